Context: an optimization exercise on an open-source flow, tuned for small area and a short achievable clock period. The choices shown serve that exercise and are no tape-out recipe. Where RTL was checked, it was by simulation tests only, not by an equivalence proof against the original. Runs are listed by start time; runs that overlapped did not see each other's results, and the first one shown may already differ from the original design. Not every run is shown, and edits may drop behaviour that the tests do not exercise. For runs 2 to 5, 7 to 11 and 16, only the layout was checked, not whether the RTL still works. The clock cells of runs 6 to 12 and 14 to 23 come from the design's own scripts or RTL, not from TritonCTS. The clock port is modelled as an ideal driver, which makes a skipped or thinned clock tree look cheaper than it is; a real chip needs a root buffer or a tree. No activity file was given, so power comes from the tool's default toggle rates.

## flow/run.sh

```bash
#!/bin/bash
# synth_recipe.tcl (not shown) runs the flow's synth.tcl, then flattens the netlist and writes it again
# the make line also repeats each setting of config.mk as NAME=value (left out here)
make -C /OpenROAD-flow-scripts/flow DESIGN_CONFIG=/design/flow/config.mk WORK_HOME=/design/flow/orfs CLKGATE_MAP_FILE= SYNTH_SCRIPT=/design/flow/synth_recipe.tcl finish
```

## flow/design.v

```verilog
module rca_adder_64 (
    input  wire [63:0] a,      
    input  wire [63:0] b,      
    input  wire        cin,    
    output wire [63:0] sum,    
    output wire        cout    
);
    assign {cout, sum} = a + b + cin;
endmodule
module carry_sel_adder_64 (
	input  wire [63:0] a,
	input  wire [63:0] b,
	input  wire        cin,
	output wire [63:0] sum,
	output wire        cout
);
	parameter BLOCK_WIDTH = 16;   
	wire [3:0] carry;   
	wire [BLOCK_WIDTH:0] sum0_block0;  
	wire [BLOCK_WIDTH:0] sum1_block0;  
	assign {sum0_block0[BLOCK_WIDTH], sum0_block0[BLOCK_WIDTH - 1:0]} = a[15:0] + b[15:0] + 1'b0;
	assign {sum1_block0[BLOCK_WIDTH], sum1_block0[BLOCK_WIDTH - 1:0]} = a[15:0] + b[15:0] + 1'b1;
	assign {carry[0], sum[15:0]} = cin ? sum1_block0 : sum0_block0;
	genvar i;
	generate
		for (i = 1; i < 4; i = i + 1) begin : cs_block
			wire [BLOCK_WIDTH:0] sum0;  
			wire [BLOCK_WIDTH:0] sum1;  
			localparam integer L = i * BLOCK_WIDTH;
			localparam integer H = i * BLOCK_WIDTH + BLOCK_WIDTH - 1;
			assign {sum0[BLOCK_WIDTH], sum0[BLOCK_WIDTH - 1:0]} = a[H:L] + b[H:L] + 1'b0;
			assign {sum1[BLOCK_WIDTH], sum1[BLOCK_WIDTH - 1:0]} = a[H:L] + b[H:L] + 1'b1;
			assign {carry[i], sum[H:L]} = carry[i - 1] ? sum1 : sum0;
		end
	endgenerate
	assign cout = carry[3];
endmodule
module ling_adder_64 (
  input  wire [63:0] a,
  input  wire [63:0] b,
  input  wire        cin,
  output wire [63:0] sum,
  output wire        cout
);
  wire [63:0] p = a ^ b;
  wire [63:0] g = a & b;
  wire [63:0] t = a | b;
  localparam BLK = 4;
  localparam NB  = 64/BLK;  
  wire [NB-1:0] Pblk, Gblk;
  genvar bi;
  generate
    for (bi=0; bi<NB; bi=bi+1) begin : GEN_BLK_PG
      localparam integer L = bi*BLK;
      localparam integer H = L+BLK-1;
      wire [3:0] pp = p[H:L];
      wire [3:0] gg = g[H:L];
      assign Pblk[bi] = &pp;  
      assign Gblk[bi] = gg[3]
                      | (pp[3] & gg[2])
                      | (pp[3] & pp[2] & gg[1])
                      | (pp[3] & pp[2] & pp[1] & gg[0]);
    end
  endgenerate
  wire [NB-1:0] Pg0 = Pblk;
  wire [NB-1:0] Gg0 = Gblk;
  function integer POW2; input integer k; begin POW2 = (1<<k); end endfunction
  wire [NB-1:0] Pg1, Gg1, Pg2, Gg2, Pg3, Gg3, Pg4, Gg4;
  genvar i1;
  generate
    for (i1=0; i1<NB; i1=i1+1) begin : LVL1
      if (i1>=1) begin
        assign Gg1[i1] = Gg0[i1] | (Pg0[i1] & Gg0[i1-1]);
        assign Pg1[i1] = Pg0[i1] & Pg0[i1-1];
      end else begin
        assign Gg1[i1] = Gg0[i1];
        assign Pg1[i1] = Pg0[i1];
      end
    end
  endgenerate
  genvar i2;
  generate
    for (i2=0; i2<NB; i2=i2+1) begin : LVL2
      if (i2>=2) begin
        assign Gg2[i2] = Gg1[i2] | (Pg1[i2] & Gg1[i2-2]);
        assign Pg2[i2] = Pg1[i2] & Pg1[i2-2];
      end else begin
        assign Gg2[i2] = Gg1[i2];
        assign Pg2[i2] = Pg1[i2];
      end
    end
  endgenerate
  genvar i3;
  generate
    for (i3=0; i3<NB; i3=i3+1) begin : LVL3
      if (i3>=4) begin
        assign Gg3[i3] = Gg2[i3] | (Pg2[i3] & Gg2[i3-4]);
        assign Pg3[i3] = Pg2[i3] & Pg2[i3-4];
      end else begin
        assign Gg3[i3] = Gg2[i3];
        assign Pg3[i3] = Pg2[i3];
      end
    end
  endgenerate
  genvar i4;
  generate
    for (i4=0; i4<NB; i4=i4+1) begin : LVL4
      if (i4>=8) begin
        assign Gg4[i4] = Gg3[i4] | (Pg3[i4] & Gg3[i4-8]);
        assign Pg4[i4] = Pg3[i4] & Pg3[i4-8];
      end else begin
        assign Gg4[i4] = Gg3[i4];
        assign Pg4[i4] = Pg3[i4];
      end
    end
  endgenerate
  wire [NB:0] Hblk;   
  assign Hblk[0] = cin;
  genvar ci;
  generate
    for (ci=1; ci<=NB; ci=ci+1) begin : GEN_HBLK
      assign Hblk[ci] = Gg4[ci-1] | (Pg4[ci-1] & cin);
    end
  endgenerate
  genvar bj;
  generate
    for (bj=0; bj<NB; bj=bj+1) begin : GEN_BLOCK_SUM
      localparam integer L = bj*BLK;
      localparam integer H = L+BLK-1;
      wire [3:0] pp = p[H:L];
      wire [3:0] gg = g[H:L];
      wire [3:0] tt = t[H:L];
      wire       h_m1 = Hblk[bj];
      wire       h0   = gg[0] | (pp[0] & h_m1);
      wire       h1   = gg[1] | (pp[1] & gg[0]) | (pp[1] & pp[0] & h_m1);
      wire       h2   = gg[2] | (pp[2] & gg[1]) | (pp[2] & pp[1] & gg[0]) | (pp[2] & pp[1] & pp[0] & h_m1);
      wire       h3   = gg[3] | (pp[3] & gg[2]) | (pp[3] & pp[2] & gg[1]) | (pp[3] & pp[2] & pp[1] & gg[0]) | (pp[3] & pp[2] & pp[1] & pp[0] & h_m1);
      assign sum[L+0] = pp[0] ^ (h_m1);
      assign sum[L+1] = pp[1] ^ (h0   & tt[0]);
      assign sum[L+2] = pp[2] ^ (h1   & tt[1]);
      assign sum[L+3] = pp[3] ^ (h2   & tt[2]);
    end
  endgenerate
  assign cout = Hblk[NB] & t[63];
endmodule
module cla_adder_64 (
  input  wire [63:0] a,
  input  wire [63:0] b,
  input  wire        cin,
  output wire [63:0] sum,
  output wire        cout
);
  localparam integer WIDTH = 64;
  localparam integer BLK   = 4;           
  localparam integer GRP   = 4;           
  localparam integer NB    = WIDTH/BLK;   
  localparam integer NG    = NB/GRP;      
  wire [WIDTH-1:0] p = a ^ b;
  wire [WIDTH-1:0] g = a & b;
  wire [NB-1:0] GP_block_G;
  wire [NB-1:0] GP_block_P;
  wire [NB:0] c_block;   
  assign c_block[0] = cin;
  wire [NG:0] c_group;   
  assign c_group[0] = cin;
  genvar bi, bj;
  generate
    for (bi = 0; bi < NB; bi = bi + 1) begin : GEN_BLK
      wire [BLK-1:0] pp, gg;
      for (bj = 0; bj < BLK; bj = bj + 1) begin : GEN_BITIDX
        assign pp[bj] = p[bi * BLK + bj];
        assign gg[bj] = g[bi * BLK + bj];
      end
      wire Pblk =  pp[3] &  pp[2] &  pp[1] &  pp[0];
      wire Gblk =  gg[3] |
                  (pp[3] & gg[2]) |
                  (pp[3] & pp[2] & gg[1]) |
                  (pp[3] & pp[2] & pp[1] & gg[0]);
      assign GP_block_P[bi] = Pblk;
      assign GP_block_G[bi] = Gblk;
    end
  endgenerate
  wire [NG-1:0] GP_group_G, GP_group_P;
  generate
    genvar gi;
    for (gi = 0; gi < NG; gi = gi + 1) begin : GEN_GRP
      localparam integer base = gi*GRP;
      wire p0 = GP_block_P[base + 0];
      wire p1 = GP_block_P[base + 1];
      wire p2 = GP_block_P[base + 2];
      wire p3 = GP_block_P[base + 3];
      wire g0 = GP_block_G[base + 0];
      wire g1 = GP_block_G[base + 1];
      wire g2 = GP_block_G[base + 2];
      wire g3 = GP_block_G[base + 3];
      wire Pgrp = p3 & p2 & p1 & p0;
      wire Ggrp = g3 |(p3 & g2) |(p3 & p2 & g1) |(p3 & p2 & p1 & g0);
      assign GP_group_P[gi] = Pgrp;
      assign GP_group_G[gi] = Ggrp;
      assign c_group[gi+1] = Ggrp | (Pgrp & c_group[gi]);
      assign c_block[base+0] = c_group[gi];
      assign c_block[base+1] = g0 | (p0 & c_block[base+0]);
      assign c_block[base+2] = g1 | (p1 & c_block[base+1]);
      assign c_block[base+3] = g2 | (p2 & c_block[base+2]);
    end
  endgenerate
  assign cout = c_group[NG];
  generate
    genvar kb;
    for (kb = 0; kb < NB; kb = kb + 1) begin : GEN_SUM_BLK
      wire c0 = c_block[kb + 0];
      wire c1 = g[kb * BLK + 0] | (p[kb * BLK + 0] & c0);
      wire c2 = g[kb * BLK + 1] | (p[kb * BLK + 1] & c1);
      wire c3 = g[kb * BLK + 2] | (p[kb * BLK + 2] & c2);
      assign sum[kb * BLK + 0] = p[kb * BLK + 0] ^ c0;
      assign sum[kb * BLK + 1] = p[kb * BLK + 1] ^ c1;
      assign sum[kb * BLK + 2] = p[kb * BLK + 2] ^ c2;
      assign sum[kb * BLK + 3] = p[kb * BLK + 3] ^ c3;
    end
  endgenerate
endmodule
module carry_skip_adder_64 (
  input  wire [63:0] a,
  input  wire [63:0] b,
  input  wire        cin,
  output wire [63:0] sum,
  output wire        cout
);
  localparam integer WIDTH = 64;
  localparam integer BLK   = 8;
  localparam integer NB = WIDTH/BLK;
  wire [WIDTH-1:0] p = a ^ b;
  wire [WIDTH-1:0] g = a & b;
  wire [NB:0] c_blk;
  assign c_blk[0] = cin;
  wire [NB-1:0] P_blk;
  wire [NB-1:0] Cout_blk;
  genvar bi, j;
  generate
    for (bi = 0; bi < NB; bi = bi + 1) begin : GEN_BLK
      localparam integer base = bi*BLK;
      wire [BLK:0] c;     
      assign c[0] = c_blk[bi];
      for (j = 0; j < BLK; j = j + 1) begin : GEN_BITS
        assign c[j+1]           = g[base+j] | (p[base+j] & c[j]);
        assign sum[base + j]    = p[base+j] ^ c[j];
      end
      wire P_all = &p[base +: BLK];
      assign P_blk[bi]  = P_all;
      assign Cout_blk[bi] = c[BLK];
      assign c_blk[bi+1] = (P_all & c_blk[bi]) | ((~P_all) & Cout_blk[bi]);
    end
  endgenerate
  assign cout = c_blk[NB];
endmodule
module adders_top (
    input  wire        clk,
    input  wire        rst_n,
    input  wire        a_bit_in,            
    input  wire        b_bit_in,            
    input  wire        cin_in,              
    input  wire        start_in,            
    output reg  [63:0] sum_out,
    output reg         cout_out,
    output wire        ready_out            
);
    reg a_q, b_q, cin_q;
    reg       start_q;
    reg [6:0] cnt;
    reg       ready_q;
    wire idle = (cnt == 7'd0);
    wire init = (cnt == 7'd62);    
    always @(posedge clk) begin
        a_q   <= a_bit_in;
        b_q   <= b_bit_in;
        cin_q <= cin_in;
    end
    always @(posedge clk) begin
        sum_out  <= {a_q ^ b_q ^ cout_out, sum_out[63:1]};
        cout_out <= init ? cin_q : ((a_q & b_q) | (cout_out & (a_q | b_q)));
    end
    always @(posedge clk or negedge rst_n) begin
        if (!rst_n) begin
            start_q <= 1'b0;
            cnt     <= 7'd0;
            ready_q <= 1'b0;
        end else begin
            start_q <= start_in;
            if (!idle)
                cnt <= cnt + 7'd1;
            else if (start_q)
                cnt <= 7'd62;
            ready_q <= (cnt == 7'd126);
        end
    end
    assign ready_out = ready_q;
endmodule
```

## flow/constraint.sdc

```tcl
create_clock -name core_clock -period 4.0 [get_ports {clk}]
set_input_delay 0.8000 -clock core_clock [delete_from_list [all_inputs] [get_ports {clk}]]
set_output_delay 0.8000 -clock core_clock [all_outputs]
set_load 0.01 [all_outputs]
```

## flow/config.mk

```make
export PLATFORM = sky130hd
export DESIGN_NAME = adders_top
export DESIGN_NICKNAME = adders_top
export VERILOG_FILES = /design/flow/design.v
export SDC_FILE = /design/flow/constraint.sdc
export NUM_CORES = 4
export LEC_CHECK = 0
export CAP_MARGIN = 20
export CORE_MARGIN = 2
export CORE_UTILIZATION = 40
export SLEW_MARGIN = 20
```

==> flow_metrics.tcl, run 1 <==
set metrics [dict create \
    status "no timing/DRC/antenna violations" \
    rsz0062_at_grt "false" \
    holdCritPathClass "register to register" \
    finish.instance_area_mm2 0.00282 \
    async_reset_ff_share_pct 11.7 \
    finalMaxSlewViolations 0 \
    drc 0 \
    grt_usage_pct 14.6 \
    final_core_util_pct 63.9 \
    avgSynthCellArea_um2 16.5 \
    crit_path_top_delay_cell "clkdlybuf4s50_1" \
    grt_overflow 0 \
    finalSetupTns_ps 0 \
    cts_resized 0 \
    drt-total-wl_mm 3.34 \
    cap_violations 0 \
    ys_ff_latch 77 \
    maxSlewHeadroom_pct 70.2 \
    vias 1118 \
    synth_flop_cell "dfxtp_1" \
    synthesis.area_mm2 0.00187 \
    drt_iter0_markers 32 \
    synthMuxAreaShare_pct 1.14 \
    start_util_pct 42.3 \
    endpoint_kind "primary output" \
    fmax_mhz 490 \
    final.period_utilization_pct 51.1 \
    fp.dieH_um 72.3 \
    slowest_delay_ps 550 \
    place_congestion 0.728 \
    met1_usage_pct 17.9 \
    htreeDepth 3 \
    yosysUniqueCellTypes 23 \
    nets 205 \
    grtUsageMet2_pct 18.8 \
    synth-simple-area-share_pct 6.17 \
    clkSinkCount 77 \
    clkTransAtPathRegs_ps 70 \
    grt_antenna_before_repair 0 \
    clock_skew_ps 5.64 \
    cts_buffers 9 \
    setup_slack_ps 1960 \
    grt_pass1_vias 1088 \
    cts.path.max_buffers 2 \
    synthCells 113 \
    synth_top_family_by_area "simple AND/OR/NAND/NOR gates" \
    arrival_ps 1240 \
    tightest_slew_ps 446 \
    dp_hpwl_mm 2.37 \
    synth_xor_area_share_pct 1.41 \
    power.total_uw 2100 \
    ant_nets 0 \
    core_area_mm2 0.00441 \
    first_pass_iters 4 \
    synth_compound_area_share_pct 2.82 \
    cts-root-buf "clkbuf_8" \
    synth_edf_count 0 \
    p_per_area_mw_per_mm2 746 \
    insertion_delay_ps 330 \
    critical_path.top_delay_family "buffers and inverters" \
    required_ps 3200 \
    critPathMaxFanout 2 \
    path_cells "clkdlybuf4s50_1" \
    postPlaceCellArea_mm2 0.00264 \
    syn_to_final_growth_pct 51.1 \
    synth_fa_ha_area_share_pct 3.08 \
    wl_per_cell_um 13.3 \
    use_met3_pct 11.4 \
    path_class "register to primary output" \
    start_kind "register" \
    io_pins 72 \
    cts_setup_buffers 0 \
    ir_worst_vdd_mv 0.446 \
    hold_viol 0 \
    grt_max_degree 13 \
    synth_fp_nets 123 \
    routed_via_density 4.44 \
    grt_pass1_wl_mm 5.36 \
    cts_tree "yes" \
    finalSetupViolCount 0 \
    cp_num_buf_inv 1 \
    yosys_warnings 1 \
    min_period_ps 2040 \
    port_buffers 71 \
    die_x_um 72.3 \
    n_antenna_cell 0 \
    busiest_layer "met2" \
    nFillCells 328 \
    die_area_mm2 0.00523 \
    leakagePower_uw 0.00115 \
    drive_gt1_share_pct 8.50 \
    num_rows 24 \
    postCtsHoldBufs 0 \
    dpl_worst_slack_ps 2300 \
    seq_area_frac_synth_pct 85.0 \
]
==> cell families after synthesis <==
kind of cell	after synthesis
AOI/OAI and AO/OA	8
xor gates and xnor gates	3
adders and majority gates	4
buffers and inverters	2
DFF	77
muxes	2
and+or+nand+nor	17
==> final cells by class <==
cell class	instances	area, um^2	share of cell area (%)
multi-input cells	34	273	9.67
clock buffers	13	159	5.63
inverters	2	7.51	0.266
clock inverters	3	18.8	0.665
repair buffers	71	711	25.2
well taps	52	65.1	2.31
flip-flops and latches	77	1590	56.3
==> power by group <==
part	switching [uW]	internal, uW
sequential	132	959
combinational	189	312
clock	252	260
==> Yosys cell counts (2+ instances only) <==
| library cell | n | area, um^2 |
|---|---|---|
| dfxtp_1 | 68 | 1360 |
| dfrtp_1 | 9 | 225 |
| nand2_1 | 4 | 15.0 |
| a21oi_1 | 3 | 15.0 |
| ha_1 | 3 | 37.5 |
| nor2_1 | 3 | 11.3 |
| a22oi_1 | 2 | 15.0 |
| a31oi_1 | 2 | 12.5 |
| inv_1 | 2 | 7.51 |
| nand2b_1 | 2 | 12.5 |
| nand3b_1 | 2 | 15.0 |
| xor2_1 | 2 | 17.5 |
==> registers in the layout (all words and copies together) (netlist names) <==
signal	count
b_q	1
a_q	1
cout_out	1
cnt	7
start_q	1
ready_q	1
cin_q	1
sum_out	64
==> path summary, 6_finish.rpt <==
path	depth (start not counted)	end	slack [ps]	from
max reg2reg	5	cnt[2]	2370	cnt[0]
min reg2reg	0	sum_out[27]	340	sum_out[28]
min	0	sum_out[27]	340	sum_out[28]
max	1	cout_out	1960	cout_out
min in group asynchronous	1	cnt[5]	780	rst_n
max in group asynchronous	1	cnt[1]	2920	rst_n
==> stage by stage <==
step,std cells,hold slack (ps)
floorplan,113,382
global placement,236,331
detailed placement,236,336
CTS,252,350
global route,252,347
finish,252,344
==> cells in the final DEF, fill, tap and decap left out <==
cell type        count
inv_6                1
nor2_1               3
mux2i_1              1
nand2_1              4
clkinv_2             2
fa_1                 1
ha_1                 3
clkbuf_8            11
xnor2_1              1
a21oi_1              3
nand4_1              1
nand3b_1             2
a22oi_1              2
dfrtp_1              9
and4_1               1
clkdlybuf4s50_1     71
a31oi_1              2
and3_1               1
and4_2               1
nor2b_1              1
nor4b_4              1
dfxtp_1             68
clkbuf_1             2
a311o_1              1
xor2_1               2
nand2b_1             2
inv_1                2
mux2_2               1
==> routing by layer <==
metal	routed length (um)	share of wire (%)	vias to the layer above
li1	-	-	542
met1	1560	47	501
met2	1370	41	71
met3	392	12	4
met4	22	0.66	0
met5	0	0	-
==> run 2: changes to the inputs <==
--- a/flow/design.v
+++ b/flow/design.v
@@ -264,33 +264,33 @@
     output reg         cout_out,
     output wire        ready_out            
 );
-    reg a_q, b_q, cin_q;
-    reg       start_q;
+    reg       s_q;
     reg [6:0] cnt;
+    reg       busy;
     reg       ready_q;
-    wire idle = (cnt == 7'd0);
-    wire init = (cnt == 7'd62);    
+    wire load_cin = (cnt == 7'd62);
+    wire last     = (cnt == 7'd127);
     always @(posedge clk) begin
-        a_q   <= a_bit_in;
-        b_q   <= b_bit_in;
-        cin_q <= cin_in;
+        s_q     <= a_bit_in ^ b_bit_in ^ cout_out;
+        sum_out <= {s_q, sum_out[63:1]};
+        if (load_cin)
+            cout_out <= cin_in;
+        else if (!last)
+            cout_out <= (a_bit_in & b_bit_in) | (cout_out & (a_bit_in | b_bit_in));
     end
     always @(posedge clk) begin
-        sum_out  <= {a_q ^ b_q ^ cout_out, sum_out[63:1]};
-        cout_out <= init ? cin_q : ((a_q & b_q) | (cout_out & (a_q | b_q)));
+        if (busy)
+            cnt <= cnt + 7'd1;
+        else
+            cnt <= 7'd62;
     end
     always @(posedge clk or negedge rst_n) begin
         if (!rst_n) begin
-            start_q <= 1'b0;
-            cnt     <= 7'd0;
+            busy    <= 1'b0;
             ready_q <= 1'b0;
         end else begin
-            start_q <= start_in;
-            if (!idle)
-                cnt <= cnt + 7'd1;
-            else if (start_q)
-                cnt <= 7'd62;
-            ready_q <= (cnt == 7'd126);
+            busy    <= busy ? !last : start_in;
+            ready_q <= busy & last;
         end
     end
     assign ready_out = ready_q;
==> run 2 against run 1 <==
Sequential share of layout area up 0.49 points. Synthesized area down 7.0%. Flip-flop and latch count down 2. Clock power down 1%. Sequential power about the same. Cell count down 4.4%. Routed wire length down 13%. Critical path type unchanged. Critical endpoint unchanged. Largest cell class unchanged. Highest routed layer unchanged.
==> flow_metrics.tcl, run 2 <==
set metrics [dict create \
    clock_skew_ps 2.99 \
    status "no timing/DRC/antenna violations" \
    postPlaceCellArea_mm2 0.00250 \
    cap_violations 0 \
    cts_buffers 9 \
    hold_ws_ps 328 \
    slowest_delay_ps 540 \
    synth_top_cell_by_area "dfxtp_1" \
    synthCells 107 \
    endpoint_kind "primary output" \
    rr_worst_depth 5 \
    cts_resized 0 \
    grt_overflow 0 \
    routed_via_density 4.34 \
    finalSetupViolCount 0 \
    drc 0 \
    cts_tree "yes" \
    synth_fp_nets 116 \
    final_cells 241 \
    rsz0062_at_grt "false" \
    die_area_mm2 0.00488 \
    clkSinkCount 75 \
    fp.dieH_um 69.9 \
    drt-total-wl_mm 2.92 \
    grt_usage_pct 13.0 \
    grt_antenna_before_repair 0 \
    synth_top_area_share_pct 83.0 \
    ys_ff_latch 75 \
    path_class "register to primary output" \
    hold_depth 0 \
    synthesis.area_mm2 0.00174 \
    synth_common_cells "dfxtp_1, nand2_1, nor2_1" \
    syn_to_final_growth_pct 54.4 \
    nets 197 \
    drt_iter0_markers 20 \
    reg_top3 "sum_out (64), cnt (7)" \
    leakagePower_uw 0.00109 \
    fmax_mhz 491 \
    ir_worst_vdd_mv 0.424 \
    regMostFlops "sum_out" \
    critPathMaxFanout 2 \
    cts_setup_buffers 0 \
    final_common_cell "dfxtp_1" \
    vias 1045 \
    grt_pass1_vias 1011 \
    start_kind "register" \
    port_buffers 71 \
    io_pins 72 \
    synth_flop_cell "dfxtp_1" \
    postCtsHoldBufs 0 \
    required_ps 3200 \
    synth_edf_count 1 \
    synth_area_leaders "dfxtp_1, dfrtp_1, nand2_1" \
    cp_num_buf_inv 1 \
    cts.path.max_buffers 2 \
    avgSynthCellArea_um2 16.2 \
    die_x_um 69.9 \
    start_util_pct 42.5 \
    core_area_mm2 0.00409 \
    grt_pass1_wl_mm 4.75 \
    min_period_ps 2040 \
    final.period_utilization_pct 50.9 \
    yosys_warnings 1 \
    layout_common_cells "dfxtp_1, clkdlybuf4s50_1, clkbuf_8" \
    finish.instance_area_mm2 0.00268 \
    finalMaxSlewViolations 0 \
    place_congestion 0.710 \
    finalSetupTns_ps 0 \
    insertion_delay_ps 320 \
    crit_path_top_delay_cell "clkdlybuf4s50_1" \
    clkTransAtPathRegs_ps 70 \
    drive_gt1_share_pct 8.90 \
    dp_hpwl_mm 2.12 \
    path_cells "clkdlybuf4s50_1" \
    p_per_area_mw_per_mm2 796 \
    largest_register_ffs 64 \
    wl_per_cell_um 12.1 \
    path_depth 1 \
    num_rows 23 \
    ant_nets 0 \
    seq_area_frac_synth_pct 87.6 \
    n_antenna_cell 0 \
    tightest_slew_ps 265 \
    first_pass_iters 4 \
    hold_viol 0 \
    critical_path.top_delay_family "buffers and inverters" \
    power.total_uw 2130 \
    maxSlewHeadroom_pct 82.3 \
    yosysMostFrequentCell "dfxtp_1" \
    holdCritPathClass "register to register" \
    arrival_ps 1240 \
    grt_max_degree 12 \
    htreeDepth 3 \
    async_reset_ff_share_pct 2.67 \
    cts-root-buf "clkbuf_8" \
    yosysUniqueCellTypes 21 \
    dp.cells 227 \
]
run 2: cell types whose count changed after synthesis, moves of 2 or more:
cell,previous run,this run
a21oi_1,3,0
dfxtp_1,68,72
nand3b_1,2,0
nand2_1,4,9
a31oi_1,2,0
nand3_1,0,2
a22oi_1,2,0
dfrtp_1,9,2
nand3_2,0,2
run 2: report_power, final:
part / internal (uW) / leakage, uW / total (uW) / switching (uW)
Clock: 271 / 0.0000932 / 505 / 234
Combinational: 329 / 0.000358 / 538 / 210
Sequential: 968 / 0.000636 / 1090 / 123
Total: 1570 / 0.00109 / 2130 / 567
run 2: final cells by class:
| cell class | count | area, um^2 |
|---|---|---|
| sequential | 75 | 1520 |
| fill | 309 | 1410 |
| timing repair buffer | 71 | 711 |
| multi-input combinational | 30 | 206 |
| clock buffer | 12 | 166 |
| tap | 50 | 62.6 |
| clock inverter | 2 | 10.0 |
| inverter | 1 | 3.75 |
run 2: metrics by stage:
step	setup WS, ps	utilization [%]
6_report	1960	65.6
5_1_grt	1910	65.6
4_1_cts	1940	65.6
3_5_place_dp	1800	61.3
3_3_place_gp	1850	61.3
2_1_floorplan	2300	-
run 2: path summary, 6_finish.rpt:
path,slack (ps),from,to
setup / recovery,1960,cout_out,cout_out
hold / removal,330,s_q,sum_out[63]
setup reg to reg,2690,cnt[0],cout_out
hold reg to reg,330,s_q,sum_out[63]
min in group asynchronous,630,rst_n,busy
max in group asynchronous,3250,rst_n,ready_q
run 2: layer usage:
| metal | track usage (%) | vias up | part of all wire, % |
|---|---|---|---|
| met4 | 7.69 | 0 | 1.7 |
| met5 | 0 | - | 0 |
| met3 | 7.65 | 6 | 11 |
| li1 | - | 501 | - |
| met1 | 15.3 | 481 | 45 |
| met2 | 18.3 | 57 | 42 |
run 2: logic make-up after synthesis:
| logic type | after synthesis | synth area share [%] |
|---|---|---|
| simple gates | 21 | 6.27 |
| fa+ha+maj | 3 | 2.59 |
| mux | 2 | 1.22 |
| buf+inv | 2 | 0.504 |
| compound gates | 1 | 0.288 |
| xor+xnor | 3 | 1.51 |
| flops | 75 | 87.6 |
==> run 3: changes to the inputs <==
--- a/flow/config.mk
+++ b/flow/config.mk
@@ -8,4 +8,5 @@
 export CAP_MARGIN = 20
 export CORE_MARGIN = 2
 export CORE_UTILIZATION = 40
+export SETUP_SLACK_MARGIN = 2.5
 export SLEW_MARGIN = 20
==> run 3 against run 2 <==
Routed wire length is 10% higher. Global-route usage grew 1.3 points. Via count grew 2.2%. Utilization up 6.3 points. First-iteration DRC count is 5.0% lower. Clock power rose by 17%. Largest cell class unchanged.
==> flow_metrics.tcl, run 3 <==
set metrics [dict create \
    drc 0 \
    rsz0062_at_grt "true" \
    postPlaceCellArea_mm2 0.00251 \
    synth_top_family_by_area "simple AND/OR/NAND/NOR gates" \
    cts_buffers 9 \
    final_cells 252 \
    drt-total-wl_mm 3.22 \
    first_pass_iters 2 \
    yosys_warnings 1 \
    syn_to_final_growth_pct 69.2 \
    port_buffers 71 \
    grt_max_degree 13 \
    status "no timing/DRC/antenna violations" \
    cts-root-buf "clkbuf_8" \
    num_rows 23 \
    maxSlewHeadroom_pct 81.1 \
    finish.instance_area_mm2 0.00294 \
    comb_power_share_pct 25.2 \
    seq_area_frac_synth_pct 87.6 \
    pwr-share-clk_pct 25.2 \
    synth_common_cells "dfxtp_1, nand2_1, nor2_1" \
    clock_skew_ps 3.59 \
    place_congestion 0.715 \
    critPathMaxFanout 2 \
    ant_nets 0 \
    synthesis.area_mm2 0.00174 \
    drive_gt1_share_pct 79.2 \
    nets 207 \
    dp_hpwl_mm 2.15 \
    min_period_ps 1700 \
    grt_overflow 0 \
    routed_via_density 4.24 \
    synth_top_cell_by_area "dfxtp_1" \
    p_sw_uw 619 \
    drt_iter0_markers 19 \
    cts_tree "yes" \
    wl_per_cell_um 12.8 \
    synth_area_leaders "dfxtp_1, dfrtp_1, nand2_1" \
    largest_register_ffs 64 \
    synth_compound_area_share_pct 0.288 \
    crit_path_top_delay_cell "edfxtp_1" \
    p_per_area_mw_per_mm2 797 \
    clkTransAtPathRegs_ps 70 \
    regMostFlops "sum_out" \
    ys_ff_latch 75 \
    vias 1068 \
    n_antenna_cell 0 \
    synthCells 107 \
    grt_pass1_wl_mm 5.21 \
    holdCritPathClass "register to register" \
    finalMaxSlewViolations 0 \
    final.period_utilization_pct 42.4 \
    htreeDepth 3 \
    synth_edf_count 1 \
    synthMuxAreaShare_pct 1.22 \
    slowest_delay_ps 410 \
    p_int_uw 1720 \
    avgSynthCellArea_um2 16.2 \
    fmax_mhz 589 \
    cp_num_buf_inv 1 \
    die_x_um 69.9 \
    core_area_mm2 0.00409 \
    required_ps 3200 \
    cap_violations 0 \
    synth_xor_area_share_pct 1.51 \
    io_pins 72 \
    dpl_worst_slack_ps 1840 \
    path_cells "buf_2" \
    cts.path.max_buffers 2 \
    endpoint_kind "primary output" \
    ir_worst_vdd_mv 0.473 \
    leakagePower_uw 0.00131 \
    postCtsHoldBufs 0 \
    path_class "register to primary output" \
    start_util_pct 42.5 \
    reg_top3 "sum_out (64), cnt (7)" \
    hold_viol 0 \
    yosysUniqueCellTypes 21 \
    grt_usage_pct 14.3 \
    async_reset_ff_share_pct 2.67 \
    switching_share_pct 26.4 \
    seqPwrFrac_pct 49.6 \
    synth_top_area_share_pct 83.0 \
    finalSetupTns_ps 0 \
    layout_common_cells "buf_6, dfxtp_2, buf_4" \
    dp.cells 227 \
    setup_slack_ps 2300 \
    start_kind "register" \
    arrival_ps 900 \
    insertion_delay_ps 330 \
    fp.dieH_um 69.9 \
    synth_fa_ha_area_share_pct 2.59 \
    grt_antenna_before_repair 0 \
    grt_pass1_vias 1086 \
    die_area_mm2 0.00488 \
    synth-simple-area-share_pct 6.27 \
    synth_fp_nets 116 \
    yosysMostFrequentCell "dfxtp_1" \
    critical_path.top_delay_family "flip-flops" \
    tightest_slew_ps 283 \
    synth_flop_cell "dfxtp_1" \
    finalSetupViolCount 0 \
    final_core_util_pct 71.9 \
    clkSinkCount 75 \
    nFillCells 284 \
]
## run 3: changes by cell type in the layout (fill, tap and decap cells not counted), sizes merged
| cell | previous run | this run |
|---|---|---|
| bufinv | 0 | 2 |
| clkdlybuf4s15 | 0 | 1 |
| clkinv | 2 | 3 |
| clkbuf | 12 | 10 |
| buf | 0 | 77 |
| clkdlybuf4s50 | 71 | 3 |
## run 3: timing repair
item | in CTS | in global routing
resized for setup | 396 | 2
buffers inserted | 6 | 4
endpoints found under the setup margin | 68 | 66
hold endpoints to repair | 0 | 0
pin swaps | 1 | 0
## run 3: power by group through the flow
stage	clock network [uW]	logic [uW]	registers, uW
floorplan	0	97.7	1170
global placement	0	540	1100
detailed placement	0	548	1110
CTS	611	590	1170
global route	645	631	1190
finish	590	590	1160
## run 3: worst register-to-register path, stage by stage, from the launching register on
cell,delay [ps]
edfxtp_1,410
buf_4,160
fa_2,340
mux2_4,270
## run 3: logic make-up (layout without fill, tap and decap cells)
logic type	after synthesis	in the layout
buffers and inverters	2	97
XOR/XNOR	3	3
multiplexers	2	2
adder cells (fa/ha/maj)	3	3
flip-flops	75	75
AND/OR/NAND/NOR	21	21
AO/OA/AOI/OAI	1	1
## run 3: through the flow
step                      hold slack (ps)  power, uW
after floorplan                       310       1270
after global placement                313       1640
after detailed placement              322       1660
after CTS                             329       2370
after global routing                  345       2470
final                                 329       2340
## run 3: final timing paths
path	start	to	slack (ps)	cells past startpoint
max	cout_out	cout_out	2300	1
min	s_q	sum_out[63]	330	0
max reg2reg	cout_out	cout_out	2580	3
min reg2reg	s_q	sum_out[63]	330	0
max in group asynchronous	rst_n	busy	3250	1
min in group asynchronous	rst_n	ready_q	630	1
## run 3: cell type report
type | count | area [um^2] | area share, %
Clock buffer | 10 | 128 | 4.34
Clock inverter | 5 | 78.8 | 2.68
Inverter | 1 | 3.75 | 0.128
Multi-Input combinational cell | 30 | 213 | 7.24
Sequential cell | 75 | 1600 | 54.5
Tap cell | 50 | 62.6 | 2.13
Timing Repair Buffer | 81 | 851 | 29.0
## run 3: metal layers
metal	vias to the layer above	global-route usage [%]	part of all wire [%]
met3	8	6.64	9.7
met2	63	20.4	43
met1	478	16.9	44
met4	0	10.3	3.2
met5	-	0	0
li1	519	-	-
==> run 4: changes to the inputs <==
--- a/flow/design.v
+++ b/flow/design.v
@@ -270,13 +270,12 @@
     reg       ready_q;
     wire load_cin = (cnt == 7'd62);
     wire last     = (cnt == 7'd127);
+    wire a_m      = a_bit_in & !last;
+    wire b_m      = b_bit_in | last;
     always @(posedge clk) begin
         s_q     <= a_bit_in ^ b_bit_in ^ cout_out;
         sum_out <= {s_q, sum_out[63:1]};
-        if (load_cin)
-            cout_out <= cin_in;
-        else if (!last)
-            cout_out <= (a_bit_in & b_bit_in) | (cout_out & (a_bit_in | b_bit_in));
+        cout_out <= load_cin ? cin_in : ((a_m & b_m) | (cout_out & (a_m | b_m)));
     end
     always @(posedge clk) begin
         if (busy)
==> flow/flow/run.sh (new file) <==
#!/bin/bash
set -euo pipefail
bash standard.sh BUFFER_PORTS_ARGS="-buffer_cell sky130_fd_sc_hd__buf_1" finish > standard.log 2>&1
==> flow/standard.sh (new file) <==
#!/bin/bash
# synth_recipe.tcl (not shown) runs the flow's synth.tcl, then flattens the netlist and writes it again
# the make line also repeats each setting of config.mk as NAME=value (left out here)
make -C /OpenROAD-flow-scripts/flow DESIGN_CONFIG=/design/flow/config.mk WORK_HOME=/design/flow/orfs CLKGATE_MAP_FILE= SYNTH_SCRIPT=/design/flow/synth_recipe.tcl "${@:-finish}"
--- a/flow/config.mk
+++ b/flow/config.mk
@@ -8,5 +8,4 @@
 export CAP_MARGIN = 20
 export CORE_MARGIN = 2
 export CORE_UTILIZATION = 40
-export SETUP_SLACK_MARGIN = 2.5
 export SLEW_MARGIN = 20
removed: flow/run.sh
==> run 4 against run 3 <==
Critical endpoint unchanged. Register-to-register slack improved by 60 ps. Still clean on timing, DRC and antenna. Fmax fell by 2.1%. First-iteration DRC count rose by 26%. Critical path type unchanged. Worst hold slack got worse by 85 ps.
==> flow_metrics.tcl, run 4 <==
set metrics [dict create \
    status "no timing/DRC/antenna violations" \
    final.period_utilization_pct 43.3 \
    grt_antenna_before_repair 0 \
    min_period_ps 1730 \
    largest_register_ffs 64 \
    io_pins 72 \
    seq_area_frac_synth_pct 85.6 \
    p_per_area_mw_per_mm2 982 \
    grt_pass1_vias 1020 \
    cts.path.max_buffers 2 \
    drc 0 \
    hold_ws_ps 244 \
    maxSlewHeadroom_pct 81.0 \
    num_rows 24 \
    drt_iter0_markers 24 \
    synth_fp_nets 121 \
    regMostFlops "sum_out" \
    fp.dieH_um 70.5 \
    synthCells 113 \
    leakagePower_uw 0.000924 \
    synth_area_leaders "dfxtp_1, dfrtp_1, xnor2_1" \
    synth_top_area_share_pct 82.7 \
    final_common_cell "dfxtp_1" \
    routed_via_density 4.28 \
    required_ps 3200 \
    dpl_worst_slack_ps 2360 \
    slowest_delay_ps 430 \
    synth_top_cell_by_area "dfxtp_1" \
    vias 1075 \
    critical_path.top_delay_family "flip-flops" \
    yosysMostFrequentCell "dfxtp_1" \
    nets 202 \
    path_class "register to primary output" \
    synthesis.area_mm2 0.00177 \
    start_util_pct 41.1 \
    synth_flop_cell "dfxtp_1" \
    finalSetupViolCount 0 \
    path_cells "buf_1" \
    drt-total-wl_mm 3.03 \
    async_reset_ff_share_pct 2.67 \
    grt_max_degree 14 \
    ir_worst_vdd_mv 0.451 \
    ant_nets 0 \
    holdCritPathClass "primary input to asynchronous set/reset pin" \
    tightest_slew_ps 284 \
    drive_gt1_share_pct 10.6 \
    die_x_um 70.5 \
    grt_overflow 0 \
    core_area_mm2 0.00429 \
    synth_edf_count 0 \
    layout_common_cells "dfxtp_1, buf_1, clkbuf_8" \
    fmax_mhz 577 \
    clkTransAtPathRegs_ps 70 \
    reg_top3 "sum_out (64), cnt (7)" \
    syn_to_final_growth_pct 30.5 \
    place_congestion 0.757 \
    finalSetupTns_ps 0 \
    first_pass_iters 3 \
    clkSinkCount 75 \
    rr_worst_depth 5 \
    cts_buffers 9 \
    hold_viol 0 \
    reg2reg_from "cnt[0]" \
    yosys_warnings 1 \
    critPathMaxFanout 5 \
    cap_violations 0 \
    cp_num_buf_inv 1 \
    ys_ff_latch 75 \
    port_buffers 71 \
    rr_endpoint "cout_out" \
    cts_resized 0 \
    grt_pass1_wl_mm 4.84 \
    finalMaxSlewViolations 0 \
    start_kind "register" \
    avgSynthCellArea_um2 15.6 \
    rsz0062_at_grt "false" \
    insertion_delay_ps 330 \
    cts_setup_buffers 0 \
    clock_skew_ps 7.49 \
    wl_per_cell_um 12.1 \
    crit_path_top_delay_cell "dfxtp_1" \
    die_area_mm2 0.00496 \
    cts-root-buf "clkbuf_8" \
    cts_tree "yes" \
    setup_slack_ps 2270 \
    path_depth 1 \
    r2r_setup_slack_ps 2640 \
    endpoint_kind "primary output" \
    grt_usage_pct 13.5 \
    n_antenna_cell 0 \
    nFillCells 384 \
    htreeDepth 3 \
    yosysUniqueCellTypes 20 \
    postCtsHoldBufs 0 \
    arrival_ps 930 \
    dp_hpwl_mm 2.22 \
    synth_common_cells "dfxtp_1, nand2_1, nand3_1, nor2_1, xnor2_1" \
]
-- run 4: power breakdown --
part	internal [uW]	switching (uW)
registers	1050	167
clock network	324	261
logic	179	286
-- run 4: metrics by stage --
stage               utilization (%)  area [um^2]  total power (uW)  instances
floorplan                         -         1770              1460        113
finish                         53.7         2310              2260        251
global route                   53.7         2310              2410        251
CTS                            53.7         2310              2300        251
detailed placement             48.8         2090              1710        235
global placement               48.8         2090              1680        235
-- run 4: metal layers --
layer | vias to the layer above | part of all wire [%] | track usage [%]
met2 | 55 | 46 | 20.1
met1 | 494 | 40 | 14.2
met3 | 6 | 11 | 9.96
li1 | 520 | - | -
met4 | 0 | 1.9 | 6.41
met5 | - | 0 | 0
-- run 4: worst max path at each step --
stage	startpoint	end
floorplan	b_bit_in	cout_out
global placement	b_bit_in	cout_out
detailed placement	b_bit_in	cout_out
CTS	cout_out	cout_out
global route	cout_out	cout_out
finish	cout_out	cout_out
-- run 4: kinds of logic (layout without fill, tap and decap cells) --
family | after synthesis | after routing | synth area share, %
flops | 75 | 75 | 85.6
simple gates | 19 | 19 | 5.67
xor+xnor | 7 | 7 | 3.47
compound gates | 6 | 6 | 2.69
fa+ha+maj | 3 | 3 | 1.98
buf+inv | 3 | 89 | 0.637
-- run 4: area by class of cell --
class,instances,area [um^2],share of cell area (%)
flip-flops and latches,75,1510,65.5
clock inverters,5,60.1,2.60
multi-input cells,35,244,10.6
well taps,52,65.1,2.82
clock buffers,11,151,6.57
inverters,2,7.51,0.326
repair buffers,71,267,11.6
==> run 5: changes to the inputs <==
==> flow/flow/run.sh (replaced) <==
#!/bin/bash
set -euo pipefail
bash standard.sh BUFFER_PORTS_ARGS="-buffer_cell sky130_fd_sc_hd__buf_2" finish > standard.log 2>&1
==> run 5 against run 4 <==
Still clean on timing, DRC and antenna. Synthesized cell count stayed put. Register-to-register slack hardly changed. Sequential power hardly changed. Routed wire length is 0.23% higher. Synthesized area stayed put. Worst hold slack worse by 9.4 ps. Non-clock buffer count stayed put. First-iteration DRC count is 38% lower. Largest cell class unchanged. Largest power group unchanged. Highest routed layer unchanged.
==> flow_metrics.tcl, run 5 <==
set metrics [dict create \
    status "no timing/DRC/antenna violations" \
    fmax_mhz 570 \
    die_area_mm2 0.00496 \
    n_antenna_cell 0 \
    synth_fa_ha_area_share_pct 1.98 \
    first_pass_iters 3 \
    holdCritPathClass "primary input to asynchronous set/reset pin" \
    slowest_delay_ps 440 \
    final.period_utilization_pct 43.9 \
    avgSynthCellArea_um2 15.6 \
    drc 0 \
    core_area_mm2 0.00429 \
    synth-simple-area-share_pct 5.67 \
    cts_tree "yes" \
    synth_top_family_by_area "simple AND/OR/NAND/NOR gates" \
    grt_overflow 0 \
    endpoint_kind "primary output" \
    nets 202 \
    die_x_um 70.5 \
    vias 1070 \
    critPathMaxFanout 5 \
    path_class "register to primary output" \
    synth_xor_area_share_pct 3.47 \
    start_kind "register" \
    seqPwrFrac_pct 50.8 \
    finalMaxSlewViolations 0 \
    p_sw_uw 697 \
    leakagePower_uw 0.00115 \
    critical_path.top_delay_family "flip-flops" \
    rsz0062_at_grt "false" \
    hold_viol 0 \
    yosysMostFrequentCell "dfxtp_1" \
    required_ps 3200 \
    dp.cells 235 \
    synth_area_leaders "dfxtp_1, dfrtp_1, xnor2_1" \
    io_pins 72 \
    synthCells 113 \
    final_cells 251 \
    routed_via_density 4.26 \
    synth_edf_count 0 \
    synth_top_area_share_pct 82.7 \
    cts_setup_buffers 0 \
    synth_fp_nets 121 \
    yosysUniqueCellTypes 20 \
    synthMuxAreaShare_pct 0 \
    ir_worst_vdd_mv 0.419 \
    cts_resized 0 \
    cts.path.max_buffers 2 \
    crit_path_top_delay_cell "dfxtp_1" \
    synth_common_cells "dfxtp_1, nand2_1, nand3_1, nor2_1, xnor2_1" \
    switching_share_pct 29.4 \
    min_period_ps 1750 \
    comb_power_share_pct 22.4 \
    ant_nets 0 \
    postCtsHoldBufs 0 \
    path_cells "buf_2" \
    p_int_uw 1680 \
    pwr-share-clk_pct 26.8 \
    synthesis.area_mm2 0.00177 \
    clock_skew_ps 4.27 \
    reg_top3 "sum_out (64), cnt (7)" \
    port_buffers 71 \
    yosys_warnings 1 \
    grt_antenna_before_repair 0 \
    wl_per_cell_um 12.1 \
    grt_pass1_wl_mm 4.88 \
    grt_max_degree 13 \
    synth_compound_area_share_pct 2.69 \
    final_common_cell "dfxtp_1" \
    arrival_ps 950 \
    cap_violations 0 \
    finalSetupViolCount 0 \
    ys_ff_latch 75 \
    cts_buffers 9 \
    grt_usage_pct 13.7 \
    drt-total-wl_mm 3.03 \
    htreeDepth 3 \
    regMostFlops "sum_out" \
    cts-root-buf "clkbuf_8" \
    clkSinkCount 75 \
    clkTransAtPathRegs_ps 70 \
    syn_to_final_growth_pct 36.5 \
    place_congestion 0.777 \
    num_rows 24 \
    start_util_pct 41.1 \
    synth_top_cell_by_area "dfxtp_1" \
    finalSetupTns_ps 0 \
    insertion_delay_ps 340 \
    tightest_slew_ps 267 \
    maxSlewHeadroom_pct 82.2 \
    drive_gt1_share_pct 45.7 \
    p_per_area_mw_per_mm2 985 \
    seq_area_frac_synth_pct 85.6 \
    fp.dieH_um 70.5 \
    async_reset_ff_share_pct 2.67 \
    layout_common_cells "dfxtp_1, buf_2, clkbuf_8" \
    final_core_util_pct 56.1 \
    drt_iter0_markers 15 \
    cp_num_buf_inv 1 \
    grt_pass1_vias 1069 \
    dp_hpwl_mm 2.17 \
    largest_register_ffs 64 \
    synth_flop_cell "dfxtp_1" \
]
run 5: changes by cell type in the layout (fill, tap and decap cells not counted), sizes merged:
cell    previous run  this run
clkbuf            11        12
bufinv             1         2
clkinv             2         1
inv                3         2
run 5: layout make-up:
| class | instances | area, um^2 |
|---|---|---|
| clock buffer | 12 | 155 |
| multi-input combinational | 35 | 244 |
| timing repair buffer | 71 | 355 |
| inverter | 2 | 7.51 |
| sequential | 75 | 1510 |
| tap | 52 | 65.1 |
| clock inverter | 4 | 72.6 |
| fill | 370 | 1880 |
run 5: path summary, 6_finish.rpt:
check | from | endpoint | depth (start not counted) | slack [ps]
worst min register to register | s_q | sum_out[63] | 0 | 340
worst max-delay path | cout_out | cout_out | 1 | 2250
min in group core_clock | s_q | sum_out[63] | 0 | 340
max in group asynchronous | rst_n | busy | 1 | 3670
worst min-delay path | rst_n | ready_q | 1 | 230
worst max register to register | cnt[0] | cout_out | 5 | 2640
run 5: logic make-up after synthesis:
group	after synthesis
flops	75
buf+inv	3
simple gates	19
xor+xnor	7
compound gates	6
fa+ha+maj	3
run 5: through the flow:
step                      area, um^2  setup slack [ps]  hold slack (ps)  total power, uW
after floorplan                 1770              2570              310             1460
final                           2410              2250              235             2370
after detailed placement        2180              2370              314             1760
after global placement          2180              2410              320             1740
after global routing            2410              2190              220             2510
after CTS                       2410              2220              208             2410
run 5: per-layer routing:
metal  wire, um  share of wire, %  GRT usage, %
met5          0                 0             0
met4         75               2.5          10.9
met3        360                12          9.24
met2       1330                44          19.4
met1       1270                42          14.0
run 5: power groups by stage:
stage | clock [uW] | combinational (uW) | sequential [uW]
floorplan | 0 | 138 | 1330
global placement | 0 | 533 | 1210
detailed placement | 0 | 541 | 1220
CTS | 654 | 545 | 1210
global route | 683 | 578 | 1250
finish | 637 | 532 | 1210
==> run 6: changes to the inputs <==
--- a/flow/design.v
+++ b/flow/design.v
@@ -265,17 +265,17 @@
     output wire        ready_out            
 );
     reg       s_q;
+    reg       c;
     reg [6:0] cnt;
     reg       busy;
     reg       ready_q;
     wire load_cin = (cnt == 7'd62);
     wire last     = (cnt == 7'd127);
-    wire a_m      = a_bit_in & !last;
-    wire b_m      = b_bit_in | last;
     always @(posedge clk) begin
-        s_q     <= a_bit_in ^ b_bit_in ^ cout_out;
-        sum_out <= {s_q, sum_out[63:1]};
-        cout_out <= load_cin ? cin_in : ((a_m & b_m) | (cout_out & (a_m | b_m)));
+        s_q      <= a_bit_in ^ b_bit_in ^ c;
+        c        <= load_cin ? cin_in : ((a_bit_in & b_bit_in) | (c & (a_bit_in | b_bit_in)));
+        sum_out  <= {s_q, sum_out[63:1]};
+        cout_out <= c;
     end
     always @(posedge clk) begin
         if (busy)
==> flow/flow/run.sh (replaced) <==
#!/bin/bash
set -euo pipefail
HERE=$(pwd)
bash standard.sh BUFFER_PORTS_ARGS="-buffer_cell sky130_fd_sc_hd__buf_1" \
  POST_CTS_TCL="$HERE/flow/clock.tcl" finish > standard.log 2>&1
==> flow/flow/clock.tcl (new file) <==
# POST_CTS hook: replace the clock tree that CTS built with a single level of
# clock buffers driven straight from the clock port. The flip-flops are split
# into NB groups by location (recursive median cuts); each group gets one
# buffer at its centroid. All flip-flops see the same one-buffer path.
set NB 4
set M sky130_fd_sc_hd__clkbuf_16
if { [info exists ::env(CLK_NB)] } { set NB $::env(CLK_NB) }
if { [info exists ::env(CLK_CELL)] } { set M $::env(CLK_CELL) }

set db [ord::get_db]
set block [ord::get_db_block]
set clknet [$block findNet clk]
set master [$db findMaster $M]

# Walk the clock tree from the port: collect tree cells and flip-flop clock pins.
set tree_insts {}
set tree_nets {}
set sinks {}
set todo [list $clknet]
while { [llength $todo] > 0 } {
  set net [lindex $todo 0]
  set todo [lrange $todo 1 end]
  foreach it [$net getITerms] {
    if { ![$it isInputSignal] && [[$it getMTerm] getSigType] != "CLOCK" } {
      # driver pin of this net
      continue
    }
    set inst [$it getInst]
    if { [[$inst getMaster] isSequential] } {
      lappend sinks $it
    } elseif { [lsearch -exact $tree_insts $inst] < 0 } {
      lappend tree_insts $inst
      foreach ot [$inst getITerms] {
        if { [$ot isOutputSignal] && [$ot getNet] != "NULL" } {
          lappend todo [$ot getNet]
          lappend tree_nets [$ot getNet]
        }
      }
    }
  }
}
puts "clock.tcl: [llength $sinks] sinks, removing [llength $tree_insts] tree cells"

foreach it $sinks { $it disconnect }
foreach inst $tree_insts { odb::dbInst_destroy $inst }
foreach net $tree_nets { if { [llength [$net getITerms]] == 0 } { odb::dbNet_destroy $net } }

# Group the sinks by recursive median cuts along the longer side.
proc split_groups { items n } {
  if { $n <= 1 || [llength $items] < 2 } { return [list $items] }
  set xs {}; set ys {}
  foreach d $items { lappend xs [lindex $d 0]; lappend ys [lindex $d 1] }
  set xs [lsort -integer $xs]; set ys [lsort -integer $ys]
  set w [expr {[lindex $xs end] - [lindex $xs 0]}]
  set h [expr {[lindex $ys end] - [lindex $ys 0]}]
  set idx [expr {$w >= $h ? 0 : 1}]
  set s [lsort -integer -index $idx $items]
  set n1 [expr {$n / 2}]
  set k [expr {[llength $s] * $n1 / $n}]
  return [concat [split_groups [lrange $s 0 [expr {$k-1}]] $n1] \
                 [split_groups [lrange $s $k end] [expr {$n - $n1}]]]
}
set data {}
foreach it $sinks {
  set inst [$it getInst]
  set b [$inst getBBox]
  lappend data [list [expr {([$b xMin]+[$b xMax])/2}] [expr {([$b yMin]+[$b yMax])/2}] $it]
}
set g 0
foreach grp [split_groups $data $NB] {
  set sx 0; set sy 0
  foreach d $grp { set sx [expr {$sx+[lindex $d 0]}]; set sy [expr {$sy+[lindex $d 1]}] }
  set cx [expr {$sx/[llength $grp]}]; set cy [expr {$sy/[llength $grp]}]
  set inst [odb::dbInst_create $block $master "clkroot_$g"]
  $inst setLocation $cx $cy
  $inst setPlacementStatus PLACED
  set net [odb::dbNet_create $block "clknet_root_$g"]
  $net setSigType CLOCK
  [$inst findITerm A] connect $clknet
  [$inst findITerm X] connect $net
  foreach d $grp { [lindex $d 2] connect $net }
  puts "clock.tcl: clkroot_$g drives [llength $grp] sinks"
  incr g
}
detailed_placement
check_placement -verbose
set_propagated_clock [all_clocks]
estimate_parasitics -placement
report_clock_skew
report_checks -group_path_count 5 -format end
==> run 6 against run 5 <==
Register-to-register slack better by 70 ps. Utilization down 5.4 points. Routed wire length down 17%. Critical endpoint is now c. Power down 29%. Worst setup slack better by 250 ps. Cell area down 9.5%. Synthesized cell count down 4.4%. Worst hold slack better by 100 ps. Clock power down 46%. Sequential share of layout area up 7.5 points. Synthesized area down 0.78%. Sequential power down 12%.
==> flow_metrics.tcl, run 6 <==
set metrics [dict create \
    status "no timing/DRC/antenna violations" \
    seqPwrFrac_pct 62.5 \
    seq_area_frac_synth_pct 87.4 \
    insertion_delay_ps 140 \
    async_reset_ff_share_pct 2.63 \
    pwr-share-clk_pct 20.4 \
    arrival_ps 1540 \
    min_to "sum_out[63]" \
    min_from "s_q" \
    synth_common_cells "dfxtp_1, nand2_1, nor2_1" \
    grt_usage_pct 10.7 \
    drc 0 \
    fmax_mhz 663 \
    finish.instance_area_mm2 0.00218 \
    tightest_slew_ps 267 \
    cap_violations 0 \
    required_ps 4030 \
    n_antenna_cell 0 \
    yosys_warnings 1 \
    leakagePower_uw 0.000868 \
    p_sw_uw 455 \
    critPathMaxFanout 1 \
    fp.dieH_um 70.2 \
    grt_overflow 0 \
    routed_via_density 4.21 \
    synth_area_leaders "dfxtp_1, dfrtp_1, nand2_1" \
    start_util_pct 40.8 \
    die_x_um 70.2 \
    final_common_cell "dfxtp_1" \
    setup_slack_ps 2490 \
    syn_to_final_growth_pct 24.4 \
    nFillCells 381 \
    ant_nets 0 \
    grt_pass1_wl_mm 4.11 \
    endpoint_kind "register" \
    final.period_utilization_pct 37.7 \
    dpl_worst_slack_ps 2330 \
    vias 986 \
    grt_pass1_vias 948 \
    drt-total-wl_mm 2.52 \
    wl_per_cell_um 10.8 \
    largest_register_ffs 64 \
    comb_power_share_pct 17.2 \
    postPlaceCellArea_mm2 0.00208 \
    maxSlewHeadroom_pct 82.2 \
    io_pins 72 \
    holdCritPathClass "register to register" \
    core_area_mm2 0.00429 \
    min_period_ps 1510 \
    reg2reg_from "cnt[0]" \
    p_per_area_mw_per_mm2 777 \
    r2r_setup_slack_ps 2710 \
    grt_antenna_before_repair 0 \
    port_buffers 71 \
    path_class "primary input to register" \
    finalMaxSlewViolations 0 \
    hold_depth 0 \
    num_rows 24 \
    yosysUniqueCellTypes 21 \
    drt_iter0_markers 36 \
    first_pass_iters 4 \
    yosysMostFrequentCell "dfxtp_1" \
    die_area_mm2 0.00493 \
    dp_hpwl_mm 1.87 \
    reg_top3 "sum_out (64), cnt (7)" \
    rr_endpoint "c" \
    avgSynthCellArea_um2 16.2 \
    clkSinkCount 76 \
    power.total_uw 1690 \
    synth_fp_nets 117 \
    clkTransAtPathRegs_ps 70 \
    final_core_util_pct 50.8 \
    p_int_uw 1240 \
    clock_skew_ps 6.00 \
    synth_edf_count 0 \
    drive_gt1_share_pct 3.85 \
    finalSetupTns_ps 0 \
    start_kind "primary input" \
    synthesis.area_mm2 0.00175 \
    rr_worst_depth 5 \
    synth_top_cell_by_area "dfxtp_1" \
    synthCells 108 \
    finalSetupViolCount 0 \
    nets 193 \
    regMostFlops "sum_out" \
    hold_viol 0 \
    synth_top_area_share_pct 84.5 \
    critPathLaunch "a_bit_in" \
    synth_flop_cell "dfxtp_1" \
    grt_max_degree 20 \
    ys_ff_latch 76 \
    place_congestion 0.786 \
    switching_share_pct 26.9 \
    layout_common_cells "dfxtp_1, buf_1, nand2_1" \
    rsz0062_at_grt "false" \
    ir_worst_vdd_mv 0.322 \
]
-- run 6: area by class of cell --
| cell class | instances | area (um^2) | area share (%) |
|---|---|---|---|
| plain buffers | 4 | 100 | 4.59 |
| inverters | 2 | 7.51 | 0.344 |
| multi-input cells | 29 | 210 | 9.64 |
| flip-flops and latches | 76 | 1530 | 70.2 |
| well taps | 52 | 65.1 | 2.98 |
| repair buffers | 71 | 267 | 12.2 |
-- run 6: critical path, cell delays in order --
cell and delay [ps]:
buf_1 80, fa_1 380, mux2_1 280
-- run 6: how the worst max path moves through the flow --
stage / cells past startpoint / slack [ps] / end
final: 3 / 2490 / c
after global placement: 3 / 2350 / c
after global routing: 3 / 2490 / c
after detailed placement: 3 / 2330 / c
after floorplan: 2 / 2450 / c
-- run 6: routing by layer --
metal / global-route usage [%] / part of all wire (%) / wire [um]
met2: 17.7 / 45 / 1140
met3: 4.04 / 8.6 / 217
met5: 0 / 0 / 0
met1: 12.0 / 44 / 1100
met4: 5.77 / 2.6 / 65
-- run 6: per-stage QoR --
step,instances,hold slack (ps)
floorplan,108,310
global placement,230,318
detailed placement,230,319
global route,234,346
finish,234,338
-- run 6: kinds of logic after synthesis --
logic type      after synthesis  synth area share [%]
simple gates                 21                  6.92
compound gates                1                 0.285
flops                        76                  87.4
buf+inv                       3                 0.642
mux                           2                  1.21
xor+xnor                      2                 0.999
fa+ha+maj                     3                  2.57
-- run 6: power by group through the flow --
stage | Sequential, uW | Clock (uW) | Combinational [uW]
final | 1060 | 345 | 291
after global routing | 1090 | 388 | 321
after detailed placement | 1080 | 0 | 296
after global placement | 1070 | 0 | 292
after floorplan | 1130 | 0 | 99.9
==> run 7: changes to the inputs <==
--- a/flow/design.v
+++ b/flow/design.v
@@ -264,24 +264,28 @@
     output reg         cout_out,
     output wire        ready_out            
 );
+    localparam [6:0] SEED = 7'b0010101;    
     reg       s_q;
-    reg       c;
+    reg       ci;
     reg [6:0] cnt;
     reg       busy;
     reg       ready_q;
-    wire load_cin = (cnt == 7'd62);
-    wire last     = (cnt == 7'd127);
+    wire first = cnt[3] & !cnt[2] & cnt[1] & cnt[0];    
+    wire last  = cnt[6] & !cnt[5] & cnt[1] & !cnt[0];   
+    wire c_in = first ? ci : cout_out;
+    wire a_m  = a_bit_in & !last;
+    wire b_m  = b_bit_in | last;
     always @(posedge clk) begin
-        s_q      <= a_bit_in ^ b_bit_in ^ c;
-        c        <= load_cin ? cin_in : ((a_bit_in & b_bit_in) | (c & (a_bit_in | b_bit_in)));
+        ci       <= cin_in;
+        s_q      <= a_m ^ b_m ^ c_in;
+        cout_out <= (a_m & b_m) | (c_in & (a_m | b_m));
         sum_out  <= {s_q, sum_out[63:1]};
-        cout_out <= c;
     end
     always @(posedge clk) begin
         if (busy)
-            cnt <= cnt + 7'd1;
+            cnt <= {cnt[5:0], cnt[6] ^ cnt[0]};
         else
-            cnt <= 7'd62;
+            cnt <= SEED;
     end
     always @(posedge clk or negedge rst_n) begin
         if (!rst_n) begin
==> run 7 against run 6 <==
Via count shrank 6.9%. Clock skew shrank 3.2 ps. Register-to-register slack lost 110 ps. Largest cell class unchanged. Worst setup slack lost 10 ps. Worst hold slack got worse by 5.1 ps.
==> flow_metrics.tcl, run 7 <==
set metrics [dict create \
    seq_area_frac_synth_pct 91.9 \
    start_kind "primary input" \
    power.total_uw 1910 \
    synth_flop_cell "dfxtp_1" \
    finish.instance_area_mm2 0.00210 \
    rr_worst_depth 3 \
    dpl_worst_slack_ps 2320 \
    switching_share_pct 28.1 \
    io_pins 72 \
    yosys_warnings 1 \
    cap_violations 0 \
    grt_pass1_vias 764 \
    finalSetupTns_ps 0 \
    async_reset_ff_share_pct 2.63 \
    critPathLaunch "b_bit_in" \
    place_congestion 0.585 \
    reg2reg_from "cnt[0]" \
    regMostFlops "sum_out" \
    seq_area_mm2 0.00153 \
    pwr-share-clk_pct 18.1 \
    required_ps 4020 \
    path_class "primary input to register" \
    ir_worst_vdd_mv 0.471 \
    reg_top3 "sum_out (64), cnt (7)" \
    avgSynthCellArea_um2 17.9 \
    grt_pass1_wl_mm 3.45 \
    synth_common_cells "dfxtp_1, and2_1, dfrtp_1, nand2b_1" \
    dp_hpwl_mm 1.88 \
    synth_fp_nets 100 \
    yosysMostFrequentCell "dfxtp_1" \
    crit_end "s_q" \
    layout_common_cells "dfxtp_1, buf_1, and2_1, clkbuf_16" \
    final.period_utilization_pct 38.0 \
    status "no timing/DRC/antenna violations" \
    yosysUniqueCellTypes 15 \
    ant_nets 0 \
    insertion_delay_ps 140 \
    syn_to_final_growth_pct 25.8 \
    synthesis.area_mm2 0.00167 \
    synthCells 93 \
    drc 0 \
    leakagePower_uw 0.000826 \
    largest_register_ffs 64 \
    hold_viol 0 \
    rsz0062_at_grt "false" \
    die_x_um 68.6 \
    clkTransAtPathRegs_ps 70 \
    rr_endpoint "s_q" \
    drt-total-wl_mm 2.47 \
    drive_gt1_share_pct 3.57 \
    synth_area_leaders "dfxtp_1, dfrtp_1, and2_1" \
    n_antenna_cell 0 \
    clock_skew_ps 2.84 \
    multiInputGateArea_um2 135 \
    synth_top_cell_by_area "dfxtp_1" \
    fp.dieH_um 68.6 \
    core_area_mm2 0.00400 \
    die_area_mm2 0.00470 \
    holdCritPathClass "register to register" \
    min_from "s_q" \
    start_util_pct 41.7 \
    synth_edf_count 0 \
    maxSlewHeadroom_pct 83.4 \
    routed_via_density 4.21 \
    grt_usage_pct 10.4 \
    grt_antenna_before_repair 0 \
    p_int_uw 1370 \
    first_pass_iters 3 \
    endpoint_kind "register" \
    finalMaxSlewViolations 0 \
    seqPwrFrac_pct 62.4 \
    wl_per_cell_um 11.3 \
    fmax_mhz 658 \
    p_sw_uw 538 \
    grt_max_degree 20 \
    vias 918 \
    num_rows 23 \
    finalSetupViolCount 0 \
    tightest_slew_ps 249 \
    postPlaceCellArea_mm2 0.00200 \
    nFillCells 367 \
    ys_ff_latch 76 \
    drt_iter0_markers 25 \
    min_period_ps 1520 \
    synth_top_area_share_pct 88.9 \
    port_buffers 71 \
    grt_overflow 0 \
    arrival_ps 1540 \
    p_per_area_mw_per_mm2 913 \
    clkSinkCount 76 \
    r2r_setup_slack_ps 2600 \
    setup_slack_ps 2480 \
    critPathMaxFanout 1 \
    comb_power_share_pct 19.4 \
    final_common_cell "dfxtp_1" \
    nets 177 \
]
[run 7: critical path, cell delays in order]
cell and delay (ps):
buf_1 70, or2_1 230, fa_1 440
[run 7: area by class of cell]
type / instances / share of cell area, %
plain buffers: 4 / 4.78
multi-input cells: 17 / 6.45
flip-flops and latches: 76 / 73.1
well taps: 50 / 2.99
repair buffers: 71 / 12.7
[run 7: how the worst min path moves through the flow]
stage                  endpoint  depth (start not counted)  slack, ps
floorplan           sum_out[63]                          0        310
global placement    sum_out[63]                          0        320
detailed placement  sum_out[63]                          0        320
global route        sum_out[63]                          0        350
finish              sum_out[63]                          0        330
[run 7: power by group through the flow]
stage / sequential [uW] / clock (uW) / combinational [uW]
5_1_grt: 1230 / 379 / 406
2_1_floorplan: 1310 / 0 / 64.5
3_5_place_dp: 1210 / 0 / 381
3_3_place_gp: 1200 / 0 / 375
6_report: 1190 / 347 / 372
[run 7: logic make-up (layout without fill, tap and decap cells)]
logic type               Yosys count  after routing  share of synthesized area, %
buffers and inverters              0             75                             0
AO/OA/AOI/OAI                      1              1                         0.300
XOR/XNOR                           1              1                         0.526
multiplexers                       1              1                         0.676
AND/OR/NAND/NOR                   13             13                          5.41
adder cells (fa/ha/maj)            1              1                          1.20
flip-flops                        76             76                          91.9
[run 7: through the flow]
stage               utilization (%)  std cells  hold WS [ps]
detailed placement             49.9        214           322
finish                         52.4        218           333
global route                   52.4        218           346
global placement               49.9        214           319
floorplan                         -         93           310
[run 7: routing by layer]
layer	GRT usage, %	routed length (um)	vias to the layer above
met2	15.9	1120	49
met1	12.2	1040	426
met3	5.84	285	2
met4	3.75	28	0
li1	-	-	441
met5	0	0	-
==> run 8: changes to the inputs <==
--- a/flow/design.v
+++ b/flow/design.v
@@ -267,18 +267,18 @@
     localparam [6:0] SEED = 7'b0010101;    
     reg       s_q;
     reg       ci;
+    reg       c;
     reg [6:0] cnt;
     reg       busy;
     reg       ready_q;
     wire first = cnt[3] & !cnt[2] & cnt[1] & cnt[0];    
     wire last  = cnt[6] & !cnt[5] & cnt[1] & !cnt[0];   
-    wire c_in = first ? ci : cout_out;
-    wire a_m  = a_bit_in & !last;
-    wire b_m  = b_bit_in | last;
+    wire c_in = first ? ci : c;
     always @(posedge clk) begin
         ci       <= cin_in;
-        s_q      <= a_m ^ b_m ^ c_in;
-        cout_out <= (a_m & b_m) | (c_in & (a_m | b_m));
+        s_q      <= a_bit_in ^ b_bit_in ^ c_in;
+        c        <= (a_bit_in & b_bit_in) | (c_in & (a_bit_in | b_bit_in));
+        cout_out <= c;
         sum_out  <= {s_q, sum_out[63:1]};
     end
     always @(posedge clk) begin
==> run 8 against run 7 <==
Via count is 0.33% lower. Global-route usage is 0.35 points lower. Utilization is 0.060 points higher. Worst setup slack better by 39 ps. Cell count is 0.92% higher. Critical path depth is 2 lower. Highest routed layer unchanged. Power is 5.2% lower. Sequential power is 3% lower. First-iteration DRC count is 48% lower.
==> flow_metrics.tcl, run 8 <==
set metrics [dict create \
    clkSinkCount 77 \
    grt_max_degree 21 \
    drc 0 \
    seq_area_frac_synth_pct 92.1 \
    seq_area_mm2 0.00155 \
    yosysMostFrequentCell "dfxtp_1" \
    num_rows 23 \
    io_pins 72 \
    port_buffers 71 \
    fmax_mhz 675 \
    core_area_mm2 0.00403 \
    cp_num_buf_inv 1 \
    nets 179 \
    reg_top3 "sum_out (64), cnt (7)" \
    holdCritPathClass "register to register" \
    critPathMaxFanout 2 \
    cap_violations 0 \
    min_period_ps 1480 \
    status "no timing/DRC/antenna violations" \
    synth_area_leaders "dfxtp_1, dfrtp_1, and2_2" \
    hold_ws_ps 337 \
    ant_nets 0 \
    yosysUniqueCellTypes 12 \
    routed_via_density 4.16 \
    finalSetupViolCount 0 \
    path_class "register to primary output" \
    arrival_ps 680 \
    synth_top_area_share_pct 89.2 \
    vias 915 \
    tightest_slew_ps 221 \
    synth_edf_count 0 \
    r2r_setup_slack_ps 2700 \
    synthesis.area_mm2 0.00168 \
    finalMaxSlewViolations 0 \
    start_util_pct 41.8 \
    grt_usage_pct 10.0 \
    grt_pass1_wl_mm 3.28 \
    grt_pass1_vias 745 \
    nFillCells 351 \
    synth_top_cell_by_area "dfxtp_1" \
    path_cells "buf_1" \
    final.period_utilization_pct 37.0 \
    start_kind "register" \
    critical_path.top_delay_family "flip-flops" \
    largest_register_ffs 64 \
    clkTransAtPathRegs_ps 70 \
    clock_skew_ps 4.27 \
    grt_antenna_before_repair 0 \
    syn_to_final_growth_pct 25.5 \
    finalSetupTns_ps 0 \
    required_ps 3200 \
    insertion_delay_ps 140 \
    leakagePower_uw 0.000857 \
    endpoint_kind "primary output" \
    synth_flop_cell "dfxtp_1" \
    final_common_cell "dfxtp_1" \
    dp.cells 216 \
    drt-total-wl_mm 2.48 \
    ys_ff_latch 77 \
    regMostFlops "sum_out" \
    grt_overflow 0 \
    synth_common_cells "dfxtp_1, and2_2, inv_1" \
    first_pass_iters 2 \
    avgSynthCellArea_um2 17.7 \
    wl_per_cell_um 11.3 \
    crit_path_top_delay_cell "dfxtp_1" \
    maxSlewHeadroom_pct 85.3 \
    die_x_um 68.9 \
    rsz0062_at_grt "false" \
    hold_viol 0 \
    p_per_area_mw_per_mm2 858 \
    async_reset_ff_share_pct 2.60 \
    power.total_uw 1810 \
    yosys_warnings 1 \
    final_cells 220 \
    drive_gt1_share_pct 4.71 \
    dp_hpwl_mm 1.80 \
    layout_common_cells "dfxtp_1, buf_1, inv_1, and2_2, clkbuf_16" \
    place_congestion 0.604 \
    multiInputGateArea_um2 118 \
    n_antenna_cell 0 \
    drt_iter0_markers 13 \
    synthCells 95 \
    die_area_mm2 0.00475 \
    synth_fp_nets 102 \
    ir_worst_vdd_mv 0.331 \
    slowest_delay_ps 370 \
    fp.dieH_um 68.9 \
]
-- run 8: changes by cell type in the layout (fill, tap and decap cells not counted), moves of 2 or more --
cell and change:
and2_1 -4, and2_2 +3, nand2b_1 -2, inv_1 +4, or2b_1 +2
-- run 8: final cells by class --
type                    instances  area share (%)
well taps                      50            2.96
inverters                       4           0.710
repair buffers                 71            12.6
flip-flops and latches         77            73.4
plain buffers                   4            4.74
multi-input cells              14            5.57
-- run 8: final timing paths --
check                             from     endpoint  depth (start not counted)
setup / recovery           sum_out[34]  sum_out[34]                          1
hold / removal                     s_q  sum_out[63]                          0
setup reg to reg                cnt[0]          s_q                          4
hold reg to reg                    s_q  sum_out[63]                          0
max in group asynchronous        rst_n         busy                          1
min in group asynchronous        rst_n      ready_q                          1
-- run 8: cells by family after synthesis --
group	synth area share, %
flip-flops	92.1
adder cells (fa/ha/maj)	1.19
buffers and inverters	0.891
AND/OR/NAND/NOR	4.16
XOR/XNOR	0.520
AO/OA/AOI/OAI	0.520
multiplexers	0.594
-- run 8: metrics by stage --
step / instance area, um^2 / setup slack (ps) / util, %
final: 2110 / 2520 / 52.5
after floorplan: 1680 / 2510 / -
after detailed placement: 2010 / 2400 / 50.0
after global routing: 2110 / 2470 / 52.5
after global placement: 2010 / 2420 / 50.0
-- run 8: metal layers --
layer / global-route usage (%) / vias to the layer above / share of wire (%) / routed length, um
met5: 0 / - / 0 / 0
met4: 3.68 / 0 / 1.3 / 32
met3: 6.33 / 4 / 12 / 304
met2: 15.3 / 52 / 42 / 1050
met1: 11.4 / 416 / 44 / 1090
li1: - / 443 / - / -
-- run 8: report_power, final --
group	switching, uW	total [uW]	leakage (uW)	internal (uW)
Combinational	190	316	0.000157	125
Sequential	123	1150	0.000651	1020
Clock	172	352	0.0000493	180
==> run 9: changes to the inputs <==
--- a/flow/config.mk
+++ b/flow/config.mk
@@ -8,4 +8,5 @@
 export CAP_MARGIN = 20
 export CORE_MARGIN = 2
 export CORE_UTILIZATION = 40
+export GPL_TIMING_DRIVEN = 1
 export SLEW_MARGIN = 20
==> run 9 against run 8 <==
Still clean on timing, DRC and antenna. Routed wire length unchanged. Register-to-register slack about the same. Utilization did not move. Critical path type unchanged.
==> flow_metrics.tcl, run 9 <==
set metrics [dict create \
    status "no timing/DRC/antenna violations" \
    finalSetupViolCount 0 \
    path_cells "buf_1" \
    clock_skew_ps 4.27 \
    vias 915 \
    synth_area_leaders "dfxtp_1, dfrtp_1, and2_2" \
    grt_overflow 0 \
    grt_max_degree 21 \
    min_period_ps 1480 \
    place_congestion 0.604 \
    seq_area_frac_synth_pct 92.1 \
    tightest_slew_ps 221 \
    nets 179 \
    met3WireLength_um 304 \
    arrival_ps 680 \
    final_core_util_pct 52.5 \
    finalMaxSlewViolations 0 \
    io_pins 72 \
    critPathMaxFanout 2 \
    core_area_mm2 0.00403 \
    largest_register_ffs 64 \
    met1_length_mm 1.09 \
    final.period_utilization_pct 37.0 \
    cap_violations 0 \
    start_util_pct 41.8 \
    dp_hpwl_mm 1.80 \
    fp.dieH_um 68.9 \
    layout_common_cells "dfxtp_1, buf_1, inv_1, and2_2, clkbuf_16" \
    drc 0 \
    critical_path.top_delay_family "flip-flops" \
    avgSynthCellArea_um2 17.7 \
    synth_top_area_share_pct 89.2 \
    p_per_area_mw_per_mm2 858 \
    regMostFlops "sum_out" \
    grt_antenna_before_repair 0 \
    yosys_warnings 1 \
    wl_per_cell_um 11.3 \
    async_reset_ff_share_pct 2.60 \
    ir_worst_vdd_mv 0.331 \
    yosysMostFrequentCell "dfxtp_1" \
    synth_fp_nets 102 \
    synthesis.area_mm2 0.00168 \
    maxSlewHeadroom_pct 85.3 \
    finalSetupTns_ps 0 \
    hold_viol 0 \
    dpl_worst_slack_ps 2400 \
    drt-total-wl_mm 2.48 \
    slowest_delay_ps 370 \
    insertion_delay_ps 140 \
    cp_num_buf_inv 1 \
    die_x_um 68.9 \
    clkTransAtPathRegs_ps 70 \
    port_buffers 71 \
    required_ps 3200 \
    holdCritPathClass "register to register" \
    reg_top3 "sum_out (64), cnt (7)" \
    first_pass_iters 2 \
    grt_pass1_vias 745 \
    crit_path_top_delay_cell "dfxtp_1" \
    drt_iter0_markers 13 \
    n_antenna_cell 0 \
    drive_gt1_share_pct 4.71 \
    setup_slack_ps 2520 \
    yosysUniqueCellTypes 12 \
    num_rows 23 \
    top_layer_used "met4" \
    fmax_mhz 675 \
    grt_pass1_wl_mm 3.28 \
    ys_ff_latch 77 \
    start_kind "register" \
    synth_edf_count 0 \
    grt_usage_pct 10.0 \
    syn_to_final_growth_pct 25.5 \
    synth_flop_cell "dfxtp_1" \
    endpoint_kind "primary output" \
    final_common_cell "dfxtp_1" \
    synth_common_cells "dfxtp_1, and2_2, inv_1" \
    leakagePower_uw 0.000857 \
    rsz0062_at_grt "false" \
    synthCells 95 \
    synth_top_cell_by_area "dfxtp_1" \
    wl_met2_mm 1.05 \
    ant_nets 0 \
    clkSinkCount 77 \
    die_area_mm2 0.00475 \
    routed_via_density 4.16 \
    path_class "register to primary output" \
]
[run 9: path summary, 6_finish.rpt]
check / startpoint / to / slack, ps / depth (start not counted)
setup / recovery: sum_out[34] / sum_out[34] / 2520 / 1
min in group asynchronous: rst_n / ready_q / 430 / 1
hold / removal: s_q / sum_out[63] / 340 / 0
hold reg to reg: s_q / sum_out[63] / 340 / 0
max in group asynchronous: rst_n / busy / 3450 / 1
setup reg to reg: cnt[0] / s_q / 2700 / 4
[run 9: through the flow]
step	power, uW	hold WS, ps	instance area, um^2	instances
6_report	1810	337	2110	220
5_1_grt	1920	352	2110	220
3_5_place_dp	1490	326	2010	216
3_3_place_gp	1480	323	2010	216
2_1_floorplan	1310	310	1680	95
[run 9: cell type report]
| cell class | instances | area [um^2] |
|---|---|---|
| Buffer | 4 | 100 |
| Fill cell | 351 | 1920 |
| Inverter | 4 | 15.0 |
| Multi-Input combinational cell | 14 | 118 |
| Sequential cell | 77 | 1550 |
| Tap cell | 50 | 62.6 |
| Timing Repair Buffer | 71 | 267 |
[run 9: report_power, final]
group | internal, uW | leakage [uW] | total [uW] | switching, uW
combinational | 125 | 0.000157 | 316 | 190
clock | 180 | 0.0000493 | 352 | 172
sequential | 1020 | 0.000651 | 1150 | 123
total | 1330 | 0.000857 | 1810 | 485
[run 9: layer usage]
layer | vias up | global-route usage [%]
met5 | - | 0
met4 | 0 | 3.68
met3 | 4 | 6.33
met2 | 52 | 15.3
met1 | 416 | 11.4
li1 | 443 | -
[run 9: cells by family after synthesis]
| group | count (synthesis) | share of synthesized area [%] |
|---|---|---|
| xor+xnor | 1 | 0.520 |
| buf+inv | 4 | 0.891 |
| compound gates | 1 | 0.520 |
| simple gates | 10 | 4.16 |
| flops | 77 | 92.1 |
| fa+ha+maj | 1 | 1.19 |
| mux | 1 | 0.594 |
==> run 10: changes to the inputs <==
--- a/flow/config.mk
+++ b/flow/config.mk
@@ -7,6 +7,5 @@
 export LEC_CHECK = 0
 export CAP_MARGIN = 20
 export CORE_MARGIN = 2
-export CORE_UTILIZATION = 40
-export GPL_TIMING_DRIVEN = 1
+export CORE_UTILIZATION = 60
 export SLEW_MARGIN = 20
==> run 10 against run 9 <==
Die area shrank 32%. Worst hold slack lost 8.5 ps. Cell count shrank 8.6%. Sequential share of layout area grew 0.84 points. Combinational power is essentially flat. Register-to-register slack gained 30 ps. Fmax grew 1.6%. Utilization grew 25 points. First-iteration DRC count shrank 31%. Via count shrank 1.2%. Synthesized cell count is the same.
==> flow_metrics.tcl, run 10 <==
set metrics [dict create \
    status "no timing/DRC/antenna violations" \
    yosys_warnings 1 \
    final.period_utilization_pct 36.4 \
    synth_flop_cell "dfxtp_1" \
    crit_path_top_delay_cell "dfxtp_1" \
    start_util_pct 62.1 \
    dp_hpwl_mm 1.75 \
    insertion_delay_ps 140 \
    grt_usage_pct 16.5 \
    routed_via_density 4.50 \
    start_kind "register" \
    regMostFlops "sum_out" \
    finalSetupTns_ps 0 \
    r2r_setup_slack_ps 2730 \
    clock_skew_ps 5.44 \
    drt-total-wl_mm 2.43 \
    grt_pass1_wl_mm 4.00 \
    core_area_mm2 0.00271 \
    io_pins 72 \
    drc 0 \
    async_reset_ff_share_pct 2.60 \
    cap_violations 0 \
    critPathMaxFanout 2 \
    arrival_ps 660 \
    required_ps 3200 \
    seq_area_frac_synth_pct 92.1 \
    dp.cells 197 \
    reg_top3 "sum_out (64), cnt (7)" \
    holdCritPathClass "register to register" \
    final_cells 201 \
    synth_top_cell_by_area "dfxtp_1" \
    n_antenna_cell 0 \
    fp.dieH_um 57.0 \
    cp_num_buf_inv 1 \
    place_congestion 0.663 \
    syn_to_final_growth_pct 24.1 \
    nFillCells 198 \
    synth_fp_nets 102 \
    p_per_area_mw_per_mm2 866 \
    vias 904 \
    largest_register_ffs 64 \
    grt_antenna_before_repair 0 \
    min_period_ps 1460 \
    synth_top_family_by_area "simple AND/OR/NAND/NOR gates" \
    slowest_delay_ps 350 \
    critical_path.top_delay_family "flip-flops" \
    port_buffers 71 \
    leakagePower_uw 0.000857 \
    synth_compound_area_share_pct 0.520 \
    grt_pass1_vias 858 \
    final_core_util_pct 77.1 \
    synth_area_leaders "dfxtp_1, dfrtp_1, and2_2" \
    fmax_mhz 686 \
    synth_fa_ha_area_share_pct 1.19 \
    nets 179 \
    ant_nets 0 \
    path_class "register to primary output" \
    power.total_uw 1810 \
    clkSinkCount 77 \
    rsz0062_at_grt "false" \
    clkTransAtPathRegs_ps 70 \
    hold_ws_ps 328 \
    synth-simple-area-share_pct 4.16 \
    yosysMostFrequentCell "dfxtp_1" \
    path_cells "buf_1" \
    yosysUniqueCellTypes 12 \
    wl_per_cell_um 12.1 \
    synth_top_area_share_pct 89.2 \
    synth_xor_area_share_pct 0.520 \
    finalSetupViolCount 0 \
    synthMuxAreaShare_pct 0.594 \
    die_x_um 57.0 \
    ir_worst_vdd_mv 0.728 \
    grt_max_degree 21 \
    layout_common_cells "dfxtp_1, buf_1, inv_1, and2_2, clkbuf_16" \
    hold_viol 0 \
    endpoint_kind "primary output" \
    synthesis.area_mm2 0.00168 \
    num_rows 19 \
    drt_iter0_markers 9 \
    tightest_slew_ps 225 \
    maxSlewHeadroom_pct 85.0 \
    grt_overflow 0 \
    die_area_mm2 0.00325 \
    avgSynthCellArea_um2 17.7 \
    first_pass_iters 3 \
    synth_common_cells "dfxtp_1, and2_2, inv_1" \
    final_common_cell "dfxtp_1" \
    drive_gt1_share_pct 4.71 \
    ys_ff_latch 77 \
    synth_edf_count 0 \
    finalMaxSlewViolations 0 \
    synthCells 95 \
]
-- run 10: cell counts in the layout (fill, tap and decap cells not counted) --
No cell type changed its count.
-- run 10: final timing paths --
| kind | start | depth (start not counted) | to |
|---|---|---|---|
| setup reg to reg | cnt[0] | 4 | s_q |
| hold / removal | s_q | 0 | sum_out[63] |
| hold reg to reg | s_q | 0 | sum_out[63] |
| setup / recovery | sum_out[42] | 1 | sum_out[42] |
| max in group asynchronous | rst_n | 1 | ready_q |
| min in group asynchronous | rst_n | 1 | busy |
-- run 10: layout make-up --
type                    instances  area (um^2)  share of cell area, %
well taps                      31         38.8                   1.86
repair buffers                 71          267                   12.8
inverters                       4         15.0                  0.719
flip-flops and latches         77         1550                   74.3
multi-input cells              14          118                   5.63
plain buffers                   4          100                   4.79
-- run 10: through the flow --
step                area (um^2)  setup WS [ps]
finish                     2090           2540
floorplan                  1680           2510
global placement           1990           2420
global route               2090           2500
detailed placement         1990           2390
-- run 10: logic make-up (layout without fill, tap and decap cells) --
logic type | count (synthesis) | after routing
compound gates | 1 | 1
xor+xnor | 1 | 1
simple gates | 10 | 10
buf+inv | 4 | 79
fa+ha+maj | 1 | 1
mux | 1 | 1
flops | 77 | 77
-- run 10: worst register-to-register path: cells and delay by family, from the launching register on --
family,cells,cell delay [ps]
AND/OR/NAND/NOR,1,140
flip-flops,1,380
multiplexers,1,150
adder cells (fa/ha/maj),1,480
buffers and inverters,1,40
-- run 10: per-layer routing --
metal / global-route usage, % / part of all wire [%] / vias to the layer above
li1: - / - / 444
met1: 19.1 / 40 / 418
met5: 0 / 0 / -
met2: 28.2 / 51 / 38
met4: 6.98 / 1.6 / 0
met3: 5.22 / 7.3 / 4
-- run 10: power by group --
part | switching, uW | internal (uW)
Sequential | 125 | 1020
Combinational | 189 | 125
Clock | 168 | 180
Total | 483 | 1330
==> run 11: changes to the inputs <==
--- a/flow/flow/clock.tcl
+++ b/flow/flow/clock.tcl
@@ -3,7 +3,7 @@
 # into NB groups by location (recursive median cuts); each group gets one
 # buffer at its centroid. All flip-flops see the same one-buffer path.
 set NB 4
-set M sky130_fd_sc_hd__clkbuf_16
+set M sky130_fd_sc_hd__buf_12
 if { [info exists ::env(CLK_NB)] } { set NB $::env(CLK_NB) }
 if { [info exists ::env(CLK_CELL)] } { set M $::env(CLK_CELL) }
 
==> run 11 against run 10 <==
Clock skew fell by 2.2 ps. First-iteration DRC count unchanged. Cell count unchanged. Clock power decreased by 5.7%. Routed wire length is 1.5% lower. Still clean on timing, DRC and antenna. Cell area down 0.96%. Critical path type is now primary input to register. Synthesized cell count is the same. Die area unchanged. Critical endpoint is now s_q. Register-to-register slack barely moved.
==> flow_metrics.tcl, run 11 <==
set metrics [dict create \
    ir_worst_vdd_mv 0.673 \
    finalMaxSlewViolations 0 \
    finalSetupTns_ps 0 \
    start_util_pct 62.1 \
    rsz0062_at_grt "false" \
    start_kind "primary input" \
    dp_hpwl_mm 1.75 \
    seq_area_frac_synth_pct 92.1 \
    crit_path_top_delay_cell "fa_1" \
    min_period_ps 1480 \
    synth_top_area_share_pct 89.2 \
    clock_skew_ps 3.28 \
    grt_overflow 0 \
    path_class "primary input to register" \
    status "no timing/DRC/antenna violations" \
    rr_worst_depth 4 \
    drt_iter0_markers 9 \
    synth_top_cell_by_area "dfxtp_1" \
    synth_flop_cell "dfxtp_1" \
    regMostFlops "sum_out" \
    port_buffers 71 \
    yosys_warnings 1 \
    ys_ff_latch 77 \
    synth_area_leaders "dfxtp_1, dfrtp_1, and2_2" \
    holdCritPathClass "register to register" \
    yosysUniqueCellTypes 12 \
    synthesis.area_mm2 0.00168 \
    leakagePower_uw 0.000845 \
    finish.instance_area_mm2 0.00207 \
    wl_per_cell_um 11.9 \
    final_common_cell "dfxtp_1" \
    slowest_delay_ps 520 \
    finalSetupViolCount 0 \
    async_reset_ff_share_pct 2.60 \
    n_antenna_cell 0 \
    final.period_utilization_pct 36.9 \
    routed_via_density 4.44 \
    drt-total-wl_mm 2.39 \
    layout_common_cells "dfxtp_1, buf_1, inv_1, and2_2, buf_12" \
    reg_top3 "sum_out (64), cnt (7)" \
    tightest_slew_ps 226 \
    synth_fp_nets 102 \
    core_area_mm2 0.00271 \
    nets 179 \
    grt_usage_pct 15.9 \
    grt_pass1_vias 849 \
    synthCells 95 \
    yosysMostFrequentCell "dfxtp_1" \
    vias 893 \
    die_area_mm2 0.00325 \
    crit_top_cell "inv_1" \
    synth_edf_count 0 \
    place_congestion 0.663 \
    first_pass_iters 3 \
    postPlaceCellArea_mm2 0.00199 \
    hold_depth 0 \
    fmax_mhz 678 \
    syn_to_final_growth_pct 22.9 \
    path_cells "buf_1, inv_1, fa_1, inv_1" \
    clkTransAtPathRegs_ps 70 \
    grt_antenna_before_repair 0 \
    maxSlewHeadroom_pct 85.0 \
    fp.dieH_um 57.0 \
    num_rows 19 \
    drc 0 \
    die_x_um 57.0 \
    avgSynthCellArea_um2 17.7 \
    cap_violations 0 \
    required_ps 4020 \
    ant_nets 0 \
    grt_max_degree 21 \
    endpoint_kind "register" \
    drive_gt1_share_pct 4.71 \
    arrival_ps 1490 \
    critPathMaxFanout 1 \
    clkSinkCount 77 \
    io_pins 72 \
    grt_pass1_wl_mm 3.90 \
    p_per_area_mw_per_mm2 866 \
    synth_common_cells "dfxtp_1, and2_2, inv_1" \
    insertion_delay_ps 110 \
    hold_viol 0 \
    largest_register_ffs 64 \
]
[run 11: cells by family after synthesis]
| family | synth area share, % |
|---|---|
| AO/OA/AOI/OAI | 0.520 |
| XOR/XNOR | 0.520 |
| adder cells (fa/ha/maj) | 1.19 |
| buffers and inverters | 0.891 |
| flip-flops | 92.1 |
| multiplexers | 0.594 |
| AND/OR/NAND/NOR | 4.16 |
[run 11: report_power, final]
| group | internal [uW] | switching, uW | total, uW | leakage (uW) |
|---|---|---|---|---|
| Sequential | 1020 | 126 | 1150 | 0.000651 |
| Combinational | 125 | 190 | 315 | 0.000157 |
| Clock | 162 | 166 | 328 | 0.0000376 |
[run 11: final cells by class]
cell class	instances	area [um^2]
Fill cell	199	641
Timing Repair Buffer	71	267
Sequential cell	77	1550
Tap cell	31	38.8
Inverter	4	15.0
Buffer	4	80.1
Multi-Input combinational cell	14	118
[run 11: final timing paths]
kind / start / endpoint / slack [ps]
worst min register to register: s_q / sum_out[63] / 330
max in group asynchronous: rst_n / busy / 3430
worst max-delay path: a_bit_in / s_q / 2520
worst min-delay path: s_q / sum_out[63] / 330
worst max register to register: cnt[0] / s_q / 2730
min in group asynchronous: rst_n / ready_q / 450
[run 11: layer usage]
| metal | share of wire (%) | GRT usage (%) |
|---|---|---|
| met1 | 41 | 18.3 |
| met2 | 51 | 27.8 |
| met3 | 7.0 | 4.54 |
| met4 | 0.96 | 6.98 |
| met5 | 0 | 0 |
[run 11: worst max-delay path, delay by kind of cell]
kind | cells | cell delay, ps
buffers and inverters | 3 | 180
adder cells (fa/ha/maj) | 1 | 520
[run 11: stage by stage]
| stage | instances | hold WS [ps] | utilization [%] | power [uW] | worst slack [ps] |
|---|---|---|---|---|---|
| floorplan | 95 | 310 | - | 1310 | 2510 |
| global placement | 197 | 317 | 73.4 | 1470 | 2420 |
| detailed placement | 197 | 321 | 73.4 | 1490 | 2390 |
| global route | 201 | 337 | 76.4 | 1890 | 2490 |
| finish | 201 | 328 | 76.4 | 1790 | 2520 |
==> run 12: changes to the inputs <==
--- a/flow/design.v
+++ b/flow/design.v
@@ -265,21 +265,20 @@
     output wire        ready_out            
 );
     localparam [6:0] SEED = 7'b0010101;    
-    reg       s_q;
-    reg       ci;
-    reg       c;
+    reg       a_q, b_q;
     reg [6:0] cnt;
     reg       busy;
     reg       ready_q;
-    wire first = cnt[3] & !cnt[2] & cnt[1] & cnt[0];    
-    wire last  = cnt[6] & !cnt[5] & cnt[1] & !cnt[0];   
-    wire c_in = first ? ci : c;
+    wire at_seed = !cnt[6] & cnt[2] & !cnt[1] & cnt[0];    
+    wire at_s1   = cnt[3] & !cnt[2] & cnt[1] & cnt[0];     
+    wire last    = cnt[6] & !cnt[5] & cnt[1] & !cnt[0];    
+    wire a_m = a_q & !at_s1;
+    wire b_m = b_q | at_s1;
     always @(posedge clk) begin
-        ci       <= cin_in;
-        s_q      <= a_bit_in ^ b_bit_in ^ c_in;
-        c        <= (a_bit_in & b_bit_in) | (c_in & (a_bit_in | b_bit_in));
-        cout_out <= c;
-        sum_out  <= {s_q, sum_out[63:1]};
+        a_q      <= a_bit_in;
+        b_q      <= b_bit_in;
+        sum_out  <= {a_m ^ b_m ^ cout_out, sum_out[63:1]};
+        cout_out <= at_seed ? cin_in : ((a_m & b_m) | (cout_out & (a_m | b_m)));
     end
     always @(posedge clk) begin
         if (busy)
==> flow/flow/run.sh (replaced) <==
#!/bin/bash
set -euo pipefail
HERE=$(pwd)
ARGS=(BUFFER_PORTS_ARGS="-buffer_cell sky130_fd_sc_hd__buf_1" POST_CTS_TCL="$HERE/flow/clock.tcl")
bash standard.sh "${ARGS[@]}" cts > standard_cts.log 2>&1
bash standard.sh "${ARGS[@]}" SETUP_SLACK_MARGIN=2.58 finish > standard_finish.log 2>&1
==> run 12 against run 11 <==
Fmax rose by 3.0%. Die area up 0.47%. Via count increased by 5.0%. Power is 11% higher. Utilization grew 3.2 points. Worst hold slack better by 21 ps. Synthesized area increased by 0.52%. Register-to-register slack lost 50 ps. Critical path type is now register to primary output. Largest cell class unchanged. Highest routed layer unchanged.
==> flow_metrics.tcl, run 12 <==
set metrics [dict create \
    synth_top_family_by_area "simple AND/OR/NAND/NOR gates" \
    clkSinkCount 76 \
    routed_via_density 4.62 \
    num_rows 19 \
    start_util_pct 62.5 \
    final_cells 203 \
    arrival_ps 630 \
    endpoint_kind "primary output" \
    dp_hpwl_mm 1.87 \
    p_per_area_mw_per_mm2 924 \
    required_ps 3200 \
    vias 938 \
    finish.instance_area_mm2 0.00216 \
    grt_usage_pct 16.8 \
    p_sw_uw 566 \
    hold_ws_ps 350 \
    fmax_mhz 698 \
    synth_top_area_share_pct 87.5 \
    hold_viol 0 \
    grt_overflow 0 \
    async_reset_ff_share_pct 2.63 \
    rsz0062_at_grt "true" \
    synth_flop_cell "dfxtp_1" \
    synth_common_cells "dfxtp_1, and2_1, inv_1" \
    leakagePower_uw 0.00100 \
    syn_to_final_growth_pct 27.4 \
    drt-total-wl_mm 2.60 \
    pwr-share-clk_pct 16.6 \
    status "no timing/DRC/antenna violations" \
    postPlaceCellArea_mm2 0.00200 \
    reg_top3 "sum_out (64), cnt (7)" \
    cap_violations 0 \
    critPathMaxFanout 2 \
    final_common_cell "dfxtp_1" \
    drc 0 \
    maxSlewHeadroom_pct 83.4 \
    synth_fp_nets 104 \
    first_pass_iters 4 \
    slowest_delay_ps 370 \
    tightest_slew_ps 248 \
    yosys_warnings 1 \
    synth_edf_count 0 \
    holdCritPathClass "register to register" \
    clkTransAtPathRegs_ps 70 \
    finalMaxSlewViolations 0 \
    ir_worst_vdd_mv 0.688 \
    insertion_delay_ps 110 \
    drt_iter0_markers 9 \
    avgSynthCellArea_um2 17.5 \
    nets 181 \
    comb_power_share_pct 22.4 \
    die_x_um 57.1 \
    synth_area_leaders "dfxtp_1, dfrtp_1, and2_1" \
    seq_area_frac_synth_pct 90.5 \
    layout_common_cells "dfxtp_1, clkbuf_2, buf_1" \
    ys_ff_latch 76 \
    grt_antenna_before_repair 0 \
    crit_path_top_delay_cell "dfxtp_1" \
    synthCells 97 \
    grt_pass1_wl_mm 4.05 \
    power.total_uw 1990 \
    final.period_utilization_pct 35.8 \
    finalSetupTns_ps 0 \
    synth_xor_area_share_pct 0 \
    synth_compound_area_share_pct 0.591 \
    cp_num_buf_inv 1 \
    synth_top_cell_by_area "dfxtp_1" \
    finalSetupViolCount 0 \
    ant_nets 0 \
    switching_share_pct 28.4 \
    min_period_ps 1430 \
    critical_path.top_delay_family "flip-flops" \
    p_int_uw 1430 \
    seqPwrFrac_pct 61.0 \
    n_antenna_cell 0 \
    wl_per_cell_um 12.8 \
    io_pins 72 \
    core_area_mm2 0.00271 \
    die_area_mm2 0.00326 \
    fp.dieH_um 57.1 \
    place_congestion 0.713 \
    synthMuxAreaShare_pct 0.591 \
    drive_gt1_share_pct 40.7 \
    grt_max_degree 20 \
    regMostFlops "sum_out" \
    yosysMostFrequentCell "dfxtp_1" \
    start_kind "register" \
    dp.cells 199 \
    synthesis.area_mm2 0.00169 \
    path_cells "clkbuf_2" \
    clock_skew_ps 3.42 \
    grt_pass1_vias 835 \
    yosysUniqueCellTypes 17 \
    port_buffers 71 \
    nFillCells 180 \
    largest_register_ffs 64 \
    synth_fa_ha_area_share_pct 1.18 \
    path_class "register to primary output" \
    synth-simple-area-share_pct 6.50 \
]
==> run 12: path summary, 6_finish.rpt <==
path / to / cells past startpoint / slack (ps) / from
max: sum_out[43] / 1 / 2570 / sum_out[43]
min in group asynchronous: busy / 1 / 450 / rst_n
min: sum_out[55] / 0 / 350 / sum_out[56]
max in group asynchronous: ready_q / 1 / 3420 / rst_n
max reg2reg: sum_out[63] / 4 / 2680 / cnt[0]
min reg2reg: sum_out[55] / 0 / 350 / sum_out[56]
==> run 12: layout make-up <==
cell class | count | area [um^2] | share of cell area, %
multi-input cells | 18 | 150 | 6.96
inverters | 3 | 11.3 | 0.522
well taps | 31 | 38.8 | 1.80
repair buffers | 71 | 329 | 15.3
flip-flops and latches | 76 | 1550 | 71.8
plain buffers | 4 | 80.1 | 3.71
==> run 12: worst register-to-register path: stages, from the launching register on <==
cell	delay, ps
dfxtp_1	380
nand4b_1	150
nor2b_1	170
fa_1	490
inv_1	40
==> run 12: logic make-up after synthesis <==
group,count (synthesis)
compound gates,1
fa+ha+maj,1
simple gates,15
buf+inv,3
flops,76
mux,1
==> run 12: per-stage QoR <==
stage / setup WS, ps / util [%]
6_report: 2570 / 79.6
5_1_grt: 2550 / 79.6
3_5_place_dp: 2690 / 73.7
3_3_place_gp: 2680 / 73.7
2_1_floorplan: 2800 / -
==> run 12: metal layers <==
layer  up-vias  wire length (um)  GRT usage [%]  part of all wire, %
met5         -                 0              0                    0
met4         0                31           4.98                  1.2
met3         3               219           7.71                  8.4
met2        43              1160           25.3                   45
met1       431              1180           22.2                   46
li1        461                 -              -                    -
==> run 12: power groups by stage <==
stage	Sequential (uW)	Combinational [uW]	Clock (uW)
after floorplan	1310	81.0	0
after global placement	1210	400	0
after detailed placement	1220	400	0
after global routing	1260	477	360
final	1220	447	331
==> run 13: changes to the inputs <==
==> flow/flow/run.sh (replaced) <==
#!/bin/bash
set -euo pipefail
HERE=$(pwd)
bash standard.sh BUFFER_PORTS_ARGS="-buffer_cell sky130_fd_sc_hd__buf_1" \
  POST_CTS_TCL="$HERE/flow/clock.tcl" finish > standard.log 2>&1
--- a/flow/config.mk
+++ b/flow/config.mk
@@ -7,5 +7,5 @@
 export LEC_CHECK = 0
 export CAP_MARGIN = 20
 export CORE_MARGIN = 2
-export CORE_UTILIZATION = 60
+export CORE_UTILIZATION = 75
 export SLEW_MARGIN = 20
==> run 13 against run 12 <==
The flow now stops in 3_5_place_dp. Synthesized area unchanged. Synthesized cell count did not move.
==> flow_metrics.tcl, run 13 <==
set metrics [dict create \
    status "did not finish" \
    lastStage "3_5_place_dp" \
    stop_error "[ERROR DPL-0033] detailed placement checks failed during check placement." \
    io_pins 72 \
    async_reset_ff_share_pct 2.63 \
    place_congestion 0.678 \
    synth_common_cells "dfxtp_1, and2_1, inv_1" \
    synth_flop_cell "dfxtp_1" \
    num_rows 17 \
    yosys_warnings 1 \
    synthCells 97 \
    port_buffers 71 \
    ys_ff_latch 76 \
    start_util_pct 78.0 \
    synth_top_area_share_pct 87.5 \
    synth_fp_nets 104 \
    dp_hpwl_mm 2.92 \
    synth_top_cell_by_area "dfxtp_1" \
    seq_area_frac_synth_pct 90.5 \
    fp.dieH_um 51.5 \
    yosysMostFrequentCell "dfxtp_1" \
    die_x_um 51.5 \
    synth_area_leaders "dfxtp_1, dfrtp_1, and2_1" \
    yosysUniqueCellTypes 17 \
    synthesis.area_mm2 0.00169 \
    avgSynthCellArea_um2 17.5 \
    synth_edf_count 0 \
]
[run 13: worst max-delay path by stage]
stage / from / end / slack [ps] / cells past startpoint
after floorplan: cnt[2] / sum_out[63] / 2800 / 4
after global placement: sum_out[44] / sum_out[44] / 2690 / 1
[run 13: stage by stage]
stage / hold WS [ps] / setup WS, ps
2_1_floorplan: 382 / 2800
3_3_place_gp: 332 / 2690
[run 13: cell families after synthesis]
family	after synthesis	synth area share, %
simple gates	15	6.50
buf+inv	3	0.665
compound gates	1	0.591
fa+ha+maj	1	1.18
flops	76	90.5
mux	1	0.591
==> run 14: changes to the inputs <==
==> flow/flow/run.sh (replaced) <==
#!/bin/bash
set -euo pipefail
HERE=$(pwd)
ARGS=(BUFFER_PORTS_ARGS="-buffer_cell sky130_fd_sc_hd__buf_1" POST_CTS_TCL="$HERE/flow/clock.tcl")
bash standard.sh "${ARGS[@]}" cts > standard_cts.log 2>&1
bash standard.sh "${ARGS[@]}" SETUP_SLACK_MARGIN=2.565 finish > standard_finish.log 2>&1
--- a/flow/config.mk
+++ b/flow/config.mk
@@ -7,5 +7,5 @@
 export LEC_CHECK = 0
 export CAP_MARGIN = 20
 export CORE_MARGIN = 2
-export CORE_UTILIZATION = 75
+export CORE_UTILIZATION = 60
 export SLEW_MARGIN = 20
==> run 14 against run 13 <==
Now clean on timing, DRC and antenna. Synthesized area stayed put. Synthesized cell count unchanged.
==> flow_metrics.tcl, run 14 <==
set metrics [dict create \
    insertion_delay_ps 110 \
    grt_pass1_vias 835 \
    fp.dieH_um 57.1 \
    finalSetupTns_ps 0 \
    synth_area_leaders "dfxtp_1, dfrtp_1, and2_1" \
    p_per_area_mw_per_mm2 926 \
    rr_worst_depth 4 \
    port_buffers 71 \
    yosys_warnings 1 \
    routed_via_density 4.60 \
    start_kind "register" \
    place_congestion 0.713 \
    drt-total-wl_mm 2.55 \
    fmax_mhz 699 \
    grt_overflow 0 \
    reg2reg_from "cnt[1]" \
    synthCells 97 \
    grt_pass1_wl_mm 4.05 \
    vias 934 \
    drc 0 \
    critPathLaunch "sum_out[43]" \
    ys_ff_latch 76 \
    hold_viol 0 \
    rr_endpoint "sum_out[63]" \
    synth_top_area_share_pct 87.5 \
    clkTransAtPathRegs_ps 70 \
    final.period_utilization_pct 35.8 \
    synth_flop_cell "dfxtp_1" \
    largest_register_ffs 64 \
    synth_top_cell_by_area "dfxtp_1" \
    layout_common_cells "dfxtp_1, buf_1, clkbuf_2" \
    reg_top3 "sum_out (64), cnt (7)" \
    wl_per_cell_um 12.5 \
    crit_end "sum_out[43]" \
    final_core_util_pct 78.1 \
    endpoint_kind "primary output" \
    synth_fp_nets 104 \
    ir_worst_vdd_mv 0.858 \
    grt_antenna_before_repair 0 \
    num_rows 19 \
    tightest_slew_ps 249 \
    core_area_mm2 0.00271 \
    required_ps 3200 \
    min_period_ps 1430 \
    synth_common_cells "dfxtp_1, and2_1, inv_1" \
    finalSetupViolCount 0 \
    cap_violations 0 \
    slowest_delay_ps 370 \
    drt_iter0_markers 12 \
    start_util_pct 62.5 \
    crit_path_top_delay_cell "dfxtp_1" \
    path_class "register to primary output" \
    syn_to_final_growth_pct 25.1 \
    critPathMaxFanout 2 \
    cp_num_buf_inv 1 \
    io_pins 72 \
    holdCritPathClass "register to register" \
    async_reset_ff_share_pct 2.63 \
    avgSynthCellArea_um2 17.5 \
    n_antenna_cell 0 \
    synthesis.area_mm2 0.00169 \
    ant_nets 0 \
    rsz0062_at_grt "true" \
    yosysUniqueCellTypes 17 \
    critical_path.top_delay_family "flip-flops" \
    die_area_mm2 0.00326 \
    grt_max_degree 20 \
    path_cells "clkbuf_2" \
    final_common_cell "dfxtp_1" \
    clock_skew_ps 3.25 \
    r2r_setup_slack_ps 2660 \
    power.total_uw 1960 \
    maxSlewHeadroom_pct 83.4 \
    regMostFlops "sum_out" \
    first_pass_iters 4 \
    clkSinkCount 76 \
    path_depth 1 \
    nets 181 \
    finalMaxSlewViolations 0 \
    seq_area_frac_synth_pct 90.5 \
    arrival_ps 630 \
    dp_hpwl_mm 1.87 \
    leakagePower_uw 0.000937 \
    yosysMostFrequentCell "dfxtp_1" \
    die_x_um 57.1 \
    drive_gt1_share_pct 22.1 \
    status "no timing/DRC/antenna violations" \
    grt_usage_pct 16.8 \
    synth_edf_count 0 \
]
[run 14: cell counts after synthesis]
No cell type changed its count.
[run 14: cell families after synthesis]
| group | count (synthesis) | synth area share, % |
|---|---|---|
| mux | 1 | 0.591 |
| compound gates | 1 | 0.591 |
| buf+inv | 3 | 0.665 |
| simple gates | 15 | 6.50 |
| fa+ha+maj | 1 | 1.18 |
| flops | 76 | 90.5 |
[run 14: how the worst min path moves through the flow]
stage           startpoint     endpoint  slack [ps]  cells past startpoint
2_1_floorplan   sum_out[1]   sum_out[0]         380                      0
3_3_place_gp   sum_out[25]  sum_out[24]         330                      0
3_5_place_dp   sum_out[16]  sum_out[15]         340                      0
5_1_grt        sum_out[54]  sum_out[53]         360                      0
6_report       sum_out[56]  sum_out[55]         350                      0
[run 14: per-layer routing]
metal | GRT usage (%) | wire (um) | up-vias
li1 | - | - | 456
met1 | 22.2 | 1130 | 432
met2 | 25.3 | 1160 | 43
met3 | 7.71 | 222 | 3
met4 | 4.98 | 31 | 0
met5 | 0 | 0 | -
[run 14: layout make-up]
| type | count | area [um^2] |
|---|---|---|
| Sequential cell | 76 | 1530 |
| Timing Repair Buffer | 71 | 304 |
| Buffer | 4 | 80.1 |
| Inverter | 3 | 11.3 |
| Fill cell | 178 | 593 |
| Multi-Input combinational cell | 18 | 150 |
| Tap cell | 31 | 38.8 |
[run 14: where the power goes]
part           internal (uW)  total (uW)  switching, uW
clock network            162         329            167
registers               1050        1210            153
logic                    182         424            241
total                   1400        1960            562
[run 14: per-stage QoR]
| stage | cell area, um^2 | hold WS [ps] | worst slack [ps] | std cells |
|---|---|---|---|---|
| 2_1_floorplan | 1690 | 382 | 2800 | 97 |
| 3_3_place_gp | 2000 | 331 | 2680 | 199 |
| 3_5_place_dp | 2000 | 336 | 2690 | 199 |
| 5_1_grt | 2120 | 356 | 2550 | 203 |
| 6_report | 2120 | 350 | 2570 | 203 |
==> run 15: changes to the inputs <==
==> flow/flow/run.sh (replaced) <==
#!/bin/bash
set -euo pipefail
HERE=$(pwd)
bash standard.sh BUFFER_PORTS_ARGS="-buffer_cell sky130_fd_sc_hd__buf_1" \
  POST_CTS_TCL="$HERE/flow/clock.tcl" finish > standard.log 2>&1
--- a/flow/config.mk
+++ b/flow/config.mk
@@ -6,6 +6,6 @@
 export NUM_CORES = 4
 export LEC_CHECK = 0
 export CAP_MARGIN = 20
-export CORE_MARGIN = 2
-export CORE_UTILIZATION = 60
+export CORE_AREA = 2 2 59 59
+export DIE_AREA = 0 0 61 61
 export SLEW_MARGIN = 20
==> run 15 against run 14 <==
Synthesized cell count unchanged. Critical endpoint is now sum_out[39]. Fmax hardly changed. Die area grew 14%. Largest cell class unchanged. Synthesized area is the same. Cell count up 6.4%. Sequential share of layout area is 0.72 points higher. Critical path type unchanged. Combinational power shrank 7.1%. Worst hold slack improved by 1.0 ps. Clock skew is essentially flat. Flip-flop and latch count did not move. Worst setup slack improved by 1.3 ps. Largest power group unchanged. First-iteration DRC count grew 130%.
==> flow_metrics.tcl, run 15 <==
set metrics [dict create \
    maxSlewHeadroom_pct 84.7 \
    yosysUniqueCellTypes 17 \
    die_x_um 61 \
    core_area_mm2 0.00308 \
    fp.dieH_um 61 \
    clkSinkCount 76 \
    grt_max_degree 20 \
    p_per_area_mw_per_mm2 919 \
    synth_area_leaders "dfxtp_1, dfrtp_1, and2_1" \
    final_common_cell "dfxtp_1" \
    r2r_setup_slack_ps 2680 \
    drt-total-wl_mm 2.49 \
    path_class "register to primary output" \
    rr_endpoint "sum_out[63]" \
    nFillCells 254 \
    yosys_warnings 1 \
    dp_hpwl_mm 1.80 \
    synth_top_cell_by_area "dfxtp_1" \
    grt_antenna_before_repair 0 \
    grt_overflow 0 \
    endpoint_kind "primary output" \
    min_to "sum_out[43]" \
    synth_common_cells "dfxtp_1, and2_1, inv_1" \
    insertion_delay_ps 110 \
    reg2reg_from "cnt[1]" \
    ir_worst_vdd_mv 0.541 \
    hold_depth 0 \
    drive_gt1_share_pct 4.07 \
    clkTransAtPathRegs_ps 70 \
    grt_usage_pct 14.5 \
    synth_top_area_share_pct 87.5 \
    synth_edf_count 0 \
    hold_ws_ps 351 \
    critPathMaxFanout 2 \
    required_ps 3200 \
    cap_violations 0 \
    final.period_utilization_pct 35.8 \
    min_from "sum_out[44]" \
    clock_skew_ps 2.99 \
    layout_common_cells "dfxtp_1, buf_1, and2_1, buf_12, inv_1" \
    holdCritPathClass "register to register" \
    start_util_pct 55.0 \
    grt_pass1_vias 805 \
    synthesis.area_mm2 0.00169 \
    nets 181 \
    die_area_mm2 0.00372 \
    synth_flop_cell "dfxtp_1" \
    num_rows 20 \
    place_congestion 0.728 \
    crit_path_top_delay_cell "dfxtp_1" \
    largest_register_ffs 64 \
    yosysMostFrequentCell "dfxtp_1" \
    start_kind "register" \
    cp_num_buf_inv 1 \
    arrival_ps 630 \
    synth_fp_nets 104 \
    regMostFlops "sum_out" \
    seq_area_frac_synth_pct 90.5 \
    finalSetupViolCount 0 \
    reg_top3 "sum_out (64), cnt (7)" \
    rr_worst_depth 4 \
    critPathLaunch "sum_out[39]" \
    n_antenna_cell 0 \
    min_period_ps 1430 \
    drt_iter0_markers 28 \
    routed_via_density 4.28 \
    ys_ff_latch 76 \
    finalMaxSlewViolations 0 \
    finalSetupTns_ps 0 \
    syn_to_final_growth_pct 23.7 \
    path_depth 1 \
    ant_nets 0 \
    synthCells 97 \
    first_pass_iters 4 \
    fmax_mhz 699 \
    io_pins 72 \
    tightest_slew_ps 230 \
    rsz0062_at_grt "false" \
    vias 924 \
    leakagePower_uw 0.000844 \
    hold_viol 0 \
    path_cells "buf_1" \
    wl_per_cell_um 11.5 \
    async_reset_ff_share_pct 2.63 \
    slowest_delay_ps 350 \
    status "no timing/DRC/antenna violations" \
    grt_pass1_wl_mm 3.71 \
    critical_path.top_delay_family "flip-flops" \
    avgSynthCellArea_um2 17.5 \
    drc 0 \
    port_buffers 71 \
]
run 15: changes by cell type in the layout (fill, tap and decap cells not counted):
cell / before / now
clkbuf_2: 30 / 0
buf_1: 41 / 71
dfxtp_1: 73 / 74
dfxtp_2: 1 / 0
run 15: worst register-to-register path: stages (launching register included):
cell	delay, ps
dfxtp_1	380
nand4b_1	140
nor2b_1	160
fa_1	490
inv_1	40
run 15: per-stage QoR:
step | instances | power, uW | area [um^2] | setup WS [ps] | util, %
global route | 216 | 2050 | 2090 | 2520 | 68.0
finish | 216 | 1920 | 2090 | 2570 | 68.0
floorplan | 97 | 1400 | 1690 | 2800 | -
global placement | 212 | 1610 | 2010 | 2680 | 65.4
detailed placement | 212 | 1620 | 2010 | 2700 | 65.4
run 15: power by group:
part           leakage (uW)  total, uW  internal [uW]  switching (uW)
logic              0.000165        394            152             242
registers          0.000642       1200           1050             151
clock network     0.0000376        326            162             164
run 15: area by class of cell:
type                    instances  area [um^2]  share of cell area, %
plain buffers                   4         80.1                   3.82
multi-input cells              18          150                   7.17
flip-flops and latches         76         1530                   73.1
inverters                       3         11.3                  0.538
well taps                      44         55.1                   2.63
repair buffers                 71          267                   12.7
run 15: metal layers:
layer	vias up	wire, um	track usage [%]
met3	2	245	7.68
li1	456	-	-
met2	50	1060	20.6
met5	-	0	0
met1	416	1160	19.1
met4	0	24	4.66
run 15: how the worst max path moves through the flow:
stage                              to  slack [ps]
after floorplan           sum_out[63]        2800
after global placement    sum_out[39]        2680
after detailed placement  sum_out[63]        2700
after global routing      sum_out[39]        2520
final                     sum_out[39]        2570
run 15: kinds of logic after synthesis:
group                    Yosys count  share of synthesized area, %
flip-flops                        76                          90.5
multiplexers                       1                         0.591
buffers and inverters              3                         0.665
adder cells (fa/ha/maj)            1                          1.18
AND/OR/NAND/NOR                   15                          6.50
AO/OA/AOI/OAI                      1                         0.591
==> run 16: changes to the inputs <==
--- a/flow/design.v
+++ b/flow/design.v
@@ -264,14 +264,14 @@
     output reg         cout_out,
     output wire        ready_out            
 );
-    localparam [6:0] SEED = 7'b0010101;    
+    localparam [6:0] SEED = 7'd121;    
     reg       a_q, b_q;
     reg [6:0] cnt;
     reg       busy;
     reg       ready_q;
-    wire at_seed = !cnt[6] & cnt[2] & !cnt[1] & cnt[0];    
-    wire at_s1   = cnt[3] & !cnt[2] & cnt[1] & cnt[0];     
-    wire last    = cnt[6] & !cnt[5] & cnt[1] & !cnt[0];    
+    wire at_seed = cnt[6] & cnt[5] & cnt[4] & cnt[3];
+    wire at_s1   = cnt[6] & cnt[5] & cnt[4] & !cnt[0];
+    wire last    = cnt[6] & cnt[2] & cnt[1] & cnt[0];
     wire a_m = a_q & !at_s1;
     wire b_m = b_q | at_s1;
     always @(posedge clk) begin
@@ -282,7 +282,7 @@
     end
     always @(posedge clk) begin
         if (busy)
-            cnt <= {cnt[5:0], cnt[6] ^ cnt[0]};
+            cnt <= {cnt[5:0], cnt[3] ^ cnt[6]};
         else
             cnt <= SEED;
     end
==> run 16 against run 15 <==
Still clean on timing, DRC and antenna. Clock power about the same. Utilization down 0.73 points. Register-to-register slack about the same. Cell area down 1.1%. Flip-flop and latch count unchanged. Critical path depth unchanged. Power up 0.29%. Fmax down 0.43%. Critical path type unchanged. Highest routed layer is now met3.
==> flow_metrics.tcl, run 16 <==
set metrics [dict create \
    cap_violations 0 \
    status "no timing/DRC/antenna violations" \
    yosysMostFrequentCell "dfxtp_1" \
    avgSynthCellArea_um2 17.2 \
    async_reset_ff_share_pct 2.63 \
    first_pass_iters 2 \
    drc 0 \
    seqPwrFrac_pct 62.6 \
    path_class "register to primary output" \
    final_core_util_pct 67.3 \
    routed_via_density 4.04 \
    wl_per_cell_um 11.4 \
    critical_path.top_delay_family "flip-flops" \
    synth_flop_cell "dfxtp_1" \
    path_cells "buf_1" \
    fmax_mhz 696 \
    synth_fa_ha_area_share_pct 1.20 \
    maxSlewHeadroom_pct 84.3 \
    synth_top_cell_by_area "dfxtp_1" \
    synth_fp_nets 104 \
    synth_common_cells "dfxtp_1, inv_1, nand2b_1" \
    largest_register_ffs 64 \
    fp.dieH_um 61 \
    ys_ff_latch 76 \
    synth_top_family_by_area "simple AND/OR/NAND/NOR gates" \
    comb_power_share_pct 20.4 \
    ant_nets 0 \
    synth-simple-area-share_pct 3.67 \
    ir_worst_vdd_mv 0.465 \
    switching_share_pct 29.4 \
    clock_skew_ps 5.81 \
    core_area_mm2 0.00308 \
    start_kind "register" \
    holdCritPathClass "register to register" \
    required_ps 3200 \
    critPathLaunch "sum_out[24]" \
    drt-total-wl_mm 2.47 \
    io_pins 72 \
    clkTransAtPathRegs_ps 70 \
    hold_viol 0 \
    r2r_setup_slack_ps 2690 \
    critPathMaxFanout 2 \
    synth_area_leaders "dfxtp_1, dfrtp_1, nand2b_1" \
    clkSinkCount 76 \
    synthCells 97 \
    syn_to_final_growth_pct 24.0 \
    path_depth 1 \
    arrival_ps 640 \
    finish.instance_area_mm2 0.00207 \
    layout_common_cells "dfxtp_1, buf_1, inv_1, nand2b_1, buf_12" \
    crit_path_top_delay_cell "dfxtp_1" \
    final_cells 216 \
    grt_antenna_before_repair 0 \
    grt_usage_pct 13.5 \
    synth_xor_area_share_pct 0.524 \
    final_common_cell "dfxtp_1" \
    crit_end "sum_out[24]" \
    power.total_uw 1930 \
    n_antenna_cell 0 \
    drt_iter0_markers 21 \
    synthesis.area_mm2 0.00167 \
    cp_num_buf_inv 1 \
    synthMuxAreaShare_pct 0.599 \
    insertion_delay_ps 120 \
    dp_hpwl_mm 1.77 \
    regMostFlops "sum_out" \
    yosys_warnings 1 \
    num_rows 20 \
    synth_compound_area_share_pct 1.42 \
    grt_max_degree 20 \
    port_buffers 71 \
    p_per_area_mw_per_mm2 932 \
    yosysUniqueCellTypes 16 \
    endpoint_kind "primary output" \
    tightest_slew_ps 235 \
    finalMaxSlewViolations 0 \
    dp.cells 212 \
    grt_overflow 0 \
    synth_edf_count 0 \
    reg2reg_from "cnt[6]" \
    place_congestion 0.711 \
    vias 873 \
    start_util_pct 54.3 \
    die_x_um 61 \
    seq_area_frac_synth_pct 91.7 \
    synth_top_area_share_pct 88.7 \
    pwr-share-clk_pct 17.0 \
    p_int_uw 1360 \
    rr_worst_depth 4 \
    leakagePower_uw 0.000841 \
    final.period_utilization_pct 35.9 \
    nets 181 \
    postPlaceCellArea_mm2 0.00199 \
    drive_gt1_share_pct 2.91 \
    grt_pass1_wl_mm 3.46 \
    finalSetupViolCount 0 \
    finalSetupTns_ps 0 \
    slowest_delay_ps 360 \
    p_sw_uw 567 \
    rsz0062_at_grt "false" \
    min_period_ps 1440 \
    grt_pass1_vias 740 \
    reg_top3 "sum_out (64), cnt (7)" \
    rr_endpoint "sum_out[63]" \
    die_area_mm2 0.00372 \
]
## run 16: worst min path at each step
stage / startpoint / to / slack, ps / depth (start not counted)
floorplan: sum_out[1] / sum_out[0] / 380 / 0
global placement: sum_out[46] / sum_out[45] / 330 / 0
detailed placement: sum_out[13] / sum_out[12] / 330 / 0
global route: sum_out[1] / sum_out[0] / 350 / 0
finish: sum_out[53] / sum_out[52] / 350 / 0
## run 16: layout make-up
class / instances / area [um^2]
sequential: 76 / 1530
timing repair buffer: 71 / 267
buffer: 4 / 80.1
inverter: 4 / 15.0
tap: 44 / 55.1
multi-input combinational: 17 / 124
fill: 247 / 1010
## run 16: per-stage QoR
step	hold WS, ps	worst slack, ps
floorplan	382	2760
global placement	333	2670
detailed placement	334	2690
global route	354	2520
finish	347	2560
## run 16: routing by layer
metal  global-route usage [%]  up-vias  part of all wire, %
li1                         -      448                    -
met5                        0        -                    0
met3                     6.82        0                  6.7
met2                     19.4       37                   47
met1                     17.7      388                   46
met4                     4.66        0                    0
## run 16: logic make-up (layout without fill, tap and decap cells)
family,count (synthesis),after routing
adders and majority gates,1,1
DFF,76,76
buffers and inverters,4,79
AOI/OAI and AO/OA,3,3
xor gates and xnor gates,1,1
muxes,1,1
and+or+nand+nor,11,11
## run 16: power by group through the flow
| stage | Combinational, uW | Sequential [uW] | Clock, uW |
|---|---|---|---|
| final | 394 | 1210 | 328 |
| after global routing | 440 | 1250 | 365 |
| after detailed placement | 401 | 1230 | 0 |
| after global placement | 402 | 1220 | 0 |
| after floorplan | 76.6 | 1320 | 0 |
==> run 17: changes to the inputs <==
--- a/flow/design.v
+++ b/flow/design.v
@@ -264,25 +264,22 @@
     output reg         cout_out,
     output wire        ready_out            
 );
-    localparam [6:0] SEED = 7'd121;    
+    localparam [6:0] SEED = 7'd115;    
     reg       a_q, b_q;
     reg [6:0] cnt;
     reg       busy;
     reg       ready_q;
-    wire at_seed = cnt[6] & cnt[5] & cnt[4] & cnt[3];
-    wire at_s1   = cnt[6] & cnt[5] & cnt[4] & !cnt[0];
-    wire last    = cnt[6] & cnt[2] & cnt[1] & cnt[0];
-    wire a_m = a_q & !at_s1;
-    wire b_m = b_q | at_s1;
+    wire at_seed = cnt[6] & cnt[5] & cnt[4] & cnt[0];
+    wire last    = cnt[3] & cnt[2] & cnt[1] & cnt[0];
     always @(posedge clk) begin
-        a_q      <= a_bit_in;
-        b_q      <= b_bit_in;
-        sum_out  <= {a_m ^ b_m ^ cout_out, sum_out[63:1]};
-        cout_out <= at_seed ? cin_in : ((a_m & b_m) | (cout_out & (a_m | b_m)));
+        a_q      <= at_seed ? cin_in : a_bit_in;
+        b_q      <= at_seed ? cin_in : b_bit_in;
+        sum_out  <= {a_q ^ b_q ^ cout_out, sum_out[63:1]};
+        cout_out <= (a_q & b_q) | (cout_out & (a_q | b_q));
     end
     always @(posedge clk) begin
         if (busy)
-            cnt <= {cnt[5:0], cnt[3] ^ cnt[6]};
+            cnt <= {cnt[5:0], cnt[2] ^ cnt[6]};
         else
             cnt <= SEED;
     end
==> run 17 against run 16 <==
Utilization is 0.69 points lower. First-iteration DRC count shrank 43%. Largest cell class unchanged. Flip-flop and latch count did not move.
==> flow_metrics.tcl, run 17 <==
set metrics [dict create \
    grtUsageMet2_pct 22.7 \
    start_kind "register" \
    insertion_delay_ps 110 \
    synth_fp_nets 99 \
    cap_violations 0 \
    arrival_ps 640 \
    grt_overflow 0 \
    busiest_layer "met2" \
    use_met3_pct 6.82 \
    die_area_mm2 0.00372 \
    synth_top_cell_by_area "dfxtp_1" \
    grt_pass1_wl_mm 3.80 \
    io_pins 72 \
    avgSynthCellArea_um2 17.9 \
    synthesis.area_mm2 0.00165 \
    vias 885 \
    setup_slack_ps 2560 \
    grt_antenna_before_repair 0 \
    finalMaxSlewViolations 0 \
    fmax_mhz 697 \
    largest_register_ffs 64 \
    final_common_cell "dfxtp_1" \
    place_congestion 0.681 \
    met1_usage_pct 18.6 \
    cp_num_buf_inv 1 \
    path_cells "buf_1" \
    hold_ws_ps 350 \
    core_area_mm2 0.00308 \
    regMostFlops "sum_out" \
    yosysMostFrequentCell "dfxtp_1" \
    slowest_delay_ps 360 \
    synthCells 92 \
    required_ps 3200 \
    dp_hpwl_mm 1.83 \
    endpoint_kind "primary output" \
    port_buffers 71 \
    clkSinkCount 76 \
    syn_to_final_growth_pct 24.4 \
    synth_flop_cell "dfxtp_1" \
    min_period_ps 1440 \
    wl_per_cell_um 11.7 \
    async_reset_ff_share_pct 2.63 \
    layout_common_cells "dfxtp_1, buf_1, nand2b_1, buf_12" \
    status "no timing/DRC/antenna violations" \
    ys_ff_latch 76 \
    hold_viol 0 \
    critPathMaxFanout 2 \
    drive_gt1_share_pct 2.40 \
    grt_usage_pct 14.7 \
    rsz0062_at_grt "false" \
    grt_pass1_vias 799 \
    seq_area_frac_synth_pct 92.9 \
    finalSetupTns_ps 0 \
    fp.dieH_um 61 \
    yosysUniqueCellTypes 13 \
    die_x_um 61 \
    critical_path.top_delay_family "flip-flops" \
    start_util_pct 53.6 \
    drc 0 \
    routed_via_density 4.19 \
    first_pass_iters 4 \
    crit_path_top_delay_cell "dfxtp_1" \
    n_antenna_cell 0 \
    nets 176 \
    synth_top_area_share_pct 89.8 \
    holdCritPathClass "register to register" \
    clock_skew_ps 1.84 \
    clkTransAtPathRegs_ps 70 \
    maxSlewHeadroom_pct 83.7 \
    reg_top3 "sum_out (64), cnt (7)" \
    grt_max_degree 20 \
    ant_nets 0 \
    synth_area_leaders "dfxtp_1, dfrtp_1, nand2b_1" \
    synth_edf_count 0 \
    drt_iter0_markers 12 \
    tightest_slew_ps 245 \
    final.period_utilization_pct 35.9 \
    yosys_warnings 1 \
    finalSetupViolCount 0 \
    synth_common_cells "dfxtp_1, nand2b_1, dfrtp_1, mux2_1, nand2_1" \
    path_class "register to primary output" \
    num_rows 20 \
    dpl_worst_slack_ps 2700 \
    drt-total-wl_mm 2.47 \
]
==> run 17: final timing paths <==
| path | slack, ps | start | cells past startpoint | endpoint |
|---|---|---|---|---|
| max | 2560 | sum_out[30] | 1 | sum_out[30] |
| min | 350 | sum_out[19] | 0 | sum_out[18] |
| max reg2reg | 3040 | cnt[0] | 2 | a_q |
| min reg2reg | 350 | sum_out[19] | 0 | sum_out[18] |
| max in group asynchronous | 3420 | rst_n | 1 | ready_q |
| min in group asynchronous | 460 | rst_n | 1 | busy |
==> run 17: area by class of cell <==
cell class              count  area, um^2
flip-flops and latches     76        1530
fillers                   273        1030
repair buffers             71         267
multi-input cells          15         114
plain buffers               4        80.1
well taps                  44        55.1
inverters                   1        3.75
==> run 17: kinds of logic after synthesis <==
logic type / count (synthesis) / share of synthesized area (%)
flip-flops: 76 / 92.9
AND/OR/NAND/NOR: 10 / 3.26
multiplexers: 2 / 1.37
AO/OA/AOI/OAI: 1 / 0.531
XOR/XNOR: 1 / 0.531
buffers and inverters: 1 / 0.227
adder cells (fa/ha/maj): 1 / 1.21
==> run 17: metal layers <==
metal / wire [um] / vias to the layer above
met4: 31 / 0
li1: - / 435
met2: 1180 / 36
met1: 1070 / 411
met3: 191 / 3
met5: 0 / -
==> run 17: stage by stage <==
step	utilization (%)	instances	cell area [um^2]
3_5_place_dp	64.0	207	1970
6_report	66.6	211	2050
5_1_grt	66.6	211	2050
3_3_place_gp	64.0	207	1970
2_1_floorplan	-	92	1650
Power of run 17 is not shown: the default activity estimate is doubtful for this run.
==> run 18: changes to the inputs <==
==> flow/flow/run.sh (replaced) <==
#!/bin/bash
set -euo pipefail
HERE=$(pwd)
bash standard.sh BUFFER_PORTS_ARGS="-buffer_cell sky130_fd_sc_hd__buf_1" \
  PRE_IO_PLACEMENT_TCL="$HERE/flow/pins.tcl" \
  POST_CTS_TCL="$HERE/flow/clock.tcl" finish > standard.log 2>&1
==> flow/flow/pins.tcl (new file) <==
# PRE_IO_PLACEMENT hook: fix the pins around the die edge in the order of
# the sum shift register, so that each sum_out flip-flop can sit next to
# its own pin. Going round the die clockwise from the left edge's lower
# part: the inputs, cout_out, sum_out[63] down to sum_out[0], ready_out.
# place_pins then leaves these pins where they are.
set block [ord::get_db_block]
set die [$block getDieArea]
set W [expr {[$die xMax] / 1000.0}]
set H [expr {[$die yMax] / 1000.0}]

set order {clk rst_n start_in cin_in a_bit_in b_bit_in cout_out}
for {set i 63} {$i >= 0} {incr i -1} { lappend order "sum_out\[$i\]" }
lappend order ready_out
set n [llength $order]

# Perimeter walk, clockwise from the lower-left corner: up the left edge,
# right along the top, down the right edge, left along the bottom.
set M 3.0 ;# keep pins this far from the corners
set L [expr {2 * ($W - 2*$M) + 2 * ($H - 2*$M)}]
set step [expr {$L / $n}]
set start [expr {$step / 2.0}]
proc snap { v off pitch } { return [expr {$off + round(($v - $off) / $pitch) * $pitch}] }
set k 0
foreach p $order {
  set t [expr {$start + $k * $step}]
  set lh [expr {$H - 2*$M}]
  set lw [expr {$W - 2*$M}]
  if { $t < $lh } {
    set x 0; set y [snap [expr {$M + $t}] 0.34 0.68]; set layer met3
  } elseif { $t < $lh + $lw } {
    set x [snap [expr {$M + $t - $lh}] 0.23 0.46]; set y $H; set layer met2
  } elseif { $t < 2*$lh + $lw } {
    set x $W; set y [snap [expr {$H - $M - ($t - $lh - $lw)}] 0.34 0.68]; set layer met3
  } else {
    set x [snap [expr {$W - $M - ($t - 2*$lh - $lw)}] 0.23 0.46]; set y 0; set layer met2
  }
  place_pin -pin_name $p -layer $layer -location [list $x $y] -force_to_die_boundary
  incr k
}
==> run 18 against run 17 <==
Die area unchanged. Register-to-register slack worse by 70 ps. Synthesized cell count unchanged. Routed wire length down 0.77%. Worst setup slack better by 5.0 ps. Synthesized area unchanged. Worst hold slack worse by 0.81 ps. First-iteration DRC count rose to 2.5 times the previous value.
==> flow_metrics.tcl, run 18 <==
set metrics [dict create \
    fmax_mhz 699 \
    final.period_utilization_pct 35.8 \
    synthCells 92 \
    finalSetupTns_ps 0 \
    dp_hpwl_mm 1.77 \
    fp.dieH_um 61 \
    critPathMaxFanout 2 \
    place_congestion 0.597 \
    holdCritPathClass "register to register" \
    synth_top_cell_by_area "dfxtp_1" \
    wl_per_cell_um 11.6 \
    first_pass_iters 4 \
    status "no timing/DRC/antenna violations" \
    synth_top_area_share_pct 89.8 \
    die_x_um 61 \
    grt_pass1_wl_mm 3.66 \
    layout_common_cells "dfxtp_1, buf_1, nand2b_1, buf_12" \
    avgSynthCellArea_um2 17.9 \
    vias 877 \
    synth_area_leaders "dfxtp_1, dfrtp_1, nand2b_1" \
    tightest_slew_ps 235 \
    path_cells "buf_1" \
    arrival_ps 630 \
    ant_nets 0 \
    ys_ff_latch 76 \
    drc 0 \
    regMostFlops "sum_out" \
    nets 176 \
    grt_max_degree 20 \
    die_area_mm2 0.00372 \
    routed_via_density 4.16 \
    clock_skew_ps 4.31 \
    crit_path_top_delay_cell "dfxtp_1" \
    maxSlewHeadroom_pct 84.3 \
    synth_flop_cell "dfxtp_1" \
    finalMaxSlewViolations 0 \
    start_kind "register" \
    finalSetupViolCount 0 \
    cp_num_buf_inv 1 \
    cap_violations 0 \
    critical_path.top_delay_family "flip-flops" \
    start_util_pct 53.6 \
    synth_common_cells "dfxtp_1, nand2b_1, dfrtp_1, mux2_1, nand2_1" \
    drt_iter0_markers 30 \
    port_buffers 71 \
    reg_top3 "sum_out (64), cnt (7)" \
    largest_register_ffs 64 \
    async_reset_ff_share_pct 2.63 \
    yosys_warnings 1 \
    yosysUniqueCellTypes 13 \
    hold_viol 0 \
    rsz0062_at_grt "false" \
    grt_overflow 0 \
    clkTransAtPathRegs_ps 70 \
    seq_area_frac_synth_pct 92.9 \
    grt_pass1_vias 786 \
    io_pins 0 \
    syn_to_final_growth_pct 24.4 \
    grt_antenna_before_repair 0 \
    yosysMostFrequentCell "dfxtp_1" \
    min_period_ps 1430 \
    path_class "register to primary output" \
    synth_fp_nets 99 \
    final_common_cell "dfxtp_1" \
    drt-total-wl_mm 2.45 \
    insertion_delay_ps 110 \
    drive_gt1_share_pct 2.40 \
    synthesis.area_mm2 0.00165 \
    required_ps 3200 \
    grt_usage_pct 14.1 \
    clkSinkCount 76 \
    slowest_delay_ps 360 \
    num_rows 20 \
    synth_edf_count 0 \
    core_area_mm2 0.00308 \
    endpoint_kind "primary output" \
    n_antenna_cell 0 \
]
==> run 18: cell counts after synthesis <==
Identical to the previous run, type by type.
==> run 18: metal layers <==
metal	vias to the layer above	GRT usage (%)	wire, um
met3	2	4.48	156
met1	398	19.3	1190
li1	437	-	-
met4	0	8.39	16
met2	40	19.5	1090
met5	-	0	0
==> run 18: area by class of cell <==
cell class                      count  area [um^2]
Fill cell                         255         1030
Tap cell                           44         55.1
Timing Repair Buffer               71          267
Buffer                              4         80.1
Sequential cell                    76         1530
Multi-Input combinational cell     15          114
Inverter                            1         3.75
==> run 18: kinds of logic after synthesis <==
family                   count (synthesis)  share of synthesized area [%]
AO/OA/AOI/OAI                            1                          0.531
XOR/XNOR                                 1                          0.531
adder cells (fa/ha/maj)                  1                           1.21
buffers and inverters                    1                          0.227
flip-flops                              76                           92.9
multiplexers                             2                           1.37
AND/OR/NAND/NOR                         10                           3.26
==> run 18: through the flow <==
step	worst slack (ps)	instance area, um^2	std cells	utilization [%]	hold WS (ps)
floorplan	2810	1650	92	-	382
global placement	2700	1970	207	64.0	334
detailed placement	2700	1970	207	64.0	335
global route	2530	2050	211	66.6	355
finish	2570	2050	211	66.6	349
==> run 18: path summary, 6_finish.rpt <==
kind                             start     endpoint  slack, ps  cells past startpoint
max                           cout_out     cout_out       2570                      1
min                        sum_out[51]  sum_out[50]        350                      0
max reg2reg                     cnt[0]          b_q       2970                      2
min reg2reg                sum_out[51]  sum_out[50]        350                      0
max in group asynchronous        rst_n         busy       3390                      1
min in group asynchronous        rst_n      ready_q        470                      1
Power of run 18 is not shown: the default activity estimate is doubtful for this run.
==> run 19: changes to the inputs <==
--- a/flow/design.v
+++ b/flow/design.v
@@ -264,13 +264,13 @@
     output reg         cout_out,
     output wire        ready_out            
 );
-    localparam [6:0] SEED = 7'd115;    
+    localparam [6:0] SEED = 7'd127;    
     reg       a_q, b_q;
     reg [6:0] cnt;
     reg       busy;
     reg       ready_q;
-    wire at_seed = cnt[6] & cnt[5] & cnt[4] & cnt[0];
-    wire last    = cnt[3] & cnt[2] & cnt[1] & cnt[0];
+    wire at_seed = cnt[5] & cnt[4] & cnt[2] & cnt[0];
+    wire last    = cnt[5] & !cnt[4] & cnt[3] & !cnt[2] & cnt[0];
     always @(posedge clk) begin
         a_q      <= at_seed ? cin_in : a_bit_in;
         b_q      <= at_seed ? cin_in : b_bit_in;
@@ -279,7 +279,7 @@
     end
     always @(posedge clk) begin
         if (busy)
-            cnt <= {cnt[5:0], cnt[2] ^ cnt[6]};
+            cnt <= ~{cnt[5:0], cnt[0] ^ cnt[6]};
         else
             cnt <= SEED;
     end
==> run 19 against run 18 <==
Utilization down 0.41 points. Cell count down 0.47%. First-iteration DRC count up 3.3%. Clock skew down 1.1 ps. Global-route usage down 0.90 points. Critical path depth unchanged. Fmax is 0.15% higher. Worst setup slack gained 2.1 ps. Worst hold slack about the same. Register-to-register slack about the same. Cell area is 0.61% lower. Flip-flop and latch count stayed put.
==> flow_metrics.tcl, run 19 <==
set metrics [dict create \
    status "no timing/DRC/antenna violations" \
    cp_num_buf_inv 1 \
    cap_violations 0 \
    dp_hpwl_mm 1.72 \
    insertion_delay_ps 110 \
    start_kind "register" \
    clock_skew_ps 3.21 \
    endpoint_kind "primary output" \
    avgSynthCellArea_um2 17.9 \
    critPathMaxFanout 2 \
    ys_ff_latch 76 \
    port_buffers 71 \
    path_cells "buf_1" \
    n_antenna_cell 0 \
    fp.dieH_um 61 \
    final.period_utilization_pct 35.7 \
    synth_flop_cell "dfxtp_1" \
    place_congestion 0.608 \
    grt_antenna_before_repair 0 \
    wl_per_cell_um 11.0 \
    yosysUniqueCellTypes 10 \
    fmax_mhz 700 \
    seq_area_frac_synth_pct 93.2 \
    first_pass_iters 4 \
    nFillCells 245 \
    grt_max_degree 20 \
    holdCritPathClass "register to register" \
    synthesis.area_mm2 0.00164 \
    grt_usage_pct 13.2 \
    num_rows 20 \
    yosysMostFrequentCell "dfxtp_1" \
    synth_edf_count 0 \
    drt_iter0_markers 31 \
    layout_common_cells "dfxtp_1, buf_1, nand2_1" \
    drc 0 \
    finalSetupViolCount 0 \
    final_common_cell "dfxtp_1" \
    finish.instance_area_mm2 0.00204 \
    synth_area_leaders "dfxtp_1, dfrtp_1, nand2_1" \
    syn_to_final_growth_pct 24.0 \
    start_util_pct 53.4 \
    largest_register_ffs 64 \
    reg_top3 "sum_out (64), cnt (7)" \
    arrival_ps 630 \
    critical_path.top_delay_family "flip-flops" \
    crit_path_top_delay_cell "dfxtp_1" \
    hold_viol 0 \
    finalMaxSlewViolations 0 \
    vias 886 \
    grt_overflow 0 \
    ant_nets 0 \
    postPlaceCellArea_mm2 0.00196 \
    synth_fp_nets 99 \
    required_ps 3200 \
    synth_top_cell_by_area "dfxtp_1" \
    grt_pass1_wl_mm 3.41 \
    regMostFlops "sum_out" \
    die_x_um 61 \
    synth_top_area_share_pct 90.1 \
    slowest_delay_ps 360 \
    min_period_ps 1430 \
    async_reset_ff_share_pct 2.63 \
    maxSlewHeadroom_pct 82.0 \
    core_area_mm2 0.00308 \
    die_area_mm2 0.00372 \
    synth_common_cells "dfxtp_1, nand2_1, dfrtp_1, mux2_1, nand4_1" \
    yosys_warnings 1 \
    drive_gt1_share_pct 2.41 \
    routed_via_density 4.22 \
    rsz0062_at_grt "false" \
    hold_ws_ps 349 \
    io_pins 0 \
    drt-total-wl_mm 2.31 \
    finalSetupTns_ps 0 \
    clkTransAtPathRegs_ps 70 \
    path_class "register to primary output" \
    tightest_slew_ps 268 \
    synthCells 92 \
    grt_pass1_vias 718 \
    clkSinkCount 76 \
    nets 175 \
]
[run 19: cell count changes after synthesis, sizes merged]
cell,previous run,this run
nand2,2,7
nand2b,4,0
and2,1,0
buf,0,1
inv,1,0
nand3,1,0
nand4,1,2
nor2,1,0
nor3,0,1
o22a,1,0
o32a,0,1
xnor2,1,0
xor2,0,1
[run 19: logic make-up (layout without fill, tap and decap cells)]
kind of cell,Yosys count,in the layout,share of synthesized area [%]
AOI/OAI and AO/OA,1,1,0.609
xor gates and xnor gates,1,1,0.533
adders and majority gates,1,1,1.22
buffers and inverters,1,75,0.457
DFF,76,76,93.2
muxes,2,2,1.37
and+or+nand+nor,10,10,2.66
[run 19: path summary, 6_finish.rpt]
path                              from     endpoint  slack, ps  depth (start not counted)
setup / recovery              cout_out     cout_out       2570                          1
hold / removal             sum_out[28]  sum_out[27]        350                          0
setup reg to reg                  busy         busy       2960                          2
hold reg to reg            sum_out[28]  sum_out[27]        350                          0
max in group asynchronous        rst_n         busy       3380                          1
min in group asynchronous        rst_n      ready_q        470                          1
[run 19: final cells by class]
class | count | area (um^2) | area share, %
Tap cell | 44 | 55.1 | 2.70
Buffer | 4 | 80.1 | 3.93
Sequential cell | 76 | 1530 | 75.1
Multi-Input combinational cell | 15 | 105 | 5.16
Timing Repair Buffer | 71 | 267 | 13.1
[run 19: per-stage QoR]
step | instances | util (%) | setup WS [ps]
6_report | 210 | 66.2 | 2570
5_1_grt | 210 | 66.2 | 2520
3_5_place_dp | 206 | 63.6 | 2700
3_3_place_gp | 206 | 63.6 | 2700
2_1_floorplan | 92 | - | 2810
[run 19: per-layer routing]
layer | part of all wire, % | up-vias | GRT usage [%]
met2 | 46 | 37 | 18.3
met1 | 46 | 408 | 17.5
li1 | - | 439 | -
met3 | 6.5 | 2 | 6.61
met4 | 0.65 | 0 | 5.59
met5 | 0 | - | 0
Power of run 19 is not shown: the default activity estimate is doubtful for this run.
==> run 20: changes to the inputs <==
--- a/flow/flow/clock.tcl
+++ b/flow/flow/clock.tcl
@@ -82,9 +82,37 @@
   puts "clock.tcl: clkroot_$g drives [llength $grp] sinks"
   incr g
 }
+set_propagated_clock [all_clocks]
+estimate_parasitics -placement
+
+# Output paths: a flip-flop that drives an output and has more load than
+# the others (cout_out also feeds the full adder) is upsized when its output
+# trails the median output slack by more than 10 ps.
+set slacks {}
+foreach port [all_outputs] { lappend slacks [get_property $port slack_max] }
+set slacks [lsort -real $slacks]
+set median [lindex $slacks [expr {[llength $slacks] / 2}]]
+foreach port [all_outputs] {
+  set s [get_property $port slack_max]
+  if { $s >= $median - 0.010 } { continue }
+  set bterm [$block findBTerm [get_full_name $port]]
+  set obuf [[lindex [[$bterm getNet] getITerms] 0] getInst]
+  foreach it [$obuf getITerms] {
+    if { [$it isInputSignal] } { set in_net [$it getNet] }
+  }
+  foreach it [$in_net getITerms] {
+    if { [$it isOutputSignal] } {
+      set ff [$it getInst]
+      set m [[$ff getMaster] getName]
+      if { [regsub {_1$} $m {_2} m2] && [[$ff getMaster] isSequential] } {
+        puts "clock.tcl: [get_full_name $port] slack $s (median $median): [$ff getName] $m -> $m2"
+        replace_cell [$ff getName] $m2
+      }
+    }
+  }
+}
 detailed_placement
 check_placement -verbose
-set_propagated_clock [all_clocks]
 estimate_parasitics -placement
 report_clock_skew
 report_checks -group_path_count 5 -format end
==> run 20 against run 19 <==
Worst hold slack lost 2.4 ps. Still clean. Fmax up 1.2%. Synthesized area stayed put. Via count grew 0.34%. First-iteration DRC count down 6.5%. Clock skew grew 1.6 ps. Cell count stayed put. Sequential share of layout area is essentially flat.
==> flow_metrics.tcl, run 20 <==
set metrics [dict create \
    status "no timing/DRC/antenna violations" \
    critical_path.top_delay_family "flip-flops" \
    finalMaxSlewViolations 0 \
    nets 175 \
    critPathLaunch "sum_out[62]" \
    clkSinkCount 76 \
    core_area_mm2 0.00308 \
    holdCritPathClass "register to register" \
    drt-total-wl_mm 2.32 \
    drive_gt1_share_pct 4.22 \
    min_period_ps 1410 \
    grt_overflow 0 \
    grt_pass1_vias 719 \
    synth_common_cells "dfxtp_1, nand2_1, dfrtp_1, mux2_1, nand4_1" \
    start_util_pct 53.4 \
    io_pins 0 \
    reg2reg_from "busy" \
    finalSetupViolCount 0 \
    synth_top_area_share_pct 90.1 \
    synth_area_leaders "dfxtp_1, dfrtp_1, nand2_1" \
    endpoint_kind "primary output" \
    die_x_um 61 \
    place_congestion 0.608 \
    slowest_delay_ps 350 \
    avgSynthCellArea_um2 17.9 \
    cap_violations 0 \
    routed_via_density 4.23 \
    largest_register_ffs 64 \
    insertion_delay_ps 110 \
    nFillCells 245 \
    final.period_utilization_pct 35.3 \
    synthCells 92 \
    drt_iter0_markers 29 \
    fmax_mhz 709 \
    path_cells "buf_1" \
    final_cells 210 \
    ant_nets 0 \
    die_area_mm2 0.00372 \
    drc 0 \
    dp.cells 206 \
    finalSetupTns_ps 0 \
    arrival_ps 610 \
    num_rows 20 \
    grt_antenna_before_repair 0 \
    ys_ff_latch 76 \
    start_kind "register" \
    seq_area_mm2 0.00154 \
    hold_ws_ps 347 \
    seq_area_frac_synth_pct 93.2 \
    synth_edf_count 0 \
    crit_path_top_delay_cell "dfxtp_1" \
    hold_viol 0 \
    async_reset_ff_share_pct 2.63 \
    first_pass_iters 4 \
    vias 889 \
    tightest_slew_ps 268 \
    grt_pass1_wl_mm 3.41 \
    n_antenna_cell 0 \
    yosys_warnings 1 \
    synthesis.area_mm2 0.00164 \
    cp_num_buf_inv 1 \
    synth_top_cell_by_area "dfxtp_1" \
    required_ps 3200 \
    critPathMaxFanout 2 \
    regMostFlops "sum_out" \
    reg_top3 "sum_out (64), cnt (7)" \
    syn_to_final_growth_pct 24.2 \
    wl_per_cell_um 11.0 \
    maxSlewHeadroom_pct 82.0 \
    yosysMostFrequentCell "dfxtp_1" \
    yosysUniqueCellTypes 10 \
    rsz0062_at_grt "false" \
    layout_common_cells "dfxtp_1, buf_1, nand2_1" \
    port_buffers 71 \
    path_class "register to primary output" \
    grt_max_degree 20 \
    dp_hpwl_mm 1.72 \
    clock_skew_ps 4.80 \
    synth_fp_nets 99 \
    clkTransAtPathRegs_ps 70 \
    min_from "sum_out[49]" \
    multiInputGateArea_um2 105 \
    synth_flop_cell "dfxtp_1" \
    grt_usage_pct 13.2 \
    fp.dieH_um 61 \
]
==> run 20: path summary, 6_finish.rpt <==
check                               to  slack, ps  cells after the start
max                        sum_out[62]       2590                      1
min                        sum_out[48]        350                      0
max reg2reg                       busy       2960                      2
min reg2reg                sum_out[48]        350                      0
max in group asynchronous         busy       3380                      1
min in group asynchronous      ready_q        470                      1
==> run 20: layout make-up <==
type | instances | area share, %
timing repair buffer | 71 | 13.1
multi-input combinational | 15 | 5.15
sequential | 76 | 75.2
tap | 44 | 2.70
buffer | 4 | 3.92
==> run 20: layer usage <==
metal	global-route usage, %	vias up	routed length (um)
met5	0	-	0
met4	5.59	0	15
met3	6.61	2	149
met2	18.3	37	1070
met1	17.5	412	1080
li1	-	438	-
==> run 20: through the flow <==
step | setup WS, ps | instance area (um^2) | utilization, %
3_5_place_dp | 2700 | 1960 | 63.6
3_3_place_gp | 2700 | 1960 | 63.6
2_1_floorplan | 2810 | 1640 | -
5_1_grt | 2540 | 2040 | 66.3
6_report | 2590 | 2040 | 66.3
==> run 20: cells by family after synthesis <==
| logic type | count (synthesis) | share of synthesized area, % |
|---|---|---|
| flip-flops | 76 | 93.2 |
| AND/OR/NAND/NOR | 10 | 2.66 |
| multiplexers | 2 | 1.37 |
| AO/OA/AOI/OAI | 1 | 0.609 |
| XOR/XNOR | 1 | 0.533 |
| buffers and inverters | 1 | 0.457 |
| adder cells (fa/ha/maj) | 1 | 1.22 |
Power of run 20 is not shown: the default activity estimate is doubtful for this run.
==> run 21: changes to the inputs <==
--- a/flow/flow/clock.tcl
+++ b/flow/flow/clock.tcl
@@ -3,7 +3,7 @@
 # into NB groups by location (recursive median cuts); each group gets one
 # buffer at its centroid. All flip-flops see the same one-buffer path.
 set NB 4
-set M sky130_fd_sc_hd__buf_12
+set M sky130_fd_sc_hd__buf_8
 if { [info exists ::env(CLK_NB)] } { set NB $::env(CLK_NB) }
 if { [info exists ::env(CLK_CELL)] } { set M $::env(CLK_CELL) }
 
==> run 21 against run 20 <==
Fmax decreased by 1.2%. Register-to-register slack about the same. Utilization decreased by 0.65 points. Worst hold slack improved by 3.0 ps. Synthesized area unchanged. Global-route usage decreased by 0.18 points. Via count decreased by 0.11%. Critical path depth unchanged. Synthesized cell count unchanged.
==> flow_metrics.tcl, run 21 <==
set metrics [dict create \
    status "no timing/DRC/antenna violations" \
    routed_via_density 4.23 \
    synth_top_cell_by_area "dfxtp_1" \
    synth_edf_count 0 \
    finalSetupTns_ps 0 \
    grt_overflow 0 \
    ys_ff_latch 76 \
    min_period_ps 1430 \
    grt_pass1_vias 720 \
    rsz0062_at_grt "false" \
    path_cells "buf_1" \
    clkTransAtPathRegs_ps 90 \
    fp.dieH_um 61 \
    reg_top3 "sum_out (64), cnt (7)" \
    grt_max_degree 20 \
    yosysUniqueCellTypes 10 \
    ant_nets 0 \
    die_area_mm2 0.00372 \
    nets 175 \
    synth_area_leaders "dfxtp_1, dfrtp_1, nand2_1" \
    avgSynthCellArea_um2 17.9 \
    fmax_mhz 700 \
    drive_gt1_share_pct 4.22 \
    die_x_um 61 \
    synth_top_area_share_pct 90.1 \
    clock_skew_ps 5.09 \
    largest_register_ffs 64 \
    wl_per_cell_um 10.8 \
    drt-total-wl_mm 2.28 \
    synthCells 92 \
    crit_path_top_delay_cell "dfxtp_1" \
    synth_fp_nets 99 \
    cp_num_buf_inv 1 \
    place_congestion 0.608 \
    holdCritPathClass "register to register" \
    yosys_warnings 1 \
    tightest_slew_ps 268 \
    drc 0 \
    critical_path.top_delay_family "flip-flops" \
    postPlaceCellArea_mm2 0.00196 \
    final_cells 210 \
    grt_pass1_wl_mm 3.39 \
    grt_antenna_before_repair 0 \
    synthesis.area_mm2 0.00164 \
    syn_to_final_growth_pct 23.0 \
    start_util_pct 53.4 \
    insertion_delay_ps 120 \
    critPathMaxFanout 2 \
    num_rows 20 \
    finish.instance_area_mm2 0.00202 \
    grt_usage_pct 13.0 \
    hold_depth 0 \
    regMostFlops "sum_out" \
    dp_hpwl_mm 1.72 \
    layout_common_cells "dfxtp_1, buf_1, nand2_1" \
    endpoint_kind "primary output" \
    cap_violations 0 \
    start_kind "register" \
    clkSinkCount 76 \
    vias 888 \
    slowest_delay_ps 350 \
    path_class "register to primary output" \
    synth_common_cells "dfxtp_1, nand2_1, dfrtp_1, mux2_1, nand4_1" \
    finalMaxSlewViolations 0 \
    core_area_mm2 0.00308 \
    drt_iter0_markers 27 \
    final.period_utilization_pct 35.7 \
    hold_viol 0 \
    first_pass_iters 2 \
    yosysMostFrequentCell "dfxtp_1" \
    rr_worst_depth 2 \
    synth_flop_cell "dfxtp_1" \
    seq_area_frac_synth_pct 93.2 \
    required_ps 3200 \
    n_antenna_cell 0 \
    maxSlewHeadroom_pct 82.0 \
    path_depth 1 \
    nFillCells 247 \
    finalSetupViolCount 0 \
    io_pins 0 \
    dp.cells 206 \
    async_reset_ff_share_pct 2.63 \
    port_buffers 71 \
    arrival_ps 630 \
]
run 21: cell counts after synthesis:
No cell type changed its count.
run 21: layout make-up:
| type | count | area (um^2) | area share, % |
|---|---|---|---|
| flip-flops and latches | 76 | 1540 | 75.9 |
| multi-input cells | 15 | 105 | 5.20 |
| repair buffers | 71 | 267 | 13.2 |
| plain buffers | 4 | 60.1 | 2.97 |
| well taps | 44 | 55.1 | 2.72 |
run 21: worst paths after layout:
check                            start  slack [ps]          end
max                        sum_out[62]        2570  sum_out[62]
min                        sum_out[49]         350  sum_out[48]
max reg2reg                       busy        2960         busy
min reg2reg                sum_out[49]         350  sum_out[48]
max in group asynchronous        rst_n        3400         busy
min in group asynchronous        rst_n         460      ready_q
run 21: layer usage:
| layer | vias to the layer above | track usage (%) | part of all wire (%) |
|---|---|---|---|
| li1 | 438 | - | - |
| met1 | 406 | 17.5 | 46 |
| met4 | 0 | 5.59 | 1.6 |
| met3 | 5 | 5.97 | 7.8 |
| met2 | 39 | 18.1 | 45 |
| met5 | - | 0 | 0 |
run 21: logic make-up (layout without fill, tap and decap cells):
family | count (synthesis) | in the layout | share of synthesized area [%]
fa+ha+maj | 1 | 1 | 1.22
flops | 76 | 76 | 93.2
mux | 2 | 2 | 1.37
compound gates | 1 | 1 | 0.609
xor+xnor | 1 | 1 | 0.533
buf+inv | 1 | 75 | 0.457
simple gates | 10 | 10 | 2.66
run 21: through the flow:
step	setup slack (ps)	utilization (%)	hold WS [ps]
floorplan	2810	-	351
global placement	2700	63.6	334
detailed placement	2700	63.6	335
global route	2510	65.7	357
finish	2570	65.7	350
Power of run 21 is not shown: the default activity estimate is doubtful for this run.
==> run 22: changes to the inputs <==
--- a/flow/flow/clock.tcl
+++ b/flow/flow/clock.tcl
@@ -3,7 +3,7 @@
 # into NB groups by location (recursive median cuts); each group gets one
 # buffer at its centroid. All flip-flops see the same one-buffer path.
 set NB 4
-set M sky130_fd_sc_hd__buf_8
+set M sky130_fd_sc_hd__buf_12
 if { [info exists ::env(CLK_NB)] } { set NB $::env(CLK_NB) }
 if { [info exists ::env(CLK_CELL)] } { set M $::env(CLK_CELL) }
 
@@ -87,14 +87,14 @@
 
 # Output paths: a flip-flop that drives an output and has more load than
 # the others (cout_out also feeds the full adder) is upsized when its output
-# trails the median output slack by more than 10 ps.
+# trails the median output slack by more than 5 ps.
 set slacks {}
 foreach port [all_outputs] { lappend slacks [get_property $port slack_max] }
 set slacks [lsort -real $slacks]
 set median [lindex $slacks [expr {[llength $slacks] / 2}]]
 foreach port [all_outputs] {
   set s [get_property $port slack_max]
-  if { $s >= $median - 0.010 } { continue }
+  if { $s >= $median - 0.005 } { continue }
   set bterm [$block findBTerm [get_full_name $port]]
   set obuf [[lindex [[$bterm getNet] getITerms] 0] getInst]
   foreach it [$obuf getITerms] {
==> run 22 against run 21 <==
Flip-flop and latch count is the same. Sequential share of layout area shrank 0.73 points. Register-to-register slack is essentially flat. Worst setup slack gained 18 ps. First-iteration DRC count shrank 30%. Critical path depth is the same. Routed wire length grew 1.8%. Critical endpoint unchanged. Worst hold slack lost 3.0 ps. Synthesized cell count is the same. Cell area grew 1.1%. Still clean on timing, DRC and antenna. Global-route usage grew 0.14 points. Synthesized area is the same.
==> flow_metrics.tcl, run 22 <==
set metrics [dict create \
    grt_overflow 0 \
    maxSlewHeadroom_pct 82.0 \
    vias 884 \
    avgSynthCellArea_um2 17.9 \
    tightest_slew_ps 268 \
    yosysMostFrequentCell "dfxtp_1" \
    rsz0062_at_grt "false" \
    drive_gt1_share_pct 4.82 \
    hold_viol 0 \
    synth_top_area_share_pct 90.1 \
    final_cells 210 \
    port_buffers 71 \
    fp.dieH_um 61 \
    grt_max_degree 20 \
    crit_path_top_delay_cell "dfxtp_1" \
    clkSinkCount 76 \
    cp_num_buf_inv 1 \
    final_core_util_pct 66.4 \
    clock_skew_ps 5.17 \
    slowest_delay_ps 350 \
    ys_ff_latch 76 \
    grt_antenna_before_repair 0 \
    finalSetupTns_ps 0 \
    grt_usage_pct 13.2 \
    largest_register_ffs 64 \
    endpoint_kind "primary output" \
    rr_endpoint "busy" \
    synth-simple-area-share_pct 2.66 \
    synthCells 92 \
    min_period_ps 1410 \
    final.period_utilization_pct 35.3 \
    r2r_setup_slack_ps 2970 \
    seq_area_frac_synth_pct 93.2 \
    hold_depth 0 \
    status "no timing/DRC/antenna violations" \
    start_util_pct 53.4 \
    critPathMaxFanout 2 \
    critical_path.top_delay_family "flip-flops" \
    synth_top_cell_by_area "dfxtp_1" \
    synth_area_leaders "dfxtp_1, dfrtp_1, nand2_1" \
    place_congestion 0.608 \
    final_common_cell "buf_1" \
    layout_common_cells "buf_1, dfxtp_1, nand2_1" \
    synth_compound_area_share_pct 0.609 \
    dp.cells 206 \
    finalSetupViolCount 0 \
    fmax_mhz 709 \
    dp_hpwl_mm 1.72 \
    reg_top3 "sum_out (64), cnt (7)" \
    synth_xor_area_share_pct 0.533 \
    synthesis.area_mm2 0.00164 \
    min_from "sum_out[49]" \
    ant_nets 0 \
    seq_area_mm2 0.00154 \
    start_kind "register" \
    path_cells "buf_1" \
    n_antenna_cell 0 \
    syn_to_final_growth_pct 24.3 \
    grt_pass1_vias 725 \
    regMostFlops "sum_out" \
    multiInputGateArea_um2 105 \
    drt_iter0_markers 19 \
    drt-total-wl_mm 2.32 \
    grt_pass1_wl_mm 3.39 \
    rr_worst_depth 2 \
    synthMuxAreaShare_pct 1.37 \
    hold_ws_ps 347 \
    clkTransAtPathRegs_ps 70 \
    first_pass_iters 4 \
    core_area_mm2 0.00308 \
    routed_via_density 4.21 \
    die_x_um 61 \
    synth_top_family_by_area "simple AND/OR/NAND/NOR gates" \
    arrival_ps 610 \
    holdCritPathClass "register to register" \
    min_to "sum_out[48]" \
    synth_edf_count 0 \
    yosysUniqueCellTypes 10 \
    yosys_warnings 1 \
    synth_fa_ha_area_share_pct 1.22 \
    drc 0 \
    synth_flop_cell "dfxtp_1" \
    wl_per_cell_um 11.0 \
    synth_common_cells "dfxtp_1, nand2_1, dfrtp_1, mux2_1, nand4_1" \
    path_class "register to primary output" \
    async_reset_ff_share_pct 2.63 \
    reg2reg_from "busy" \
    synth_fp_nets 99 \
    cap_violations 0 \
    nFillCells 244 \
    required_ps 3200 \
    finalMaxSlewViolations 0 \
    insertion_delay_ps 110 \
    num_rows 20 \
    io_pins 0 \
    die_area_mm2 0.00372 \
    nets 175 \
]
[run 22: kinds of logic after synthesis]
| kind of cell | after synthesis |
|---|---|
| compound gates | 1 |
| xor+xnor | 1 |
| fa+ha+maj | 1 |
| buf+inv | 1 |
| flops | 76 |
| mux | 2 |
| simple gates | 10 |
[run 22: through the flow]
step                setup WS (ps)  cell area [um^2]
detailed placement           2700              1960
finish                       2590              2040
global placement             2700              1960
floorplan                    2810              1640
global route                 2540              2040
[run 22: area by class of cell]
type / instances / share of cell area (%)
multi-input combinational: 15 / 5.14
tap: 44 / 2.69
buffer: 4 / 3.92
sequential: 76 / 75.2
timing repair buffer: 71 / 13.0
[run 22: worst max path at each step]
stage,startpoint,to,slack [ps],cells past startpoint
after floorplan,a_bit_in,a_q,2810,1
after global placement,cout_out,cout_out,2700,1
after detailed placement,cout_out,cout_out,2700,1
after global routing,sum_out[27],sum_out[27],2540,1
final,sum_out[62],sum_out[62],2590,1
[run 22: per-layer routing]
metal  track usage (%)  up-vias  part of all wire [%]
met5                 0        -                     0
met4              5.59        0                  0.73
met3              6.61        2                   6.5
met2              18.6       37                    47
met1              17.2      408                    46
li1                  -      437                     -
Power of run 22 is not shown: the default activity estimate is doubtful for this run.
==> run 23: changes to the inputs <==
--- a/flow/flow/clock.tcl
+++ b/flow/flow/clock.tcl
@@ -66,8 +66,27 @@
   set b [$inst getBBox]
   lappend data [list [expr {([$b xMin]+[$b xMax])/2}] [expr {([$b yMin]+[$b yMax])/2}] $it]
 }
+# With the pins in shift-register order round the die edge the flip-flops
+# form a ring; group them by the die edge they are nearest to.
+proc edge_groups { items } {
+  set block [ord::get_db_block]
+  set die [$block getDieArea]
+  set W [$die xMax]; set H [$die yMax]
+  set g {{} {} {} {}}
+  foreach d $items {
+    set x [lindex $d 0]; set y [lindex $d 1]
+    set dist [list $x [expr {$H - $y}] [expr {$W - $x}] $y]
+    set best 0
+    for {set i 1} {$i < 4} {incr i} { if {[lindex $dist $i] < [lindex $dist $best]} { set best $i } }
+    lset g $best [concat [lindex $g $best] [list $d]]
+  }
+  set out {}
+  foreach grp $g { if {[llength $grp] > 0} { lappend out $grp } }
+  return $out
+}
+if { $NB == 4 } { set groups [edge_groups $data] } else { set groups [split_groups $data $NB] }
 set g 0
-foreach grp [split_groups $data $NB] {
+foreach grp $groups {
   set sx 0; set sy 0
   foreach d $grp { set sx [expr {$sx+[lindex $d 0]}]; set sy [expr {$sy+[lindex $d 1]}] }
   set cx [expr {$sx/[llength $grp]}]; set cy [expr {$sy/[llength $grp]}]
@@ -87,14 +106,14 @@
 
 # Output paths: a flip-flop that drives an output and has more load than
 # the others (cout_out also feeds the full adder) is upsized when its output
-# trails the median output slack by more than 5 ps.
+# trails the median output slack by more than 10 ps.
 set slacks {}
 foreach port [all_outputs] { lappend slacks [get_property $port slack_max] }
 set slacks [lsort -real $slacks]
 set median [lindex $slacks [expr {[llength $slacks] / 2}]]
 foreach port [all_outputs] {
   set s [get_property $port slack_max]
-  if { $s >= $median - 0.005 } { continue }
+  if { $s >= $median - 0.010 } { continue }
   set bterm [$block findBTerm [get_full_name $port]]
   set obuf [[lindex [[$bterm getNet] getITerms] 0] getInst]
   foreach it [$obuf getITerms] {
==> run 23 against run 22 <==
Worst hold slack got worse by 16 ps. Critical endpoint is now sum_out[29]. Via count unchanged. Flip-flop and latch count unchanged.
==> flow_metrics.tcl, run 23 <==
set metrics [dict create \
    rsz0062_at_grt "false" \
    reg_top3 "sum_out (64), cnt (7)" \
    grt_pass1_wl_mm 3.37 \
    synth_xor_area_share_pct 0.533 \
    synth_fp_nets 99 \
    synth_top_cell_by_area "dfxtp_1" \
    tightest_slew_ps 282 \
    dpl_worst_slack_ps 2700 \
    fp.dieH_um 61 \
    drt_iter0_markers 24 \
    rr_worst_depth 2 \
    core_area_mm2 0.00308 \
    clock_skew_ps 17.7 \
    grt_usage_pct 13.0 \
    arrival_ps 620 \
    avgSynthCellArea_um2 17.9 \
    synth_top_area_share_pct 90.1 \
    endpoint_kind "primary output" \
    yosysUniqueCellTypes 10 \
    synth_fa_ha_area_share_pct 1.22 \
    min_period_ps 1420 \
    ant_nets 0 \
    n_antenna_cell 0 \
    nets 175 \
    grt_pass1_vias 730 \
    path_depth 1 \
    synth_top_family_by_area "simple AND/OR/NAND/NOR gates" \
    yosysMostFrequentCell "dfxtp_1" \
    hold_ws_ps 331 \
    drive_gt1_share_pct 4.22 \
    drc 0 \
    clkTransAtPathRegs_ps 80 \
    routed_via_density 4.21 \
    die_x_um 61 \
    yosys_warnings 1 \
    async_reset_ff_share_pct 2.63 \
    io_pins 0 \
    cap_violations 0 \
    cp_num_buf_inv 1 \
    grt_max_degree 25 \
    final.period_utilization_pct 35.6 \
    holdCritPathClass "register to register" \
    wl_per_cell_um 11.0 \
    synth-simple-area-share_pct 2.66 \
    vias 884 \
    hold_viol 0 \
    critPathMaxFanout 2 \
    place_congestion 0.608 \
    synth_flop_cell "dfxtp_1" \
    fmax_mhz 703 \
    finalSetupViolCount 0 \
    syn_to_final_growth_pct 24.2 \
    setup_slack_ps 2580 \
    synthCells 92 \
    num_rows 20 \
    seq_area_frac_synth_pct 93.2 \
    finalMaxSlewViolations 0 \
    synth_compound_area_share_pct 0.609 \
    critical_path.top_delay_family "flip-flops" \
    largest_register_ffs 64 \
    first_pass_iters 2 \
    required_ps 3200 \
    insertion_delay_ps 120 \
    synthMuxAreaShare_pct 1.37 \
    slowest_delay_ps 350 \
    synth_area_leaders "dfxtp_1, dfrtp_1, nand2_1" \
    synthesis.area_mm2 0.00164 \
    path_cells "buf_1" \
    hold_depth 0 \
    finalSetupTns_ps 0 \
    die_area_mm2 0.00372 \
    synth_edf_count 0 \
    start_util_pct 53.4 \
    layout_common_cells "dfxtp_1, buf_1, nand2_1" \
    clkSinkCount 76 \
    finish.instance_area_mm2 0.00204 \
    grt_overflow 0 \
    postPlaceCellArea_mm2 0.00196 \
    maxSlewHeadroom_pct 81.0 \
    synth_common_cells "dfxtp_1, nand2_1, dfrtp_1, mux2_1, nand4_1" \
    crit_path_top_delay_cell "dfxtp_1" \
    port_buffers 71 \
    status "no timing/DRC/antenna violations" \
    path_class "register to primary output" \
    dp_hpwl_mm 1.72 \
    grt_antenna_before_repair 0 \
    regMostFlops "sum_out" \
    ys_ff_latch 76 \
    drt-total-wl_mm 2.32 \
    start_kind "register" \
]
run 23: cell types whose count changed in the layout (fill, tap and decap cells not counted):
cell     before  now
dfxtp_1      70   71
dfxtp_2       4    3
run 23: layout make-up:
| class | instances | area (um^2) |
|---|---|---|
| plain buffers | 4 | 80.1 |
| fillers | 246 | 1040 |
| multi-input cells | 15 | 105 |
| flip-flops and latches | 76 | 1540 |
| well taps | 44 | 55.1 |
| repair buffers | 71 | 267 |
run 23: cells by family (layout without fill, tap and decap cells):
kind of cell | Yosys count | count (layout)
xor gates and xnor gates | 1 | 1
AOI/OAI and AO/OA | 1 | 1
and+or+nand+nor | 10 | 10
DFF | 76 | 76
adders and majority gates | 1 | 1
muxes | 2 | 2
buffers and inverters | 1 | 75
run 23: final timing paths:
kind,from,endpoint,slack [ps]
min in group asynchronous,rst_n,ready_q,470
min reg2reg,sum_out[15],sum_out[14],330
max in group asynchronous,rst_n,busy,3380
max,sum_out[29],sum_out[29],2580
min,sum_out[15],sum_out[14],330
max reg2reg,busy,busy,2960
run 23: per-stage QoR:
stage               util, %  cells
global route           66.3    210
global placement       63.6    206
finish                 66.3    210
floorplan                 -     92
detailed placement     63.6    206
run 23: layer usage:
metal | track usage, % | part of all wire (%) | up-vias
met4 | 6.52 | 2.1 | 0
met5 | 0 | 0 | -
met3 | 5.97 | 7.3 | 5
met1 | 16.6 | 47 | 403
met2 | 18.6 | 44 | 39
li1 | - | - | 437
Power of run 23 is not shown: the default activity estimate is doubtful for this run.

[port drivers added, routing unchanged]
Ports are ideal in the flow. The routed layouts listed here were re-timed in OpenROAD.
Step 1 assumes that a clkbuf_16 drives the clock port and a buf_2 every other input.
Step 2, shift: input delay + t, output delay - t, t = (earliest + latest rising clock arrival at the registers) / 2. This alone moves slack from input paths to output paths.
a / b / c = no drivers / after step 1 / after step 2; a / b = the first two.
run | shift t [ns] | slack for setup (ns) | hold slack, ns | worst slew at a driven data input, ns
run 1 | 0.356 | 1.958 / 1.931 / 2.287 | 0.344 / 0.344 / 0.344 | 0.03
run 2 | 0.346 | 1.963 / 1.939 / 1.810 | 0.328 / 0.328 / 0.328 | 0.04
run 3 | 0.353 | 2.302 / 2.281 / 2.155 | 0.329 / 0.329 / 0.329 | 0.03
run 4 | 0.356 | 2.267 / 2.241 / 2.365 | 0.244 / 0.251 / 0.340 | 0.03
run 5 | 0.365 | 2.245 / 2.220 / 2.379 | 0.235 / 0.241 / 0.338 | 0.03
run 6 | 0.206 | 2.491 / 2.487 / 2.334 | 0.338 / 0.338 / 0.338 | 0.03
run 7 | 0.204 | 2.480 / 2.457 / 2.325 | 0.333 / 0.333 / 0.333 | 0.03
run 8 | 0.206 | 2.520 / 2.451 / 2.401 | 0.337 / 0.337 / 0.337 | 0.03
run 9 | 0.206 | 2.520 / 2.451 / 2.401 | 0.337 / 0.337 / 0.337 | 0.03
run 10 | 0.201 | 2.543 / 2.481 / 2.383 | 0.328 / 0.328 / 0.328 | 0.03
run 11 | 0.180 | 2.524 / 2.502 / 2.384 | 0.328 / 0.328 / 0.328 | 0.03
run 12 | 0.182 | 2.567 / 2.495 / 2.677 | 0.350 / 0.350 / 0.350 | 0.03
run 14 | 0.181 | 2.568 / 2.497 / 2.664 | 0.350 / 0.350 / 0.350 | 0.03
run 15 | 0.182 | 2.570 / 2.498 / 2.680 | 0.351 / 0.351 / 0.351 | 0.03
run 16 | 0.182 | 2.564 / 2.494 / 2.676 | 0.347 / 0.347 / 0.347 | 0.03
run 17 | 0.183 | 2.565 / 2.492 / 2.675 | 0.350 / 0.350 / 0.350 | 0.03
run 18 | 0.181 | 2.570 / 2.500 / 2.682 | 0.349 / 0.349 / 0.349 | 0.03
run 19 | 0.182 | 2.572 / 2.500 / 2.682 | 0.349 / 0.349 / 0.349 | 0.04
run 20 | 0.181 | 2.589 / 2.517 / 2.698 | 0.347 / 0.347 / 0.347 | 0.04
run 21 | 0.181 | 2.571 / 2.509 / 2.690 | 0.350 / 0.350 / 0.350 | 0.04
run 22 | 0.181 | 2.589 / 2.517 / 2.698 | 0.347 / 0.347 / 0.347 | 0.04
run 23 | 0.185 | 2.578 / 2.503 / 2.689 | 0.331 / 0.331 / 0.331 | 0.04
After both steps setup and hold are still met in every run listed. The setup slack of run 10, which loses most, moves by -0.062 ns with the drivers and by -0.160 ns with both steps.
